This design comes from an exercise in tuning for small area on the open sky130 flow, not from production work. At most, simulation tests tie the RTL to the original design; equivalence was not proved. Runs are listed by start time; runs that overlapped did not see each other's results, and the first one shown may already differ from the original design. Some runs may be left out. An edit can pass the tests and still lose a function that they never use. Only the layout flow was run in run 3; the RTL was not checked for function there. The clock cells of runs 5 to 17 come from the design's own scripts or RTL, not from TritonCTS. The clock port is modelled as an ideal driver, which makes a skipped or thinned clock tree look cheaper than it is; a real chip needs a root buffer or a tree. No activity file was given, so power comes from the tool's default toggle rates.

==> design.v <==
module top_module (input clk, input rst, input tx_start, output tx_pin, input rx_pin, output w_led_ale);
    reg [7:0] rx_char;
    reg [7:0] mem [3:0];
    reg [7:0] tx_char;
    reg [32:0] counter;
    reg [1:0] i;
    reg [1:0] j;
    reg go;
    wire [7:0] w_rx_char;
    reg[22:0] r_cnt_led_ale;
    wire w_rx_done;
    wire w_start_tx;
    reg r_tx_start;
    wire w_tx_complete;
    uart_tx ut (.clk(clk),
                .rst(rst),
                .start_tx(w_start_tx),
                .out(tx_pin),
                .w_out_ff(tx_char),
                .w_tx_complete(w_tx_complete));
    uart_rx urx(.clk(clk),
                .rst(rst),
                .rx_char(w_rx_char),
                .rx_pin(rx_pin),
                .wo_rx_done(w_rx_done));
    always @(posedge clk)
    begin
     if (rst)
     begin
       rx_char <= 8'h00;
       mem[0] <= 8'h61;
       mem[1] <= 8'h62;
       mem[2] <= 8'h63;
       mem[3] <= 8'h64;
       i <= 0;
       r_cnt_led_ale <= 0;
     end
     else
     begin
       rx_char <= w_rx_char;
       if (w_rx_done)
       begin
         mem[i] <= w_rx_char;
         i <= i + 1;
         if (i == 3)
            i <= 0;
       end
       r_cnt_led_ale <= r_cnt_led_ale + 1;
     end
    end
    always @(posedge clk)
    begin
     if (rst)
     begin
        go <= 1'h1;
        j <= 2'd1;
        tx_char <= 8'h61;
     end
     else
     begin
        if (w_tx_complete)
        begin
          j <= j + 1;
          if (j == 3)
             j <= 0;
          go <= 1;
          tx_char <= mem[j];
        end
        else
        begin
          go <= 0;
        end
     end
    end
    assign w_led_ale = r_cnt_led_ale[21];
    assign w_start_tx = go;
endmodule
module uart_rx(input clk, input rst, output [7:0] rx_char, input rx_pin, output wo_rx_done);
    reg[31:0] t;
    reg[31:0] t_sampling;
    reg[7:0]  state_rx;
    reg[7:0]  r_rx_char;
    reg r_rx_done;
    always @(posedge clk)
    if (rst)
    begin
        t <= 0;
        t_sampling <= 0;
        state_rx <= 0;
        r_rx_char <= 8'h41;
        r_rx_done <= 0;
    end
    else
    begin
        t <= t + 1;
        case (state_rx)
        0:  begin
               r_rx_done <= 0;
               if (rx_pin == 0)
               begin
                 state_rx <= 1;
                 t_sampling <= t + (117*2 * 3) / 2;
              end
            end
        1,2,3,4,5,6,7,8:
              if (t == t_sampling)
              begin
                state_rx <= state_rx + 8'h01;
                t_sampling <= t_sampling + 117*2;
                r_rx_char <= (r_rx_char >> 1) | (rx_pin << 7);
              end
        9:
              if (t == t_sampling)
              begin
                r_rx_done <=  1;
                state_rx <= 0;
              end
        endcase
     end
     assign rx_char = r_rx_char;
     assign wo_rx_done = r_rx_done;
endmodule
module uart_tx(input clk, input rst, input start_tx, output out, input [7:0] w_out_ff, output w_tx_complete);
    reg[7:0] out_ff;
    reg[4:0] counter;
    reg tx;
    reg [31:0] t;
    reg [31:0] t_sampling;
    reg r_tx_complete;
    always @(posedge clk)
        if (rst)
        begin
            out_ff <= 0;
            counter <= 0;
            tx <= 1;
            t <= 0;
            t_sampling <= 0;
            r_tx_complete <= 0;
        end
        else
        begin
            t <= t + 1;
            case (counter)
            0: begin
               r_tx_complete <= 0;
               if (start_tx)
               begin
                  tx <= 0;
                  counter <= 1;
                  out_ff <= w_out_ff;  
                  t_sampling <= t + 117 * 2;
               end
               else
                  tx <= 1;   
               end
            1,2,3,4,5,6,7,8:
                  begin
                  r_tx_complete <= 0;
                  if (t == t_sampling)
                    begin
                      tx <= out_ff[0];
                      out_ff <= out_ff >> 1;
                      counter <= counter + 4'h01;
                      t_sampling <= t + 117 * 2;
                    end
                  end
            9:  begin
                r_tx_complete <= 0;
                if (t == t_sampling)
                begin
                     tx <= 1;  
                     counter <= 10;
                     t_sampling <= t + 117 * 2;
                end
                end
           10: if (t == t_sampling)
                begin
                     counter <= 0;
                     r_tx_complete <= 1;
                end
                else
                     r_tx_complete <= 0;
            endcase
        end
    assign out = tx;
    assign w_tx_complete = r_tx_complete;
endmodule
==> run.sh <==
#!/bin/bash
# synth_recipe.tcl (not shown) runs the flow's synth.tcl, then flattens the netlist and writes it again
# the make line also repeats each setting of config.mk as NAME=value (left out here)
make -C /OpenROAD-flow-scripts/flow DESIGN_CONFIG=/design/flow/config.mk WORK_HOME=/design/flow/orfs CLKGATE_MAP_FILE= SYNTH_SCRIPT=/design/flow/synth_recipe.tcl finish
==> config.mk <==
export PLATFORM = sky130hd
export DESIGN_NAME = top_module
export DESIGN_NICKNAME = top_module
export VERILOG_FILES = /design/flow/design.v
export SDC_FILE = /design/flow/constraint.sdc
export NUM_CORES = 4
export LEC_CHECK = 0
export CAP_MARGIN = 20
export CORE_MARGIN = 2
export CORE_UTILIZATION = 40
export SLEW_MARGIN = 20
==> constraint.sdc <==
create_clock -name core_clock -period 10.0 [get_ports {clk}]
set_input_delay 2.0000 -clock core_clock [delete_from_list [all_inputs] [get_ports {clk}]]
set_output_delay 2.0000 -clock core_clock [all_outputs]
set_load 0.01 [all_outputs]
==> run_results.csv, run 1 <==
group,metric,value,unit
clock_network,numClockSinks,227,
grt,grt_usage,0.180,
worst_setup_path,worst-endpoint-required,10.44,ns
die,die_height,180,um
clock_network,numCtsBuffers,28,
grt,grt_pass1_wl,49100,um
synthesis,yosys.area.top_type_share,0.316,
synthesis,ys_warn_count,3,
status,outcome,"timing/DRC/antenna clean",
clock_network,root_buffer,"clkbuf_16",
synthesis,synthesis.area_per_instance,8.75,sq um
clock_network,clk_latency,0.55,ns
synthesis,synth-seq-area-share,0.394,
die,design.core.area,30500,sq um
synthesis,post_synth_inst_count,1410,
timing,min_period_over_period,0.436,
final_layout,num_antenna_cells,0,
route,post-route-drc-count,0,
final_layout,layoutNonFillerInstCount,1775,
worst_setup_path,worst_ep_arrival_time,4.80,ns
clock_network,hold_buffers,0,
pwr,power_frac_seq,0.387,
worst_setup_path,timing.critical_path.to_type,"register",
synthesis,netlist_top_cells_area,"dfxtp_1, edfxtp_1, xor2_1, xnor2_1, nor2_1",
timing,final-setup-viol-count,0,
worst_setup_path,worst-setup-path-type,"in -> reg",
pwr,pwr-share-clk,0.335,
route,detailroute.via_count,9918,
placed_design,post-place-cells,1723,
final_layout,area.growth.synth_to_final,8.37,%
route,drtAntennaViolNets,0,
hold_path,hold_path.class,"reg -> reg",
die,floorplan_die_width,180,um
placed_design,place_hpwl,19700,um
worst_setup_path,cp-start-kind,"primary input",
synthesis,synth_area_leader_cell,"dfxtp_1",
die,fp-row-count,64,
clock_network,tritoncts,"yes",
die,design.portCount,6,
pwr,power.density_cell_area,215,nW/um^2
synthesis,mappedNetlistNets,1430,
clock_network,h_tree_level_count,1,
timing,finalHoldViolations,0,
grt,grt_max_degree,113,
worst_setup_path,critical_path.max_fanout,17,
grt,first_global_vias,9482,
grt,antenna_violations_before_repair,0,
grt,grt_overflow,0,
route,drt_pre_antenna_iters,5,
clock_network,post-cts-setup-buffer-count,0,
timing,tightestPinTransition,1.00,ns
pwr,switching_share,0.352,
die,die_outline_area,32300,sq um
final_layout,design.final.nets,1377,
pwr,pwr_total,0.00288,W
die,effective_utilization_at_floorplan,0.404,
timing,grt_setup_unrepaired,"no",
timing,slew_viol_final,0,
clock_network,clk_pin_slew_worst_paths,0.06,ns
synthesis,yosys_register_bits,227,
pwr,leakage,4.64,nW
route,wl_per_cell,16.6,um
placed_design,place.port_buffers,4,
synthesis,synthFlopType,"dfxtp_1",
synthesis,synth_cell_types,77,
final_layout,fraction_of_final_layout_cells_sized_beyond_drive_strength_1,0.0718,
synthesis,async_flop_share,0,
placed_design,gp_congestion,0.867,
synthesis,netlist_area,12300,sq um
route,finalWirelength,29500,um
pwr,cell_internal_pwr,0.00187,W
timing,hold_ws,0.442,ns
timing,layout_min_cycle_time,4.36,ns
timing,fin_skew,0.0116,ns
final_layout,finalInstanceArea,13400,sq um
run,cap_viol_max_count,0,
timing,totalNegativeSetupSlack,0,ns
clock_network,ctsResizeCount,0,
pwr,gate_power_share,0.278,
placed_design,post_dp_cell_area,12500,sq um
pwr,reported_net_switching_power,0.00101,W
clock_network,max-clock-path-buffers,3,
final_layout,layout_common_cells,"dfxtp_1, nor2_1, xor2_1, nand2_1, a21oi_1",
timing,slew-limit-headroom,0.329,
route,routed_via_density,5.59,
timing,fmax,0.229,GHz
synthesis,count_of_flip_flops_with_a_built_in_enable_after_synthesis,32,
final_layout,mostFrequentLayoutCell,"dfxtp_1",
route,initialDrtViolationCount,718,
pwr,vdd.ir_drop.worst,0.000151,V
worst paths after layout:
| kind | startpoint | end | slack, ns | depth (start not counted) |
|---|---|---|---|---|
| worst max-delay path | rx_pin | urx.t_sampling[4] | 5.64 | 6 |
| worst min-delay path | r_cnt_led_ale[0] | r_cnt_led_ale[0] | 0.44 | 1 |
| worst max register to register | urx.state_rx[0] | urx.t_sampling[4] | 6.69 | 8 |
| worst min register to register | r_cnt_led_ale[0] | r_cnt_led_ale[0] | 0.44 | 1 |
synth_stat cells (9+ instances only):
master,count
nand2_1,99
xor2_1,106
nor3_1,37
o31ai_1,10
clkbuf_1,55
buf_6,9
inv_1,20
and3_1,20
edfxtp_1,32
nor2_1,135
nand3_1,63
xnor2_1,76
nand4_1,35
or3_1,18
o21ai_0,56
a31oi_1,13
ha_1,16
a21oi_1,80
nor2b_1,14
mux2i_1,21
nand2b_1,15
and2_1,37
and4_1,10
dfxtp_1,195
a211oi_1,34
a311oi_1,10
buf_2,27
nor4_1,32
flip-flops by register name, indices dropped and copies added (netlist names), 5 cells and up:
signal,flops
mem,32
r_cnt_led_ale,22
tx_char,8
urx.r_rx_char,8
urx.state_rx,8
urx.t,32
urx.t_sampling,32
ut.counter,5
ut.out_ff,8
ut.t,32
ut.t_sampling,32
routing by layer:
layer  up-vias  part of all wire  global-route usage
met2       228              0.45               0.288
li1       4959                 -                   -
met3        60             0.044              0.0251
met4         0             0.032              0.0676
met1      4671              0.47               0.248
met5         -                 0                   0
worst max-delay path, stage by stage:
cell and delay, ns:
clkdlybuf4s50_1 0.50, o2bb2ai_1 0.33, or2_1 0.58, nor3_2 0.89, a211oi_1 0.18, a311oi_1 0.31
through the flow:
stage | utilization | setup WS [ns]
2_1_floorplan | - | 6.54
3_3_place_gp | 0.410 | 5.27
3_5_place_dp | 0.410 | 5.18
4_1_cts | 0.438 | 5.74
5_1_grt | 0.438 | 5.52
6_report | 0.438 | 5.64
power by group through the flow:
| stage | sequential (W) | clock [W] | combinational (W) |
|---|---|---|---|
| final | 0.00112 | 0.000964 | 0.000800 |
| after global routing | 0.00113 | 0.00102 | 0.000888 |
| after CTS | 0.00111 | 0.000990 | 0.000796 |
| after detailed placement | 0.00113 | 0 | 0.000794 |
| after global placement | 0.00113 | 0 | 0.000781 |
| after floorplan | 0.00110 | 0 | 0.000608 |
cell families (layout without fill, tap and decap cells):
group | Yosys count | in the layout | synth area share
buffers and inverters | 120 | 89 | 0.0456
AND/OR/NAND/NOR | 558 | 558 | 0.235
flip-flops | 227 | 227 | 0.394
AO/OA/AOI/OAI | 277 | 277 | 0.147
multiplexers | 30 | 30 | 0.0326
adder cells (fa/ha/maj) | 16 | 16 | 0.0162
XOR/XNOR | 182 | 182 | 0.129
cell type report:
class                           instances  area (sq um)
Multi-Input combinational cell       1063          6920
Sequential cell                       227          4860
Clock buffer                           39           773
Tap cell                              396           495
Timing Repair Buffer                   17           139
Fill cell                            2964         17100
Inverter                               20          75.1
Clock inverter                         13           100
==> run 2: changes to the inputs <==
==> design.v (replaced) <==
module top_module (input clk, input rst, input tx_start, output tx_pin, input rx_pin, output w_led_ale);
    reg [21:0] led;
    always @(posedge clk)
        if (rst) led <= 0;
        else     led <= led + 1'b1;
    assign w_led_ale = led[21];
    reg [3:0] h;
    reg [7:0] u;
    reg [7:0] rsh;
    wire r_idle = h[3] & h[1];
    wire u_end  = (u == 8'd233);
    always @(posedge clk)
        if (rst) h <= 4'd11;
        else if (r_idle) h <= rx_pin ? 4'd11 : 4'd0;
        else if (u_end)  h <= h + 1'b1;
    always @(posedge clk)
        if (r_idle)     u <= 8'd117;
        else if (u_end) u <= 8'd0;
        else            u <= u + 1'b1;
    always @(posedge clk)
        if (!r_idle && u_end && h != 0 && h != 9) rsh <= {rx_pin, rsh[7:1]};
    wire we = (h == 4'd10);
    reg [7:0] mem0, mem1, mem2, mem3;
    reg [1:0] i;
    reg wrapped;
    always @(posedge clk) begin
        if (we && i == 2'd0) mem0 <= rsh;
        if (we && i == 2'd1) mem1 <= rsh;
        if (we && i == 2'd2) mem2 <= rsh;
        if (we && i == 2'd3) mem3 <= rsh;
    end
    always @(posedge clk)
        if (rst) begin
            i <= 0;
            wrapped <= 0;
        end else if (we) begin
            i <= i + 1'b1;
            if (i == 2'd3) wrapped <= 1'b1;
        end
    reg [3:0] b;
    reg [7:0] r;
    reg [7:0] c;
    reg [1:0] j;
    wire r_end = (r == 8'd233);
    wire load  = (b == 4'd10) && (r == 8'd232);
    wire valid = wrapped | (i > j);
    reg [7:0] m;
    always @(*)
        case (j)
        2'd0: m = mem0;
        2'd1: m = mem1;
        2'd2: m = mem2;
        default: m = mem3;
        endcase
    wire [7:0] rd = valid ? m : {5'b01100, {1'b0, j} + 3'd1};
    always @(posedge clk)
        if (rst) begin
            b <= 4'd10;
            r <= 8'd233;
        end else if (r_end) begin
            r <= 8'd0;
            b <= (b == 4'd10) ? 4'd0 : b + 1'b1;
            if (b == 4'd9) r <= 8'd232;
        end else
            r <= r + 1'b1;
    always @(posedge clk)
        if (rst) begin
            c <= 8'h61;
            j <= 2'd1;
        end else if (load) begin
            c <= rd;
            j <= j + 1'b1;
        end
    wire [3:0] bm = b - 1'b1;
    assign tx_pin = (b == 4'd0) ? 1'b0 : (b <= 4'd8) ? c[bm[2:0]] : 1'b1;
endmodule
==> run_results.csv, run 2 <==
group,metric,value,unit
synthesis,synth-seq-area-share,0.535,
grt,busiest_metal_layer_after_global_routing,"met2",
grt,grt_pass1_wl,13000,um
worst_setup_path,critical_path.max_stage_delay,0.52,ns
final_layout,mostFrequentLayoutCell,"dfxtp_1",
pwr,pwr-share-clk,0.283,
worst_setup_path,worst-endpoint-required,8.00,ns
worst_setup_path,timing.critical_path.to_type,"output pin",
die,design.portCount,6,
synthesis,async_flop_share,0,
grt,global_route.usage.met3,0.0445,
die,effective_utilization_at_floorplan,0.411,
final_layout,final.fill_count,1026,
die,floorplan_die_width,109,um
placed_design,place.port_buffers,4,
clock_network,root_buffer,"clkbuf_8",
final_layout,largest_register_ff_count,22,
clock_network,numCtsBuffers,9,
timing,tightestPinTransition,0.960,ns
grt,first_global_vias,2760,
final_layout,top_register,"led",
die,design.core.area,10800,sq um
synthesis,netlist_area,4450,sq um
placed_design,post-place-cells,538,
timing,slew_viol_final,0,
clock_network,clk_pin_slew_worst_paths,0.09,ns
synthesis,synthesized_area_fraction_occupied_by_ao_oa_aoi_and_oai_cells,0.112,
clock_network,h_tree_level_count,3,
route,routed_via_density,5.20,
placed_design,place_hpwl,5090,um
die,fp-row-count,38,
synthesis,synth_cell_types,60,
pwr,power.density_cell_area,212,nW/um^2
clock_network,ctsResizeCount,0,
worst_setup_path,worst_ep_arrival_time,2.62,ns
synthesis,synthesis.area_per_instance,10.9,sq um
worst_setup_path,worst-setup-path-type,"reg -> out",
final_layout,design.final.nets,438,
synthesis,yosys-mux-area-fraction,0.0270,
final_layout,num_antenna_cells,0,
pwr,gate_power_share,0.246,
hold_path,hold_path.class,"reg -> reg",
pwr,vdd.ir_drop.worst,0.0000991,V
synthesis,synth_fa_ha_area_frac,0.0703,
final_layout,layoutNonFillerInstCount,554,
worst_setup_path,critPathSlowestCell,"dfxtp_1",
run,cap_viol_max_count,0,
timing,fmax,0.216,GHz
synthesis,synthFlopType,"dfxtp_1",
final_layout,area.growth.synth_to_final,8.83,%
timing,finalHoldViolations,0,
die,die_outline_area,12000,sq um
final_layout,fin_util,0.447,
timing,layout_min_cycle_time,4.62,ns
clock_network,tritoncts,"yes",
grt,global_route.usage.met1,0.175,
synthesis,synthTopCellsByCount,"dfxtp_1, edfxtp_1, nor2_1",
worst_setup_path,cp-start-kind,"register",
synthesis,synth_top_family_by_area,"simple AND/OR/NAND/NOR gates",
synthesis,yosys_register_bits,99,
pwr,reported_net_switching_power,0.000316,W
final_layout,fraction_of_final_layout_cells_sized_beyond_drive_strength_1,0.0870,
synthesis,post_synth_inst_count,407,
synthesis,mappedNetlistNets,436,
synthesis,synth_area_leader_cell,"edfxtp_1",
worst_setup_path,critical_path.max_fanout,8,
die,die_height,109,um
synthesis,netlist_top_cells_area,"edfxtp_1, dfxtp_1, ha_1, nor2_1, xnor2_1",
worst_setup_path,crit_chain,"inv_1 -> ha_1 -> mux4_2 -> mux2i_1 -> nor3_1 -> o31a_1 -> clkdlybuf4s50_1",
synthesis,synthSimpleGateAreaFrac,0.181,
pwr,cell_internal_pwr,0.000712,W
clock_network,hold_buffers,0,
timing,final-setup-viol-count,0,
worst_setup_path,top_family_by_delay_on_critical_path,"buffers and inverters",
synthesis,ys_warn_count,1,
route,finalWirelength,7690,um
timing,fin_skew,0.00552,ns
route,post-route-drc-count,0,
placed_design,gp_congestion,0.745,
clock_network,post-cts-setup-buffer-count,0,
timing,min_period_over_period,0.462,
pwr,power_frac_seq,0.471,
route,wl_per_cell,13.9,um
status,outcome,"timing/DRC/antenna clean",
pwr,leakage,1.74,nW
clock_network,clk_latency,0.36,ns
worst_setup_path,worst-path-buf-inv,2,
synthesis,yosys.area.top_type_share,0.270,
pwr,switching_share,0.307,
grt,grt_max_degree,54,
route,detailroute.via_count,2882,
grt,globalRouteMet2Util,0.235,
synthesis,synth_xor_area_frac,0.0472,
grt,antenna_violations_before_repair,0,
final_layout,layout_common_cells,"dfxtp_1, edfxtp_1, nor2_1, nand2_1, ha_1",
route,initialDrtViolationCount,199,
synthesis,post-synth-top-count-cell,"dfxtp_1",
timing,totalNegativeSetupSlack,0,ns
timing,slew-limit-headroom,0.360,
clock_network,numClockSinks,99,
route,drtAntennaViolNets,0,
grt,grt_usage,0.141,
synthesis,count_of_flip_flops_with_a_built_in_enable_after_synthesis,40,
clock_network,max-clock-path-buffers,2,
grt,grt_overflow,0,
timing,grt_setup_unrepaired,"no",
route,drt_pre_antenna_iters,4,
-- run 2: cell count changes after synthesis, sizes merged, moves of 41 or more --
cell | before | now
nand2 | 99 | 30
clkbuf | 55 | 9
dfxtp | 195 | 59
xnor2 | 76 | 14
xor2 | 106 | 10
nand3 | 63 | 17
buf | 45 | 4
nor2 | 136 | 34
o21ai | 58 | 17
a21oi | 81 | 22
-- run 2: cells by family (layout without fill, tap and decap cells) --
kind of cell    count (synthesis)  count (layout)
flops                          99              99
mux                             9               9
fa+ha+maj                      25              25
compound gates                 73              73
buf+inv                        32              39
simple gates                  145             145
xor+xnor                       24              24
-- run 2: cell type report --
cell class	count	area, sq um	share of cell area
multi-input cells	276	1950	0.402
well taps	140	175	0.0362
clock buffers	10	138	0.0284
clock inverters	6	96.3	0.0199
repair buffers	4	35.0	0.00723
flip-flops and latches	99	2380	0.492
inverters	19	71.3	0.0147
-- run 2: per-layer routing --
layer	wire, um	share of wire
met2	3690	0.48
met1	3660	0.48
met5	0	0
met4	89	0.012
met3	250	0.033
-- run 2: worst paths after layout --
path	from	end	slack, ns	cells after the start
worst max-delay path	b[0]	tx_pin	5.38	7
worst min-delay path	c[4]	c[4]	0.45	2
worst max register to register	b[0]	c[0]	7.95	6
worst min register to register	c[4]	c[4]	0.45	2
-- run 2: stage by stage --
| stage | cell area (sq um) | worst slack [ns] | hold slack [ns] | power, W |
|---|---|---|---|---|
| finish | 4840 | 5.38 | 0.455 | 0.00103 |
| global placement | 4610 | 5.76 | 0.436 | 0.000741 |
| global route | 4840 | 5.16 | 0.478 | 0.00110 |
| floorplan | 4450 | 6.33 | 0.425 | 0.000689 |
| CTS | 4840 | 5.32 | 0.457 | 0.00104 |
| detailed placement | 4610 | 5.74 | 0.446 | 0.000749 |
-- run 2: power by group through the flow --
| stage | clock network (W) | registers (W) | logic [W] |
|---|---|---|---|
| floorplan | 0 | 0.000485 | 0.000204 |
| global placement | 0 | 0.000492 | 0.000249 |
| detailed placement | 0 | 0.000494 | 0.000255 |
| CTS | 0.000303 | 0.000485 | 0.000256 |
| global route | 0.000320 | 0.000490 | 0.000288 |
| finish | 0.000291 | 0.000484 | 0.000253 |
-- run 2: worst min-delay path: stages (launching register included) --
cell and delay [ns]:
dfxtp_1 0.32, nand2_1 0.05, a21oi_1 0.05
==> run 3: changes to the inputs <==
==> design.v (replaced) <==
module top_module (input clk, input rst, input tx_start, output tx_pin, input rx_pin, output w_led_ale);
    reg [20:0] ls;
    reg led;
    wire ls_z = (ls[19:0] == 20'd0);
    always @(posedge clk)
        if (rst) begin
            ls  <= 21'd1;
            led <= 1'b0;
        end else begin
            ls  <= {ls[19:0], ls[20] ^ ls[18] ^ ls_z};
            if (ls_z & ~ls[20]) led <= ~led;
        end
    assign w_led_ale = led;
    localparam [7:0] S_END = 8'd241, S_117 = 8'd139, S_232 = 8'd120;
    reg [3:0] h;
    reg [7:0] u;
    reg [7:0] rsh;
    wire r_idle = h[3] & h[1];
    wire u_end  = (u == S_END);
    always @(posedge clk)
        if (rst) h <= 4'd11;
        else if (r_idle) h <= rx_pin ? 4'd11 : 4'd0;
        else if (u_end)  h <= h + 1'b1;
    always @(posedge clk)
        if (r_idle) u <= S_117;
        else        u <= {u[6:0], u[7] ^ u[5] ^ u[4] ^ u[3] ^ u_end};
    always @(posedge clk)
        if (!r_idle && u_end && h != 0 && h != 9) rsh <= {rx_pin, rsh[7:1]};
    wire we = (h == 4'd10);
    reg [7:0] mem0, mem1, mem2, mem3;
    reg [1:0] i;
    reg wrapped;
    always @(posedge clk) begin
        if (we && i == 2'd0) mem0 <= rsh;
        if (we && i == 2'd1) mem1 <= rsh;
        if (we && i == 2'd2) mem2 <= rsh;
        if (we && i == 2'd3) mem3 <= rsh;
    end
    always @(posedge clk)
        if (rst) begin
            i <= 0;
            wrapped <= 0;
        end else if (we) begin
            i <= i + 1'b1;
            if (i == 2'd3) wrapped <= 1'b1;
        end
    reg [3:0] b;
    reg [7:0] r;
    reg [7:0] c;
    reg [1:0] j;
    wire r_end = (r == S_END);
    wire load  = (b == 4'd9);
    wire valid = wrapped | (i > j);
    reg [7:0] m;
    always @(*)
        case (j)
        2'd0: m = mem0;
        2'd1: m = mem1;
        2'd2: m = mem2;
        default: m = mem3;
        endcase
    wire [7:0] rd = valid ? m : {5'b01100, {1'b0, j} + 3'd1};
    always @(posedge clk)
        if (rst) begin
            b <= 4'd10;
            r <= S_END;
        end else begin
            if (r_end | load) b <= (b == 4'd11) ? 4'd0 : b + 1'b1;
            if (r_end && b == 4'd8) r <= S_232;
            else r <= {r[6:0], r[7] ^ r[5] ^ r[4] ^ r[3] ^ r_end};
        end
    always @(posedge clk)
        if (rst) begin
            c <= 8'h61;
            j <= 2'd1;
        end else if (load) begin
            c <= rd;
            j <= j + 1'b1;
        end
    assign tx_pin = b[3] ? ~(b[1] & b[0]) : c[b[2:0]];
endmodule
--- a/config.mk
+++ b/config.mk
@@ -8,4 +8,6 @@
 export CAP_MARGIN = 20
 export CORE_MARGIN = 2
 export CORE_UTILIZATION = 40
+export CTS_CLUSTER_DIAMETER = 300
+export CTS_CLUSTER_SIZE = 100
 export SLEW_MARGIN = 20
==> run_results.csv, run 3 <==
group,metric,value,unit
route,finalWirelength,6020,um
synthesis,count_of_flip_flops_with_a_built_in_enable_after_synthesis,40,
grt,grt_usage,0.127,
clock_network,ctsResizeCount,0,
synthesis,synthTopCellsByCount,"dfxtp_1, edfxtp_1, nor2b_1",
final_layout,num_antenna_cells,0,
die,design.portCount,6,
final_layout,top_register,"ls",
synthesis,yosys_register_bits,99,
worst_setup_path,critPathSlowestCell,"mux4_2",
final_layout,finalInstanceArea,4140,sq um
worst_setup_path,reg2reg_depth,5,
placed_design,gp_congestion,0.733,
timing,slew-limit-headroom,0.599,
synthesis,mappedNetlistNets,325,
clock_network,clk_latency,0.36,ns
timing,final-setup-viol-count,0,
worst_setup_path,cp-start-kind,"register",
synthesis,synthFlopType,"dfxtp_1",
grt,grt_overflow,0,
pwr,vdd.ir_drop.worst,0.000113,V
status,outcome,"timing/DRC/antenna clean",
worst_setup_path,worst-path-buf-inv,1,
synthesis,post_synth_inst_count,304,
timing,min_period_over_period,0.429,
worst_setup_path,crit_start,"b[0]",
synthesis,netlist_area,3800,sq um
clock_network,clk_pin_slew_worst_paths,0.10,ns
placed_design,place_hpwl,3980,um
pwr,power.density_cell_area,179,nW/um^2
synthesis,ys_warn_count,1,
timing,fin_skew,0.00930,ns
route,wl_per_cell,13.6,um
final_layout,multiInputGateArea,1320,sq um
run,cap_viol_max_count,0,
grt,antenna_violations_before_repair,0,
clock_network,hold_buffers,0,
die,die_outline_area,10300,sq um
worst_setup_path,critical_path.max_stage_delay,0.53,ns
synthesis,synth_cell_types,48,
timing,fmax,0.233,GHz
worst_setup_path,crit_chain,"mux4_2 -> nor2b_1 -> a211oi_1 -> a21oi_1 -> clkdlybuf4s50_1",
route,initialDrtViolationCount,118,
timing,finalHoldViolations,0,
hold_path,hold_path.class,"reg -> reg",
route,post-route-drc-count,0,
worst_setup_path,worst-setup-path-type,"reg -> out",
route,drtAntennaViolNets,0,
timing,timing.final.ws_setup,5.71,ns
clock_network,root_buffer,"clkbuf_8",
timing,hold_ws,0.450,ns
worst_setup_path,critical_path_cell_count,5,
clock_network,max-clock-path-buffers,2,
final_layout,area.growth.synth_to_final,8.99,%
synthesis,synth_area_leader_cell,"edfxtp_1",
synthesis,yosys.area.top_type_share,0.316,
worst_setup_path,regToRegStartpoint,"h[0]",
final_layout,fraction_of_final_layout_cells_sized_beyond_drive_strength_1,0.0860,
synthesis,synth-seq-area-share,0.627,
synthesis,netlist_top_cells_area,"edfxtp_1, dfxtp_1, ha_1, nor2b_1, a222oi_1",
clock_network,tritoncts,"yes",
timing,grt_setup_unrepaired,"no",
pwr,leakage,1.49,nW
die,fp-row-count,35,
worst_setup_path,worst_ep_arrival_time,2.29,ns
route,drt_pre_antenna_iters,4,
clock_network,numClockSinks,99,
grt,grt_pass1_wl,9930,um
route,detailroute.via_count,2158,
route,routed_via_density,4.87,
placed_design,place.port_buffers,4,
final_layout,design.final.nets,330,
grt,grt_max_degree,41,
timing,totalNegativeSetupSlack,0,ns
synthesis,synthesis.area_per_instance,12.5,sq um
clock_network,post-cts-setup-buffer-count,0,
final_layout,mostFrequentLayoutCell,"dfxtp_1",
worst_setup_path,endpoint,"tx_pin",
die,effective_utilization_at_floorplan,0.411,
synthesis,async_flop_share,0,
timing,tightestPinTransition,0.599,ns
die,die_height,101,um
grt,first_global_vias,2024,
worst_setup_path,top_family_by_delay_on_critical_path,"multiplexers",
timing,layout_min_cycle_time,4.29,ns
placed_design,post-place-ws,6.08,ns
clock_network,numCtsBuffers,9,
worst_setup_path,r2r_end,"mem0[6]",
die,floorplan_die_width,101,um
timing,slew_viol_final,0,
final_layout,layout_common_cells,"dfxtp_1, edfxtp_1, nor2b_1, nand2_1, ha_1",
worst_setup_path,critical_path.max_fanout,8,
worst_setup_path,timing.critical_path.to_type,"output pin",
final_layout,sequential_cell_area,2380,sq um
worst_setup_path,ff2ff_setup_slack,8.16,ns
placed_design,post_dp_cell_area,3960,sq um
final_layout,final.fill_count,845,
worst_setup_path,worst-endpoint-required,8.00,ns
final_layout,largest_register_ff_count,21,
clock_network,h_tree_level_count,3,
synthesis,post-synth-top-count-cell,"dfxtp_1",
die,design.core.area,9240,sq um
-- run 3: cell types whose count changed after synthesis, moves of 9 or more --
cell     delta
nand2_1    -13
nand3_1     -9
nor2_1     -24
nor2b_1    +16
o21ai_0     -9
xor2_1      -9
-- run 3: worst min-delay path by stage --
stage          start  endpoint  slack [ns]  depth (start not counted)
2_1_floorplan   u[0]      u[1]        0.40                          1
3_3_place_gp    u[6]      u[7]        0.42                          1
3_5_place_dp    u[0]      u[1]        0.43                          1
4_1_cts         u[6]      u[7]        0.45                          1
5_1_grt         u[6]      u[7]        0.45                          1
6_report        u[6]      u[7]        0.45                          1
-- run 3: where the power goes --
| group | total [W] | internal, W | switching [W] |
|---|---|---|---|
| Sequential | 0.000445 | 0.000433 | 0.0000121 |
| Combinational | 0.0000589 | 0.0000283 | 0.0000305 |
| Clock | 0.000237 | 0.0000947 | 0.000142 |
-- run 3: layout make-up --
cell class | count | area share
repair buffers | 5 | 0.0115
well taps | 129 | 0.0390
clock buffers | 9 | 0.0299
multi-input cells | 182 | 0.319
clock inverters | 7 | 0.0148
flip-flops and latches | 99 | 0.575
inverters | 12 | 0.0109
-- run 3: per-stage QoR --
step,total power (W),utilization,std cells
final,0.000741,0.448,443
after global placement,0.000512,0.428,427
after floorplan,0.000499,-,304
after global routing,0.000775,0.448,443
after CTS,0.000751,0.448,443
after detailed placement,0.000513,0.428,427
-- run 3: cells by family after synthesis --
group | share of synthesized area
AO/OA/AOI/OAI | 0.0938
XOR/XNOR | 0.0231
adder cells (fa/ha/maj) | 0.0560
buffers and inverters | 0.0257
flip-flops | 0.627
multiplexers | 0.0224
AND/OR/NAND/NOR | 0.152
-- run 3: worst register-to-register path: stages (launching register included) --
cell	delay [ns]
dfxtp_1	0.38
inv_1	0.11
ha_1	0.14
nand2_1	0.05
nor2_1	0.35
and2_1	0.46
-- run 3: routing by layer --
| layer | part of all wire | vias up | GRT usage |
|---|---|---|---|
| met5 | 0 | - | 0 |
| met4 | 0.015 | 0 | 0.0593 |
| met3 | 0.030 | 7 | 0.0393 |
| met2 | 0.46 | 23 | 0.191 |
| met1 | 0.50 | 1027 | 0.168 |
| li1 | - | 1101 | - |
==> run 4: changes to the inputs <==
==> design.v (replaced) <==
module top_module (input clk, input rst, input tx_start, output tx_pin, input rx_pin, output w_led_ale);
    reg [20:0] ls;
    reg led;
    wire ls_z = (ls[19:0] == 20'd0);
    always @(posedge clk)
        if (rst) begin
            ls  <= 21'd1;
            led <= 1'b0;
        end else begin
            ls  <= {ls[19:0], ls[20] ^ ls[18] ^ ls_z};
            if (ls_z & ~ls[20]) led <= ~led;
        end
    assign w_led_ale = led;
    localparam [7:0] S_END = 8'd241, S_117 = 8'd139, S_232 = 8'd120;
    reg [3:0] h;
    reg [7:0] u;
    reg [7:0] rsh;
    wire r_idle = h[3] & h[1];
    wire u_end  = (u == S_END);
    always @(posedge clk)
        if (rst) h <= 4'd11;
        else if (r_idle) h <= rx_pin ? 4'd11 : 4'd0;
        else if (u_end)  h <= {h[3] | (h[2] & h[1] & h[0]), h[2] ^ (h[1] & h[0]), h[1] ^ h[0], ~h[0]};
    always @(posedge clk)
        if (r_idle) u <= S_117;
        else        u <= {u[6:0], u[7] ^ u[5] ^ u[4] ^ u[3] ^ u_end};
    always @(posedge clk)
        if (!r_idle && u_end && h != 0 && h != 9) rsh <= {rx_pin, rsh[7:1]};
    wire we = (h == 4'd10);
    reg [7:0] mem0, mem1, mem2, mem3;
    reg [1:0] i;
    always @(posedge clk) begin
        if (rst | (we && i == 2'b00)) mem0 <= rst ? 8'h61 : rsh;
        if (rst | (we && i == 2'b01)) mem1 <= rst ? 8'h62 : rsh;
        if (rst | (we && i == 2'b11)) mem2 <= rst ? 8'h63 : rsh;
        if (rst | (we && i == 2'b10)) mem3 <= rst ? 8'h64 : rsh;
    end
    always @(posedge clk)
        if (rst) i <= 0;
        else if (we) i <= {i[0], ~i[1]};
    reg [3:0] b;
    reg [7:0] r;
    reg [7:0] c;
    reg [1:0] j;
    wire r_end = (r == S_END);
    wire load  = (b == 4'd9);
    reg [7:0] rd;
    always @(*)
        case (j)
        2'b00: rd = mem0;
        2'b01: rd = mem1;
        2'b11: rd = mem2;
        default: rd = mem3;
        endcase
    always @(posedge clk)
        if (rst) begin
            b <= 4'd10;
            r <= S_END;
        end else begin
            if (r_end | load) b <= {(b[3] & ~(b[1] & b[0])) | (b[2] & b[1] & b[0]), ~b[3] & (b[2] ^ (b[1] & b[0])), ~(b[3] & b[1] & b[0]) & (b[1] ^ b[0]), ~b[0]};
            if (r_end && b == 4'd8) r <= S_232;
            else r <= {r[6:0], r[7] ^ r[5] ^ r[4] ^ r[3] ^ r_end};
        end
    always @(posedge clk)
        if (rst) j <= 2'd1;
        else if (load) j <= {j[0], ~j[1]};
    always @(posedge clk)
        if (rst | load) c <= rst ? 8'h61 : rd;
    assign tx_pin = b[3] ? ~(b[1] & b[0]) : c[b[2:0]];
endmodule
--- a/config.mk
+++ b/config.mk
@@ -8,6 +8,4 @@
 export CAP_MARGIN = 20
 export CORE_MARGIN = 2
 export CORE_UTILIZATION = 40
-export CTS_CLUSTER_DIAMETER = 300
-export CTS_CLUSTER_SIZE = 100
 export SLEW_MARGIN = 20
==> run_results.csv, run 4 <==
group,metric,value,unit
timing,timing.final.ws_setup,5.80,ns
placed_design,place_hpwl,3570,um
worst_setup_path,critical_path.max_stage_delay,0.51,ns
worst_setup_path,worst-endpoint-required,8.00,ns
synthesis,yosys.area.top_type_share,0.394,
worst_setup_path,r2r_end,"mem1[4]",
status,outcome,"timing/DRC/antenna clean",
grt,grt_pass1_wl,9640,um
die,die_height,99.6,um
clock_network,clk_pin_slew_worst_paths,0.09,ns
placed_design,post_dp_cell_area,3840,sq um
final_layout,mostFrequentLayoutCell,"dfxtp_1",
synthesis,synthTopCellsByCount,"dfxtp_1, edfxtp_1, nor2b_1",
route,finalWirelength,5380,um
worst_setup_path,crit_start,"b[1]",
timing,tightestPinTransition,0.701,ns
grt,antenna_violations_before_repair,0,
pwr,leakage,1.48,nW
route,post-route-drc-count,0,
synthesis,synth-seq-area-share,0.668,
timing,grt_setup_unrepaired,"no",
timing,totalNegativeSetupSlack,0,ns
die,effective_utilization_at_floorplan,0.415,
timing,fmax,0.238,GHz
die,fp-row-count,34,
placed_design,gp_congestion,0.703,
route,wl_per_cell,13.8,um
synthesis,yosys_register_bits,98,
synthesis,ys_warn_count,1,
worst_setup_path,critPathSlowestCell,"mux4_2",
die,floorplan_die_width,99.6,um
worst_setup_path,top_family_by_delay_on_critical_path,"multiplexers",
die,design.core.area,8810,sq um
final_layout,fraction_of_final_layout_cells_sized_beyond_drive_strength_1,0.152,
worst_setup_path,endpoint,"tx_pin",
final_layout,largest_register_ff_count,21,
hold_path,holdCritStartpoint,"u[0]",
synthesis,netlist_area,3660,sq um
clock_network,root_buffer,"clkbuf_8",
worst_setup_path,ff2ff_setup_slack,7.94,ns
clock_network,clk_latency,0.35,ns
clock_network,numClockSinks,98,
worst_setup_path,critical_path_cell_count,5,
synthesis,post_synth_inst_count,267,
route,drtAntennaViolNets,0,
synthesis,synthFlopType,"dfxtp_1",
timing,fin_skew,0.0112,ns
final_layout,top_register,"ls",
synthesis,synth_cell_types,40,
grt,first_global_vias,2027,
pwr,vdd.ir_drop.worst,0.0000985,V
timing,final-setup-viol-count,0,
route,routed_via_density,4.98,
worst_setup_path,regToRegStartpoint,"h[0]",
worst_setup_path,worst-setup-path-type,"reg -> out",
timing,slew-limit-headroom,0.531,
worst_setup_path,crit_chain,"mux4_2 -> and2_1 -> a211oi_1 -> a21oi_1 -> clkdlybuf4s50_1",
final_layout,design.final.nets,289,
synthesis,synth_area_leader_cell,"edfxtp_1",
synthesis,async_flop_share,0,
placed_design,place.port_buffers,4,
clock_network,post-cts-setup-buffer-count,0,
synthesis,count_of_flip_flops_with_a_built_in_enable_after_synthesis,48,
worst_setup_path,cp-start-kind,"register",
timing,min_period_over_period,0.420,
final_layout,num_antenna_cells,0,
die,die_outline_area,9920,sq um
worst_setup_path,timing.critical_path.to_type,"output pin",
worst_setup_path,reg2reg_depth,7,
worst_setup_path,critical_path.max_fanout,5,
clock_network,hold_buffers,0,
route,drt_pre_antenna_iters,4,
clock_network,h_tree_level_count,3,
grt,grt_max_degree,49,
final_layout,finalInstanceArea,4060,sq um
final_layout,layout_common_cells,"dfxtp_1, edfxtp_1, nor2b_1, nand2_1, and2_1",
timing,hold_ws,0.450,ns
timing,layout_min_cycle_time,4.20,ns
die,design.portCount,6,
timing,slew_viol_final,0,
clock_network,max-clock-path-buffers,2,
timing,finalHoldViolations,0,
pwr,power.density_cell_area,192,nW/um^2
synthesis,mappedNetlistNets,278,
route,detailroute.via_count,1947,
run,cap_viol_max_count,0,
grt,grt_usage,0.125,
synthesis,netlist_top_cells_area,"edfxtp_1, dfxtp_1, mux4_2, nor2b_1, ha_1",
worst_setup_path,worst_ep_arrival_time,2.20,ns
worst_setup_path,worst-path-buf-inv,1,
synthesis,post-synth-top-count-cell,"dfxtp_1",
clock_network,tritoncts,"yes",
placed_design,post-place-ws,5.72,ns
final_layout,area.growth.synth_to_final,11.1,%
hold_path,hold_path.class,"reg -> reg",
route,initialDrtViolationCount,62,
clock_network,numCtsBuffers,9,
grt,grt_overflow,0,
clock_network,ctsResizeCount,0,
synthesis,synthesis.area_per_instance,13.7,sq um
-- run 4: area by class of cell --
cell class | instances | area [sq um]
Multi-Input combinational cell | 152 | 1150
Sequential cell | 98 | 2440
Clock buffer | 11 | 174
Timing Repair Buffer | 10 | 85.1
Fill cell | 776 | 4750
Tap cell | 108 | 135
Inverter | 7 | 26.3
Clock inverter | 5 | 48.8
-- run 4: layer usage --
layer / track usage / share of wire
met5: 0 / 0
met3: 0.0492 / 0.034
met4: 0.0390 / 0.0099
met1: 0.150 / 0.46
met2: 0.209 / 0.49
-- run 4: power breakdown --
part	internal (W)	total (W)	switching [W]
sequential	0.000443	0.000456	0.0000133
combinational	0.0000301	0.0000589	0.0000287
clock	0.000134	0.000264	0.000130
-- run 4: cell families (layout without fill, tap and decap cells) --
family | Yosys count | after routing | share of synthesized area
AOI/OAI and AO/OA | 28 | 28 | 0.0476
xor gates and xnor gates | 10 | 10 | 0.0240
adders and majority gates | 7 | 7 | 0.0240
buffers and inverters | 17 | 33 | 0.0178
DFF | 98 | 98 | 0.668
muxes | 12 | 12 | 0.0671
and+or+nand+nor | 95 | 95 | 0.152
-- run 4: per-stage QoR --
stage	cells	utilization	total power [W]
final	391	0.461	0.000779
after global routing	391	0.461	0.000817
after CTS	391	0.461	0.000791
after detailed placement	375	0.436	0.000525
after global placement	375	0.436	0.000523
after floorplan	267	-	0.000507
-- run 4: worst min-delay path by stage --
| stage | cells past startpoint | to |
|---|---|---|
| 6_report | 1 | u[1] |
| 5_1_grt | 1 | u[1] |
| 4_1_cts | 1 | u[1] |
| 3_5_place_dp | 1 | u[1] |
| 3_3_place_gp | 1 | u[1] |
| 2_1_floorplan | 1 | u[1] |
==> run 5: changes to the inputs <==
==> flow/run.sh (new file) <==
#!/bin/bash
# The standard ORFS layout (standard.sh: standard synthesis, floorplan, placement,
# routing), except that clock tree synthesis is replaced by flow/manual_cts.tcl: the clock
# port drives MCTS_NBUF clock buffers, each driving one cluster of nearby flip-flops.
set -euo pipefail
export MCTS_NBUF=4
export MCTS_BUF=sky130_fd_sc_hd__clkbuf_16
bash standard.sh "PRE_CTS_TCL=$PWD/flow/manual_cts.tcl" finish > standard_flow.log 2>&1
==> flow/manual_cts.tcl (new file) <==
# Sourced by ORFS cts.tcl as PRE_CTS_TCL. Replaces TritonCTS with a one-level clock tree:
# the clock port drives a few clock buffers, each driving one cluster of nearby flip-flops.
proc manual_clock_tree {args} {
  set nbuf $::env(MCTS_NBUF)
  set bufm $::env(MCTS_BUF)
  set db [ord::get_db]
  set block [ord::get_db_block]
  set master [$db findMaster $bufm]
  set clknet [$block findNet clk]
  set sinks {}
  foreach it [$clknet getITerms] {
    if {[$it isInputSignal] || [[$it getMTerm] getSigType] == "CLOCK" || [[$it getMTerm] getName] == "CLK"} {
      set inst [$it getInst]
      set bb [$inst getBBox]
      lappend sinks [list $it [expr {([$bb xMin] + [$bb xMax]) / 2.0}] [expr {([$bb yMin] + [$bb yMax]) / 2.0}]]
    }
  }
  set n [llength $sinks]
  puts "manual_clock_tree: $n sinks, $nbuf x $bufm"
  # k-means on sink locations, seeded by sorting along x then y
  set sorted [lsort -real -index 1 $sinks]
  set cx {}; set cy {}
  for {set k 0} {$k < $nbuf} {incr k} {
    set s [lindex $sorted [expr {int(($k + 0.5) * $n / $nbuf)}]]
    lappend cx [lindex $s 1]; lappend cy [lindex $s 2]
  }
  for {set iter 0} {$iter < 50} {incr iter} {
    set assign {}
    set sx [lrepeat $nbuf 0.0]; set sy [lrepeat $nbuf 0.0]; set sc [lrepeat $nbuf 0]
    foreach s $sinks {
      set best 0; set bd 1e30
      for {set k 0} {$k < $nbuf} {incr k} {
        set d [expr {abs([lindex $s 1] - [lindex $cx $k]) + abs([lindex $s 2] - [lindex $cy $k])}]
        if {$d < $bd} {set bd $d; set best $k}
      }
      lappend assign $best
      lset sx $best [expr {[lindex $sx $best] + [lindex $s 1]}]
      lset sy $best [expr {[lindex $sy $best] + [lindex $s 2]}]
      lset sc $best [expr {[lindex $sc $best] + 1}]
    }
    for {set k 0} {$k < $nbuf} {incr k} {
      if {[lindex $sc $k] > 0} {
        lset cx $k [expr {[lindex $sx $k] / [lindex $sc $k]}]
        lset cy $k [expr {[lindex $sy $k] / [lindex $sc $k]}]
      }
    }
  }
  for {set k 0} {$k < $nbuf} {incr k} {
    set inst [odb::dbInst_create $block $master "mcts_buf_$k"]
    set net [odb::dbNet_create $block "mcts_net_$k"]
    $net setSigType CLOCK
    $inst setLocation [expr {int([lindex $cx $k])}] [expr {int([lindex $cy $k])}]
    $inst setPlacementStatus PLACED
    foreach mt [[$inst getMaster] getMTerms] {
      set it [$inst findITerm [$mt getName]]
      if {[$mt getSigType] == "POWER"} { $it connect [$block findNet VDD] } 
      if {[$mt getSigType] == "GROUND"} { $it connect [$block findNet VSS] }
    }
    [$inst findITerm A] connect $clknet
    [$inst findITerm X] connect $net
    puts "  cluster $k: [lindex $sc $k] sinks at [lindex $cx $k] [lindex $cy $k]"
  }
  set i 0
  foreach s $sinks {
    set it [lindex $s 0]
    set k [lindex $assign $i]
    $it disconnect
    $it connect [$block findNet "mcts_net_$k"]
    incr i
  }
  set_propagated_clock [all_clocks]
}
rename clock_tree_synthesis orig_clock_tree_synthesis
proc clock_tree_synthesis {args} { manual_clock_tree }
==> standard.sh (new file) <==
#!/bin/bash
# synth_recipe.tcl (not shown) runs the flow's synth.tcl, then flattens the netlist and writes it again
# the make line also repeats each setting of config.mk as NAME=value (left out here)
make -C /OpenROAD-flow-scripts/flow DESIGN_CONFIG=/design/flow/config.mk WORK_HOME=/design/flow/orfs CLKGATE_MAP_FILE= SYNTH_SCRIPT=/design/flow/synth_recipe.tcl "${@:-finish}"
--- a/config.mk
+++ b/config.mk
@@ -7,5 +7,6 @@
 export LEC_CHECK = 0
 export CAP_MARGIN = 20
 export CORE_MARGIN = 2
-export CORE_UTILIZATION = 40
+export CORE_UTILIZATION = 75
+export PLACE_DENSITY = 0.85
 export SLEW_MARGIN = 20
removed: run.sh
==> run_results.csv, run 5 <==
group,metric,value,unit
timing,finalHoldViolations,0,
timing,layout_min_cycle_time,4.01,ns
hold_path,holdCritStartpoint,"u[2]",
clock_network,hold_buffers,0,
placed_design,place.port_buffers,4,
final_layout,design.final.nets,283,
worst_setup_path,worst-endpoint-required,8.00,ns
final_layout,area.growth.synth_to_final,6.09,%
pwr,leakage,1.41,nW
timing,final-setup-viol-count,0,
route,drt_pre_antenna_iters,4,
pwr,pwr-share-clk,0.239,
timing,min_period_over_period,0.401,
synthesis,ys_warn_count,1,
timing,grt_setup_unrepaired,"no",
grt,grt_usage,0.203,
worst_setup_path,critical_path.max_fanout,5,
pwr,cell_internal_pwr,0.000546,W
timing,slew-limit-headroom,0.333,
synthesis,synth_cell_types,40,
clock_network,clk_latency,0.16,ns
worst_setup_path,crit_chain,"mux4_2 -> and2_1 -> a211oi_1 -> a21oi_1 -> clkdlybuf4s50_1",
clock_network,clk_pin_slew_worst_paths,0.09,ns
worst_setup_path,worst-setup-path-type,"reg -> out",
route,finalWirelength,5280,um
grt,antenna_violations_before_repair,0,
timing,hold_ws,0.445,ns
hold_path,timing.hold.worst_endpoint,"u[3]",
worst_setup_path,timing.critical_path.to_type,"output pin",
synthesis,netlist_area,3660,sq um
placed_design,post_dp_cell_area,3780,sq um
synthesis,post_synth_inst_count,267,
final_layout,mostFrequentLayoutCell,"dfxtp_1",
pwr,switching_share,0.194,
synthesis,post-synth-top-count-cell,"dfxtp_1",
clock_network,ctsResizeCount,0,
synthesis,synth-seq-area-share,0.668,
final_layout,fin_util,0.821,
route,initialDrtViolationCount,106,
worst_setup_path,ff2ff_setup_slack,7.96,ns
die,design.core.area,4720,sq um
pwr,power.density_cell_area,174,nW/um^2
synthesis,synthesis.area_per_instance,13.7,sq um
worst_setup_path,cp-start-kind,"register",
route,detailroute.via_count,1932,
worst_setup_path,reg2reg_depth,6,
timing,slew_viol_final,0,
final_layout,top_register,"ls",
final_layout,finalInstanceArea,3880,sq um
final_layout,largest_register_ff_count,21,
timing,fin_skew,0.0259,ns
final_layout,layout_common_cells,"dfxtp_1, edfxtp_1, nor2b_1, nand2_1, and2_1",
synthesis,async_flop_share,0,
synthesis,synthTopCellsByCount,"dfxtp_1, edfxtp_1, nor2b_1",
placed_design,gp_congestion,0.742,
timing,totalNegativeSetupSlack,0,ns
hold_path,hold_path.class,"reg -> reg",
synthesis,synth_area_leader_cell,"edfxtp_1",
final_layout,fraction_of_final_layout_cells_sized_beyond_drive_strength_1,0.111,
status,outcome,"timing/DRC/antenna clean",
pwr,power_frac_seq,0.675,
timing,fmax,0.249,GHz
clock_network,post-cts-setup-buffer-count,0,
pwr,vdd.ir_drop.worst,0.000140,V
worst_setup_path,critPathSlowestCell,"mux4_2",
pwr,reported_net_switching_power,0.000131,W
worst_setup_path,r2r_end,"mem0[1]",
die,floorplan_die_width,73.8,um
worst_setup_path,worst_ep_arrival_time,2.01,ns
hold_path,min_delay_path_depth,1,
worst_setup_path,regToRegStartpoint,"h[0]",
die,design.portCount,6,
route,routed_via_density,5.73,
route,wl_per_cell,15.7,um
route,post-route-drc-count,0,
synthesis,count_of_flip_flops_with_a_built_in_enable_after_synthesis,48,
grt,grt_max_degree,49,
die,fp-row-count,25,
route,drtAntennaViolNets,0,
synthesis,synthFlopType,"dfxtp_1",
synthesis,yosys_register_bits,98,
placed_design,place_hpwl,3690,um
run,cap_viol_max_count,0,
die,effective_utilization_at_floorplan,0.774,
pwr,gate_power_share,0.086,
synthesis,mappedNetlistNets,278,
grt,grt_pass1_wl,8650,um
final_layout,num_antenna_cells,0,
timing,tightestPinTransition,0.987,ns
pwr,pwr_total,0.000677,W
final_layout,final.fill_count,261,
synthesis,yosys.area.top_type_share,0.394,
grt,first_global_vias,1890,
worst_setup_path,critical_path.max_stage_delay,0.52,ns
synthesis,netlist_top_cells_area,"edfxtp_1, dfxtp_1, mux4_2, nor2b_1, ha_1",
grt,grt_overflow,0,
die,die_outline_area,5450,sq um
die,die_height,73.8,um
==> run 5: cell counts after synthesis <==
Identical to the previous run, type by type.
==> run 5: critical path: cells and delay by family, from the launching register on <==
| family | cells | cell delay [ns] |
|---|---|---|
| AOI/OAI and AO/OA | 2 | 0.26 |
| muxes | 1 | 0.52 |
| buffers and inverters | 1 | 0.48 |
| and+or+nand+nor | 1 | 0.17 |
| DFF | 1 | 0.45 |
==> run 5: layout make-up <==
| type | instances | area (sq um) | share of cell area |
|---|---|---|---|
| buffer | 4 | 100 | 0.0258 |
| inverter | 7 | 26.3 | 0.00677 |
| multi-input combinational | 152 | 1150 | 0.296 |
| sequential | 98 | 2440 | 0.630 |
| tap | 67 | 83.8 | 0.0216 |
| timing repair buffer | 9 | 77.6 | 0.0200 |
==> run 5: worst max path at each step <==
stage	startpoint	endpoint	slack, ns	depth (start not counted)
final	b[1]	tx_pin	5.99	5
after global routing	rst	mem3[0]	5.81	5
after CTS	rst	mem0[1]	5.96	5
after detailed placement	rst	mem0[1]	5.80	5
after global placement	rst	mem3[5]	5.81	5
after floorplan	b[1]	tx_pin	6.66	4
==> run 5: per-stage QoR <==
step           worst slack [ns]  std cells
5_1_grt                    5.81        337
4_1_cts                    5.96        337
6_report                   5.99        337
2_1_floorplan              6.66        267
3_3_place_gp               5.81        333
3_5_place_dp               5.80        333
==> run 5: cells by family (layout without fill, tap and decap cells) <==
kind of cell               Yosys count  in the layout  share of synthesized area
xor gates and xnor gates            10             10                     0.0240
muxes                               12             12                     0.0671
DFF                                 98             98                      0.668
and+or+nand+nor                     95             95                      0.152
adders and majority gates            7              7                     0.0240
buffers and inverters               17             20                     0.0178
AOI/OAI and AO/OA                   28             28                     0.0476
==> run 5: metal layers <==
layer / part of all wire / track usage
met1: 0.44 / 0.272
met2: 0.52 / 0.376
met3: 0.020 / 0.0123
met4: 0.020 / 0.0283
met5: 0 / 0
==> run 5: power groups by stage <==
stage                     combinational, W  sequential [W]  clock, W
after floorplan                  0.0000465        0.000461         0
after global placement           0.0000565        0.000465         0
after detailed placement         0.0000589        0.000466         0
after CTS                        0.0000593        0.000457  0.000164
after global routing             0.0000655        0.000459  0.000177
final                            0.0000584        0.000457  0.000162
==> run 6: changes to the inputs <==
--- a/flow/run.sh
+++ b/flow/run.sh
@@ -3,6 +3,6 @@
 # routing), except that clock tree synthesis is replaced by flow/manual_cts.tcl: the clock
 # port drives MCTS_NBUF clock buffers, each driving one cluster of nearby flip-flops.
 set -euo pipefail
-export MCTS_NBUF=4
+export MCTS_NBUF=3
 export MCTS_BUF=sky130_fd_sc_hd__clkbuf_16
 bash standard.sh "PRE_CTS_TCL=$PWD/flow/manual_cts.tcl" finish > standard_flow.log 2>&1
==> run_results.csv, run 6 <==
group,metric,value,unit
grt,antenna_violations_before_repair,0,
synthesis,synth_cell_types,40,
final_layout,area.growth.synth_to_final,5.41,%
hold_path,timing.hold.worst_endpoint,"u[3]",
pwr,power.density_cell_area,172,nW/um^2
synthesis,yosys.area.top_type_share,0.394,
timing,slew_viol_final,0,
final_layout,num_antenna_cells,0,
timing,layout_min_cycle_time,4.06,ns
placed_design,place_hpwl,3690,um
die,floorplan_die_width,73.8,um
route,wl_per_cell,16.0,um
grt,grt_pass1_wl,8730,um
placed_design,gp_congestion,0.742,
worst_setup_path,worst-endpoint-required,8.00,ns
die,fp-row-count,25,
hold_path,min_delay_path_depth,1,
synthesis,async_flop_share,0,
worst_setup_path,worst-setup-path-type,"reg -> out",
synthesis,post_synth_inst_count,267,
synthesis,netlist_area,3660,sq um
synthesis,synthTopCellsByCount,"dfxtp_1, edfxtp_1, nor2b_1",
grt,grt_max_degree,49,
synthesis,synth_area_leader_cell,"edfxtp_1",
synthesis,netlist_top_cells_area,"edfxtp_1, dfxtp_1, mux4_2, nor2b_1, ha_1",
synthesis,mappedNetlistNets,278,
worst_setup_path,reg2reg_depth,6,
die,die_height,73.8,um
status,outcome,"timing/DRC/antenna clean",
worst_setup_path,ff2ff_setup_slack,7.95,ns
timing,final-setup-viol-count,0,
die,design.portCount,6,
timing,tightestPinTransition,0.983,ns
clock_network,clk_pin_slew_worst_paths,0.12,ns
worst_setup_path,critical_path.max_fanout,5,
pwr,leakage,1.40,nW
timing,fmax,0.247,GHz
route,drt_pre_antenna_iters,4,
timing,fin_skew,0.0275,ns
pwr,vdd.ir_drop.worst,0.000151,V
final_layout,mostFrequentLayoutCell,"dfxtp_1",
final_layout,fraction_of_final_layout_cells_sized_beyond_drive_strength_1,0.108,
timing,min_period_over_period,0.406,
route,drtAntennaViolNets,0,
final_layout,largest_register_ff_count,21,
grt,grt_usage,0.206,
route,routed_via_density,5.76,
synthesis,post-synth-top-count-cell,"dfxtp_1",
die,effective_utilization_at_floorplan,0.774,
die,design.core.area,4720,sq um
timing,finalHoldViolations,0,
hold_path,holdCritStartpoint,"u[2]",
run,cap_viol_max_count,0,
worst_setup_path,timing.critical_path.to_type,"output pin",
synthesis,synthesis.area_per_instance,13.7,sq um
synthesis,yosys_register_bits,98,
worst_setup_path,cp-start-kind,"register",
synthesis,ys_warn_count,1,
worst_setup_path,worst_ep_arrival_time,2.06,ns
timing,hold_ws,0.449,ns
timing,slew-limit-headroom,0.336,
grt,first_global_vias,1860,
route,detailroute.via_count,1936,
synthesis,count_of_flip_flops_with_a_built_in_enable_after_synthesis,48,
timing,totalNegativeSetupSlack,0,ns
worst_setup_path,r2r_end,"mem3[0]",
final_layout,layout_common_cells,"dfxtp_1, edfxtp_1, nor2b_1, nand2_1, and2_1",
final_layout,design.final.nets,282,
route,post-route-drc-count,0,
hold_path,hold_path.class,"reg -> reg",
placed_design,place.port_buffers,4,
timing,grt_setup_unrepaired,"no",
final_layout,top_register,"ls",
die,die_outline_area,5450,sq um
clock_network,ctsResizeCount,0,
synthesis,synth-seq-area-share,0.668,
route,initialDrtViolationCount,145,
route,finalWirelength,5370,um
clock_network,clk_latency,0.18,ns
grt,grt_overflow,0,
synthesis,synthFlopType,"dfxtp_1",
worst_setup_path,regToRegStartpoint,"h[0]",
clock_network,post-cts-setup-buffer-count,0,
clock_network,hold_buffers,0,
-- run 6: cell counts after synthesis --
No cell type changed its count.
-- run 6: cells by family after synthesis --
family	share of synthesized area
AO/OA/AOI/OAI	0.0476
XOR/XNOR	0.0240
adder cells (fa/ha/maj)	0.0240
buffers and inverters	0.0178
flip-flops	0.668
multiplexers	0.0671
AND/OR/NAND/NOR	0.152
-- run 6: how the worst max path moves through the flow --
stage | slack (ns) | start | depth (start not counted) | to
floorplan | 6.66 | b[1] | 4 | tx_pin
global placement | 5.81 | rst | 5 | mem3[5]
detailed placement | 5.80 | rst | 5 | mem0[1]
CTS | 5.93 | b[1] | 5 | tx_pin
global route | 5.83 | rst | 5 | mem3[0]
finish | 5.94 | b[1] | 5 | tx_pin
-- run 6: routing by layer --
| layer | global-route usage | routed length [um] | vias to the layer above |
|---|---|---|---|
| met5 | 0 | 0 | - |
| li1 | - | - | 958 |
| met2 | 0.374 | 2810 | 15 |
| met4 | 0.0303 | 74 | 0 |
| met1 | 0.282 | 2400 | 958 |
| met3 | 0.0123 | 82 | 5 |
-- run 6: per-stage QoR --
step / util / cell area [sq um] / worst slack, ns / power (W) / std cells
finish: 0.816 / 3850 / 5.94 / 0.000662 / 336
global route: 0.816 / 3850 / 5.83 / 0.000685 / 336
CTS: 0.816 / 3850 / 5.93 / 0.000664 / 336
detailed placement: 0.800 / 3780 / 5.80 / 0.000525 / 333
global placement: 0.800 / 3780 / 5.81 / 0.000521 / 333
floorplan: - / 3660 / 6.66 / 0.000507 / 267
-- run 6: layout make-up --
cell class	instances	area [sq um]
multi-input cells	152	1150
flip-flops and latches	98	2440
inverters	7	26.3
repair buffers	9	77.6
fillers	264	870
plain buffers	3	75.1
well taps	67	83.8
-- run 6: worst max-delay path, cell delays in order (launching register included) --
cell and delay [ns]:
dfxtp_1 0.46, mux4_2 0.52, and2_1 0.17, a211oi_1 0.20, a21oi_1 0.06, clkdlybuf4s50_1 0.48
-- run 6: where the power goes --
group | internal, W | total (W) | switching, W
sequential | 0.000443 | 0.000457 | 0.0000137
clock | 0.0000559 | 0.000147 | 0.0000911
combinational | 0.0000296 | 0.0000584 | 0.0000288
total | 0.000528 | 0.000662 | 0.000134
==> run 7: changes to the inputs <==
--- a/design.v
+++ b/design.v
@@ -1,13 +1,15 @@
 module top_module (input clk, input rst, input tx_start, output tx_pin, input rx_pin, output w_led_ale);
-    reg [20:0] ls;
+    localparam [20:0] LS_INV = 21'h0aaaaa;
+    reg [20:0] lsq;
     reg led;
+    wire [20:0] ls = lsq ^ LS_INV;
     wire ls_z = (ls[19:0] == 20'd0);
     always @(posedge clk)
         if (rst) begin
-            ls  <= 21'd1;
+            lsq <= 21'd1 ^ LS_INV;
             led <= 1'b0;
         end else begin
-            ls  <= {ls[19:0], ls[20] ^ ls[18] ^ ls_z};
+            lsq <= {ls[19:0], ls[20] ^ ls[18] ^ ls_z} ^ LS_INV;
             if (ls_z & ~ls[20]) led <= ~led;
         end
     assign w_led_ale = led;
@@ -18,14 +20,14 @@
     wire r_idle = h[3] & h[1];
     wire u_end  = (u == S_END);
     always @(posedge clk)
-        if (rst) h <= 4'd11;
-        else if (r_idle) h <= rx_pin ? 4'd11 : 4'd0;
-        else if (u_end)  h <= {h[3] | (h[2] & h[1] & h[0]), h[2] ^ (h[1] & h[0]), h[1] ^ h[0], ~h[0]};
+        if (rst | r_idle | u_end)
+            h <= (rst | (r_idle & rx_pin)) ? 4'd11 : r_idle ? 4'd0 :
+                 {h[3] | (h[2] & h[1] & h[0]), h[2] ^ (h[1] & h[0]), h[1] ^ h[0], ~h[0]};
     always @(posedge clk)
         if (r_idle) u <= S_117;
         else        u <= {u[6:0], u[7] ^ u[5] ^ u[4] ^ u[3] ^ u_end};
     always @(posedge clk)
-        if (!r_idle && u_end && h != 0 && h != 9) rsh <= {rx_pin, rsh[7:1]};
+        if (u_end && h != 9) rsh <= {rx_pin, rsh[7:1]};
     wire we = (h == 4'd10);
     reg [7:0] mem0, mem1, mem2, mem3;
     reg [1:0] i;
--- a/flow/run.sh
+++ b/flow/run.sh
@@ -3,6 +3,6 @@
 # routing), except that clock tree synthesis is replaced by flow/manual_cts.tcl: the clock
 # port drives MCTS_NBUF clock buffers, each driving one cluster of nearby flip-flops.
 set -euo pipefail
-export MCTS_NBUF=3
+export MCTS_NBUF=4
 export MCTS_BUF=sky130_fd_sc_hd__clkbuf_16
 bash standard.sh "PRE_CTS_TCL=$PWD/flow/manual_cts.tcl" finish > standard_flow.log 2>&1
==> run_results.csv, run 7 <==
group,metric,value,unit
timing,timing.final.ws_setup,5.92,ns
worst_setup_path,cp-start-kind,"register",
synthesis,synth-seq-area-share,0.687,
synthesis,synthFlopType,"edfxtp_1",
clock_network,post-cts-setup-buffer-count,0,
grt,first_global_vias,2002,
timing,fin_skew,0.0177,ns
grt,grt_usage,0.228,
route,routed_via_density,6.07,
timing,totalNegativeSetupSlack,0,ns
final_layout,area.growth.synth_to_final,5.92,%
synthesis,netlist_area,3620,sq um
worst_setup_path,worst-endpoint-required,8.00,ns
final_layout,multiInputGateArea,1070,sq um
worst_setup_path,timing.critical_path.to_type,"output pin",
timing,fmax,0.245,GHz
die,die_height,73.4,um
route,wl_per_cell,17.5,um
synthesis,post_synth_inst_count,262,
route,post-route-drc-count,0,
final_layout,sequential_cell_area,2480,sq um
worst_setup_path,critPathSlowestCell,"mux4_2",
placed_design,place.port_buffers,4,
final_layout,design.final.nets,279,
clock_network,hold_buffers,0,
worst_setup_path,top_family_by_delay_on_critical_path,"multiplexers",
route,drtAntennaViolNets,0,
final_layout,largest_register_ff_count,21,
pwr,power.density_cell_area,186,nW/um^2
worst_setup_path,critical_path.max_fanout,5,
die,design.core.area,4690,sq um
die,fp-row-count,25,
worst_setup_path,worst_ep_arrival_time,2.08,ns
route,dr_wl_met3,168,um
placed_design,place_hpwl,3720,um
route,highest_metal_layer_with_signal_wires,"met4",
route,initialDrtViolationCount,126,
grt,antenna_violations_before_repair,0,
pwr,leakage,1.40,nW
synthesis,post-synth-top-count-cell,"edfxtp_1",
synthesis,ys_warn_count,1,
status,outcome,"timing/DRC/antenna clean",
route,drt-met1-wl,2420,um
run,cap_viol_max_count,0,
timing,slew-limit-headroom,0.499,
worst_setup_path,worst-setup-path-type,"reg -> out",
placed_design,post-place-ws,5.75,ns
clock_network,ctsResizeCount,0,
worst_setup_path,worst-path-buf-inv,1,
pwr,power_frac_seq,0.665,
die,floorplan_die_width,73.4,um
synthesis,mappedNetlistNets,272,
worst_setup_path,critical_path.max_stage_delay,0.55,ns
timing,slew_viol_final,0,
pwr,cell_internal_pwr,0.000563,W
synthesis,synth_area_leader_cell,"edfxtp_1",
final_layout,final.fill_count,267,
timing,finalHoldViolations,0,
timing,layout_min_cycle_time,4.08,ns
pwr,gate_power_share,0.106,
grt,grt_max_degree,41,
clock_network,clk_latency,0.16,ns
hold_path,hold_path.class,"reg -> reg",
worst_setup_path,crit_chain,"mux4_2 -> and2_1 -> a211oi_1 -> a21oi_1 -> clkdlybuf4s50_1",
timing,grt_setup_unrepaired,"no",
clock_network,clk_pin_slew_worst_paths,0.09,ns
pwr,switching_share,0.208,
synthesis,synth_cell_types,42,
route,drt_pre_antenna_iters,4,
synthesis,synthTopCellsByCount,"edfxtp_1, dfxtp_1, nand2_1",
grt,grt_pass1_wl,9490,um
final_layout,num_antenna_cells,0,
synthesis,count_of_flip_flops_with_a_built_in_enable_after_synthesis,52,
final_layout,mostFrequentLayoutCell,"edfxtp_1",
route,detailroute.via_count,1950,
final_layout,top_register,"lsq",
synthesis,netlist_top_cells_area,"edfxtp_1, dfxtp_1, mux4_2, nand2_1, ha_1",
synthesis,yosys.area.top_type_share,0.432,
route,met2_wirelength,2960,um
synthesis,async_flop_share,0,
timing,final-setup-viol-count,0,
die,effective_utilization_at_floorplan,0.771,
pwr,vdd.ir_drop.worst,0.000139,V
final_layout,fraction_of_final_layout_cells_sized_beyond_drive_strength_1,0.127,
synthesis,yosys_register_bits,98,
final_layout,layout_common_cells,"edfxtp_1, dfxtp_1, nand2_1, nor2_1, o21ai_0",
timing,min_period_over_period,0.408,
pwr,pwr-share-clk,0.229,
grt,grt_overflow,0,
pwr,reported_net_switching_power,0.000148,W
route,finalWirelength,5630,um
synthesis,synthesis.area_per_instance,13.8,sq um
die,design.portCount,6,
die,die_outline_area,5390,sq um
placed_design,gp_congestion,0.757,
timing,tightestPinTransition,0.750,ns
==> run 7: worst paths after layout <==
path | depth (start not counted) | end | slack (ns) | from
worst max register to register | 3 | rsh[4] | 7.98 | u[5]
worst min register to register | 1 | lsq[5] | 0.39 | lsq[4]
worst min-delay path | 1 | lsq[5] | 0.39 | lsq[4]
worst max-delay path | 5 | tx_pin | 5.92 | b[1]
==> run 7: metrics by stage <==
stage	hold slack (ns)	utilization	instances	power [W]	instance area, sq um
after global routing	0.414	0.816	321	0.000740	3830
after floorplan	0.358	-	262	0.000533	3620
after CTS	0.392	0.816	321	0.000713	3830
final	0.389	0.816	321	0.000711	3830
after global placement	0.367	0.795	317	0.000550	3730
after detailed placement	0.370	0.795	317	0.000556	3730
==> run 7: cell families after synthesis <==
kind of cell	Yosys count	synth area share
XOR/XNOR	8	0.0194
flip-flops	98	0.687
multiplexers	11	0.0651
buffers and inverters	16	0.0170
adder cells (fa/ha/maj)	6	0.0208
AO/OA/AOI/OAI	28	0.0467
AND/OR/NAND/NOR	95	0.145
==> run 7: area by class of cell <==
cell class	count	share of cell area
flip-flops and latches	98	0.648
multi-input cells	148	0.280
plain buffers	4	0.0261
repair buffers	9	0.0203
well taps	54	0.0176
inverters	8	0.00784
==> run 7: power by group through the flow <==
stage               Combinational (W)  Clock (W)  Sequential, W
global route                0.0000865   0.000177       0.000477
finish                      0.0000756   0.000163       0.000472
CTS                         0.0000763   0.000164       0.000472
detailed placement          0.0000751          0       0.000481
global placement            0.0000711          0       0.000479
floorplan                   0.0000585          0       0.000474
==> run 7: metal layers <==
metal,vias up,GRT usage
li1,947,-
met1,971,0.308
met2,25,0.417
met3,7,0.0192
met4,0,0.0323
met5,-,0
==> run 7: worst reg2reg max path, stage by stage, from the launching register on <==
cell	delay [ns]
dfxtp_1	0.38
nand4_1	0.13
or4_1	0.53
a21oi_1	0.60
==> run 8: changes to the inputs <==
--- a/flow/run.sh
+++ b/flow/run.sh
@@ -5,4 +5,4 @@
 set -euo pipefail
 export MCTS_NBUF=4
 export MCTS_BUF=sky130_fd_sc_hd__clkbuf_16
-bash standard.sh "PRE_CTS_TCL=$PWD/flow/manual_cts.tcl" finish > standard_flow.log 2>&1
+bash standard.sh "PRE_CTS_TCL=$PWD/flow/manual_cts.tcl" "BUFFER_PORTS_ARGS=-buffer_cell sky130_fd_sc_hd__buf_1" finish > standard_flow.log 2>&1
--- a/config.mk
+++ b/config.mk
@@ -5,8 +5,9 @@
 export SDC_FILE = /design/flow/constraint.sdc
 export NUM_CORES = 4
 export LEC_CHECK = 0
-export CAP_MARGIN = 20
+export CAP_MARGIN = 0
 export CORE_MARGIN = 2
 export CORE_UTILIZATION = 75
+export GPL_TIMING_DRIVEN = 0
 export PLACE_DENSITY = 0.85
-export SLEW_MARGIN = 20
+export SLEW_MARGIN = 0
==> run_results.csv, run 8 <==
group,metric,value,unit
synthesis,synthFlopType,"edfxtp_1",
grt,grt_usage,0.223,
final_layout,finalInstanceArea,3800,sq um
route,wl_per_cell,17.5,um
synthesis,async_flop_share,0,
hold_path,hold_path.class,"reg -> reg",
route,detailroute.via_count,1998,
worst_setup_path,crit_start,"b[1]",
synthesis,synthTopCellsByCount,"edfxtp_1, dfxtp_1, nand2_1",
timing,fmax,0.272,GHz
run,cap_viol_max_count,0,
synthesis,yosys_register_bits,98,
timing,tightestPinTransition,1.32,ns
synthesis,yosys.area.top_type_share,0.432,
placed_design,place_hpwl,3940,um
route,drtAntennaViolNets,0,
grt,antenna_violations_before_repair,0,
die,die_outline_area,5390,sq um
die,design.portCount,6,
die,die_height,73.4,um
timing,grt_setup_unrepaired,"no",
synthesis,netlist_top_cells_area,"edfxtp_1, dfxtp_1, mux4_2, nand2_1, ha_1",
synthesis,synth-seq-area-share,0.687,
route,drt_pre_antenna_iters,4,
die,fp-row-count,25,
worst_setup_path,r2r_end,"mem2[7]",
synthesis,count_of_flip_flops_with_a_built_in_enable_after_synthesis,52,
synthesis,post-synth-top-count-cell,"edfxtp_1",
clock_network,hold_buffers,0,
placed_design,place.port_buffers,4,
timing,slew_viol_final,0,
worst_setup_path,regToRegStartpoint,"h[0]",
final_layout,final.fill_count,266,
worst_setup_path,endpoint,"tx_pin",
timing,totalNegativeSetupSlack,0,ns
route,post-route-drc-count,0,
synthesis,synthesis.area_per_instance,13.8,sq um
pwr,leakage,1.38,nW
die,floorplan_die_width,73.4,um
synthesis,netlist_area,3620,sq um
final_layout,fraction_of_final_layout_cells_sized_beyond_drive_strength_1,0.114,
route,finalWirelength,5680,um
timing,finalHoldViolations,0,
route,routed_via_density,6.15,
clock_network,post-cts-setup-buffer-count,0,
grt,first_global_vias,1947,
synthesis,synth_area_leader_cell,"edfxtp_1",
clock_network,ctsResizeCount,0,
die,effective_utilization_at_floorplan,0.771,
route,initialDrtViolationCount,136,
placed_design,gp_congestion,0.775,
placed_design,post_dp_cell_area,3700,sq um
worst_setup_path,critical_path.max_fanout,5,
worst_setup_path,timing.critical_path.to_type,"output pin",
timing,final-setup-viol-count,0,
final_layout,top_register,"lsq",
final_layout,area.growth.synth_to_final,5.19,%
worst_setup_path,reg2reg_depth,5,
final_layout,mostFrequentLayoutCell,"edfxtp_1",
clock_network,clk_latency,0.17,ns
worst_setup_path,worst-endpoint-required,8.00,ns
worst_setup_path,cp-start-kind,"register",
grt,grt_overflow,0,
grt,grt_pass1_wl,9300,um
pwr,vdd.ir_drop.worst,0.000158,V
synthesis,post_synth_inst_count,262,
timing,min_period_over_period,0.368,
final_layout,layout_common_cells,"edfxtp_1, dfxtp_1, nand2_1, nor2_1, o21ai_0",
pwr,power.density_cell_area,186,nW/um^2
clock_network,clk_pin_slew_worst_paths,0.11,ns
worst_setup_path,worst_ep_arrival_time,1.68,ns
synthesis,ys_warn_count,1,
grt,grt_max_degree,34,
worst_setup_path,worst-setup-path-type,"reg -> out",
status,outcome,"timing/DRC/antenna clean",
synthesis,mappedNetlistNets,272,
timing,slew-limit-headroom,0.113,
timing,fin_skew,0.0397,ns
final_layout,num_antenna_cells,0,
synthesis,synth_cell_types,42,
final_layout,design.final.nets,283,
die,design.core.area,4690,sq um
worst_setup_path,ff2ff_setup_slack,7.62,ns
final_layout,largest_register_ff_count,21,
timing,layout_min_cycle_time,3.68,ns
==> run 8: layout make-up <==
| class | instances | area [sq um] | share of cell area |
|---|---|---|---|
| Sequential cell | 98 | 2480 | 0.653 |
| Multi-Input combinational cell | 148 | 1070 | 0.282 |
| Buffer | 12 | 131 | 0.0345 |
| Tap cell | 54 | 67.6 | 0.0178 |
| Inverter | 8 | 30.0 | 0.00789 |
| Timing Repair Buffer | 5 | 20.0 | 0.00526 |
==> run 8: metal layers <==
| layer | track usage | part of all wire | routed length [um] |
|---|---|---|---|
| met4 | 0.0424 | 0.017 | 97 |
| met3 | 0.0192 | 0.045 | 253 |
| met2 | 0.396 | 0.52 | 2930 |
| met1 | 0.308 | 0.42 | 2400 |
| met5 | 0 | 0 | 0 |
==> run 8: worst min-delay path by stage <==
stage / from / endpoint / slack [ns] / cells past startpoint
floorplan: lsq[0] / lsq[1] / 0.36 / 1
global placement: lsq[12] / lsq[13] / 0.37 / 1
detailed placement: lsq[0] / lsq[1] / 0.37 / 1
CTS: lsq[12] / lsq[13] / 0.40 / 1
global route: lsq[16] / lsq[17] / 0.41 / 1
finish: lsq[12] / lsq[13] / 0.40 / 1
==> run 8: per-stage QoR <==
step / cells / hold WS (ns) / setup WS, ns / power (W) / util
after floorplan: 262 / 0.358 / 6.66 / 0.000533 / -
after CTS: 324 / 0.402 / 6.31 / 0.000710 / 0.810
after detailed placement: 320 / 0.373 / 6.24 / 0.000554 / 0.788
final: 325 / 0.399 / 6.32 / 0.000709 / 0.811
after global routing: 325 / 0.411 / 6.18 / 0.000735 / 0.811
after global placement: 320 / 0.368 / 6.29 / 0.000548 / 0.788
==> run 8: cell families (layout without fill, tap and decap cells) <==
group           Yosys count  in the layout  share of synthesized area
compound gates           28             28                     0.0467
xor+xnor                  8              8                     0.0194
fa+ha+maj                 6              6                     0.0208
buf+inv                  16             25                     0.0170
flops                    98             98                      0.687
mux                      11             11                     0.0651
simple gates             95             95                      0.145
==> run 8: report_power, final <==
part	internal [W]	leakage [nW]	switching (W)
clock network	0.0000731	0.0493	0.0000896
registers	0.000453	0.874	0.0000193
logic	0.0000338	0.459	0.0000402
==> run 8: critical path: stages, from the launching register on <==
cell	delay [ns]
dfxtp_1	0.45
mux4_2	0.53
and2_1	0.17
a211oi_1	0.19
a21oi_1	0.06
buf_1	0.13
==> run 9: changes to the inputs <==
--- a/flow/run.sh
+++ b/flow/run.sh
@@ -5,4 +5,4 @@
 set -euo pipefail
 export MCTS_NBUF=4
 export MCTS_BUF=sky130_fd_sc_hd__clkbuf_16
-bash standard.sh "PRE_CTS_TCL=$PWD/flow/manual_cts.tcl" "BUFFER_PORTS_ARGS=-buffer_cell sky130_fd_sc_hd__buf_1" finish > standard_flow.log 2>&1
+bash standard.sh "PRE_CTS_TCL=$PWD/flow/manual_cts.tcl" finish > standard_flow.log 2>&1
--- a/config.mk
+++ b/config.mk
@@ -5,9 +5,9 @@
 export SDC_FILE = /design/flow/constraint.sdc
 export NUM_CORES = 4
 export LEC_CHECK = 0
-export CAP_MARGIN = 0
+export CAP_MARGIN = 20
 export CORE_MARGIN = 2
 export CORE_UTILIZATION = 75
 export GPL_TIMING_DRIVEN = 0
 export PLACE_DENSITY = 0.85
-export SLEW_MARGIN = 0
+export SLEW_MARGIN = 20
==> run_results.csv, run 9 <==
group,metric,value,unit
route,finalWirelength,5710,um
timing,grt_setup_unrepaired,"no",
route,drtAntennaViolNets,0,
final_layout,design.final.nets,282,
status,outcome,"timing/DRC/antenna clean",
hold_path,hold_path.class,"reg -> reg",
synthesis,netlist_area,3620,sq um
placed_design,place_hpwl,4010,um
timing,tightestPinTransition,0.882,ns
pwr,pwr-share-clk,0.229,
clock_network,hold_buffers,0,
placed_design,post_dp_cell_area,3730,sq um
pwr,power_frac_seq,0.663,
placed_design,gp_congestion,0.753,
synthesis,synthTopCellsByCount,"edfxtp_1, dfxtp_1, nand2_1",
final_layout,layout_common_cells,"edfxtp_1, dfxtp_1, nand2_1, nor2_1",
final_layout,fin_util,0.817,
timing,fmax,0.248,GHz
timing,layout_min_cycle_time,4.04,ns
synthesis,synth-seq-area-share,0.687,
worst_setup_path,critical_path.max_stage_delay,0.53,ns
pwr,reported_net_switching_power,0.000149,W
die,die_outline_area,5390,sq um
die,fp-row-count,25,
pwr,pwr_total,0.000711,W
clock_network,clk_latency,0.16,ns
grt,grt_overflow,0,
die,die_height,73.4,um
timing,min_period_over_period,0.404,
synthesis,synth_area_leader_cell,"edfxtp_1",
synthesis,yosys.area.top_type_share,0.432,
clock_network,ctsResizeCount,0,
synthesis,synth_cell_types,42,
clock_network,post-cts-setup-buffer-count,0,
grt,first_global_vias,2023,
synthesis,count_of_flip_flops_with_a_built_in_enable_after_synthesis,52,
pwr,cell_internal_pwr,0.000562,W
grt,grt_pass1_wl,9290,um
route,initialDrtViolationCount,58,
worst_setup_path,timing.critical_path.to_type,"output pin",
worst_setup_path,crit_chain,"mux4_2 -> and2_1 -> a211oi_1 -> a21oi_1 -> clkdlybuf4s50_1",
synthesis,yosys_register_bits,98,
synthesis,ys_warn_count,1,
route,wl_per_cell,17.6,um
timing,slew-limit-headroom,0.409,
worst_setup_path,worst-setup-path-type,"reg -> out",
grt,grt_max_degree,31,
pwr,leakage,1.39,nW
final_layout,mostFrequentLayoutCell,"edfxtp_1",
die,effective_utilization_at_floorplan,0.771,
worst_setup_path,worst-endpoint-required,8.00,ns
worst_setup_path,cp-start-kind,"register",
route,drt_pre_antenna_iters,4,
synthesis,mappedNetlistNets,272,
synthesis,netlist_top_cells_area,"edfxtp_1, dfxtp_1, mux4_2, nand2_1, ha_1",
worst_setup_path,worst_ep_arrival_time,2.04,ns
synthesis,async_flop_share,0,
pwr,power.density_cell_area,186,nW/um^2
synthesis,synthesis.area_per_instance,13.8,sq um
pwr,switching_share,0.210,
placed_design,place.port_buffers,4,
final_layout,num_antenna_cells,0,
route,detailroute.via_count,1985,
timing,fin_skew,0.0200,ns
timing,totalNegativeSetupSlack,0,ns
run,cap_viol_max_count,0,
worst_setup_path,ff2ff_setup_slack,7.92,ns
worst_setup_path,worst-path-buf-inv,1,
worst_setup_path,critical_path.max_fanout,5,
synthesis,post_synth_inst_count,262,
grt,antenna_violations_before_repair,0,
timing,finalHoldViolations,0,
clock_network,clk_pin_slew_worst_paths,0.09,ns
final_layout,area.growth.synth_to_final,6.02,%
timing,final-setup-viol-count,0,
grt,grt_usage,0.226,
timing,slew_viol_final,0,
final_layout,finalInstanceArea,3830,sq um
die,design.core.area,4690,sq um
pwr,vdd.ir_drop.worst,0.000178,V
die,floorplan_die_width,73.4,um
route,routed_via_density,6.13,
final_layout,fraction_of_final_layout_cells_sized_beyond_drive_strength_1,0.119,
synthesis,synthFlopType,"edfxtp_1",
final_layout,largest_register_ff_count,21,
final_layout,final.fill_count,256,
pwr,gate_power_share,0.108,
final_layout,top_register,"lsq",
worst_setup_path,top_family_by_delay_on_critical_path,"multiplexers",
route,post-route-drc-count,0,
worst_setup_path,critPathSlowestCell,"mux4_2",
synthesis,post-synth-top-count-cell,"edfxtp_1",
die,design.portCount,6,
-- run 9: cell types whose count changed in the layout (fill, tap and decap cells not counted), sizes merged --
cell / previous run / this run
buf: 7 / 2
clkdlybuf4s50: 0 / 4
-- run 9: cells by family after synthesis --
kind of cell	Yosys count	synth area share
compound gates	28	0.0467
simple gates	95	0.145
fa+ha+maj	6	0.0208
xor+xnor	8	0.0194
flops	98	0.687
buf+inv	16	0.0170
mux	11	0.0651
-- run 9: final cells by class --
class | count | area, sq um | share of cell area
buffer | 12 | 131 | 0.0343
tap | 54 | 67.6 | 0.0176
sequential | 98 | 2480 | 0.648
multi-input combinational | 148 | 1080 | 0.282
inverter | 8 | 30.0 | 0.00783
timing repair buffer | 4 | 40.0 | 0.0104
-- run 9: final timing paths --
path	to	startpoint	cells past startpoint
hold / removal	lsq[17]	lsq[16]	1
setup / recovery	tx_pin	b[1]	5
setup reg to reg	rsh[7]	u[5]	3
hold reg to reg	lsq[17]	lsq[16]	1
-- run 9: per-layer routing --
layer | part of all wire | vias to the layer above | GRT usage
met2 | 0.52 | 43 | 0.418
met4 | 0.027 | 0 | 0.0646
met3 | 0.035 | 16 | 0.0192
met1 | 0.41 | 970 | 0.286
met5 | 0 | - | 0
li1 | - | 956 | -
-- run 9: power groups by stage --
stage	registers (W)	logic [W]	clock network, W
floorplan	0.000474	0.0000585	0
global placement	0.000478	0.0000717	0
detailed placement	0.000480	0.0000755	0
CTS	0.000472	0.0000774	0.000163
global route	0.000475	0.0000862	0.000175
finish	0.000472	0.0000768	0.000163
-- run 9: per-stage QoR --
stage                     setup slack [ns]  std cells  hold slack (ns)
after floorplan                       6.66        262            0.358
after CTS                             5.96        324            0.384
after global routing                  5.84        324            0.405
after global placement                5.91        320            0.366
after detailed placement              6.04        320            0.372
final                                 5.96        324            0.381
==> run 10: changes to the inputs <==
==> flow/run.sh (replaced) <==
#!/bin/bash
# The standard ORFS layout (standard.sh: standard synthesis, floorplan, placement,
# routing), except that clock tree synthesis is replaced by flow/manual_cts.tcl: the clock
# port drives MCTS_NBUF clock buffers, each driving one cluster of nearby flip-flops.
set -euo pipefail
export MCTS_NBUF=4
export MCTS_BUF=sky130_fd_sc_hd__buf_12
bash standard.sh "PRE_CTS_TCL=$PWD/flow/manual_cts.tcl" "BUFFER_PORTS_ARGS=-buffer_cell sky130_fd_sc_hd__buf_1" finish > standard_flow.log 2>&1
--- a/config.mk
+++ b/config.mk
@@ -5,9 +5,9 @@
 export SDC_FILE = /design/flow/constraint.sdc
 export NUM_CORES = 4
 export LEC_CHECK = 0
-export CAP_MARGIN = 20
+export CAP_MARGIN = 0
 export CORE_MARGIN = 2
 export CORE_UTILIZATION = 75
 export GPL_TIMING_DRIVEN = 0
 export PLACE_DENSITY = 0.85
-export SLEW_MARGIN = 20
+export SLEW_MARGIN = 0
==> run_results.csv, run 10 <==
group,metric,value,unit
clock_network,post-cts-setup-buffer-count,0,
route,drt_pre_antenna_iters,4,
grt,first_global_vias,1960,
worst_setup_path,worst-endpoint-required,8.00,ns
die,effective_utilization_at_floorplan,0.771,
die,die_height,73.4,um
pwr,power.density_cell_area,185,nW/um^2
route,initialDrtViolationCount,123,
worst_setup_path,worst-setup-path-type,"reg -> out",
synthesis,yosys_register_bits,98,
timing,finalHoldViolations,0,
synthesis,async_flop_share,0,
timing,min_period_over_period,0.369,
die,die_outline_area,5390,sq um
synthesis,netlist_area,3620,sq um
synthesis,synth_cell_types,42,
pwr,vdd.ir_drop.worst,0.000140,V
final_layout,fraction_of_final_layout_cells_sized_beyond_drive_strength_1,0.114,
route,routed_via_density,6.09,
route,post-route-drc-count,0,
worst_setup_path,worst_ep_arrival_time,1.69,ns
timing,layout_min_cycle_time,3.69,ns
timing,grt_setup_unrepaired,"no",
synthesis,post_synth_inst_count,262,
synthesis,synthesis.area_per_instance,13.8,sq um
timing,totalNegativeSetupSlack,0,ns
timing,final-setup-viol-count,0,
placed_design,place_hpwl,3940,um
synthesis,yosys.area.top_type_share,0.432,
synthesis,synthFlopType,"edfxtp_1",
final_layout,top_register,"lsq",
clock_network,clk_pin_slew_worst_paths,0.12,ns
die,design.portCount,6,
final_layout,area.growth.synth_to_final,4.64,%
status,outcome,"timing/DRC/antenna clean",
final_layout,layoutNonFillerInstCount,325,
synthesis,mappedNetlistNets,272,
final_layout,layout_common_cells,"edfxtp_1, dfxtp_1, nand2_1, nor2_1, o21ai_0",
synthesis,synth-seq-area-share,0.687,
clock_network,clk_latency,0.14,ns
worst_setup_path,critical_path.max_fanout,5,
timing,slew_viol_final,0,
die,design.core.area,4690,sq um
final_layout,num_antenna_cells,0,
pwr,leakage,1.37,nW
route,wl_per_cell,17.3,um
route,drtAntennaViolNets,0,
worst_setup_path,critical_path.max_stage_delay,0.52,ns
die,fp-row-count,25,
grt,grt_overflow,0,
grt,antenna_violations_before_repair,0,
synthesis,synth_area_leader_cell,"edfxtp_1",
hold_path,hold_path.class,"reg -> reg",
synthesis,ys_warn_count,1,
placed_design,post-place-cells,320,
route,detailroute.via_count,1980,
worst_setup_path,timing.critical_path.to_type,"output pin",
grt,grt_pass1_wl,9290,um
final_layout,design.final.nets,283,
synthesis,netlist_top_cells_area,"edfxtp_1, dfxtp_1, mux4_2, nand2_1, ha_1",
grt,grt_usage,0.224,
worst_setup_path,critPathSlowestCell,"mux4_2",
worst_setup_path,crit_chain,"mux4_2 -> and2_1 -> a211oi_1 -> a21oi_1 -> buf_1",
worst_setup_path,cp-start-kind,"register",
synthesis,post-synth-top-count-cell,"edfxtp_1",
timing,tightestPinTransition,1.34,ns
placed_design,gp_congestion,0.775,
final_layout,largest_register_ff_count,21,
grt,grt_max_degree,34,
clock_network,ctsResizeCount,0,
final_layout,mostFrequentLayoutCell,"edfxtp_1",
synthesis,synthTopCellsByCount,"edfxtp_1, dfxtp_1, nand2_1",
timing,fmax,0.271,GHz
timing,slew-limit-headroom,0.0961,
clock_network,hold_buffers,0,
timing,fin_skew,0.0409,ns
worst_setup_path,worst-path-buf-inv,1,
placed_design,place.port_buffers,4,
synthesis,count_of_flip_flops_with_a_built_in_enable_after_synthesis,52,
worst_setup_path,top_family_by_delay_on_critical_path,"multiplexers",
route,finalWirelength,5630,um
run,cap_viol_max_count,0,
die,floorplan_die_width,73.4,um
run 10: cell types whose count changed in the layout (fill, tap and decap cells not counted), moves of 4 or more:
cell,delta
buf_12,+4
clkdlybuf4s50_1,-4
clkbuf_16,-4
buf_1,+4
run 10: final timing paths:
path | cells after the start | slack (ns) | end | from
worst max register to register | 5 | 7.56 | mem2[7] | h[0]
worst max-delay path | 5 | 6.31 | tx_pin | b[1]
worst min-delay path | 1 | 0.40 | lsq[5] | lsq[4]
worst min register to register | 1 | 0.40 | lsq[5] | lsq[4]
run 10: metal layers:
layer,GRT usage,up-vias,part of all wire
met1,0.316,981,0.44
met2,0.399,30,0.52
met3,0.0110,9,0.032
met5,0,-,0
met4,0.0364,0,0.014
li1,-,960,-
run 10: logic make-up (layout without fill, tap and decap cells):
logic type                 count (synthesis)  after routing  synth area share
AOI/OAI and AO/OA                         28             28            0.0467
xor gates and xnor gates                   8              8            0.0194
adders and majority gates                  6              6            0.0208
buffers and inverters                     16             25            0.0170
DFF                                       98             98             0.687
muxes                                     11             11            0.0651
and+or+nand+nor                           95             95             0.145
run 10: worst register-to-register path: cells and delay by family, from the launching register on:
kind                       cells  cell delay [ns]
AOI/OAI and AO/OA              1             1.02
DFF                            1             0.48
and+or+nand+nor                2             0.29
adders and majority gates      1             0.16
buffers and inverters          1             0.10
run 10: area by class of cell:
type | count | area (sq um)
sequential | 98 | 2480
multi-input combinational | 148 | 1070
fill | 275 | 908
tap | 54 | 67.6
timing repair buffer | 5 | 20.0
buffer | 12 | 111
inverter | 8 | 30.0
run 10: power by group:
part           switching [W]  total [W]  internal [W]
sequential         0.0000187   0.000472      0.000453
clock              0.0000889   0.000154     0.0000650
combinational      0.0000405  0.0000743     0.0000339
total               0.000148   0.000700      0.000552
run 10: metrics by stage:
step	setup slack (ns)	util	total power [W]	hold slack, ns	cell area (sq um)
6_report	6.31	0.806	0.000700	0.397	3780
5_1_grt	6.19	0.806	0.000726	0.412	3780
2_1_floorplan	6.66	-	0.000533	0.358	3620
3_5_place_dp	6.24	0.788	0.000554	0.373	3700
4_1_cts	6.30	0.805	0.000702	0.402	3780
3_3_place_gp	6.29	0.788	0.000548	0.368	3700
==> run 11: changes to the inputs <==
==> flow/run.sh (replaced) <==
#!/bin/bash
# The standard ORFS layout (standard.sh: standard synthesis, floorplan, placement,
# routing), except that clock tree synthesis is replaced by flow/manual_cts.tcl: the clock
# port drives MCTS_NBUF clock buffers, each driving one cluster of nearby flip-flops.
set -euo pipefail
export MCTS_NBUF=3
export MCTS_BUF=sky130_fd_sc_hd__clkbuf_16
bash standard.sh "PRE_CTS_TCL=$PWD/flow/manual_cts.tcl" "BUFFER_PORTS_ARGS=-buffer_cell sky130_fd_sc_hd__buf_1" finish > standard_flow.log 2>&1
--- a/flow/manual_cts.tcl
+++ b/flow/manual_cts.tcl
@@ -24,19 +24,34 @@
     set s [lindex $sorted [expr {int(($k + 0.5) * $n / $nbuf)}]]
     lappend cx [lindex $s 1]; lappend cy [lindex $s 2]
   }
-  for {set iter 0} {$iter < 50} {incr iter} {
-    set assign {}
-    set sx [lrepeat $nbuf 0.0]; set sy [lrepeat $nbuf 0.0]; set sc [lrepeat $nbuf 0]
+  # balanced k-means: each cluster takes at most ceil(n / nbuf) sinks, nearest pairs first
+  set cap [expr {($n + $nbuf - 1) / $nbuf}]
+  for {set iter 0} {$iter < 30} {incr iter} {
+    set pairs {}
+    set idx 0
     foreach s $sinks {
-      set best 0; set bd 1e30
       for {set k 0} {$k < $nbuf} {incr k} {
-        set d [expr {abs([lindex $s 1] - [lindex $cx $k]) + abs([lindex $s 2] - [lindex $cy $k])}]
-        if {$d < $bd} {set bd $d; set best $k}
+        lappend pairs [list [expr {abs([lindex $s 1] - [lindex $cx $k]) + abs([lindex $s 2] - [lindex $cy $k])}] $idx $k]
       }
-      lappend assign $best
-      lset sx $best [expr {[lindex $sx $best] + [lindex $s 1]}]
-      lset sy $best [expr {[lindex $sy $best] + [lindex $s 2]}]
-      lset sc $best [expr {[lindex $sc $best] + 1}]
+      incr idx
+    }
+    set pairs [lsort -real -index 0 $pairs]
+    set assign [lrepeat $n -1]
+    set sc [lrepeat $nbuf 0]
+    foreach p $pairs {
+      set idx [lindex $p 1]; set k [lindex $p 2]
+      if {[lindex $assign $idx] < 0 && [lindex $sc $k] < $cap} {
+        lset assign $idx $k
+        lset sc $k [expr {[lindex $sc $k] + 1}]
+      }
+    }
+    set sx [lrepeat $nbuf 0.0]; set sy [lrepeat $nbuf 0.0]
+    set idx 0
+    foreach s $sinks {
+      set k [lindex $assign $idx]
+      lset sx $k [expr {[lindex $sx $k] + [lindex $s 1]}]
+      lset sy $k [expr {[lindex $sy $k] + [lindex $s 2]}]
+      incr idx
     }
     for {set k 0} {$k < $nbuf} {incr k} {
       if {[lindex $sc $k] > 0} {
==> run_results.csv, run 11 <==
group,metric,value,unit
status,outcome,"timing/DRC/antenna clean",
synthesis,synthesized_area_fraction_occupied_by_ao_oa_aoi_and_oai_cells,0.0467,
synthesis,synth-seq-area-share,0.687,
worst_setup_path,worst_ep_arrival_time,1.71,ns
worst_setup_path,crit_chain,"mux4_2 -> and2_1 -> a211oi_1 -> a21oi_1 -> buf_1",
grt,grt_pass1_wl,9220,um
final_layout,design.final.nets,282,
pwr,power_frac_seq,0.683,
synthesis,synthSimpleGateAreaFrac,0.145,
worst_setup_path,cp-start-kind,"register",
timing,fin_skew,0.00915,ns
clock_network,post-cts-setup-buffer-count,0,
die,design.portCount,6,
synthesis,synthTopCellsByCount,"edfxtp_1, dfxtp_1, nand2_1",
placed_design,post-place-cells,320,
pwr,power.density_cell_area,183,nW/um^2
worst_setup_path,critical_path.max_stage_delay,0.53,ns
placed_design,gp_congestion,0.775,
timing,hold_ws,0.402,ns
timing,min_period_over_period,0.371,
route,post-route-drc-count,0,
clock_network,clk_latency,0.17,ns
final_layout,area.growth.synth_to_final,4.50,%
grt,grt_max_degree,34,
die,floorplan_die_width,73.4,um
hold_path,hold_path.class,"reg -> reg",
synthesis,synthFlopType,"edfxtp_1",
synthesis,synth_xor_area_frac,0.0194,
clock_network,ctsResizeCount,0,
timing,slew_viol_final,0,
worst_setup_path,critPathSlowestCell,"mux4_2",
synthesis,yosys.area.top_type_share,0.432,
worst_setup_path,top_family_by_delay_on_critical_path,"multiplexers",
worst_setup_path,timing.critical_path.to_type,"output pin",
die,die_outline_area,5390,sq um
timing,grt_setup_unrepaired,"no",
synthesis,netlist_area,3620,sq um
route,finalWirelength,5580,um
synthesis,async_flop_share,0,
pwr,cell_internal_pwr,0.000543,W
synthesis,post_synth_inst_count,262,
synthesis,mappedNetlistNets,272,
hold_path,holdCritStartpoint,"lsq[14]",
timing,fmax,0.270,GHz
timing,slew-limit-headroom,0.110,
clock_network,clk_pin_slew_worst_paths,0.12,ns
worst_setup_path,worst-setup-path-type,"reg -> out",
grt,antenna_violations_before_repair,0,
worst_setup_path,crit_start,"b[1]",
synthesis,synth_cell_types,42,
route,detailroute.via_count,1970,
placed_design,place_hpwl,3940,um
final_layout,num_antenna_cells,0,
die,design.core.area,4690,sq um
timing,totalNegativeSetupSlack,0,ns
synthesis,post-synth-top-count-cell,"edfxtp_1",
pwr,reported_net_switching_power,0.000148,W
pwr,switching_share,0.214,
worst_setup_path,regToRegStartpoint,"h[0]",
grt,grt_usage,0.221,
pwr,gate_power_share,0.107,
clock_network,hold_buffers,0,
final_layout,layout_common_cells,"edfxtp_1, dfxtp_1, nand2_1, nor2_1, o21ai_0",
synthesis,yosys-mux-area-fraction,0.0651,
synthesis,yosys_register_bits,98,
synthesis,synth_fa_ha_area_frac,0.0208,
route,wl_per_cell,17.2,um
route,initialDrtViolationCount,125,
final_layout,fraction_of_final_layout_cells_sized_beyond_drive_strength_1,0.111,
worst_setup_path,worst-endpoint-required,8.00,ns
final_layout,mostFrequentLayoutCell,"edfxtp_1",
grt,first_global_vias,1941,
worst_setup_path,worst-path-buf-inv,1,
final_layout,top_register,"lsq",
final_layout,layoutNonFillerInstCount,324,
die,die_height,73.4,um
die,effective_utilization_at_floorplan,0.771,
placed_design,place.port_buffers,4,
timing,final-setup-viol-count,0,
synthesis,synthesis.area_per_instance,13.8,sq um
pwr,leakage,1.37,nW
run,cap_viol_max_count,0,
final_layout,largest_register_ff_count,21,
final_layout,final.fill_count,269,
die,fp-row-count,25,
worst_setup_path,critical_path.max_fanout,5,
synthesis,count_of_flip_flops_with_a_built_in_enable_after_synthesis,52,
pwr,vdd.ir_drop.worst,0.000184,V
grt,grt_overflow,0,
route,routed_via_density,6.08,
route,drtAntennaViolNets,0,
synthesis,synth_area_leader_cell,"edfxtp_1",
timing,tightestPinTransition,1.32,ns
synthesis,synth_top_family_by_area,"simple AND/OR/NAND/NOR gates",
pwr,pwr-share-clk,0.210,
timing,finalHoldViolations,0,
synthesis,ys_warn_count,1,
timing,layout_min_cycle_time,3.71,ns
route,drt_pre_antenna_iters,4,
synthesis,netlist_top_cells_area,"edfxtp_1, dfxtp_1, mux4_2, nand2_1, ha_1",
[run 11: changes by cell type in the layout (fill, tap and decap cells not counted)]
cell	previous run	this run
buf_12	4	0
clkbuf_16	0	3
[run 11: path summary, 6_finish.rpt]
kind | to | slack [ns] | depth (start not counted)
worst max-delay path | tx_pin | 6.29 | 5
worst min-delay path | lsq[15] | 0.40 | 1
worst max register to register | mem2[2] | 7.56 | 5
worst min register to register | lsq[15] | 0.40 | 1
[run 11: cells by family after synthesis]
group | Yosys count
flops | 98
buf+inv | 16
xor+xnor | 8
simple gates | 95
compound gates | 28
mux | 11
fa+ha+maj | 6
[run 11: layout make-up]
| class | count | area (sq um) | share of cell area |
|---|---|---|---|
| flip-flops and latches | 98 | 2480 | 0.657 |
| multi-input cells | 148 | 1070 | 0.284 |
| plain buffers | 11 | 106 | 0.0281 |
| well taps | 54 | 67.6 | 0.0179 |
| inverters | 8 | 30.0 | 0.00795 |
| repair buffers | 5 | 20.0 | 0.00530 |
[run 11: worst register-to-register path, cell delays in order (launching register included)]
cell	delay (ns)
edfxtp_1	0.49
inv_1	0.10
ha_1	0.16
and3b_1	0.21
nand2_1	0.09
o21ai_0	1.01
[run 11: per-layer routing]
| layer | up-vias | track usage | wire length, um |
|---|---|---|---|
| met5 | - | 0 | 0 |
| li1 | 958 | - | - |
| met3 | 4 | 0.0137 | 147 |
| met4 | 0 | 0.0283 | 36 |
| met1 | 985 | 0.319 | 2510 |
| met2 | 23 | 0.390 | 2890 |
[run 11: power by group through the flow]
| stage | logic (W) | registers, W | clock network, W |
|---|---|---|---|
| 6_report | 0.0000735 | 0.000472 | 0.000145 |
| 5_1_grt | 0.0000827 | 0.000476 | 0.000159 |
| 4_1_cts | 0.0000737 | 0.000472 | 0.000145 |
| 3_5_place_dp | 0.0000733 | 0.000480 | 0 |
| 3_3_place_gp | 0.0000695 | 0.000478 | 0 |
| 2_1_floorplan | 0.0000585 | 0.000474 | 0 |
[run 11: metrics by stage]
step           instance area, sq um   util  setup slack [ns]  power, W
6_report                       3780  0.805              6.29  0.000690
4_1_cts                        3770  0.804              6.29  0.000690
2_1_floorplan                  3620      -              6.66  0.000533
5_1_grt                        3780  0.805              6.15  0.000717
3_3_place_gp                   3700  0.788              6.29  0.000548
3_5_place_dp                   3700  0.788              6.24  0.000554
==> run 12: changes to the inputs <==
--- a/design.v
+++ b/design.v
@@ -13,7 +13,7 @@
             if (ls_z & ~ls[20]) led <= ~led;
         end
     assign w_led_ale = led;
-    localparam [7:0] S_END = 8'd241, S_117 = 8'd139, S_232 = 8'd120;
+    localparam [7:0] S_END = 8'd11, S_117 = 8'd49, S_232 = 8'd5, S_X = 8'd139;
     reg [3:0] h;
     reg [7:0] u;
     reg [7:0] rsh;
@@ -25,7 +25,7 @@
                  {h[3] | (h[2] & h[1] & h[0]), h[2] ^ (h[1] & h[0]), h[1] ^ h[0], ~h[0]};
     always @(posedge clk)
         if (r_idle) u <= S_117;
-        else        u <= {u[6:0], u[7] ^ u[5] ^ u[4] ^ u[3] ^ u_end};
+        else        u <= {u[6:0], u[7] ^ u[0] ^ u[1] ^ u[6] ^ u_end};
     always @(posedge clk)
         if (u_end && h != 9) rsh <= {rx_pin, rsh[7:1]};
     wire we = (h == 4'd10);
@@ -55,18 +55,18 @@
         default: rd = mem3;
         endcase
     always @(posedge clk)
+        if (rst) j <= 2'd1;
+        else if (load) j <= {j[0], ~j[1]};
+    always @(posedge clk)
+        if (rst | load) c <= rst ? 8'h61 : rd;
+    always @(posedge clk)
         if (rst) begin
             b <= 4'd10;
             r <= S_END;
         end else begin
             if (r_end | load) b <= {(b[3] & ~(b[1] & b[0])) | (b[2] & b[1] & b[0]), ~b[3] & (b[2] ^ (b[1] & b[0])), ~(b[3] & b[1] & b[0]) & (b[1] ^ b[0]), ~b[0]};
             if (r_end && b == 4'd8) r <= S_232;
-            else r <= {r[6:0], r[7] ^ r[5] ^ r[4] ^ r[3] ^ r_end};
+            else r <= {r[6:0], r[7] ^ r[0] ^ r[1] ^ r[6] ^ r_end};
         end
-    always @(posedge clk)
-        if (rst) j <= 2'd1;
-        else if (load) j <= {j[0], ~j[1]};
-    always @(posedge clk)
-        if (rst | load) c <= rst ? 8'h61 : rd;
     assign tx_pin = b[3] ? ~(b[1] & b[0]) : c[b[2:0]];
 endmodule
==> run_results.csv, run 12 <==
group,metric,value,unit
final_layout,layout_common_cells,"edfxtp_1, dfxtp_1, nand2_1, nor2_1, and2_1",
run,cap_viol_max_count,0,
die,die_height,73.2,um
synthesis,count_of_flip_flops_with_a_built_in_enable_after_synthesis,52,
timing,slew_viol_final,0,
grt,grt_usage,0.222,
timing,fmax,0.269,GHz
worst_setup_path,timing.critical_path.to_type,"output pin",
synthesis,synthFlopType,"edfxtp_1",
route,finalWirelength,5480,um
final_layout,area.growth.synth_to_final,4.88,%
route,initialDrtViolationCount,114,
grt,grt_pass1_wl,9170,um
synthesis,mappedNetlistNets,266,
synthesis,synth_cell_types,41,
final_layout,top_register,"lsq",
synthesis,post-synth-top-count-cell,"edfxtp_1",
timing,fin_skew,0.00593,ns
route,routed_via_density,6.03,
die,design.portCount,6,
timing,final-setup-viol-count,0,
final_layout,design.final.nets,276,
route,met2_wirelength,2900,um
synthesis,ys_warn_count,1,
worst_setup_path,worst-endpoint-required,8.00,ns
worst_setup_path,worst_ep_arrival_time,1.71,ns
status,outcome,"timing/DRC/antenna clean",
worst_setup_path,cp-start-kind,"register",
die,die_outline_area,5350,sq um
die,fp-row-count,25,
hold_path,hold_path.class,"reg -> reg",
worst_setup_path,critical_path.max_fanout,5,
route,highest_metal_layer_with_signal_wires,"met4",
synthesis,synthesis.area_per_instance,14.0,sq um
final_layout,layoutNonFillerInstCount,318,
timing,layout_min_cycle_time,3.71,ns
timing,slew-limit-headroom,0.145,
placed_design,place.port_buffers,4,
final_layout,fraction_of_final_layout_cells_sized_beyond_drive_strength_1,0.102,
final_layout,num_antenna_cells,0,
clock_network,clk_latency,0.17,ns
route,drt-met1-wl,2290,um
pwr,power.density_cell_area,186,nW/um^2
synthesis,synth_area_leader_cell,"edfxtp_1",
final_layout,largest_register_ff_count,21,
route,wl_per_cell,17.2,um
grt,grt_overflow,0,
route,detailroute.via_count,1919,
grt,first_global_vias,1933,
final_layout,mostFrequentLayoutCell,"edfxtp_1",
synthesis,synth-seq-area-share,0.692,
route,drtAntennaViolNets,0,
synthesis,async_flop_share,0,
route,dr_wl_met3,230,um
clock_network,post-cts-setup-buffer-count,0,
placed_design,place_hpwl,3900,um
worst_setup_path,worst-setup-path-type,"reg -> out",
synthesis,netlist_area,3590,sq um
synthesis,yosys.area.top_type_share,0.435,
clock_network,clk_pin_slew_worst_paths,0.11,ns
route,drt_pre_antenna_iters,4,
timing,hold_ws,0.394,ns
timing,finalHoldViolations,0,
synthesis,synthTopCellsByCount,"edfxtp_1, dfxtp_1, nand2_1",
die,floorplan_die_width,73.2,um
timing,totalNegativeSetupSlack,0,ns
route,post-route-drc-count,0,
synthesis,netlist_top_cells_area,"edfxtp_1, dfxtp_1, mux4_2, and2_1, ha_1",
synthesis,yosys_register_bits,98,
die,design.core.area,4660,sq um
pwr,leakage,1.36,nW
final_layout,final.fill_count,258,
die,effective_utilization_at_floorplan,0.770,
grt,antenna_violations_before_repair,0,
timing,grt_setup_unrepaired,"no",
pwr,vdd.ir_drop.worst,0.000145,V
timing,min_period_over_period,0.371,
placed_design,post-place-cells,314,
timing,tightestPinTransition,1.27,ns
synthesis,post_synth_inst_count,256,
grt,grt_max_degree,34,
placed_design,gp_congestion,0.813,
clock_network,hold_buffers,0,
clock_network,ctsResizeCount,0,
## run 12: changes by cell type after synthesis, moves of 2 or more
cell,previous run,this run
inv_1,8,6
and2_1,10,13
nand3_1,2,4
xor2_1,3,5
nand2_1,21,19
nor2_1,19,16
nor2b_1,8,12
o21ai_0,11,8
nand2b_1,4,2
## run 12: path summary, 6_finish.rpt
check | from | endpoint | slack (ns) | cells after the start
setup / recovery | b[1] | tx_pin | 6.29 | 5
hold / removal | lsq[16] | lsq[17] | 0.39 | 1
setup reg to reg | h[0] | mem2[7] | 7.60 | 5
hold reg to reg | lsq[16] | lsq[17] | 0.39 | 1
## run 12: cells by family (layout without fill, tap and decap cells)
family / Yosys count / in the layout / synth area share
AO/OA/AOI/OAI: 25 / 25 / 0.0436
XOR/XNOR: 9 / 9 / 0.0220
adder cells (fa/ha/maj): 6 / 6 / 0.0209
buffers and inverters: 14 / 22 / 0.0150
flip-flops: 98 / 98 / 0.692
multiplexers: 11 / 11 / 0.0656
AND/OR/NAND/NOR: 93 / 93 / 0.141
## run 12: critical path, cell delays in order, from the launching register on
cell      delay (ns)
dfxtp_1         0.47
mux4_2          0.53
and2_1          0.17
a211oi_1        0.20
a21oi_1         0.06
buf_1           0.13
## run 12: report_power, final
group	total, W	internal (W)	switching [W]
logic	0.0000816	0.0000381	0.0000435
registers	0.000477	0.000456	0.0000208
clock network	0.000143	0.0000557	0.0000868
total	0.000701	0.000550	0.000151
## run 12: metrics by stage
| stage | area [sq um] | utilization | setup slack (ns) | power (W) |
|---|---|---|---|---|
| floorplan | 3590 | - | 6.66 | 0.000544 |
| global route | 3760 | 0.808 | 6.17 | 0.000732 |
| finish | 3760 | 0.808 | 6.29 | 0.000701 |
| global placement | 3670 | 0.788 | 6.28 | 0.000560 |
| detailed placement | 3670 | 0.788 | 6.17 | 0.000566 |
| CTS | 3750 | 0.804 | 6.28 | 0.000704 |
## run 12: final cells by class
class,count,area [sq um],share of cell area
Sequential cell,98,2480,0.660
Timing Repair Buffer,5,22.5,0.00598
Tap cell,54,67.6,0.0180
Buffer,11,106,0.0283
Inverter,6,22.5,0.00598
Multi-Input combinational cell,144,1060,0.282
## run 12: layer usage
| metal | up-vias | track usage |
|---|---|---|
| met4 | 0 | 0.0309 |
| met3 | 4 | 0.0152 |
| met5 | - | 0 |
| li1 | 930 | - |
| met2 | 38 | 0.387 |
| met1 | 947 | 0.318 |
==> run 13: changes to the inputs <==
==> flow/run.sh (replaced) <==
#!/bin/bash
# The standard ORFS layout (standard.sh) with three changes:
# - synthesis: flow/synth.tcl runs the standard synthesis script (synth_recipe.tcl)
#   but has ABC map the logic between the registers with flow/abc_area.script, an
#   area-oriented mapping; the registers are the standard synthesis's;
# - clock tree: flow/manual_cts.tcl replaces clock tree synthesis: the clock port drives
#   MCTS_NBUF clock buffers, each driving one cluster of nearby flip-flops;
# - port buffers are buf_1.
# Everything goes to standard_flow.log here; ORFS keeps each step's log under orfs/logs.
set -euo pipefail
export MCTS_NBUF=3
export MCTS_BUF=sky130_fd_sc_hd__clkbuf_16
export AREA_ABC_SCRIPT=$PWD/flow/abc_area.script
export FLOW_SYNTH_TCL=$PWD/synth_recipe.tcl
bash standard.sh "SYNTH_SCRIPT=$PWD/flow/synth.tcl" "PRE_CTS_TCL=$PWD/flow/manual_cts.tcl" \
  "BUFFER_PORTS_ARGS=-buffer_cell sky130_fd_sc_hd__buf_1" finish > standard_flow.log 2>&1
==> flow/abc_area.script (new file) <==
strash
&get -n
&st
&syn3
&put
dch -f
amap
==> flow/synth.tcl (new file) <==
# The standard synthesis script (synth_recipe.tcl in the work folder), with one change:
# ABC maps the logic between the registers with flow/abc_area.script (area-oriented
# mapping) instead of ORFS's delay-oriented script. Registers, their names and cell types
# come from the passes before ABC and are the standard synthesis's.
proc abc {args} {
  set i [lsearch -exact $args -script]
  if {$i >= 0} {
    lset args [expr {$i + 1}] $::env(AREA_ABC_SCRIPT)
  }
  puts "abc (area script): $args"
  yosys abc {*}$args
}
source $::env(FLOW_SYNTH_TCL)
==> run_results.csv, run 13 <==
group,metric,value,unit
die,effective_utilization_at_floorplan,0.787,
worst_setup_path,ff2ff_setup_slack,7.69,ns
hold_path,holdCritStartpoint,"lsq[2]",
worst_setup_path,top_family_by_delay_on_critical_path,"buffers and inverters",
pwr,cell_internal_pwr,0.000543,W
die,fp-row-count,24,
grt,grt_usage,0.219,
grt,grt_pass1_wl,9060,um
placed_design,post-place-ws,5.27,ns
worst_setup_path,critical_path.max_fanout,37,
synthesis,synth-seq-area-share,0.714,
worst_setup_path,worst-setup-path-type,"in -> reg",
timing,fmax,0.220,GHz
synthesis,async_flop_share,0,
final_layout,fraction_of_final_layout_cells_sized_beyond_drive_strength_1,0.0180,
die,design.core.area,4410,sq um
synthesis,count_of_flip_flops_with_a_built_in_enable_after_synthesis,52,
placed_design,place.port_buffers,4,
worst_setup_path,cp-start-kind,"primary input",
synthesis,synthTopCellsByCount,"edfxtp_1, dfxtp_1, clkinv_1, nor2_1",
route,drtAntennaViolNets,0,
final_layout,layout_common_cells,"edfxtp_1, dfxtp_1, clkinv_1, nor2_1",
route,routed_via_density,6.19,
clock_network,clk_latency,0.17,ns
synthesis,netlist_area,3480,sq um
worst_setup_path,critPathSlowestCell,"a21oi_1",
clock_network,post-cts-setup-buffer-count,0,
timing,grt_setup_unrepaired,"no",
synthesis,mappedNetlistNets,280,
final_layout,final.fill_count,245,
pwr,pwr_total,0.000700,W
final_layout,design.final.nets,290,
pwr,gate_power_share,0.102,
synthesis,post_synth_inst_count,270,
worst_setup_path,reg2reg_depth,4,
final_layout,top_register,"lsq",
timing,fin_skew,0.0120,ns
synthesis,synthesis.area_per_instance,12.9,sq um
hold_path,timing.hold.worst_endpoint,"lsq[3]",
final_layout,largest_register_ff_count,21,
timing,timing.final.ws_setup,5.46,ns
synthesis,synthFlopType,"edfxtp_1",
worst_setup_path,r2r_end,"mem1[3]",
worst_setup_path,worst-endpoint-required,9.81,ns
worst_setup_path,crit_chain,"buf_2 -> clkinv_1 -> a21oi_1",
die,die_height,72.1,um
worst_setup_path,critical_path.max_stage_delay,0.96,ns
worst_setup_path,regToRegStartpoint,"h[0]",
placed_design,place_hpwl,3470,um
final_layout,area.growth.synth_to_final,4.64,%
timing,slew-limit-headroom,0.173,
timing,final-setup-viol-count,0,
route,finalWirelength,5440,um
run,cap_viol_max_count,0,
synthesis,post-synth-top-count-cell,"edfxtp_1",
pwr,vdd.ir_drop.worst,0.000140,V
synthesis,netlist_top_cells_area,"edfxtp_1, dfxtp_1, a221oi_1, clkinv_1, nor2_1",
route,drt_pre_antenna_iters,4,
hold_path,hold_path.class,"reg -> reg",
hold_path,min_delay_path_depth,1,
pwr,leakage,1.26,nW
clock_network,hold_buffers,0,
timing,layout_min_cycle_time,4.54,ns
die,floorplan_die_width,72.1,um
synthesis,synth_cell_types,31,
placed_design,gp_congestion,0.912,
grt,antenna_violations_before_repair,0,
synthesis,yosys.area.top_type_share,0.449,
timing,min_period_over_period,0.454,
clock_network,clk_pin_slew_worst_paths,0.12,ns
die,design.portCount,6,
grt,first_global_vias,2042,
clock_network,ctsResizeCount,0,
pwr,power.density_cell_area,193,nW/um^2
route,post-route-drc-count,0,
worst_setup_path,timing.critical_path.to_type,"register",
timing,tightestPinTransition,1.23,ns
route,initialDrtViolationCount,164,
worst_setup_path,worst_ep_arrival_time,4.34,ns
grt,grt_overflow,0,
worst_setup_path,worst-path-buf-inv,2,
pwr,power_frac_seq,0.684,
route,wl_per_cell,16.5,um
synthesis,yosys_register_bits,98,
final_layout,mostFrequentLayoutCell,"edfxtp_1",
timing,totalNegativeSetupSlack,0,ns
synthesis,ys_warn_count,1,
pwr,pwr-share-clk,0.214,
route,detailroute.via_count,2042,
pwr,switching_share,0.225,
synthesis,synth_area_leader_cell,"edfxtp_1",
die,die_outline_area,5190,sq um
pwr,reported_net_switching_power,0.000158,W
timing,slew_viol_final,0,
timing,finalHoldViolations,0,
grt,grt_max_degree,38,
final_layout,fin_util,0.824,
final_layout,num_antenna_cells,0,
status,outcome,"timing/DRC/antenna clean",
## run 13: cell types whose count changed after synthesis, sizes merged, moves of 4 or more
| cell | before | now |
|---|---|---|
| nor3 | 1 | 8 |
| nor2 | 16 | 23 |
| a221oi | 0 | 20 |
| and2 | 13 | 0 |
| inv | 6 | 0 |
| xnor2 | 4 | 0 |
| o21ai | 8 | 13 |
| mux4 | 10 | 0 |
| clkbuf | 5 | 0 |
| clkinv | 0 | 23 |
## run 13: how the worst max path moves through the flow
stage,from,to,slack [ns],cells past startpoint
after floorplan,rst,mem2[0],6.66,2
after global placement,rst,mem3[4],4.24,3
after detailed placement,rst,mem3[4],5.27,3
after CTS,rst,mem3[6],5.44,3
after global routing,rst,mem3[6],5.27,3
final,rst,mem2[3],5.46,3
## run 13: logic make-up after synthesis
| family | after synthesis | synth area share |
|---|---|---|
| XOR/XNOR | 2 | 0.00504 |
| buffers and inverters | 23 | 0.0248 |
| flip-flops | 98 | 0.714 |
| AND/OR/NAND/NOR | 88 | 0.125 |
| adder cells (fa/ha/maj) | 6 | 0.0216 |
| AO/OA/AOI/OAI | 53 | 0.109 |
## run 13: metal layers
| layer | global-route usage | wire (um) |
|---|---|---|
| met1 | 0.284 | 2300 |
| met5 | 0 | 0 |
| met3 | 0.0222 | 225 |
| met2 | 0.400 | 2870 |
| met4 | 0.0482 | 38 |
## run 13: area by class of cell
type | count | area [sq um] | area share
Timing Repair Buffer | 5 | 21.3 | 0.00585
Inverter | 23 | 86.3 | 0.0237
Tap cell | 52 | 65.1 | 0.0179
Sequential cell | 98 | 2480 | 0.682
Buffer | 3 | 75.1 | 0.0206
Multi-Input combinational cell | 149 | 907 | 0.249
## run 13: power by group through the flow
stage	Clock (W)	Combinational (W)	Sequential (W)
4_1_cts	0.000150	0.0000715	0.000479
3_3_place_gp	0	0.0000681	0.000487
3_5_place_dp	0	0.0000706	0.000487
5_1_grt	0.000161	0.0000817	0.000484
6_report	0.000150	0.0000716	0.000479
2_1_floorplan	0	0.0000546	0.000482
## run 13: stage by stage
| stage | instances | hold slack, ns | cell area, sq um |
|---|---|---|---|
| 2_1_floorplan | 270 | 0.353 | 3480 |
| 3_3_place_gp | 326 | 0.360 | 3560 |
| 3_5_place_dp | 326 | 0.364 | 3560 |
| 4_1_cts | 329 | 0.390 | 3630 |
| 5_1_grt | 330 | 0.417 | 3640 |
| 6_report | 330 | 0.394 | 3640 |
==> run 14: changes to the inputs <==
--- a/design.v
+++ b/design.v
@@ -13,22 +13,24 @@
             if (ls_z & ~ls[20]) led <= ~led;
         end
     assign w_led_ale = led;
-    localparam [7:0] S_END = 8'd11, S_117 = 8'd49, S_232 = 8'd5, S_X = 8'd139;
+    localparam [7:0] T_INV = 8'h55;
+    localparam [7:0] S_END = 8'd79, S_117 = 8'd243, S_232 = 8'd167, S_X = 8'd207;
     reg [3:0] h;
-    reg [7:0] u;
+    reg [7:0] uq;
+    wire [7:0] u = uq ^ T_INV;
     reg [7:0] rsh;
-    wire r_idle = h[3] & h[1];
+    wire r_idle = (h == 4'd15);
     wire u_end  = (u == S_END);
     always @(posedge clk)
         if (rst | r_idle | u_end)
-            h <= (rst | (r_idle & rx_pin)) ? 4'd11 : r_idle ? 4'd0 :
-                 {h[3] | (h[2] & h[1] & h[0]), h[2] ^ (h[1] & h[0]), h[1] ^ h[0], ~h[0]};
+            h <= (rst | (r_idle & rx_pin) | (h == 4'd9)) ? 4'd15 :
+                 {h[3] ^ (h[2] & h[1] & h[0]), h[2] ^ (h[1] & h[0]), h[1] ^ h[0], ~h[0]};
     always @(posedge clk)
-        if (r_idle) u <= S_117;
-        else        u <= {u[6:0], u[7] ^ u[0] ^ u[1] ^ u[6] ^ u_end};
+        if (rst | r_idle) uq <= S_117 ^ T_INV;
+        else              uq <= T_INV ^ {u[6:0], u[7] ^ u[0] ^ u[4] ^ u[5] ^ u_end};
     always @(posedge clk)
         if (u_end && h != 9) rsh <= {rx_pin, rsh[7:1]};
-    wire we = (h == 4'd10);
+    wire we = r_idle & (u[6] == 1'b0);
     reg [7:0] mem0, mem1, mem2, mem3;
     reg [1:0] i;
     always @(posedge clk) begin
@@ -41,7 +43,8 @@
         if (rst) i <= 0;
         else if (we) i <= {i[0], ~i[1]};
     reg [3:0] b;
-    reg [7:0] r;
+    reg [7:0] rq;
+    wire [7:0] r = rq ^ T_INV;
     reg [7:0] c;
     reg [1:0] j;
     wire r_end = (r == S_END);
@@ -62,11 +65,11 @@
     always @(posedge clk)
         if (rst) begin
             b <= 4'd10;
-            r <= S_END;
+            rq <= S_END ^ T_INV;
         end else begin
             if (r_end | load) b <= {(b[3] & ~(b[1] & b[0])) | (b[2] & b[1] & b[0]), ~b[3] & (b[2] ^ (b[1] & b[0])), ~(b[3] & b[1] & b[0]) & (b[1] ^ b[0]), ~b[0]};
-            if (r_end && b == 4'd8) r <= S_232;
-            else r <= {r[6:0], r[7] ^ r[0] ^ r[1] ^ r[6] ^ r_end};
+            if (r_end && b == 4'd8) rq <= S_232 ^ T_INV;
+            else rq <= T_INV ^ {r[6:0], r[7] ^ r[0] ^ r[4] ^ r[5] ^ r_end};
         end
     assign tx_pin = b[3] ? ~(b[1] & b[0]) : c[b[2:0]];
 endmodule
==> run_results.csv, run 14 <==
group,metric,value,unit
status,outcome,"timing/DRC/antenna clean",
synthesis,count_of_flip_flops_with_a_built_in_enable_after_synthesis,52,
synthesis,synthTopCellsByCount,"edfxtp_1, dfxtp_1, nor2_1",
synthesis,synth_fa_ha_area_frac,0.0182,
run,cap_viol_max_count,0,
placed_design,post_dp_cell_area,3530,sq um
final_layout,finalInstanceArea,3610,sq um
route,drt_pre_antenna_iters,5,
die,effective_utilization_at_floorplan,0.786,
placed_design,place_hpwl,3600,um
synthesis,synthFlopType,"edfxtp_1",
synthesis,mappedNetlistNets,284,
worst_setup_path,timing.critical_path.to_type,"register",
pwr,power.density_cell_area,180,nW/um^2
placed_design,gp_congestion,0.854,
hold_path,hold_path.class,"reg -> reg",
final_layout,area.growth.synth_to_final,4.69,%
worst_setup_path,worst-endpoint-required,9.79,ns
synthesis,netlist_area,3440,sq um
route,drtAntennaViolNets,0,
clock_network,clk_latency,0.17,ns
final_layout,layout_common_cells,"edfxtp_1, dfxtp_1, nor2_1, nand2_1, clkinv_1",
route,initialDrtViolationCount,87,
timing,slew-limit-headroom,0.119,
synthesis,synthesis.area_per_instance,12.5,sq um
synthesis,synth_top_family_by_area,"simple AND/OR/NAND/NOR gates",
die,floorplan_die_width,71.8,um
synthesis,netlist_top_cells_area,"edfxtp_1, dfxtp_1, a221oi_1, nor2_1, nand2_1",
timing,min_period_over_period,0.425,
timing,layout_min_cycle_time,4.25,ns
route,finalWirelength,5430,um
synthesis,post_synth_inst_count,275,
timing,totalNegativeSetupSlack,0,ns
synthesis,synth_cell_types,25,
synthesis,async_flop_share,0,
placed_design,place.port_buffers,4,
timing,finalHoldViolations,0,
route,post-route-drc-count,0,
grt,globalRouteMet2Util,0.405,
die,design.portCount,6,
timing,fin_skew,0.00662,ns
die,die_outline_area,5150,sq um
timing,tightestPinTransition,1.31,ns
grt,antenna_violations_before_repair,0,
grt,first_global_vias,2100,
worst_setup_path,cp-start-kind,"primary input",
timing,grt_setup_unrepaired,"no",
grt,grt_max_degree,38,
final_layout,design.final.nets,294,
synthesis,post-synth-top-count-cell,"edfxtp_1",
pwr,vdd.ir_drop.worst,0.000208,V
clock_network,ctsResizeCount,0,
route,routed_via_density,6.18,
die,design.core.area,4380,sq um
pwr,leakage,1.25,nW
clock_network,post-cts-setup-buffer-count,0,
route,wl_per_cell,16.2,um
final_layout,largest_register_ff_count,21,
grt,grt_overflow,0,
timing,fmax,0.235,GHz
synthesis,synthSimpleGateAreaFrac,0.122,
clock_network,clk_pin_slew_worst_paths,0.11,ns
worst_setup_path,worst-setup-path-type,"in -> reg",
die,die_height,71.8,um
clock_network,hold_buffers,0,
timing,slew_viol_final,0,
grt,global_route.usage.met1,0.278,
worst_setup_path,worst_ep_arrival_time,4.04,ns
grt,grt_usage,0.217,
synthesis,ys_warn_count,1,
final_layout,fraction_of_final_layout_cells_sized_beyond_drive_strength_1,0.0177,
timing,final-setup-viol-count,0,
synthesis,synth-seq-area-share,0.721,
synthesis,yosys-mux-area-fraction,0,
final_layout,fin_util,0.822,
grt,busiest_metal_layer_after_global_routing,"met2",
final_layout,num_antenna_cells,0,
route,detailroute.via_count,2069,
synthesis,synth_xor_area_frac,0,
worst_setup_path,critical_path.max_fanout,37,
synthesis,yosys.area.top_type_share,0.453,
final_layout,top_register,"lsq",
synthesis,yosys_register_bits,98,
final_layout,mostFrequentLayoutCell,"edfxtp_1",
grt,global_route.usage.met3,0.0211,
grt,grt_pass1_wl,8980,um
die,fp-row-count,24,
synthesis,synth_area_leader_cell,"edfxtp_1",
synthesis,synthesized_area_fraction_occupied_by_ao_oa_aoi_and_oai_cells,0.114,
[run 14: changes by cell type after synthesis, sizes merged, moves of 3 or more]
cell and change:
a21oi +3, or2 -3, nand2 +9, or3 -3
nor2 +11, nor2b -6
[run 14: layout make-up]
cell class / instances / area (sq um)
buffer: 3 / 75.1
fill: 240 / 778
inverter: 23 / 86.3
multi-input combinational: 154 / 876
sequential: 98 / 2480
tap: 52 / 65.1
timing repair buffer: 5 / 21.3
[run 14: cell families (layout without fill, tap and decap cells)]
group	after synthesis	count (layout)
flip-flops	98	98
AND/OR/NAND/NOR	94	94
AO/OA/AOI/OAI	55	55
buffers and inverters	23	31
adder cells (fa/ha/maj)	5	5
[run 14: path summary, 6_finish.rpt]
kind / from / end / slack (ns) / cells past startpoint
hold reg to reg: lsq[16] / lsq[17] / 0.39 / 1
setup / recovery: rst / mem1[4] / 5.75 / 3
setup reg to reg: h[0] / mem3[1] / 7.21 / 7
hold / removal: lsq[16] / lsq[17] / 0.39 / 1
[run 14: routing by layer]
layer | up-vias | share of wire
met2 | 51 | 0.51
met1 | 988 | 0.43
met3 | 6 | 0.047
met4 | 0 | 0.0065
met5 | - | 0
li1 | 1024 | -
[run 14: power by group]
| group | total, W | internal [W] | switching, W |
|---|---|---|---|
| Sequential | 0.000457 | 0.000444 | 0.0000127 |
| Clock | 0.000145 | 0.0000558 | 0.0000889 |
| Combinational | 0.0000469 | 0.0000161 | 0.0000307 |
[run 14: critical path, stage by stage]
cell	delay [ns]
buf_2	0.52
clkinv_1	0.74
o21ai_0	0.75
[run 14: metrics by stage]
step	hold WS (ns)	setup slack [ns]	total power [W]	std cells
6_report	0.392	5.75	0.000649	335
3_3_place_gp	0.361	4.46	0.000509	331
2_1_floorplan	0.352	6.81	0.000497	275
5_1_grt	0.401	5.53	0.000670	335
3_5_place_dp	0.363	5.54	0.000512	331
4_1_cts	0.393	5.74	0.000649	334
==> run 15: changes to the inputs <==
--- a/flow/run.sh
+++ b/flow/run.sh
@@ -2,7 +2,7 @@
 # The standard ORFS layout (standard.sh) with three changes:
 # - synthesis: flow/synth.tcl runs the standard synthesis script (synth_recipe.tcl)
 #   but has ABC map the logic between the registers with flow/abc_area.script, an
-#   area-oriented mapping; the registers are the standard synthesis's;
+#   area-oriented mapping, and skips extract_fa; the registers are the standard synthesis's;
 # - clock tree: flow/manual_cts.tcl replaces clock tree synthesis: the clock port drives
 #   MCTS_NBUF clock buffers, each driving one cluster of nearby flip-flops;
 # - port buffers are buf_1.
==> flow/synth.tcl (replaced) <==
# The standard synthesis script (synth_recipe.tcl in the work folder), with two changes
# to the logic between the registers:
# - ABC maps it with flow/abc_area.script (area-oriented mapping) instead of ORFS's
#   delay-oriented script;
# - Yosys's extract_fa is skipped, so XORs are left to ABC instead of becoming half-adder
#   cells.
# The registers, their names and cell types come from the same passes as in the standard
# synthesis, and are the standard synthesis's.
proc abc {args} {
  set i [lsearch -exact $args -script]
  if {$i >= 0} {
    lset args [expr {$i + 1}] $::env(AREA_ABC_SCRIPT)
  }
  puts "abc (area script): $args"
  yosys abc {*}$args
}
proc extract_fa {args} { puts "extract_fa skipped" }
source $::env(FLOW_SYNTH_TCL)
==> run_results.csv, run 15 <==
group,metric,value,unit
final_layout,multiInputGateArea,812,sq um
synthesis,synth_xor_area_frac,0,
timing,finalHoldViolations,0,
timing,slew_viol_final,0,
synthesis,yosys.area.top_type_share,0.462,
synthesis,synthesized_area_fraction_occupied_by_ao_oa_aoi_and_oai_cells,0.117,
final_layout,largest_register_ff_count,21,
synthesis,synth_area_leader_cell,"edfxtp_1",
placed_design,gp_congestion,0.758,
worst_setup_path,cp-start-kind,"primary input",
final_layout,finalInstanceArea,3530,sq um
worst_setup_path,r2r_end,"mem0[1]",
final_layout,mostFrequentLayoutCell,"edfxtp_1",
grt,grt_pass1_wl,9040,um
die,die_outline_area,5060,sq um
synthesis,synthSimpleGateAreaFrac,0.124,
die,die_height,71.1,um
route,finalWirelength,5290,um
final_layout,final.fill_count,232,
pwr,reported_net_switching_power,0.000127,W
route,wl_per_cell,16.0,um
timing,totalNegativeSetupSlack,0,ns
pwr,vdd.ir_drop.worst,0.000151,V
route,post-route-drc-count,0,
hold_path,min_delay_path_depth,1,
synthesis,yosys_register_bits,98,
hold_path,timing.hold.worst_endpoint,"lsq[9]",
worst_setup_path,top_family_by_delay_on_critical_path,"buffers and inverters",
timing,tightestPinTransition,1.33,ns
worst_setup_path,critical_path.max_stage_delay,0.75,ns
synthesis,netlist_top_cells_area,"edfxtp_1, dfxtp_1, a221oi_1, nor2_1, nand2_1",
clock_network,hold_buffers,0,
grt,first_global_vias,2054,
synthesis,ys_warn_count,1,
die,effective_utilization_at_floorplan,0.776,
die,fp-row-count,24,
route,drtAntennaViolNets,0,
pwr,power.density_cell_area,181,nW/um^2
final_layout,design.final.nets,285,
synthesis,synth-seq-area-share,0.735,
synthesis,async_flop_share,0,
worst_setup_path,critPathSlowestCell,"o21ai_0",
timing,fin_skew,0.00890,ns
worst_setup_path,worst-path-buf-inv,2,
pwr,gate_power_share,0.061,
synthesis,synth_top_family_by_area,"simple AND/OR/NAND/NOR gates",
pwr,pwr-share-clk,0.230,
final_layout,top_register,"lsq",
synthesis,synth_fa_ha_area_frac,0,
worst_setup_path,reg2reg_depth,8,
placed_design,post_dp_cell_area,3460,sq um
synthesis,netlist_area,3380,sq um
worst_setup_path,ff2ff_setup_slack,7.32,ns
grt,grt_usage,0.221,
final_layout,area.growth.synth_to_final,4.63,%
worst_setup_path,critical_path.max_fanout,38,
route,routed_via_density,6.21,
timing,grt_setup_unrepaired,"no",
grt,grt_overflow,0,
worst_setup_path,worst_ep_arrival_time,4.04,ns
clock_network,clk_latency,0.17,ns
hold_path,holdCritStartpoint,"lsq[8]",
synthesis,yosys-mux-area-fraction,0,
final_layout,layout_common_cells,"edfxtp_1, dfxtp_1, nor2_1, nand2_1, clkinv_1",
pwr,switching_share,0.199,
worst_setup_path,timing.critical_path.to_type,"register",
hold_path,hold_path.class,"reg -> reg",
clock_network,post-cts-setup-buffer-count,0,
pwr,leakage,1.20,nW
worst_setup_path,regToRegStartpoint,"h[1]",
worst_setup_path,worst-setup-path-type,"in -> reg",
synthesis,synth_cell_types,24,
pwr,power_frac_seq,0.709,
synthesis,synthFlopType,"edfxtp_1",
die,floorplan_die_width,71.1,um
pwr,cell_internal_pwr,0.000511,W
run,cap_viol_max_count,0,
final_layout,sequential_cell_area,2480,sq um
route,detailroute.via_count,2055,
clock_network,ctsResizeCount,0,
worst_setup_path,crit_chain,"buf_2 -> clkinv_1 -> o21ai_0",
timing,slew-limit-headroom,0.104,
timing,min_period_over_period,0.424,
route,drt_pre_antenna_iters,4,
die,design.core.area,4350,sq um
timing,fmax,0.236,GHz
route,initialDrtViolationCount,154,
clock_network,clk_pin_slew_worst_paths,0.11,ns
synthesis,post_synth_inst_count,272,
placed_design,place_hpwl,3470,um
timing,final-setup-viol-count,0,
worst_setup_path,worst-endpoint-required,9.80,ns
synthesis,mappedNetlistNets,276,
synthesis,synthesis.area_per_instance,12.4,sq um
grt,grt_max_degree,39,
grt,antenna_violations_before_repair,0,
timing,layout_min_cycle_time,4.24,ns
status,outcome,"timing/DRC/antenna clean",
final_layout,num_antenna_cells,0,
synthesis,synthTopCellsByCount,"edfxtp_1, dfxtp_1, nor2_1",
synthesis,post-synth-top-count-cell,"edfxtp_1",
synthesis,count_of_flip_flops_with_a_built_in_enable_after_synthesis,52,
placed_design,place.port_buffers,4,
die,design.portCount,6,
final_layout,fraction_of_final_layout_cells_sized_beyond_drive_strength_1,0.0143,
run 15: changes by cell type after synthesis, sizes merged, moves of 3 or more:
cell / before / now
ha: 5 / 0
nor2: 34 / 37
o21ai: 13 / 16
a221oi: 20 / 17
run 15: worst max path at each step:
stage,startpoint,to,slack [ns],cells after the start
4_1_cts,rst,mem1[6],5.73,3
5_1_grt,rst,mem1[1],5.51,3
3_3_place_gp,rst,mem1[4],4.53,3
3_5_place_dp,rst,mem1[4],5.58,3
6_report,rst,mem1[6],5.76,3
2_1_floorplan,rst,mem0[0],6.89,2
run 15: per-layer routing:
layer  GRT usage  vias to the layer above  part of all wire  wire length (um)
met3      0.0114                        7             0.048               252
met2       0.404                       59              0.51              2700
li1            -                     1014                 -                 -
met1       0.297                      975              0.43              2250
met5           0                        -                 0                 0
met4      0.0461                        0             0.016                82
run 15: logic make-up (layout without fill, tap and decap cells):
group                  count (synthesis)  after routing
AOI/OAI and AO/OA                     57             57
buffers and inverters                 22             29
and+or+nand+nor                       95             95
DFF                                   98             98
run 15: layout make-up:
| cell class | count | area share |
|---|---|---|
| Tap cell | 52 | 0.0184 |
| Timing Repair Buffer | 4 | 0.00460 |
| Inverter | 22 | 0.0234 |
| Multi-Input combinational cell | 152 | 0.230 |
| Buffer | 3 | 0.0212 |
| Sequential cell | 98 | 0.703 |
run 15: power groups by stage:
stage / logic, W / clock network (W) / registers, W
after floorplan: 0.0000285 / 0 / 0.000458
after global routing: 0.0000459 / 0.000160 / 0.000454
after CTS: 0.0000393 / 0.000148 / 0.000452
after detailed placement: 0.0000388 / 0 / 0.000461
final: 0.0000391 / 0.000147 / 0.000452
after global placement: 0.0000375 / 0 / 0.000460
run 15: stage by stage:
stage	util	instances	worst slack [ns]	hold WS, ns	power, W
after floorplan	-	272	6.89	0.352	0.000487
after global placement	0.794	328	4.53	0.360	0.000498
after detailed placement	0.794	328	5.58	0.367	0.000500
after CTS	0.811	331	5.73	0.392	0.000639
after global routing	0.811	331	5.51	0.409	0.000660
final	0.811	331	5.76	0.392	0.000638
==> run 16: changes to the inputs <==
==> design.v (replaced) <==
module top_module (input clk, input rst, input tx_start, output tx_pin, input rx_pin, output w_led_ale);
    localparam [20:0] LS_INV = 21'h0aaaaa;
    reg [20:0] lsq;
    reg led;
    wire [20:0] ls = lsq ^ LS_INV;
    wire ls_z = (ls[19:0] == 20'd0);
    always @(posedge clk)
        if (rst) begin
            lsq <= 21'd1 ^ LS_INV;
            led <= 1'b0;
        end else begin
            lsq <= {ls[19:0], ls[20] ^ ls[18] ^ ls_z} ^ LS_INV;
            if (ls_z & ~ls[20]) led <= ~led;
        end
    assign w_led_ale = led;
    localparam [7:0] T_INV = 8'h55;
    localparam [7:0] S_END = 8'd79, S_117 = 8'd243, S_232 = 8'd167, S_X = 8'd207;
    reg [3:0] hq;
    wire [3:0] h = hq ^ 4'hf;
    reg [7:0] uq;
    wire [7:0] u = uq ^ T_INV;
    reg [7:0] rsh;
    wire r_idle = (h == 4'd15);
    wire u_end  = (u == S_END);
    always @(posedge clk)
        if (rst | r_idle | u_end)
            hq <= 4'hf ^ ((rst | (r_idle & rx_pin) | (h == 4'd9)) ? 4'd15 :
                 {h[3] ^ (h[2] & h[1] & h[0]), h[2] ^ (h[1] & h[0]), h[1] ^ h[0], ~h[0]});
    always @(posedge clk)
        if (rst | r_idle) uq <= S_117 ^ T_INV;
        else              uq <= T_INV ^ {u[6:0], u[7] ^ u[0] ^ u[4] ^ u[5] ^ u_end};
    always @(posedge clk)
        if (u_end && h != 9) rsh <= {rx_pin, rsh[7:1]};
    wire we = r_idle & (u[6] == 1'b0);
    reg [7:0] memq0, memq1, memq2, memq3;
    wire [7:0] mem0 = memq0 ^ 8'hff;
    wire [7:0] mem1 = memq1 ^ 8'hff;
    wire [7:0] mem2 = memq2 ^ 8'hff;
    wire [7:0] mem3 = memq3 ^ 8'hff;
    reg [1:0] i;
    always @(posedge clk) begin
        if (rst | (we && i == 2'b00)) memq0 <= (rst ? 8'h61 : rsh) ^ 8'hff;
        if (rst | (we && i == 2'b01)) memq1 <= (rst ? 8'h62 : rsh) ^ 8'hff;
        if (rst | (we && i == 2'b11)) memq2 <= (rst ? 8'h63 : rsh) ^ 8'hff;
        if (rst | (we && i == 2'b10)) memq3 <= (rst ? 8'h64 : rsh) ^ 8'hff;
    end
    always @(posedge clk)
        if (rst) i <= 0;
        else if (we) i <= {i[0], ~i[1]};
    reg [3:0] bq;
    wire [3:0] b = bq ^ 4'hf;
    reg [7:0] rq;
    wire [7:0] r = rq ^ T_INV;
    reg [7:0] cq;
    wire [7:0] c = cq ^ 8'hff;
    reg [1:0] j;
    wire r_end = (r == S_END);
    wire load  = (b == 4'd9);
    reg [7:0] rd;
    always @(*)
        case (j)
        2'b00: rd = mem0;
        2'b01: rd = mem1;
        2'b11: rd = mem2;
        default: rd = mem3;
        endcase
    always @(posedge clk)
        if (rst) j <= 2'd1;
        else if (load) j <= {j[0], ~j[1]};
    always @(posedge clk)
        if (rst | load) cq <= (rst ? 8'h61 : rd) ^ 8'hff;
    always @(posedge clk)
        if (rst) begin
            bq <= 4'd10 ^ 4'hf;
            rq <= S_END ^ T_INV;
        end else begin
            if (r_end | load) bq <= 4'hf ^ {(b[3] & ~(b[1] & b[0])) | (b[2] & b[1] & b[0]), ~b[3] & (b[2] ^ (b[1] & b[0])), ~(b[3] & b[1] & b[0]) & (b[1] ^ b[0]), ~b[0]};
            if (r_end && b == 4'd8) rq <= S_232 ^ T_INV;
            else rq <= T_INV ^ {r[6:0], r[7] ^ r[0] ^ r[4] ^ r[5] ^ r_end};
        end
    assign tx_pin = b[3] ? ~(b[1] & b[0]) : c[b[2:0]];
endmodule
==> run_results.csv, run 16 <==
group,metric,value,unit
grt,grt_usage,0.211,
final_layout,fraction_of_final_layout_cells_sized_beyond_drive_strength_1,0.0144,
grt,global_route.usage.met3,0.0114,
synthesis,yosys_register_bits,98,
synthesis,synthesis.area_per_instance,12.4,sq um
timing,slew-limit-headroom,0.0552,
pwr,switching_share,0.199,
route,drt_pre_antenna_iters,4,
route,drtAntennaViolNets,0,
worst_setup_path,timing.critical_path.to_type,"register",
synthesis,synth_area_leader_cell,"edfxtp_1",
die,fp-row-count,24,
route,detailroute.via_count,2048,
synthesis,async_flop_share,0,
pwr,gate_power_share,0.068,
pwr,power_frac_seq,0.709,
route,finalWirelength,5110,um
clock_network,clk_latency,0.17,ns
timing,layout_min_cycle_time,4.63,ns
worst_setup_path,worst-setup-path-type,"in -> reg",
grt,globalRouteMet2Util,0.372,
pwr,reported_net_switching_power,0.000128,W
clock_network,clk_pin_slew_worst_paths,0.11,ns
grt,global_route.usage.met1,0.298,
clock_network,hold_buffers,0,
clock_network,ctsResizeCount,0,
synthesis,post_synth_inst_count,270,
grt,grt_max_degree,34,
final_layout,top_register,"lsq",
timing,tightestPinTransition,1.41,ns
route,wl_per_cell,15.5,um
die,floorplan_die_width,70.9,um
timing,fmax,0.216,GHz
run,cap_viol_max_count,0,
final_layout,layout_common_cells,"edfxtp_1, nor2_1, dfxtp_1, nand2_1, a221oi_1",
timing,grt_setup_unrepaired,"no",
final_layout,mostFrequentLayoutCell,"edfxtp_1",
synthesis,netlist_top_cells_area,"edfxtp_1, dfxtp_1, a221oi_1, nor2_1, nand2_1",
synthesis,synthTopCellsByCount,"edfxtp_1, nor2_1, dfxtp_1",
timing,slew_viol_final,0,
synthesis,synthFlopType,"edfxtp_1",
final_layout,num_antenna_cells,0,
final_layout,largest_register_ff_count,21,
pwr,pwr-share-clk,0.224,
grt,grt_overflow,0,
timing,fin_skew,0.00936,ns
worst_setup_path,worst-endpoint-required,9.80,ns
timing,totalNegativeSetupSlack,0,ns
grt,first_global_vias,1942,
status,outcome,"timing/DRC/antenna clean",
synthesis,synth_cell_types,26,
pwr,power.density_cell_area,183,nW/um^2
timing,final-setup-viol-count,0,
die,die_outline_area,5030,sq um
timing,finalHoldViolations,0,
final_layout,design.final.nets,283,
route,initialDrtViolationCount,113,
die,design.core.area,4320,sq um
grt,grt_pass1_wl,8550,um
synthesis,mappedNetlistNets,274,
placed_design,place_hpwl,3450,um
worst_setup_path,worst_ep_arrival_time,4.43,ns
pwr,cell_internal_pwr,0.000516,W
worst_setup_path,critical_path.max_fanout,32,
grt,antenna_violations_before_repair,0,
final_layout,fin_util,0.813,
timing,min_period_over_period,0.463,
synthesis,synth-seq-area-share,0.739,
pwr,vdd.ir_drop.worst,0.000197,V
route,routed_via_density,6.22,
synthesis,ys_warn_count,1,
synthesis,netlist_area,3360,sq um
placed_design,place.port_buffers,4,
placed_design,gp_congestion,0.852,
die,die_height,70.9,um
grt,busiest_metal_layer_after_global_routing,"met2",
synthesis,post-synth-top-count-cell,"edfxtp_1",
pwr,leakage,1.20,nW
synthesis,count_of_flip_flops_with_a_built_in_enable_after_synthesis,52,
clock_network,post-cts-setup-buffer-count,0,
route,post-route-drc-count,0,
worst_setup_path,cp-start-kind,"primary input",
final_layout,area.growth.synth_to_final,4.66,%
die,effective_utilization_at_floorplan,0.776,
synthesis,yosys.area.top_type_share,0.465,
die,design.portCount,6,
hold_path,hold_path.class,"reg -> reg",
run 16: cell families after synthesis:
family	after synthesis	synth area share
buffers and inverters	17	0.0190
flip-flops	98	0.739
AND/OR/NAND/NOR	99	0.124
XOR/XNOR	1	0.00261
AO/OA/AOI/OAI	55	0.115
run 16: worst max-delay path, cell delays in order:
cell and delay [ns]:
clkbuf_2 0.54, clkinv_1 0.87, a21oi_1 0.99
run 16: power by group through the flow:
stage,Clock (W),Combinational (W),Sequential (W)
after global placement,0,0.0000421,0.000465
after CTS,0.000145,0.0000439,0.000457
after global routing,0.000155,0.0000501,0.000460
after floorplan,0,0.0000330,0.000463
after detailed placement,0,0.0000437,0.000466
final,0.000144,0.0000435,0.000457
run 16: area by class of cell:
type,count,area (sq um)
Sequential cell,98,2480
Multi-Input combinational cell,155,811
Fill cell,246,811
Buffer,3,75.1
Tap cell,52,65.1
Inverter,17,63.8
Timing Repair Buffer,4,16.3
run 16: path summary, 6_finish.rpt:
check	startpoint	to	slack, ns	cells past startpoint
setup reg to reg	hq[0]	memq1[7]	7.32	5
setup / recovery	rst	memq3[6]	5.37	3
hold / removal	lsq[12]	lsq[13]	0.39	1
hold reg to reg	lsq[12]	lsq[13]	0.39	1
run 16: through the flow:
stage / instances / setup slack (ns) / instance area (sq um) / hold slack, ns / power, W
detailed placement: 326 / 4.33 / 3440 / 0.365 / 0.000510
CTS: 329 / 4.49 / 3510 / 0.392 / 0.000646
global route: 329 / 5.16 / 3510 / 0.398 / 0.000665
global placement: 326 / 4.32 / 3440 / 0.360 / 0.000507
finish: 329 / 5.37 / 3510 / 0.389 / 0.000644
floorplan: 270 / 6.60 / 3360 / 0.352 / 0.000496
run 16: per-layer routing:
layer | part of all wire | wire length (um) | up-vias
met1 | 0.44 | 2250 | 990
li1 | - | - | 1005
met4 | 0.0084 | 43 | 0
met5 | 0 | 0 | -
met2 | 0.50 | 2560 | 46
met3 | 0.051 | 261 | 7
==> run 17: changes to the inputs <==
--- a/design.v
+++ b/design.v
@@ -14,7 +14,7 @@
         end
     assign w_led_ale = led;
     localparam [7:0] T_INV = 8'h55;
-    localparam [7:0] S_END = 8'd79, S_117 = 8'd243, S_232 = 8'd167, S_X = 8'd207;
+    localparam [7:0] S_END = 8'd143, S_117 = 8'd163, S_232 = 8'd199, S_X = 8'd15;
     reg [3:0] hq;
     wire [3:0] h = hq ^ 4'hf;
     reg [7:0] uq;
@@ -28,10 +28,10 @@
                  {h[3] ^ (h[2] & h[1] & h[0]), h[2] ^ (h[1] & h[0]), h[1] ^ h[0], ~h[0]});
     always @(posedge clk)
         if (rst | r_idle) uq <= S_117 ^ T_INV;
-        else              uq <= T_INV ^ {u[6:0], u[7] ^ u[0] ^ u[4] ^ u[5] ^ u_end};
+        else              uq <= T_INV ^ {u[6:0], u[7] ^ u[2] ^ u[4] ^ u[6] ^ u_end};
     always @(posedge clk)
         if (u_end && h != 9) rsh <= {rx_pin, rsh[7:1]};
-    wire we = r_idle & (u[6] == 1'b0);
+    wire we = r_idle & (u[7] == 1'b0);
     reg [7:0] memq0, memq1, memq2, memq3;
     wire [7:0] mem0 = memq0 ^ 8'hff;
     wire [7:0] mem1 = memq1 ^ 8'hff;
@@ -76,7 +76,7 @@
         end else begin
             if (r_end | load) bq <= 4'hf ^ {(b[3] & ~(b[1] & b[0])) | (b[2] & b[1] & b[0]), ~b[3] & (b[2] ^ (b[1] & b[0])), ~(b[3] & b[1] & b[0]) & (b[1] ^ b[0]), ~b[0]};
             if (r_end && b == 4'd8) rq <= S_232 ^ T_INV;
-            else rq <= T_INV ^ {r[6:0], r[7] ^ r[0] ^ r[4] ^ r[5] ^ r_end};
+            else rq <= T_INV ^ {r[6:0], r[7] ^ r[2] ^ r[4] ^ r[6] ^ r_end};
         end
     assign tx_pin = b[3] ? ~(b[1] & b[0]) : c[b[2:0]];
 endmodule
==> run_results.csv, run 17 <==
group,metric,value,unit
timing,finalHoldViolations,0,
final_layout,design.final.nets,275,
final_layout,finalInstanceArea,3500,sq um
grt,grt_max_degree,42,
synthesis,mappedNetlistNets,266,
timing,grt_setup_unrepaired,"no",
worst_setup_path,worst-setup-path-type,"in -> reg",
synthesis,synth_area_leader_cell,"edfxtp_1",
route,met2_wirelength,2640,um
route,finalWirelength,5150,um
clock_network,clk_latency,0.17,ns
route,highest_metal_layer_with_signal_wires,"met4",
worst_setup_path,ff2ff_setup_slack,6.80,ns
final_layout,fraction_of_final_layout_cells_sized_beyond_drive_strength_1,0.0112,
worst_setup_path,worst-endpoint-required,9.80,ns
die,design.portCount,6,
final_layout,final.fill_count,259,
grt,antenna_violations_before_repair,0,
placed_design,post_dp_cell_area,3430,sq um
timing,slew-limit-headroom,0.0971,
placed_design,gp_congestion,0.843,
worst_setup_path,crit_chain,"buf_1 -> clkinv_1 -> a21oi_1",
synthesis,post_synth_inst_count,262,
synthesis,synthFlopType,"edfxtp_1",
final_layout,largest_register_ff_count,21,
worst_setup_path,r2r_end,"memq0[4]",
run,cap_viol_max_count,0,
route,initialDrtViolationCount,181,
final_layout,top_register,"lsq",
synthesis,ys_warn_count,1,
clock_network,post-cts-setup-buffer-count,0,
route,detailroute.via_count,1992,
die,design.core.area,4320,sq um
grt,grt_usage,0.207,
synthesis,synth_cell_types,26,
synthesis,synthesis.area_per_instance,12.8,sq um
die,die_outline_area,5010,sq um
hold_path,timing.hold.worst_endpoint,"lsq[15]",
grt,grt_overflow,0,
synthesis,count_of_flip_flops_with_a_built_in_enable_after_synthesis,52,
placed_design,post-place-ws,4.24,ns
route,drt_pre_antenna_iters,4,
timing,tightestPinTransition,1.35,ns
final_layout,mostFrequentLayoutCell,"edfxtp_1",
synthesis,post-synth-top-count-cell,"edfxtp_1",
worst_setup_path,regToRegStartpoint,"hq[0]",
die,floorplan_die_width,70.8,um
final_layout,layout_common_cells,"edfxtp_1, dfxtp_1, nor2_1, nand2_1, a221oi_1",
synthesis,netlist_area,3350,sq um
hold_path,hold_path.class,"reg -> reg",
pwr,vdd.ir_drop.worst,0.000163,V
grt,grt_pass1_wl,8420,um
route,routed_via_density,6.21,
die,fp-row-count,24,
route,post-route-drc-count,0,
route,drt-met1-wl,2240,um
timing,fin_skew,0.0122,ns
worst_setup_path,critical_path.max_fanout,41,
timing,final-setup-viol-count,0,
die,effective_utilization_at_floorplan,0.774,
timing,min_period_over_period,0.560,
status,outcome,"timing/DRC/antenna clean",
worst_setup_path,cp-start-kind,"primary input",
die,die_height,70.8,um
final_layout,area.growth.synth_to_final,4.64,%
timing,slew_viol_final,0,
worst_setup_path,reg2reg_depth,7,
worst_setup_path,critical_path.max_stage_delay,1.32,ns
synthesis,async_flop_share,0,
synthesis,yosys_register_bits,98,
final_layout,num_antenna_cells,0,
clock_network,hold_buffers,0,
worst_setup_path,worst_ep_arrival_time,5.40,ns
clock_network,ctsResizeCount,0,
timing,fmax,0.179,GHz
synthesis,yosys.area.top_type_share,0.467,
pwr,leakage,1.20,nW
placed_design,place_hpwl,3300,um
route,drtAntennaViolNets,0,
worst_setup_path,worst-path-buf-inv,2,
placed_design,place.port_buffers,4,
timing,totalNegativeSetupSlack,0,ns
timing,timing.final.ws_setup,4.40,ns
clock_network,clk_pin_slew_worst_paths,0.11,ns
synthesis,netlist_top_cells_area,"edfxtp_1, dfxtp_1, a221oi_1, nor2_1, nand2_1",
hold_path,min_delay_path_depth,1,
synthesis,synth-seq-area-share,0.742,
final_layout,fin_util,0.810,
worst_setup_path,timing.critical_path.to_type,"register",
route,wl_per_cell,16.0,um
timing,layout_min_cycle_time,5.60,ns
pwr,power.density_cell_area,189,nW/um^2
worst_setup_path,critPathSlowestCell,"clkinv_1",
worst_setup_path,top_family_by_delay_on_critical_path,"buffers and inverters",
hold_path,holdCritStartpoint,"lsq[14]",
grt,first_global_vias,1858,
route,dr_wl_met3,226,um
synthesis,synthTopCellsByCount,"edfxtp_1, dfxtp_1, nor2_1",
run 17: worst reg2reg max path: cells and delay by family, from the launching register on:
family | cells | cell delay, ns
AOI/OAI and AO/OA | 1 | 1.11
and+or+nand+nor | 4 | 0.81
DFF | 1 | 0.45
buffers and inverters | 2 | 0.44
run 17: report_power, final:
group / total, W / switching (W) / leakage (nW) / internal [W]
logic: 0.0000513 / 0.0000338 / 0.303 / 0.0000175
clock network: 0.000144 / 0.0000886 / 0.0370 / 0.0000558
registers: 0.000467 / 0.0000149 / 0.863 / 0.000452
total: 0.000662 / 0.000137 / 1.20 / 0.000525
run 17: metrics by stage:
step	cells	power, W	hold WS, ns
after floorplan	262	0.000510	0.352
after global placement	318	0.000524	0.360
after detailed placement	318	0.000527	0.366
after CTS	321	0.000664	0.393
after global routing	321	0.000684	0.408
final	321	0.000662	0.392
run 17: layer usage:
| metal | global-route usage | vias up |
|---|---|---|
| li1 | - | 998 |
| met1 | 0.289 | 938 |
| met2 | 0.369 | 52 |
| met3 | 0.0142 | 4 |
| met4 | 0.0377 | 0 |
| met5 | 0 | - |
run 17: logic make-up after synthesis:
family	synth area share
DFF	0.742
and+or+nand+nor	0.124
AOI/OAI and AO/OA	0.116
buffers and inverters	0.0135
xor gates and xnor gates	0.00524
run 17: worst max path at each step:
stage | startpoint | end | slack (ns) | depth (start not counted)
after global placement | rst | memq3[3] | 4.19 | 3
after global routing | rst | memq3[4] | 3.99 | 3
after floorplan | rst | memq2[0] | 6.40 | 2
after detailed placement | rst | memq3[3] | 4.24 | 3
after CTS | rst | memq3[2] | 4.40 | 3
final | rst | memq3[1] | 4.40 | 3
run 17: area by class of cell:
type,instances,area (sq um),share of cell area
buffer,3,75.1,0.0214
inverter,12,45.0,0.0129
multi-input combinational,152,818,0.234
sequential,98,2480,0.709
tap,52,65.1,0.0186
timing repair buffer,4,15.0,0.00429

==> separate check: timing with driven ports <==
Ports are ideal in the flow. The routed layouts listed here were re-timed in OpenROAD.
Step 1: set_driving_cell puts a clkbuf_16 on clk and a buf_2 on each other input, an assumption about the parent block.
Step 2 also shifts input and output timing later by t, the mid clock arrival at the registers, as if the neighbouring blocks saw the same clock.
Slacks: ideal ports / drivers / drivers and shift; pairs: ideal ports / drivers.
run	t (ns)	setup WS [ns]	worst setup path after step 2	worst register clock-pin slew, ns	cell pins on the clock port's net
run 1	0.592	5.641 / 5.663 / 5.071	input to register	0.06 / 0.06	1
run 2	0.393	5.378 / 5.345 / 5.738	register to output	0.09 / 0.09	1
run 3	0.389	5.713 / 5.682 / 6.071	register to output	0.10 / 0.10	1
run 4	0.372	5.801 / 5.771 / 5.759	input to register	0.09 / 0.09	1
run 5	0.223	5.986 / 5.911 / 5.815	input to register	0.10 / 0.10	4
run 6	0.226	5.944 / 5.883 / 5.810	input to register	0.12 / 0.12	3
run 7	0.226	5.920 / 5.844 / 5.797	input to register	0.10 / 0.10	4
run 8	0.220	6.318 / 6.249 / 6.249	input to register	0.11 / 0.11	4
run 9	0.218	5.960 / 5.894 / 6.023	input to register	0.10 / 0.10	4
run 10	0.201	6.315 / 6.239 / 6.211	input to register	0.12 / 0.12	4
run 11	0.226	6.294 / 6.236 / 6.251	input to register	0.12 / 0.12	3
run 12	0.228	6.286 / 6.223 / 6.173	input to register	0.11 / 0.11	3
run 13	0.225	5.464 / 5.500 / 5.275	input to register	0.12 / 0.12	3
run 14	0.218	5.753 / 5.782 / 5.564	input to register	0.11 / 0.11	3
run 15	0.230	5.759 / 5.800 / 5.570	input to register	0.11 / 0.11	3
run 16	0.225	5.372 / 5.408 / 5.184	input to register	0.11 / 0.11	3
run 17	0.226	4.399 / 4.425 / 4.199	input to register	0.11 / 0.11	3
After both steps setup and hold are still met in every run listed. The setup slack of run 1, which loses most, moves by +0.022 ns with the drivers and by -0.570 ns with both steps.
